Context: an optimization exercise on an open-source flow, tuned for small area. The choices shown serve that exercise and are no tape-out recipe. RTL that was checked went through simulation tests only; none was proved equivalent to the original. Runs are listed by start time; runs that overlapped did not see each other's results, and the first one shown may already differ from the original design. The series may have gaps, and a smaller design here may also do less where the tests do not look. No functional check of the RTL was part of run 18. The clock cells of runs 6 to 18 come from the design's own scripts or RTL, not from TritonCTS. The clock port is modelled as an ideal driver, which makes a skipped or thinned clock tree look cheaper than it is; a real chip needs a root buffer or a tree. No activity file was given, so power comes from the tool's default toggle rates.

===== flow/design.v =====
module DigitTo7Seg(input unsigned [3:0] digit, output reg [6:0] segment);
	always@(digit)
	begin
		case(digit)
		4'h1: segment = 7'b1111001;
		4'h2: segment = 7'b0100100;
		4'h3: segment = 7'b0110000;
		4'h4: segment = 7'b0011001;
		4'h5: segment = 7'b0010010;
		4'h6: segment = 7'b0000010;
		4'h7: segment = 7'b1111000;
		4'h8: segment = 7'b0000000;
		4'h9: segment = 7'b0011000;
		4'ha: segment = 7'b0001000;
		4'hb: segment = 7'b0000011;
		4'hc: segment = 7'b1000110;
		4'hd: segment = 7'b0100001;
		4'he: segment = 7'b0000110;
		4'hf: segment = 7'b0001110;
		4'h0: segment = 7'b1000000;
		endcase
end
endmodule
module TimeTo7Seg(input unsigned [5:0] minutes, hours, output [6:0] segment0, segment1, segment2, segment3);
	wire [5:0] minutesOne, minutesTen, hoursOne, hoursTen;
	assign minutesOne = minutes % 4'd10;
	DigitTo7Seg digitTo7Seg0(minutesOne[3:0], segment0);
	assign minutesTen = minutes / 4'd10;
	DigitTo7Seg digitTo7Seg1(minutesTen[3:0], segment1);
	assign hoursOne = hours % 4'd10;
	DigitTo7Seg digitTo7Seg2(hoursOne[3:0], segment2);
	assign hoursTen = hours / 4'd10;
	DigitTo7Seg digitTo7Seg3(hoursTen[3:0], segment3);
endmodule
module TimeOfDay
	#(parameter CounterMax = 50,
	  parameter MicroSecondsMax = 1000,
	  parameter MilliSecondsMax = 1000)
	(input reset, clk_50MHz, incrementMinutes, incrementHours, output reg unsigned [5:0] minutes, hours);
	integer counter;
	integer microSeconds;
	integer milliSeconds;
	integer seconds;
	reg incrementMinutesOld;
	reg incrementHoursOld;
	always@(posedge clk_50MHz or posedge reset)
	begin
		if(reset)
		begin
			counter = 0;
			microSeconds = 0;
			milliSeconds = 0;
			seconds = 0;
			minutes = 0;
			hours = 0;
			incrementMinutesOld = 0;
			incrementHoursOld = 0;
		end
		else
		begin
			if(incrementMinutes && !incrementMinutesOld)
			begin
				minutes = minutes + 1'b1;
			end
			incrementMinutesOld = incrementMinutes;
			if(incrementHours && !incrementHoursOld)
			begin
				hours = hours + 1'b1;
			end
			incrementHoursOld = incrementHours;
			counter = counter + 1;
			if(counter >= CounterMax)
			begin
				microSeconds = microSeconds + 1;
				counter = 0;
			end
			if(microSeconds >= MicroSecondsMax)
			begin
				milliSeconds = milliSeconds + 1;
				microSeconds = 0;
			end
			if(milliSeconds >= MilliSecondsMax)
			begin
				seconds = seconds + 1;
				milliSeconds = 0;
			end
			if(seconds >= 60)
			begin
				minutes = minutes + 1'b1;
				seconds = 0;
			end
			if(minutes >= 60)
			begin
				hours = hours + 1'b1;
				minutes = 0;
			end
			if(hours >= 24)
			begin
				hours = 0;
			end
		end
	end
endmodule
module UartTx
	#(parameter ClockFrequency = 1000000,
	  parameter BaudRate = 9600,
	  parameter NrOfDataBits = 8)
	(input reset,
     input clock,
	 input startTransmission,
	 input [NrOfDataBits-1 : 0] dataBits,
	 output reg ready,
     output reg tx);
	localparam TxStartBit=2'b01, TxDataBits=2'b10, TxStopBit=2'b11;
	integer txClockCounter;
	integer bitCounter;
	reg [1:0] state;
	reg startTransmissionSyncronized;
	always@(posedge clock or posedge reset)
	begin
		if(reset)
		begin
			txClockCounter = 0;
			bitCounter = 0;
			state = TxStartBit;
			startTransmissionSyncronized = 0;
			ready = 1;
			tx = 1;
		end
		else
		begin
			if(startTransmission)
			begin
				startTransmissionSyncronized = 1;
			end
			if(txClockCounter < (ClockFrequency/(BaudRate)-1))
			begin
				txClockCounter = txClockCounter + 1;
			end
			else
			begin
				txClockCounter = 0;
				case(state)
				TxStartBit:
				begin
					if(startTransmissionSyncronized)
					begin
						startTransmissionSyncronized = 0;
						ready = 0;
						tx = 0;
						bitCounter = 0;
						state = TxDataBits;
					end
				end	
				TxDataBits:
				begin
					tx = dataBits[bitCounter];
					bitCounter = bitCounter + 1;
					if(bitCounter >= NrOfDataBits)
					begin
						state = TxStopBit;
					end
				end
				TxStopBit:
				begin
					tx = 1;
					ready = 1;
					state = TxStartBit;
				end
			endcase
			end
		end
	end
endmodule
module clock_top(
	input clk,
	input rst_n,
	input [3:1] key_n,
	input [9:0] sw,
	output [6:0] hex0,
	output [6:0] hex1,
	output [6:0] hex2,
	output [6:0] hex3,
	output [7:0] ledg
);
	wire [3:0] KEY = {key_n, rst_n};
	assign ledg[0] = (~KEY[3:0]) || sw[9:8] || 0;
	assign ledg[7:3] = 5'b00000;
	wire [5:0] minutes, hours;
	TimeOfDay#(
	.CounterMax(24),
	.MicroSecondsMax(10),
	.MilliSecondsMax(10))
	timeOfDay(!KEY[0], clk, !KEY[2], !KEY[3], minutes, hours);
	TimeTo7Seg timeTo7Seg(minutes, hours, hex0, hex1, hex2, hex3);
	UartTx#(
	.ClockFrequency(24_000_000),
	.BaudRate(9600),
	.NrOfDataBits(8))
	uartTx(
		.reset(!KEY[0]),
		.clock(clk),
		.startTransmission(!KEY[1]),
		.dataBits(sw[7:0]),
		.ready(ledg[1]),
		.tx(ledg[2])
	);
endmodule

===== flow/run.sh =====
#!/bin/bash
# synth_recipe.tcl (not shown) runs the flow's synth.tcl, then flattens the netlist and writes it again
# the make line also repeats each setting of config.mk as NAME=value (left out here)
make -C /OpenROAD-flow-scripts/flow DESIGN_CONFIG=/design/flow/config.mk WORK_HOME=/design/flow/orfs CLKGATE_MAP_FILE= SYNTH_SCRIPT=/design/flow/synth_recipe.tcl finish

===== flow/config.mk =====
export PLATFORM = sky130hd
export DESIGN_NAME = clock_top
export DESIGN_NICKNAME = clock_top
export VERILOG_FILES = /design/flow/design.v
export SDC_FILE = /design/flow/constraint.sdc
export NUM_CORES = 4
export LEC_CHECK = 0
export CAP_MARGIN = 20
export CORE_MARGIN = 2
export CORE_UTILIZATION = 40
export SLEW_MARGIN = 20

===== flow/constraint.sdc =====
create_clock -name core_clock -period 15.0 [get_ports {clk}]
set_input_delay 3.0000 -clock core_clock [delete_from_list [all_inputs] [get_ports {clk}]]
set_output_delay 3.0000 -clock core_clock [all_outputs]
set_load 0.01 [all_outputs]

==> impl_metrics.env, run 1 <==
export IMPL_status="complete, no violations"
export IMPL_cts_hold_buffers_added=0
export IMPL_max_freq_ghz=0.1135
export IMPL_worstReg2RegEnd="timeOfDay.hours[3]"
export IMPL_fin_util=0.4471
export IMPL_ys_flop_type="dfrtp_1"
export IMPL_finalSetupTns_ns=0
export IMPL_clock_skew_final_ns=0.01033
export IMPL_cp_depth=24
export IMPL_n_antenna_cell=0
export IMPL_cp_slowest_stage_delay_ns=0.70
export IMPL_port_buffers=45
export IMPL_startpoint="timeOfDay.counter[0]"
export IMPL_grt_overflow=0
export IMPL_reg2regPathDepth=24
export IMPL_synth_top_area_cell="dfrtp_1"
export IMPL_cap_violations=0
export IMPL_hpwl_mm=24.69
export IMPL_r2r_start="timeOfDay.counter[0]"
export IMPL_std_cell_rows=71
export IMPL_synthAdderAreaFrac=0.03633
export IMPL_peakVddDrop_mv=0.08933
export IMPL_via_count=12901
export IMPL_grt_setup_unrepaired="no"
export IMPL_die_w_um=198.6
export IMPL_synth_xor_area_share=0.1092
export IMPL_maxSlewHeadroom=0.4003
export IMPL_place_gp_congestion=0.9002
export IMPL_crit_top_cell="or3_1"
export IMPL_syn_inst=1833
export IMPL_grt_max_degree=64
export IMPL_critical_path_arrival_ns=9.24
export IMPL_worstSkewPairLatency_ns=0.54
export IMPL_vias_per_cell=5.520
export IMPL_critPathBufInv=1
export IMPL_synth_distinct_cells=94
export IMPL_drc=0
export IMPL_cp_slowest_cell="or4_1"
export IMPL_h_tree_depth=1
export IMPL_yosysWarnings=3
export IMPL_ys_top_cells_by_area="dfrtp_1, nor2_1, xnor2_1"
export IMPL_hold_slack_ns=0.4849
export IMPL_worst_pin_slew_ns=0.8965
export IMPL_syn_avg_cell_area_um2=8.266
export IMPL_ant_nets=0
export IMPL_drive_gt1_frac=0.06627
export IMPL_cp_cell_sequence="ha_1 > nand4_2 > or4_1 > or3_1 > a211o_1 > nor4b_4 > nand3_2 > nand2_1 > o211ai_1 > or4_1 > o21ai_2 > mux2i_1 > nand4b_1 > or4_4 > o21ai_2 > or3_1 > xor2_1 > inv_1 > a21o_1 > or3_1 > xor2_1 > and2_1 > a211oi_1 > o21a_1"
export IMPL_end_kind="flip-flop"
export IMPL_cts_tree="built"
export IMPL_routedWlPerCell_um=15.06
export IMPL_synth_top_area_frac=0.3435
export IMPL_synth_compound_area_frac=0.1359
export IMPL_grt_pass1_vias=11860
export IMPL_antenna_found_initial=0
export IMPL_drt_initial_drc_count=797
export IMPL_path_max_fanout=16
export IMPL_crit_end="timeOfDay.hours[3]"
export IMPL_setup_viol=0
export IMPL_dieHeight_um=198.6
export IMPL_synthArstFlopShare=1.000
export IMPL_finalHoldViolations=0
export IMPL_synth_edff_count=0
export IMPL_clockBufferDepth=3
export IMPL_io_pins=51
export IMPL_cts_sinks=211
export IMPL_crit_family="simple AND/OR/NAND/NOR gates"
export IMPL_grt_usage=0.1780
export IMPL_synth_area_mux_share=0.02609
export IMPL_cts_resized=0
export IMPL_drt_wl_total_mm=35.21
export IMPL_synth_seq_cells=211
export IMPL_synth_top_family_by_area="simple AND/OR/NAND/NOR gates"
export IMPL_cp_start_kind="flip-flop"
export IMPL_r2r_slack_ns=6.19
export IMPL_dpl_worst_slack_ns=6.300
export IMPL_numCtsBuffers=25
export IMPL_cts_setup_buffers=0
export IMPL_power_density_nw_per_um2=104.0
export IMPL_dr_pass1_iters=5
export IMPL_critPathRequiredTime_ns=15.43
export IMPL_synth_simple_area_share=0.2963
export IMPL_clock_root_buffer="clkbuf_16"
export IMPL_ys_seq_area_frac=0.3487
export IMPL_hold_class="flip-flop to flip-flop"
export IMPL_cts_clk_slew_worst_paths_ns=0.06
export IMPL_worst_slack_ns=6.191
export IMPL_die_area_um2=39450
export IMPL_fin_crit_sh=0.5872
export IMPL_fin_nets=1866
export IMPL_p_leak_nw=7.065
export IMPL_core_area_um2=37490
export IMPL_finalCriticalPeriod_ns=8.809
export IMPL_grt_pass1_wl_mm=59.17
export IMPL_slew_viol_final=0
export IMPL_initial_core_util=0.4042
export IMPL_netlist_area_um2=15150
export IMPL_crit_type="flip-flop to flip-flop"
export IMPL_area_delta_synth_final_pct=10.61
[area by class of cell]
cell class	count	area [µm²]
clock buffers	31	688.2
clock inverters	15	235.2
fillers	3690	20730
inverters	47	176.4
multi-input cells	1465	9194
flip-flops and latches	211	5284
well taps	511	639.4
repair buffers	57	543.0
[metal layers]
| layer | global-route usage | vias up | routed length [µm] |
|---|---|---|---|
| met5 | 0 | - | 0 |
| met4 | 0.04312 | 0 | 725 |
| met3 | 0.02035 | 45 | 1184 |
| met2 | 0.2853 | 233 | 16100 |
| met1 | 0.2563 | 6208 | 17190 |
| li1 | - | 6415 | - |
[worst min-delay path by stage]
stage | start | endpoint | slack [ns] | cells past startpoint
after global placement | uartTx.tx | uartTx.tx | 0.48 | 2
after detailed placement | uartTx.txClockCounter[0] | uartTx.txClockCounter[0] | 0.49 | 1
after floorplan | uartTx.txClockCounter[0] | uartTx.txClockCounter[0] | 0.46 | 1
final | uartTx.tx | uartTx.tx | 0.48 | 2
after global routing | uartTx.txClockCounter[0] | uartTx.txClockCounter[0] | 0.50 | 1
after CTS | uartTx.txClockCounter[0] | uartTx.txClockCounter[0] | 0.49 | 1
[cells by family (layout without fill, tap and decap cells)]
family                     count (synthesis)  after routing
muxes                                     36             36
DFF                                      211            211
other                                      1              6
buffers and inverters                    162            150
adders and majority gates                 44             44
and+or+nand+nor                          892            892
AOI/OAI and AO/OA                        299            299
xor gates and xnor gates                 188            188
[cell usage in the layout, fill, tap and decap left out, types with 10 or more instances in the layout]
cell type          n
a21o_1            12
and2_1            34
xnor2_1          103
nand4_1           46
a31oi_1           14
nand2_1          168
nor4_1            25
xor2_1            84
and3_1            57
or2_2             13
o21ai_0           71
clkdlybuf4s50_1   44
a22o_1            28
a21oi_1           47
mux2i_1           26
o22ai_1           11
nor2b_1           10
clkbuf_16         25
nor2_1           279
nand3_1          112
or4_1             12
nor3_1            55
dfrtp_1          208
buf_4             11
ha_1              44
a211oi_1          16
inv_1             45
and4_1            10
or3_1             17
o31ai_1           16
[synthesized netlist by cell type, drive strengths merged, types with 31 or more instances]
cell type    n
a21oi       51
and2        35
and3        58
buf         39
clkbuf      76
dfrtp      208
ha          44
inv         46
nand2      168
nand3      113
nand4       50
nor2       281
nor3        56
nor4        31
o21ai       76
xnor2      104
xor2        84
[sequential cells by signal, summed over array words and instances, names as in the netlist]
register and count:
timeOfDay.counter 32, timeOfDay.microSeconds 32, timeOfDay.milliSeconds 32, timeOfDay.seconds 32
uartTx.bitCounter 32, uartTx.txClockCounter 32, timeOfDay.hours 6, timeOfDay.minutes 6
uartTx.state 2, timeOfDay.incrementHoursOld 1, timeOfDay.incrementMinutesOld 1, uartTx.ready 1
uartTx.startTransmissionSyncronized 1, uartTx.tx 1
[worst reg2reg max path: stages, from the launching register on]
cell and delay, ns:
dfrtp_1 0.47, ha_1 0.34, nand4_2 0.24, or4_1 0.70, or3_1 0.45, a211o_1 0.34, nor4b_4 0.27, nand3_2 0.26
nand2_1 0.58, o211ai_1 0.27, or4_1 0.62, o21ai_2 0.41, mux2i_1 0.27, nand4b_1 0.11, or4_4 0.50, o21ai_2 0.42
or3_1 0.21, xor2_1 0.37, inv_1 0.16, a21o_1 0.22, or3_1 0.39, xor2_1 0.37, and2_1 0.41, a211oi_1 0.13
o21a_1 0.20
[report_power, final]
part / switching, W / internal, W
sequential: 0.0000166 / 0.000577
combinational: 0.000244 / 0.000228
clock: 0.000248 / 0.000429
total: 0.000508 / 0.00123
[stage by stage]
stage	total power [W]	cell area, µm²	instances
3_5_place_dp	0.001079	15830	2290
2_1_floorplan	0.0008850	15170	1838
3_3_place_gp	0.001071	15830	2290
4_1_cts	0.001771	16750	2336
5_1_grt	0.001852	16760	2337
6_report	0.001742	16760	2337
==> inputs of run 2 (changes only) <==
==> flow/design.v (replaced) <==
module DigitTo7Seg(input [3:0] digit, output reg [6:0] segment);
	always @(*)
		case (digit)
		4'h0: segment = 7'b1000000;
		4'h1: segment = 7'b1111001;
		4'h2: segment = 7'b0100100;
		4'h3: segment = 7'b0110000;
		4'h4: segment = 7'b0011001;
		4'h5: segment = 7'b0010010;
		4'h6: segment = 7'b0000010;
		4'h7: segment = 7'b1111000;
		4'h8: segment = 7'b0000000;
		4'h9: segment = 7'b0011000;
		default: segment = 7'bxxxxxxx;
		endcase
endmodule
module TimeTo7Seg(input [3:0] mu, input [2:0] mt, input [3:0] hu, input [1:0] ht,
	output [6:0] segment0, segment1, segment2, segment3);
	DigitTo7Seg digitTo7Seg0(mu, segment0);
	DigitTo7Seg digitTo7Seg1({1'b0, mt}, segment1);
	DigitTo7Seg digitTo7Seg2(hu, segment2);
	DigitTo7Seg digitTo7Seg3({2'b0, ht}, segment3);
endmodule
module TimeOfDay(input clk, input rst_n, input keyMin_n, input keyHour_n, input mtick,
	output reg [3:0] mu, output reg [2:0] mt, output reg [3:0] hu, output reg [1:0] ht);
	reg minOld, hourOld;
	wire bm = ~keyMin_n & ~minOld;
	wire bh = ~keyHour_n & ~hourOld;
	wire [1:0] im = {1'b0, bm} + {1'b0, mtick};
	wire [3:0] mus = mu + {2'b0, im};
	wire mcar = mus >= 4'd10;
	wire mov = mcar & (mt == 3'd5);
	wire [3:0] mu1 = mcar ? mus - 4'd10 : mus;
	wire [2:0] mt1 = mt + {2'b0, mcar};
	wire [1:0] ih = {1'b0, bh} + {1'b0, mov};
	wire [3:0] hus = hu + {2'b0, ih};
	wire hcar = hus >= 4'd10;
	wire [3:0] hu1 = hcar ? hus - 4'd10 : hus;
	wire [1:0] ht1 = ht + {1'b0, hcar};
	wire hov = (ht1 == 2'd2) & (hu1 >= 4'd4);
	always @(posedge clk or negedge rst_n)
		if (!rst_n) begin
			minOld <= 1'b0;
			hourOld <= 1'b0;
			mu <= 4'd0;
			mt <= 3'd0;
			hu <= 4'd0;
			ht <= 2'd0;
		end else begin
			minOld <= ~keyMin_n;
			hourOld <= ~keyHour_n;
			mu <= mov ? 4'd0 : mu1;
			mt <= mov ? 3'd0 : mt1;
			hu <= hov ? 4'd0 : hu1;
			ht <= hov ? 2'd0 : ht1;
		end
endmodule
module UartTx(input clk, input rst_n, input send_n, input utick, input [7:0] dataBits,
	output ready, output reg tx);
	reg [3:0] st;
	reg req;
	wire idle = ~st[3] & st[0];
	wire rq = req | ~send_n;
	wire start = utick & idle & rq;
	assign ready = idle;
	always @(posedge clk or negedge rst_n)
		if (!rst_n) begin
			st <= 4'b0001;
			req <= 1'b0;
			tx <= 1'b1;
		end else begin
			req <= rq & ~start;
			if (utick) begin
				if (idle) begin
					if (rq) begin
						st <= 4'b1000;
						tx <= 1'b0;
					end
				end else begin
					st <= st + 4'd1;
					tx <= st[3] ? dataBits[st[2:0]] : 1'b1;
				end
			end
		end
endmodule
module clock_top(
	input clk,
	input rst_n,
	input [3:1] key_n,
	input [9:0] sw,
	output [6:0] hex0,
	output [6:0] hex1,
	output [6:0] hex2,
	output [6:0] hex3,
	output [7:0] ledg
);
	assign ledg[0] = ~rst_n | ~key_n[1] | ~key_n[2] | ~key_n[3] | sw[9] | sw[8];
	assign ledg[7:3] = 5'b00000;
	wire pc, mtick, utick;
	TimeBase timeBase(.clk(clk), .rst_n(rst_n), .pc(pc), .mtick(mtick), .utick(utick));
	wire [3:0] mu, hu;
	wire [2:0] mt;
	wire [1:0] ht;
	TimeOfDay timeOfDay(.clk(clk), .rst_n(rst_n), .keyMin_n(key_n[2]), .keyHour_n(key_n[3]),
		.mtick(mtick), .mu(mu), .mt(mt), .hu(hu), .ht(ht));
	TimeTo7Seg timeTo7Seg(.mu(mu), .mt(mt), .hu(hu), .ht(ht),
		.segment0(hex0), .segment1(hex1), .segment2(hex2), .segment3(hex3));
	UartTx uartTx(.clk(clk), .rst_n(rst_n), .send_n(key_n[1]), .utick(utick),
		.dataBits(sw[7:0]), .ready(ledg[1]), .tx(ledg[2]));
endmodule
module TimeBase(input clk, input rst_n, output pc, output mtick, output utick);
	reg [8:0] pre;
	reg [2:0] ub;
	reg [8:0] mb;
	assign pc = &pre;
	assign utick = pc & (&ub);
	assign mtick = pc & (&mb);
	always @(posedge clk or negedge rst_n)
		if (!rst_n) begin
			pre <= 9'd12;
			ub <= 3'd3;
			mb <= 9'd224;
		end else begin
			pre <= (pre + 9'd1) | {5'b0, pc, pc, 2'b0};
			ub <= (ub + {2'b0, pc}) | {1'b0, utick, utick};
			mb <= (mb + {8'b0, pc}) | {1'b0, mtick, mtick, mtick, 5'b0};
		end
endmodule
==> run 2 against run 1 <==
Compared with the run above: clock skew fell by 0.0035 ns; highest routed layer unchanged; critical endpoint is now ledg[0]; synthesized cell count shrank 85%; non-clock buffer count decreased by 12.
==> impl_metrics.env, run 2 <==
export IMPL_status="complete, no violations"
export IMPL_die_area_um2=7430
export IMPL_grt_max_degree=44
export IMPL_p_int_w=0.0003323
export IMPL_finalCriticalPeriod_ns=7.489
export IMPL_core_area_um2=6459
export IMPL_synthArstFlopShare=1.000
export IMPL_cts_tree="built"
export IMPL_critical_path_arrival_ns=4.49
export IMPL_via_count=1960
export IMPL_synth_xor_area_share=0.06528
export IMPL_seqPwrFrac=0.301
export IMPL_synth_area_mux_share=0.03056
export IMPL_drt_initial_drc_count=102
export IMPL_netlist_area_um2=2703
export IMPL_path_max_fanout=43
export IMPL_synth_most_common_cell="dfrtp_1"
export IMPL_numCtsBuffers=5
export IMPL_end_kind="output port"
export IMPL_p_switching_w=0.0001998
export IMPL_synth_compound_area_frac=0.09630
export IMPL_hold_class="flip-flop to flip-flop"
export IMPL_p_total_w=0.0005321
export IMPL_synth_simple_area_share=0.1870
export IMPL_antenna_found_initial=0
export IMPL_maxSlewHeadroom=0.5999
export IMPL_h_tree_depth=2
export IMPL_hold_path_end="timeBase.pre[5]"
export IMPL_drive_gt1_frac=0.07837
export IMPL_routedWlPerCell_um=11.59
export IMPL_synthAdderAreaFrac=0.1537
export IMPL_stdcell_area_um2=3246
export IMPL_syn_avg_cell_area_um2=9.652
export IMPL_ant_nets=0
export IMPL_crit_type="primary input to output port"
export IMPL_synth_top_family_by_area="simple AND/OR/NAND/NOR gates"
export IMPL_dr_pass1_iters=4
export IMPL_drc=0
export IMPL_fin_nets=365
export IMPL_worstSkewPairLatency_ns=0.28
export IMPL_syn_inst=280
export IMPL_mostFrequentLayoutCell="clkdlybuf4s50_1"
export IMPL_cts_setup_buffers=0
export IMPL_cts_sinks=42
export IMPL_io_pins=51
export IMPL_fin_crit_sh=0.4992
export IMPL_mostFrequentLayoutCells="clkdlybuf4s50_1, dfrtp_1, ha_1, nor2_1, a21oi_1"
export IMPL_hold_slack_ns=0.4718
export IMPL_synth_top_area_cell="dfrtp_1"
export IMPL_synth_edff_count=0
export IMPL_finalSetupTns_ns=0
export IMPL_dpl_cell_area_um2=3139
export IMPL_r2r_slack_ns=9.21
export IMPL_dieHeight_um=86.20
export IMPL_slew_viol_final=0
export IMPL_worstReg2RegEnd="timeOfDay.hu[1]"
export IMPL_critPathRequiredTime_ns=12.00
export IMPL_hpwl_mm=3.417
export IMPL_yosysWarnings=4
export IMPL_reg_largest_list="timeBase.mb x9, timeBase.pre x9"
export IMPL_area_delta_synth_final_pct=20.09
export IMPL_p_sw_frac=0.3754
export IMPL_place_gp_congestion=0.7449
export IMPL_min_from="timeBase.pre[5]"
export IMPL_cp_start_kind="primary input"
export IMPL_grt_pass1_vias=1857
export IMPL_grt_overflow=0
export IMPL_ys_top_cells_by_area="dfrtp_1, ha_1, dfstp_2"
export IMPL_max_freq_ghz=0.1335
export IMPL_setup_viol=0
export IMPL_peakVddDrop_mv=0.05752
export IMPL_worst_pin_slew_ns=0.5958
export IMPL_synth_common_cells="dfrtp_1, ha_1, nor2_1"
export IMPL_clock_root_buffer="clkbuf_8"
export IMPL_cap_violations=0
export IMPL_port_buffers=44
export IMPL_ys_seq_area_frac=0.3931
export IMPL_grt_pass1_wl_mm=8.266
export IMPL_reg2regPathDepth=24
export IMPL_p_clk_frac=0.163
export IMPL_clock_skew_final_ns=0.006843
export IMPL_std_cell_rows=29
export IMPL_power_density_nw_per_um2=163.9
export IMPL_ys_flop_type="dfrtp_1"
export IMPL_drt_wl_total_mm=4.589
export IMPL_die_w_um=86.20
export IMPL_r2r_start="timeBase.pre[2]"
export IMPL_grt_usage=0.1356
export IMPL_cts_hold_buffers_added=0
export IMPL_synth_seq_cells=42
export IMPL_n_antenna_cell=0
export IMPL_cts_clk_slew_worst_paths_ns=0.08
export IMPL_finalHoldViolations=0
export IMPL_whs_path_depth=1
export IMPL_power_frac_comb=0.537
export IMPL_clockBufferDepth=2
export IMPL_grt_setup_unrepaired="no"
export IMPL_synth_top_area_frac=0.3056
export IMPL_cts_resized=0
export IMPL_initial_core_util=0.4184
export IMPL_synth_distinct_cells=46
export IMPL_p_leak_nw=1.514
export IMPL_vias_per_cell=4.949
[run 2: changes by cell type after synthesis, sizes merged, moves of 72 or more]
| cell | change |
|---|---|
| xnor2 | -94 |
| nor2 | -253 |
| xor2 | -76 |
| nand3 | -106 |
| nand2 | -149 |
| dfrtp | -175 |
| clkbuf | -72 |
[run 2: per-layer routing]
metal	global-route usage	up-vias	wire (µm)	share of wire
li1	-	997	-	-
met1	0.1916	916	2219	0.48
met2	0.2079	41	2165	0.47
met3	0.03048	6	144	0.031
met4	0.04403	0	59	0.013
met5	0	-	0	0
[run 2: worst max path at each step]
stage	start	end	slack [ns]	cells after the start
after global placement	key_n[2]	timeOfDay.hu[0]	7.48	20
final	rst_n	ledg[0]	7.51	5
after detailed placement	key_n[2]	timeOfDay.hu[1]	7.32	20
after CTS	rst_n	ledg[0]	7.46	5
after global routing	key_n[2]	timeOfDay.ht[1]	7.22	20
after floorplan	key_n[2]	timeOfDay.ht[1]	8.30	19
[run 2: cell type report]
class | count | area, µm²
inverters | 20 | 75.07
well taps | 77 | 96.34
clock inverters | 1 | 30.03
flip-flops and latches | 42 | 1062
multi-input cells | 204 | 1463
repair buffers | 45 | 442.9
fillers | 601 | 3213
clock buffers | 7 | 76.32
[run 2: worst max-delay path, stage by stage]
cell,delay [ns]
buf_2,0.07
buf_4,0.44
nand4_1,0.15
or3_1,0.31
clkdlybuf4s50_1,0.49
[run 2: power groups by stage]
stage,Clock (W),Combinational [W],Sequential (W)
finish,0.0000865,0.000286,0.000160
CTS,0.0000893,0.000288,0.000160
global placement,0,0.000285,0.000163
global route,0.0000945,0.000322,0.000165
floorplan,0,0.000182,0.000146
detailed placement,0,0.000286,0.000162
[run 2: logic make-up (layout without fill, tap and decap cells)]
family,Yosys count,count (layout)
compound gates,44,44
xor+xnor,18,18
fa+ha+maj,32,32
buf+inv,39,73
flops,42,42
mux,7,7
other cells,1,6
simple gates,97,97
[run 2: through the flow]
stage,util,cells,worst slack [ns]
floorplan,-,285,8.299
CTS,0.5025,396,7.464
finish,0.5025,396,7.511
detailed placement,0.4861,388,7.319
global placement,0.4861,388,7.478
global route,0.5025,396,7.224
==> inputs of run 3 (changes only) <==
==> flow/flow/run.sh (new file) <==
#!/bin/bash
set -euo pipefail
export BUFFER_PORTS_ARGS="-buffer_cell sky130_fd_sc_hd__buf_1"
export CTS_ARGS="-sink_clustering_enable -repair_clock_nets -dont_use_dummy_load -buf_list sky130_fd_sc_hd__clkbuf_4 sky130_fd_sc_hd__clkbuf_8"
bash standard.sh > standard.log 2>&1
==> flow/standard.sh (new file) <==
#!/bin/bash
# synth_recipe.tcl (not shown) runs the flow's synth.tcl, then flattens the netlist and writes it again
# the make line also repeats each setting of config.mk as NAME=value (left out here)
make -C /OpenROAD-flow-scripts/flow DESIGN_CONFIG=/design/flow/config.mk WORK_HOME=/design/flow/orfs CLKGATE_MAP_FILE= SYNTH_SCRIPT=/design/flow/synth_recipe.tcl "${@:-finish}"
removed: flow/run.sh
==> run 3 against run 2 <==
Compared with the run above: the run now fails in 4_1_cts; synthesized area did not move; synthesized cell count is the same.
==> impl_metrics.env, run 3 <==
export IMPL_netlist_area_um2=2703
export IMPL_place_gp_congestion=0.7643
export IMPL_synth_seq_cells=42
export IMPL_dpl_worst_slack_ns=7.670
export IMPL_syn_inst=280
export IMPL_dieHeight_um=86.20
export IMPL_synth_top_area_cell="dfrtp_1"
export IMPL_ys_top_cells_by_area="dfrtp_1, ha_1, dfstp_2"
export IMPL_numPlacedInstances=388
export IMPL_port_buffers=44
export IMPL_synth_most_common_cell="dfrtp_1"
export IMPL_yosysWarnings=4
export IMPL_std_cell_rows=29
export IMPL_synthArstFlopShare=1.000
export IMPL_ys_flop_type="dfrtp_1"
export IMPL_initial_core_util=0.4184
export IMPL_synth_edff_count=0
export IMPL_error_message="[ERROR STA-0564] clock_tree_synthesis positional arguments not supported."
export IMPL_hpwl_mm=3.394
export IMPL_die_w_um=86.20
export IMPL_synth_distinct_cells=46
export IMPL_synth_top_area_frac=0.3056
export IMPL_failed_stage="4_1_cts"
export IMPL_syn_avg_cell_area_um2=9.652
export IMPL_io_pins=51
export IMPL_status="aborted with a tool error"
export IMPL_ys_seq_area_frac=0.3931
export IMPL_synth_common_cells="dfrtp_1, ha_1, nor2_1"
[run 3: worst max path at each step]
| stage | startpoint | end | slack (ns) |
|---|---|---|---|
| 3_3_place_gp | key_n[2] | timeOfDay.hu[0] | 7.84 |
| 2_1_floorplan | key_n[2] | timeOfDay.ht[1] | 8.30 |
| 3_5_place_dp | key_n[2] | timeOfDay.hu[1] | 7.67 |
[run 3: logic make-up after synthesis]
group,after synthesis,synth area share
simple gates,97,0.1870
fa+ha+maj,32,0.1537
compound gates,44,0.09630
xor+xnor,18,0.06528
buf+inv,39,0.07268
mux,7,0.03056
other cells,1,0.001388
flops,42,0.3931
[run 3: power groups by stage]
stage          clock network, W  registers [W]  logic [W]
2_1_floorplan                 0       0.000146   0.000182
3_3_place_gp                  0       0.000162   0.000221
3_5_place_dp                  0       0.000162   0.000226
[run 3: stage by stage]
| step | cell area [µm²] | utilization | hold WS [ns] | total power (W) |
|---|---|---|---|---|
| detailed placement | 2870 | 0.4444 | 0.4514 | 0.0003879 |
| global placement | 2870 | 0.4444 | 0.4508 | 0.0003836 |
| floorplan | 2721 | - | 0.4342 | 0.0003279 |
==> inputs of run 4 (changes only) <==
==> flow/flow/run.sh (replaced) <==
#!/bin/bash
set -euo pipefail
export BUFFER_PORTS_ARGS="-buffer_cell sky130_fd_sc_hd__buf_1"
export CTS_ARGS="-sink_clustering_enable -repair_clock_nets -dont_use_dummy_load -buf_list {sky130_fd_sc_hd__clkbuf_4 sky130_fd_sc_hd__clkbuf_8}"
bash standard.sh > standard.log 2>&1
==> run 4 against run 3 <==
Compared with the run above: the run now finishes clean; synthesized area is the same; synthesized cell count stayed put.
==> impl_metrics.env, run 4 <==
export IMPL_end_kind="output port"
export IMPL_p_total_w=0.0004450
export IMPL_die_area_um2=7430
export IMPL_reg2regPathDepth=24
export IMPL_vias_per_cell=4.919
export IMPL_place_gp_congestion=0.7643
export IMPL_cts_clk_slew_worst_paths_ns=0.07
export IMPL_startpoint="rst_n"
export IMPL_drc=0
export IMPL_finalSetupTns_ns=0
export IMPL_cts_resized=0
export IMPL_synthArstFlopShare=1.000
export IMPL_grt_usage=0.1304
export IMPL_drive_gt1_frac=0.07595
export IMPL_crit_type="primary input to output port"
export IMPL_cts_hold_buffers_added=0
export IMPL_slew_viol_final=0
export IMPL_fin_nets=365
export IMPL_r2r_slack_ns=9.25
export IMPL_cp_start_kind="primary input"
export IMPL_critical_path_arrival_ns=4.10
export IMPL_worstReg2RegEnd="timeOfDay.hu[1]"
export IMPL_worst_pin_slew_ns=0.5643
export IMPL_setup_viol=0
export IMPL_clock_skew_final_ns=0.01950
export IMPL_drt_wl_total_mm=4.413
export IMPL_synth_top_family_by_area="simple AND/OR/NAND/NOR gates"
export IMPL_synth_distinct_cells=46
export IMPL_synthAdderAreaFrac=0.1537
export IMPL_dr_pass1_iters=4
export IMPL_mostFrequentLayoutCells="buf_1, dfrtp_1, ha_1, nor2_1, a21oi_1"
export IMPL_clock_root_buffer="clkbuf_8"
export IMPL_max_freq_ghz=0.1408
export IMPL_cap_violations=0
export IMPL_grt_pass1_vias=1824
export IMPL_fin_crit_sh=0.4734
export IMPL_finalHoldViolations=0
export IMPL_r2r_start="timeBase.pre[2]"
export IMPL_drt_initial_drc_count=43
export IMPL_syn_inst=280
export IMPL_grt_pass1_wl_mm=7.900
export IMPL_ys_top_cells_by_area="dfrtp_1, ha_1, dfstp_2"
export IMPL_die_w_um=86.20
export IMPL_synth_common_cells="dfrtp_1, ha_1, nor2_1"
export IMPL_cts_setup_buffers=0
export IMPL_hold_class="flip-flop to flip-flop"
export IMPL_mostFrequentLayoutCell="buf_1"
export IMPL_grt_setup_unrepaired="no"
export IMPL_ys_seq_area_frac=0.3931
export IMPL_n_antenna_cell=0
export IMPL_antenna_found_initial=0
export IMPL_synth_most_common_cell="dfrtp_1"
export IMPL_ys_flop_type="dfrtp_1"
export IMPL_stdcell_area_um2=2939
export IMPL_dpl_cell_area_um2=2870
export IMPL_cts_sinks=42
export IMPL_status="complete, no violations"
export IMPL_min_from="timeBase.pre[5]"
export IMPL_h_tree_depth=2
export IMPL_grt_overflow=0
export IMPL_std_cell_rows=29
export IMPL_core_area_um2=6459
export IMPL_cts_tree="built"
export IMPL_finalCriticalPeriod_ns=7.101
export IMPL_whs_path_depth=1
export IMPL_maxSlewHeadroom=0.6211
export IMPL_numPlacedInstances=388
export IMPL_synth_edff_count=0
export IMPL_synth_xor_area_share=0.06528
export IMPL_synth_compound_area_frac=0.09630
export IMPL_area_delta_synth_final_pct=8.750
export IMPL_synth_area_mux_share=0.03056
export IMPL_io_pins=51
export IMPL_hpwl_mm=3.394
export IMPL_synth_top_area_cell="dfrtp_1"
export IMPL_via_count=1933
export IMPL_clockBufferDepth=2
export IMPL_synth_top_area_frac=0.3056
export IMPL_routedWlPerCell_um=11.23
export IMPL_peakVddDrop_mv=0.06629
export IMPL_numCtsBuffers=5
export IMPL_synth_seq_cells=42
export IMPL_hold_slack_ns=0.4663
export IMPL_dieHeight_um=86.20
export IMPL_netlist_area_um2=2703
export IMPL_syn_avg_cell_area_um2=9.652
export IMPL_path_max_fanout=43
export IMPL_reg_largest_list="timeBase.mb x9, timeBase.pre x9"
export IMPL_initial_core_util=0.4184
export IMPL_grt_max_degree=44
export IMPL_worstSkewPairLatency_ns=0.29
export IMPL_ant_nets=0
export IMPL_stdcell_count=393
export IMPL_critPathRequiredTime_ns=12.00
export IMPL_power_density_nw_per_um2=151.4
export IMPL_hold_path_end="timeBase.pre[5]"
export IMPL_synth_simple_area_share=0.1870
export IMPL_yosysWarnings=4
export IMPL_port_buffers=44
export IMPL_p_leak_nw=1.383
## run 4: cell counts after synthesis
No cell type changed its count.
## run 4: area by class of cell
type / count / area (µm²)
clock buffer: 5 / 68.82
fill: 615 / 3520
inverter: 20 / 75.07
multi-input combinational: 204 / 1463
sequential: 42 / 1062
tap: 77 / 96.34
timing repair buffer: 45 / 173.9
## run 4: critical path, cell delays in order
cell and delay [ns]:
clkbuf_2 0.07, buf_4 0.43, nand4_1 0.14, or3_1 0.31, buf_1 0.13
## run 4: per-stage QoR
stage	utilization	setup WS (ns)
floorplan	-	8.299
global placement	0.4444	7.840
detailed placement	0.4444	7.670
CTS	0.4551	7.850
global route	0.4551	7.658
finish	0.4551	7.899
## run 4: worst max path at each step
stage,endpoint,slack [ns],cells after the start
after floorplan,timeOfDay.ht[1],8.30,19
after global placement,timeOfDay.hu[0],7.84,20
after detailed placement,timeOfDay.hu[1],7.67,20
after CTS,ledg[0],7.85,5
after global routing,timeOfDay.ht[1],7.66,20
final,ledg[0],7.90,5
## run 4: cell families after synthesis
| kind of cell | after synthesis |
|---|---|
| AND/OR/NAND/NOR | 97 |
| AO/OA/AOI/OAI | 44 |
| flip-flops | 42 |
| buffers and inverters | 39 |
| adder cells (fa/ha/maj) | 32 |
| XOR/XNOR | 18 |
| multiplexers | 7 |
| other | 1 |
## run 4: power by group
group          switching (W)   total, W  internal [W]
combinational       0.000133   0.000223     0.0000903
clock              0.0000321  0.0000621     0.0000300
sequential         0.0000304   0.000160      0.000129
total               0.000195   0.000445      0.000250
## run 4: routing by layer
metal  share of wire  vias up  track usage
met5               0        -            0
met2            0.47       29       0.2149
li1                -     1000            -
met4          0.0093        0      0.04119
met3           0.033        5      0.02286
met1            0.49      899       0.1758
==> inputs of run 5 (changes only) <==
==> flow/design.v (replaced) <==
module DigitTo7Seg(input [3:0] digit, output [6:0] segment);
	wire d0 = digit[0];
	wire d1 = digit[1];
	wire d2 = digit[2];
	wire d3 = digit[3];
	assign segment[0] = (d0 & ~d1 & ~d2 & ~d3) | (~d0 & ~d1 & d2);
	assign segment[1] = (d0 & ~d1 & d2) | (~d0 & d1 & d2);
	assign segment[2] = (~d0 & d1 & ~d2);
	assign segment[3] = (d0 & ~d1 & ~d2) | (~d0 & ~d1 & d2) | (d0 & d1 & d2);
	assign segment[4] = (d0) | (~d1 & d2);
	assign segment[5] = (d0 & ~d2 & ~d3) | (d1 & ~d2) | (d0 & d1);
	assign segment[6] = (~d1 & ~d2 & ~d3) | (d0 & d1 & d2);
endmodule
module Digit5To7Seg(input [2:0] digit, output [6:0] segment);
	wire d0 = digit[0];
	wire d1 = digit[1];
	wire d2 = digit[2];
	assign segment[0] = (d0 & ~d1 & ~d2) | (~d0 & d2);
	assign segment[1] = (d0 & d2);
	assign segment[2] = (~d0 & d1);
	assign segment[3] = (d0 & ~d1 & ~d2) | (~d0 & d2);
	assign segment[4] = (d0) | (d2);
	assign segment[5] = (d0 & ~d2) | (d1);
	assign segment[6] = (~d1 & ~d2);
endmodule
module Digit2To7Seg(input [1:0] digit, output [6:0] segment);
	wire d0 = digit[0];
	wire d1 = digit[1];
	assign segment[0] = (d0);
	assign segment[1] = 1'b0;
	assign segment[2] = (d1);
	assign segment[3] = (d0);
	assign segment[4] = (d0);
	assign segment[5] = (d0) | (d1);
	assign segment[6] = (~d1);
endmodule
module TimeTo7Seg(input [3:0] mu, input [2:0] mt, input [3:0] hu, input [1:0] ht,
	output [6:0] segment0, segment1, segment2, segment3);
	DigitTo7Seg digitTo7Seg0(mu, segment0);
	Digit5To7Seg digitTo7Seg1(mt, segment1);
	DigitTo7Seg digitTo7Seg2(hu, segment2);
	Digit2To7Seg digitTo7Seg3(ht, segment3);
endmodule
module TimeOfDay(input clk, input rst_n, input keyMin_n, input keyHour_n, input mtick,
	output reg [3:0] mu, output reg [2:0] mt, output reg [3:0] hu, output reg [1:0] ht);
	reg minOld, hourOld;
	wire bm = ~keyMin_n & ~minOld;
	wire bh = ~keyHour_n & ~hourOld;
	wire tk = mtick;
	wire mu0 = mu[0];
	wire mu1 = mu[1];
	wire mu2 = mu[2];
	wire mu3 = mu[3];
	wire mt0 = mt[0];
	wire mt1 = mt[1];
	wire mt2 = mt[2];
	wire hu0 = hu[0];
	wire hu1 = hu[1];
	wire hu2 = hu[2];
	wire hu3 = hu[3];
	wire ht0 = ht[0];
	wire ht1 = ht[1];
	wire mov = ~((~bm & ~tk) | (~mt2) | (~mu3) | (~mt0) | (~mu0 & ~bm) | (~mu0 & ~tk));
	always @(posedge clk or negedge rst_n)
		if (!rst_n) begin
			minOld <= 1'b0;
			hourOld <= 1'b0;
			mu <= 4'd0;
			mt <= 3'd0;
			hu <= 4'd0;
			ht <= 2'd0;
		end else begin
			minOld <= ~keyMin_n;
			hourOld <= ~keyHour_n;
			mu <= {(mu1 & mu2 & bm & tk) | (mu0 & mu1 & mu2 & tk) | (mu0 & mu1 & mu2 & bm) | (mu3 & ~bm & ~tk) | (~mu0 & mu3 & ~bm) | (~mu0 & mu3 & ~tk), (mu0 & mu1 & ~mu2 & tk) | (mu2 & ~bm & ~tk) | (mu1 & ~mu2 & bm & tk) | (mu0 & mu1 & ~mu2 & bm) | (~mu1 & mu2) | (~mu0 & mu2 & ~tk) | (~mu0 & mu2 & ~bm), ~((~mu1 & ~bm & ~tk) | (~mu0 & ~mu1 & ~tk) | (mu0 & mu1 & bm) | (~mu0 & ~mu1 & ~bm) | (mu1 & bm & tk) | (mu0 & mu1 & tk) | (mu3)), ~((~mu0 & ~bm & ~tk) | (mu0 & bm & ~tk) | (~mu0 & bm & tk) | (mu0 & ~bm & tk) | (mu3 & mt0 & mt2 & bm & tk))};
			mt <= {(mu0 & mu3 & mt0 & mt1 & tk) | (mt2 & ~bm & ~tk) | (~mu3 & mt2) | (~mu0 & mt2 & ~bm) | (~mt0 & mt2) | (mu3 & mt0 & mt1 & bm & tk) | (~mu0 & mt2 & ~tk) | (mu0 & mu3 & mt0 & mt1 & bm), ~((~mt1 & ~bm & ~tk) | (~mt0 & ~mt1) | (~mu3 & ~mt1) | (~mu0 & ~mt1 & ~bm) | (mu0 & mu3 & mt0 & mt1 & bm) | (mt2) | (mu3 & mt0 & mt1 & bm & tk) | (~mu0 & ~mt1 & ~tk) | (mu0 & mu3 & mt0 & mt1 & tk)), (mu0 & mu3 & ~mt0 & tk) | (mt0 & ~bm & ~tk) | (mu0 & mu3 & ~mt0 & bm) | (~mu3 & mt0) | (~mu0 & mt0 & ~bm) | (mu3 & ~mt0 & bm & tk) | (~mu0 & mt0 & ~tk)};
			hu <= {(hu1 & hu2 & bh & mov) | (hu0 & hu1 & hu2 & mov) | (hu0 & hu1 & hu2 & bh) | (hu3 & ~bh & ~mov) | (~hu0 & hu3 & ~mov) | (~hu0 & hu3 & ~bh), ~((~hu2 & ~bh & ~mov) | (~hu1 & ~hu2) | (~hu0 & ~hu2 & ~bh) | (~hu0 & ~hu2 & ~mov) | (ht1) | (hu1 & hu2 & bh & mov) | (hu0 & hu1 & hu2 & mov) | (hu0 & hu1 & hu2 & bh)), ~((~hu1 & ~bh & ~mov) | (~hu0 & ~hu1 & ~bh) | (hu0 & hu1 & mov) | (hu3) | (~hu0 & ~hu1 & ~mov) | (hu1 & bh & mov) | (hu0 & hu1 & bh)), (~hu0 & ~bh & mov) | (hu0 & ~bh & ~mov) | (~hu0 & bh & ~mov) | (hu0 & ~hu1 & bh & mov) | (hu0 & ~ht1 & bh & mov)};
			ht <= {(hu3 & ht0 & bh & mov) | (hu0 & hu3 & ht0 & mov) | (ht1 & ~bh & ~mov) | (~hu1 & ht1) | (~hu0 & ht1 & ~bh) | (hu0 & hu3 & ht0 & bh) | (~hu0 & ht1 & ~mov), (hu0 & hu3 & ~ht0 & mov) | (~hu0 & ht0 & ~bh) | (~hu3 & ht0) | (hu3 & ~ht0 & bh & mov) | (~hu0 & ht0 & ~mov) | (hu0 & hu3 & ~ht0 & bh) | (ht0 & ~bh & ~mov)};
		end
endmodule
module UartTx(input clk, input rst_n, input send_n, input utick, input [7:0] dataBits,
	output ready, output reg tx);
	reg [3:0] st;
	reg req;
	wire idle = ~st[3] & st[0];
	wire rq = req | ~send_n;
	wire tick = utick;
	wire s0 = st[0];
	wire s1 = st[1];
	wire s2 = st[2];
	wire s3 = st[3];
	assign ready = idle;
	always @(posedge clk or negedge rst_n)
		if (!rst_n) begin
			st <= 4'b0001;
			req <= 1'b0;
			tx <= 1'b1;
		end else begin
			req <= rq & ~(utick & idle);
			st <= {~((~s3 & ~rq) | (s0 & s1 & s2 & tick) | (~s3 & ~tick) | (~s0 & ~s3)), (s2 & ~tick) | (s0 & s1 & ~s2 & tick) | (~s1 & s2) | (~s0 & s2), (s1 & ~tick) | (s0 & ~s1 & s3 & tick) | (~s0 & s1), (s0 & ~tick) | (~s0 & tick) | (s0 & ~s3 & ~rq)};
			if (utick & ~(idle & ~rq))
				tx <= st[3] ? dataBits[st[2:0]] : ~idle;
		end
endmodule
module clock_top(
	input clk,
	input rst_n,
	input [3:1] key_n,
	input [9:0] sw,
	output [6:0] hex0,
	output [6:0] hex1,
	output [6:0] hex2,
	output [6:0] hex3,
	output [7:0] ledg
);
	assign ledg[0] = ~rst_n | ~key_n[1] | ~key_n[2] | ~key_n[3] | sw[9] | sw[8];
	assign ledg[7:3] = 5'b00000;
	wire mtick, utick;
	TimeBase timeBase(.clk(clk), .rst_n(rst_n), .utick(utick), .mtick(mtick));
	wire [3:0] mu, hu;
	wire [2:0] mt;
	wire [1:0] ht;
	TimeOfDay timeOfDay(.clk(clk), .rst_n(rst_n), .keyMin_n(key_n[2]), .keyHour_n(key_n[3]),
		.mtick(mtick), .mu(mu), .mt(mt), .hu(hu), .ht(ht));
	TimeTo7Seg timeTo7Seg(.mu(mu), .mt(mt), .hu(hu), .ht(ht),
		.segment0(hex0), .segment1(hex1), .segment2(hex2), .segment3(hex3));
	UartTx uartTx(.clk(clk), .rst_n(rst_n), .send_n(key_n[1]), .utick(utick),
		.dataBits(sw[7:0]), .ready(ledg[1]), .tx(ledg[2]));
endmodule
module TimeBase(input clk, input rst_n, output utick, output mtick);
	reg [1:0] j;
	reg [4:0] c32;
	reg [3:0] c9;
	reg [6:0] c125;
	reg [2:0] c5;
	wire jt = j[1] & ~j[0];
	wire t9 = (c9[2] & c9[3]);
	wire t125 = (~c125[1] & ~c125[2] & c125[3] & ~c125[4] & ~c125[5] & c125[6]);
	wire t5 = (c5[2]);
	assign utick = jt & t125 & t5;
	assign mtick = jt & (&c32) & t9 & t125;
	wire s0 = c5[0];
	wire s1 = c5[1];
	wire s2 = c5[2];
	wire en = t125;
	always @(posedge clk or negedge rst_n)
		if (!rst_n) begin
			j <= 2'd0;
			c32 <= 5'd0;
			c9 <= 4'd8;
			c125 <= 7'd16;
			c5 <= 3'd0;
		end else begin
			j <= {j[0], ~j[1]};
			c32 <= c32 + {4'd0, jt};
			c9 <= {c9[2:0], (~c9[0] & ~c9[1] & ~c9[3]) | (c9[0] & c9[3])};
			c125 <= {c125[5:0], (~c125[4] & ~c125[6]) | (c125[5] & ~c125[6]) | (c125[4] & ~c125[5] & c125[6])};
			c5 <= {(~s0 & s1 & en) | (s2 & ~en), (s0 & en) | (s1 & ~en), (~s1 & ~s2 & en) | (s0 & ~en)};
		end
endmodule
==> run 5 against run 4 <==
Compared with the run above: largest power group is now sequential cells; critical path depth stayed put; global-route usage is 0.82 points lower; count of clock-buffer cells in the layout stayed put; clock power is 4.2% higher; fmax is 0.16% lower; non-clock buffer count stayed put; clock skew is 0.0052 ns lower; wire length is 24% lower.
==> impl_metrics.env, run 5 <==
export IMPL_mostFrequentLayoutCell="buf_1"
export IMPL_grt_setup_unrepaired="no"
export IMPL_grt_pass1_vias=1306
export IMPL_stdcell_count=301
export IMPL_yosysWarnings=3
export IMPL_min_from="timeBase.c125[0]"
export IMPL_ys_seq_area_frac=0.4994
export IMPL_peakVddDrop_mv=0.05496
export IMPL_cts_setup_buffers=0
export IMPL_place_gp_congestion=0.7196
export IMPL_maxSlewHeadroom=0.6524
export IMPL_reg_largest_list="timeBase.c125 x7, timeBase.c32 x5"
export IMPL_cts_clk_slew_worst_paths_ns=0.08
export IMPL_vias_per_cell=4.714
export IMPL_power_density_nw_per_um2=145.4
export IMPL_grt_usage=0.1222
export IMPL_hpwl_mm=2.407
export IMPL_hold_class="flip-flop to flip-flop"
export IMPL_die_w_um=76.71
export IMPL_cts_tree="built"
export IMPL_grt_overflow=0
export IMPL_std_cell_rows=26
export IMPL_cts_hold_buffers_added=0
export IMPL_regMostFlops="timeBase.c125"
export IMPL_seqPwrFrac=0.466
export IMPL_dr_pass1_iters=4
export IMPL_mostFrequentLayoutCells="buf_1, dfrtp_1, nand2_1, o21ai_0, nor2_1"
export IMPL_area_delta_synth_final_pct=9.941
export IMPL_grt_pass1_wl_mm=5.761
export IMPL_worst_pin_slew_ns=0.5214
export IMPL_p_leak_nw=0.9718
export IMPL_clock_skew_final_ns=0.01426
export IMPL_clockBufferDepth=2
export IMPL_io_pins=51
export IMPL_port_buffers=44
export IMPL_critical_path_arrival_ns=4.11
export IMPL_drt_initial_drc_count=30
export IMPL_synth_most_common_cell="dfrtp_1"
export IMPL_clock_root_buffer="clkbuf_8"
export IMPL_crit_type="primary input to output port"
export IMPL_dpl_cell_area_um2=2256
export IMPL_worstSkewPairLatency_ns=0.29
export IMPL_n_antenna_cell=0
export IMPL_cap_violations=0
export IMPL_synth_top_area_frac=0.4497
export IMPL_syn_inst=197
export IMPL_setup_viol=0
export IMPL_end_kind="output port"
export IMPL_fin_util=0.4552
export IMPL_dieHeight_um=76.71
export IMPL_slew_viol_final=0
export IMPL_cp_start_kind="primary input"
export IMPL_syn_avg_cell_area_um2=10.73
export IMPL_via_count=1419
export IMPL_initial_core_util=0.4140
export IMPL_cts_resized=0
export IMPL_finalSetupTns_ns=0
export IMPL_power_frac_comb=0.342
export IMPL_ys_flop_type="dfrtp_1"
export IMPL_core_area_um2=5107
export IMPL_grt_max_degree=44
export IMPL_stdcell_area_um2=2325
export IMPL_r2r_start="timeBase.c125[5]"
export IMPL_numCtsBuffers=5
export IMPL_p_switching_w=0.0001289
export IMPL_synth_seq_cells=42
export IMPL_max_freq_ghz=0.1406
export IMPL_startpoint="rst_n"
export IMPL_path_max_fanout=43
export IMPL_critPathRequiredTime_ns=12.00
export IMPL_fin_nets=250
export IMPL_hold_slack_ns=0.3751
export IMPL_netlist_area_um2=2115
export IMPL_drive_gt1_frac=0.1299
export IMPL_p_int_w=0.0002092
export IMPL_h_tree_depth=2
export IMPL_synth_top_area_cell="dfrtp_1"
export IMPL_synth_distinct_cells=48
export IMPL_synth_edff_count=0
export IMPL_die_area_um2=5884
export IMPL_routedWlPerCell_um=11.14
export IMPL_fin_crit_sh=0.4742
export IMPL_antenna_found_initial=0
export IMPL_largest_reg_flops=7
export IMPL_finalHoldViolations=0
export IMPL_finalCriticalPeriod_ns=7.112
export IMPL_synthArstFlopShare=1.000
export IMPL_p_clk_frac=0.191
export IMPL_synth_common_cells="dfrtp_1, nand2_1, buf_4"
export IMPL_drc=0
export IMPL_numPlacedInstances=296
export IMPL_ys_top_cells_by_area="dfrtp_1, dfstp_2, buf_4"
export IMPL_cts_sinks=42
export IMPL_ant_nets=0
export IMPL_status="complete, no violations"
export IMPL_p_sw_frac=0.3813
export IMPL_drt_wl_total_mm=3.352
[run 5: power by group through the flow]
stage	clock network (W)	logic, W	registers [W]
after floorplan	0	0.000110	0.000141
after global placement	0	0.000115	0.000160
after detailed placement	0	0.000117	0.000161
after CTS	0.0000675	0.000118	0.000158
after global routing	0.0000718	0.000131	0.000163
final	0.0000647	0.000116	0.000158
[run 5: layout make-up]
| cell class | count | area (µm²) |
|---|---|---|
| multi-input combinational | 132 | 912.1 |
| timing repair buffer | 45 | 173.9 |
| sequential | 42 | 1056 |
| tap | 70 | 87.58 |
| fill | 527 | 2783 |
| inverter | 7 | 26.28 |
| clock buffer | 5 | 68.82 |
[run 5: worst paths after layout]
path,endpoint,slack [ns],cells after the start
worst max-delay path,ledg[0],7.89,5
worst min-delay path,timeBase.c125[1],0.38,0
worst max register to register,timeOfDay.hu[3],12.69,5
worst min register to register,timeBase.c125[1],0.38,0
max in group asynchronous,timeBase.c125[4],11.86,2
min in group asynchronous,timeBase.c125[1],2.77,2
[run 5: through the flow]
| step | power (W) | setup slack, ns |
|---|---|---|
| finish | 0.0003381 | 7.888 |
| floorplan | 0.0002506 | 8.581 |
| global placement | 0.0002750 | 7.839 |
| global route | 0.0003652 | 7.730 |
| detailed placement | 0.0002776 | 7.832 |
| CTS | 0.0003432 | 7.831 |
[run 5: worst max-delay path: stages]
cell,delay (ns)
clkbuf_2,0.07
buf_4,0.43
nand4_1,0.15
or3_1,0.32
buf_1,0.13
[run 5: cell families (layout without fill, tap and decap cells)]
kind of cell    after synthesis  count (layout)  share of synthesized area
simple gates                 73              73                     0.2000
other cells                   1               6                   0.001773
mux                           9               9                    0.06094
compound gates               27              27                    0.08343
flops                        42              42                     0.4994
xor+xnor                     14              14                    0.05798
fa+ha+maj                     3               3                    0.01834
buf+inv                      28              57                    0.07810
[run 5: routing by layer]
metal	vias to the layer above	part of all wire	global-route usage	routed length, µm
met5	-	0	0	0
met3	2	0.048	0.04235	160
li1	713	-	-	-
met1	670	0.46	0.1557	1540
met4	0	0.0045	0.04909	15
met2	34	0.49	0.1904	1636
==> inputs of run 6 (changes only) <==
--- a/flow/design.v
+++ b/flow/design.v
@@ -17,8 +17,8 @@
 	wire d2 = digit[2];
-	assign segment[0] = (d0 & ~d1 & ~d2) | (~d0 & d2);
-	assign segment[1] = (d0 & d2);
+	assign segment[0] = (d0 & ~d1 & ~d2) | (d1 & d2);
+	assign segment[1] = (~d1 & d2);
 	assign segment[2] = (~d0 & d1);
-	assign segment[3] = (d0 & ~d1 & ~d2) | (~d0 & d2);
-	assign segment[4] = (d0) | (d2);
-	assign segment[5] = (d0 & ~d2) | (d1);
+	assign segment[3] = (d0 & ~d1 & ~d2) | (d1 & d2);
+	assign segment[4] = (d0);
+	assign segment[5] = (d0 & ~d2) | (~d0 & d1);
 	assign segment[6] = (~d1 & ~d2);
@@ -30,7 +30,7 @@
 	assign segment[1] = 1'b0;
-	assign segment[2] = (d1);
+	assign segment[2] = (~d0 & d1);
 	assign segment[3] = (d0);
 	assign segment[4] = (d0);
-	assign segment[5] = (d0) | (d1);
-	assign segment[6] = (~d1);
+	assign segment[5] = (d1);
+	assign segment[6] = (~d1) | (d0);
 endmodule
@@ -62,3 +62,3 @@
 	wire ht1 = ht[1];
-	wire mov = ~((~bm & ~tk) | (~mt2) | (~mu3) | (~mt0) | (~mu0 & ~bm) | (~mu0 & ~tk));
+	wire mov = ~((~bm & ~tk) | (~mt2) | (~mu3) | (~mu0 & ~bm) | (mt1) | (~mu0 & ~tk));
 	always @(posedge clk or negedge rst_n)
@@ -74,6 +74,6 @@
 			hourOld <= ~keyHour_n;
-			mu <= {(mu1 & mu2 & bm & tk) | (mu0 & mu1 & mu2 & tk) | (mu0 & mu1 & mu2 & bm) | (mu3 & ~bm & ~tk) | (~mu0 & mu3 & ~bm) | (~mu0 & mu3 & ~tk), (mu0 & mu1 & ~mu2 & tk) | (mu2 & ~bm & ~tk) | (mu1 & ~mu2 & bm & tk) | (mu0 & mu1 & ~mu2 & bm) | (~mu1 & mu2) | (~mu0 & mu2 & ~tk) | (~mu0 & mu2 & ~bm), ~((~mu1 & ~bm & ~tk) | (~mu0 & ~mu1 & ~tk) | (mu0 & mu1 & bm) | (~mu0 & ~mu1 & ~bm) | (mu1 & bm & tk) | (mu0 & mu1 & tk) | (mu3)), ~((~mu0 & ~bm & ~tk) | (mu0 & bm & ~tk) | (~mu0 & bm & tk) | (mu0 & ~bm & tk) | (mu3 & mt0 & mt2 & bm & tk))};
-			mt <= {(mu0 & mu3 & mt0 & mt1 & tk) | (mt2 & ~bm & ~tk) | (~mu3 & mt2) | (~mu0 & mt2 & ~bm) | (~mt0 & mt2) | (mu3 & mt0 & mt1 & bm & tk) | (~mu0 & mt2 & ~tk) | (mu0 & mu3 & mt0 & mt1 & bm), ~((~mt1 & ~bm & ~tk) | (~mt0 & ~mt1) | (~mu3 & ~mt1) | (~mu0 & ~mt1 & ~bm) | (mu0 & mu3 & mt0 & mt1 & bm) | (mt2) | (mu3 & mt0 & mt1 & bm & tk) | (~mu0 & ~mt1 & ~tk) | (mu0 & mu3 & mt0 & mt1 & tk)), (mu0 & mu3 & ~mt0 & tk) | (mt0 & ~bm & ~tk) | (mu0 & mu3 & ~mt0 & bm) | (~mu3 & mt0) | (~mu0 & mt0 & ~bm) | (mu3 & ~mt0 & bm & tk) | (~mu0 & mt0 & ~tk)};
-			hu <= {(hu1 & hu2 & bh & mov) | (hu0 & hu1 & hu2 & mov) | (hu0 & hu1 & hu2 & bh) | (hu3 & ~bh & ~mov) | (~hu0 & hu3 & ~mov) | (~hu0 & hu3 & ~bh), ~((~hu2 & ~bh & ~mov) | (~hu1 & ~hu2) | (~hu0 & ~hu2 & ~bh) | (~hu0 & ~hu2 & ~mov) | (ht1) | (hu1 & hu2 & bh & mov) | (hu0 & hu1 & hu2 & mov) | (hu0 & hu1 & hu2 & bh)), ~((~hu1 & ~bh & ~mov) | (~hu0 & ~hu1 & ~bh) | (hu0 & hu1 & mov) | (hu3) | (~hu0 & ~hu1 & ~mov) | (hu1 & bh & mov) | (hu0 & hu1 & bh)), (~hu0 & ~bh & mov) | (hu0 & ~bh & ~mov) | (~hu0 & bh & ~mov) | (hu0 & ~hu1 & bh & mov) | (hu0 & ~ht1 & bh & mov)};
-			ht <= {(hu3 & ht0 & bh & mov) | (hu0 & hu3 & ht0 & mov) | (ht1 & ~bh & ~mov) | (~hu1 & ht1) | (~hu0 & ht1 & ~bh) | (hu0 & hu3 & ht0 & bh) | (~hu0 & ht1 & ~mov), (hu0 & hu3 & ~ht0 & mov) | (~hu0 & ht0 & ~bh) | (~hu3 & ht0) | (hu3 & ~ht0 & bh & mov) | (~hu0 & ht0 & ~mov) | (hu0 & hu3 & ~ht0 & bh) | (ht0 & ~bh & ~mov)};
+			mu <= {(mu1 & mu2 & bm & tk) | (mu0 & mu1 & mu2 & tk) | (mu0 & mu1 & mu2 & bm) | (mu3 & ~bm & ~tk) | (~mu0 & mu3 & ~tk) | (~mu0 & mu3 & ~bm), (mu0 & mu1 & ~mu2 & tk) | (mu2 & ~bm & ~tk) | (mu1 & ~mu2 & bm & tk) | (mu0 & mu1 & ~mu2 & bm) | (~mu1 & mu2) | (~mu0 & mu2 & ~tk) | (~mu0 & mu2 & ~bm), ~((~mu1 & ~bm & ~tk) | (~mu0 & ~mu1 & ~tk) | (mu0 & mu1 & bm) | (~mu0 & ~mu1 & ~bm) | (mu1 & bm & tk) | (mu0 & mu1 & tk) | (mu3)), ~((~mu0 & ~bm & ~tk) | (mu0 & bm & ~tk) | (~mu0 & bm & tk) | (mu0 & ~bm & tk) | (mu0 & mu3 & ~mt1 & mt2 & bm))};
+			mt <= {~((~mt2 & ~bm & ~tk) | (~mt0) | (~mu3 & ~mt2) | (~mu0 & ~mt2 & ~bm) | (mu0 & mu3 & ~mt1 & bm) | (mu3 & ~mt1 & bm & tk) | (mu0 & mu3 & ~mt1 & tk) | (~mu0 & ~mt2 & ~tk)), ~((~mt1 & ~bm & ~tk) | (~mt0 & ~mt1) | (~mu3 & ~mt1) | (~mu0 & ~mt1 & ~bm) | (mu0 & mu3 & mt2 & bm) | (mu0 & mu3 & mt2 & tk) | (mu3 & mt2 & bm & tk) | (~mu0 & ~mt1 & ~tk)), (mt0 & ~bm & ~tk) | (mu0 & mu3 & ~mt0 & bm) | (~mu3 & mt0) | (mu3 & ~mt0 & bm & tk) | (mu0 & mu3 & ~mt0 & tk) | (~mu0 & mt0 & ~bm) | (~mu0 & mt0 & ~tk) | (mt0 & mt1)};
+			hu <= {(hu1 & hu2 & bh & mov) | (hu0 & hu1 & hu2 & mov) | (hu0 & hu1 & hu2 & bh) | (hu3 & ~bh & ~mov) | (~hu0 & hu3 & ~mov) | (~hu0 & hu3 & ~bh), ~((~hu2 & ~bh & ~mov) | (~hu1 & ~hu2) | (~hu0 & ~hu2 & ~bh) | (~hu0 & ~hu2 & ~mov) | (~ht0 & ht1) | (hu1 & hu2 & bh & mov) | (hu0 & hu1 & hu2 & mov) | (hu0 & hu1 & hu2 & bh)), ~((~hu1 & ~bh & ~mov) | (~hu0 & ~hu1 & ~bh) | (hu0 & hu1 & mov) | (hu3) | (~hu0 & ~hu1 & ~mov) | (hu1 & bh & mov) | (hu0 & hu1 & bh)), ~((~hu0 & ~bh & ~mov) | (hu0 & ~bh & mov) | (~hu0 & bh & mov) | (hu0 & bh & ~mov) | (hu1 & ~ht0 & ht1 & bh & mov))};
+			ht <= {(hu0 & hu3 & mov) | (ht1 & ~bh & ~mov) | (~hu1 & ht1) | (~hu0 & ht1 & ~bh) | (~hu0 & ht1 & ~mov) | (hu3 & bh & mov) | (hu0 & hu3 & bh) | (ht0), (~hu3 & ht0) | (~hu0 & ht0 & ~mov) | (hu3 & ~ht0 & bh & mov) | (~hu0 & ht0 & ~bh) | (ht0 & ~bh & ~mov) | (hu0 & hu3 & ~ht0 & mov) | (hu0 & hu3 & ~ht0 & bh)};
 		end
@@ -81,12 +81,12 @@
 module UartTx(input clk, input rst_n, input send_n, input utick, input [7:0] dataBits,
-	output ready, output reg tx);
+	output ready, output tx);
 	reg [3:0] st;
+	reg txn;   
+	assign tx = ~txn;
 	reg req;
-	wire idle = ~st[3] & st[0];
+	wire s0 = st[0], s1 = st[1], s2 = st[2], s3 = st[3];
 	wire rq = req | ~send_n;
-	wire tick = utick;
-	wire s0 = st[0];
-	wire s1 = st[1];
-	wire s2 = st[2];
-	wire s3 = st[3];
+	wire tk = utick;
+	wire idle = (~s2 & ~s3);
+	wire [7:0] g = {dataBits[7], dataBits[6], dataBits[5], dataBits[4], dataBits[3], dataBits[2], dataBits[1], dataBits[0]};
 	assign ready = idle;
@@ -94,10 +94,10 @@
 		if (!rst_n) begin
-			st <= 4'b0001;
+			st <= 4'd0;
 			req <= 1'b0;
-			tx <= 1'b1;
+			txn <= 1'b0;
 		end else begin
 			req <= rq & ~(utick & idle);
-			st <= {~((~s3 & ~rq) | (s0 & s1 & s2 & tick) | (~s3 & ~tick) | (~s0 & ~s3)), (s2 & ~tick) | (s0 & s1 & ~s2 & tick) | (~s1 & s2) | (~s0 & s2), (s1 & ~tick) | (s0 & ~s1 & s3 & tick) | (~s0 & s1), (s0 & ~tick) | (~s0 & tick) | (s0 & ~s3 & ~rq)};
+			st <= {(~s2 & rq & tk) | (s3 & ~tk) | (~s1 & s3) | (~s0 & s3) | (s0 & ~s2), (s2 & ~tk) | (s0 & s1 & tk) | (s2 & s3), (s1 & ~tk) | (s0 & ~s1 & tk) | (~s0 & s1), (s0 & ~tk) | (~s0 & s3 & tk)};
 			if (utick & ~(idle & ~rq))
-				tx <= st[3] ? dataBits[st[2:0]] : ~idle;
+				txn <= st[3] ? ~g[st[2:0]] : idle;
 		end
@@ -136,4 +136,4 @@
 	wire jt = j[1] & ~j[0];
-	wire t9 = (c9[2] & c9[3]);
-	wire t125 = (~c125[1] & ~c125[2] & c125[3] & ~c125[4] & ~c125[5] & c125[6]);
+	wire t9 = (~c9[0] & ~c9[2] & c9[3]);
+	wire t125 = (~c125[0] & ~c125[1] & ~c125[2] & ~c125[3] & ~c125[4] & ~c125[5] & c125[6]);
 	wire t5 = (c5[2]);
@@ -149,4 +149,4 @@
 			c32 <= 5'd0;
-			c9 <= 4'd8;
-			c125 <= 7'd16;
+			c9 <= 4'd0;
+			c125 <= 7'd0;
 			c5 <= 3'd0;
==> flow/flow/run.sh (replaced) <==
#!/bin/bash
# The standard layout with three changes:
#  - the logic is mapped with an area-oriented ABC script (flow/synth.tcl, flow/area.abc).
#    The standard synthesis runs first; the area-mapped netlist, whose registers are the
#    same, then gets the standard synthesis's register names (flow/pair_regs.py) and
#    replaces the standard netlist before floorplanning;
#  - every port gets the smallest buffer (buf_1) instead of the default;
#  - the clock reaches the registers through a few clkbuf cells fed straight from the
#    clock port (flow/post_cts.tcl) instead of the two-level H-tree.
# Each tool's output goes to a log file of its own in this folder.
set -euo pipefail
W=$PWD
R=orfs/results/sky130hd/clock_top/base
export MY_FLOW_DIR=$W/flow
export AREA_ABC_SCRIPT=$W/flow/area.abc
export BUFFER_PORTS_ARGS="-buffer_cell sky130_fd_sc_hd__buf_1"
export CTS_ARGS="-sink_clustering_enable -repair_clock_nets -dont_use_dummy_load"
export POST_CTS_TCL=$W/flow/post_cts.tcl
export MY_CLK_BUFS=${MY_CLK_BUFS:-3}
export MY_CLK_BUF_CELL=${MY_CLK_BUF_CELL:-sky130_fd_sc_hd__clkbuf_8}

# 1. standard synthesis
bash standard.sh synth > std_synth.log 2>&1
cp $R/1_2_yosys.v std_1_2_yosys.v
# 2. area-oriented synthesis in a folder of its own
sed -e "s#SYNTH_SCRIPT=[^ ]*#SYNTH_SCRIPT=$W/flow/synth.tcl#" \
    -e "s#WORK_HOME=[^ ]*#WORK_HOME=$W/orfs_area#" standard.sh > area_synth.sh
bash area_synth.sh synth > area_synth.log 2>&1
# 3. area netlist with the standard register names replaces the standard netlist
if python3 flow/pair_regs.py std_1_2_yosys.v orfs_area/$R/1_2_yosys.v > paired_1_2_yosys.v 2> pair_regs.log; then
  cp paired_1_2_yosys.v $R/1_2_yosys.v
else
  cat pair_regs.log
fi
# 4. the rest of the standard flow
bash standard.sh > flow.log 2>&1
==> flow/flow/area.abc (new file) <==
strash
&get -n
&st
&syn2
&dch
&nf -R 1000 -p
&put
topo
dnsize
==> flow/flow/clkbuf.tcl (new file) <==
# Replace the clock tree by K buffers fed straight from the clock port, each
# driving one cluster of registers (k-means on the register positions).
proc my_clock_buffers {K bufname} {
  set block [ord::get_db_block]
  set db [ord::get_db]
  set clkport [$block findBTerm clk]
  set clknet [$clkport getNet]
  # collect sinks through any existing clock buffers, remove those buffers
  set sinks {}
  set todo [list $clknet]
  set dead {}
  while {[llength $todo]} {
    set net [lindex $todo 0]; set todo [lrange $todo 1 end]
    foreach it [$net getITerms] {
      if {[$it isInputSignal] == 0 && [$it getIoType] != "INPUT"} continue
      set inst [$it getInst]
      set m [[$inst getMaster] getName]
      if {[string match "sky130_fd_sc_hd__clkbuf*" $m] || [string match "sky130_fd_sc_hd__clkinv*" $m]} {
        foreach o [$inst getITerms] { if {[$o getIoType] == "OUTPUT" && [$o getNet] != "NULL"} { lappend todo [$o getNet] } }
        lappend dead $inst
      } else {
        lappend sinks $it
      }
    }
    if {$net != $clknet} { lappend deadnets $net }
  }
  foreach it $sinks { $it disconnect }
  foreach inst $dead { odb::dbInst_destroy $inst }
  if {[info exists deadnets]} { foreach n $deadnets { odb::dbNet_destroy $n } }
  # positions
  set pts {}
  foreach it $sinks { set b [[$it getInst] getBBox]; lappend pts [list [expr {([$b xMin]+[$b xMax])/2}] [expr {([$b yMin]+[$b yMax])/2}]] }
  set n [llength $pts]
  # init centroids spread along x
  set sorted [lsort -integer -index 0 $pts]
  set cs {}
  for {set k 0} {$k < $K} {incr k} { lappend cs [lindex $sorted [expr {int(($k + 0.5) * $n / $K)}]] }
  for {set iter 0} {$iter < 30} {incr iter} {
    set asg {}
    foreach p $pts {
      set best 0; set bd 1e18
      for {set k 0} {$k < $K} {incr k} {
        set c [lindex $cs $k]
        set d [expr {abs([lindex $p 0]-[lindex $c 0]) + abs([lindex $p 1]-[lindex $c 1])}]
        if {$d < $bd} { set bd $d; set best $k }
      }
      lappend asg $best
    }
    set ncs {}
    for {set k 0} {$k < $K} {incr k} {
      set sx 0; set sy 0; set c 0
      foreach p $pts a $asg { if {$a == $k} { set sx [expr {$sx + [lindex $p 0]}]; set sy [expr {$sy + [lindex $p 1]}]; incr c } }
      if {$c} { lappend ncs [list [expr {$sx / $c}] [expr {$sy / $c}]] } else { lappend ncs [lindex $cs $k] }
    }
    set cs $ncs
  }
  set master [$db findMaster $bufname]
  for {set k 0} {$k < $K} {incr k} {
    set inst [odb::dbInst_create $block $master clkbuf_my_$k]
    set net [odb::dbNet_create $block clknet_my_$k]
    $net setSigType CLOCK
    [$inst findITerm A] connect $clknet
    [$inst findITerm X] connect $net
    foreach it $sinks a $asg { if {$a == $k} { $it connect $net } }
    set c [lindex $cs $k]
    $inst setLocation [expr {int([lindex $c 0])}] [expr {int([lindex $c 1])}]
    $inst setPlacementStatus PLACED
  }
  puts "my_clock_buffers: $n sinks, $K x $bufname, removed [llength $dead] buffers"
}
==> flow/flow/pair_regs.py (new file) <==
#!/usr/bin/env python3
"""Give the registers of the area-mapped netlist the instance names the standard synthesis
gave them. Both netlists come from the same design up to ABC, so each register drives the
same named net in both; registers are paired by that net. Other cells with generated names
(_NNN_) get a prefix so they cannot clash.
usage: pair_regs.py STANDARD.v AREA.v > OUT.v   (exit 1 if the registers do not pair)"""
import re, sys

INST = re.compile(r'^  (sky130_fd_sc_hd__\w+) (\\\S+ |\S+) \($')

def blocks(text):
    """yields (start line, end line, cell type, instance name, {pin: net})"""
    lines = text.split('\n')
    i = 0
    while i < len(lines):
        m = INST.match(lines[i])
        if m:
            j = i
            pins = {}
            while not lines[j].rstrip().endswith(');'):
                j += 1
                pm = re.match(r'^\s*\.(\w+)\((.*?)\)\s*,?\s*(\);)?\s*$', lines[j])
                if pm: pins[pm.group(1)] = pm.group(2).strip()
            yield i, j, m.group(1), m.group(2), pins
            i = j + 1
        else:
            i += 1

def is_reg(cell): return re.match(r'sky130_fd_sc_hd__(df|sdf|edf|dl)', cell) is not None
def base(cell): return re.sub(r'_\d+$', '', cell)

std = open(sys.argv[1]).read()
area = open(sys.argv[2]).read()
std_regs = {}
for _, _, cell, name, pins in blocks(std):
    if is_reg(cell): std_regs[pins['Q']] = (name, base(cell))
lines = area.split('\n')
seen = set()
for i, j, cell, name, pins in blocks(area):
    if is_reg(cell):
        q = pins.get('Q')
        if q not in std_regs or std_regs[q][1] != base(cell) or q in seen:
            sys.exit(f"pair_regs: register {name} ({cell}, Q {q}) has no partner")
        seen.add(q)
        new = std_regs[q][0]
    elif re.fullmatch(r'_\d+_', name):
        new = '_a' + name[1:]
    else:
        continue
    lines[i] = f'  {cell} {new} ('
if seen != set(std_regs):
    sys.exit(f"pair_regs: {len(std_regs) - len(seen)} standard registers have no partner")
sys.stdout.write('\n'.join(lines))
==> flow/flow/post_cts.tcl (new file) <==
# After CTS: replace the clock tree by a few buffers fed straight from the
# clock port, then legalise and re-check hold.
source $::env(MY_FLOW_DIR)/clkbuf.tcl
my_clock_buffers $::env(MY_CLK_BUFS) $::env(MY_CLK_BUF_CELL)
detailed_placement
estimate_parasitics -placement
==> flow/flow/synth.tcl (new file) <==
# The standard flow's synthesis script (synth_recipe.tcl), with ABC run on an area-oriented
# script (flow/area.abc) instead of ORFS's speed script. Everything before ABC,
# including the flip-flop mapping, is unchanged, so the registers are the same.
proc synth {args} { yosys synth -nofsm -noshare {*}$args }
proc abc {args} {
  set i [lsearch -exact $args -script]
  if {$i >= 0} { lset args [expr {$i + 1}] $::env(AREA_ABC_SCRIPT) }
  yosys abc {*}$args
}
source $::env(SCRIPTS_DIR)/synth.tcl
# left out here: clear keep_hierarchy, flatten, clean up, hide names made inside functions, write 1_2_yosys.v
==> run 6 against run 5 <==
Compared with the run above: largest power group unchanged; sequential share of layout area about the same; final cell count up 3.7%; still clean on timing, DRC and antenna; first-iteration DRC count rose to 2.7 times the previous value; worst hold slack better by 0.0032 ns.
==> impl_metrics.env, run 6 <==
export IMPL_status="complete, no violations"
export IMPL_p_switching_w=0.0001033
export IMPL_synth_distinct_cells=40
export IMPL_syn_avg_cell_area_um2=10.22
export IMPL_multi_input_area_um2=924.6
export IMPL_grt_pass1_vias=1330
export IMPL_grt_pass1_wl_mm=5.920
export IMPL_drive_gt1_frac=0.07438
export IMPL_ys_top_cells_by_area="dfrtp_1, buf_4, nor2_1"
export IMPL_fin_crit_sh=0.4728
export IMPL_power_frac_comb=0.337
export IMPL_slew_viol_final=0
export IMPL_hpwl_mm=2.582
export IMPL_r2r_slack_ns=12.87
export IMPL_drt_wl_total_mm=3.392
export IMPL_setup_viol=0
export IMPL_min_from="timeBase.j[0]"
export IMPL_routedWlPerCell_um=10.87
export IMPL_critPathRequiredTime_ns=12.00
export IMPL_core_area_um2=5107
export IMPL_yosysWarnings=3
export IMPL_syn_inst=207
export IMPL_mostFrequentLayoutCells="buf_1, dfrtp_1, nor2_1, nand2_1, o21ai_0"
export IMPL_p_sw_frac=0.3611
export IMPL_ys_flop_type="dfrtp_1"
export IMPL_seqCellArea_um2=1051
export IMPL_cp_start_kind="primary input"
export IMPL_max_freq_ghz=0.1410
export IMPL_finalHoldViolations=0
export IMPL_n_antenna_cell=0
export IMPL_initial_core_util=0.4140
export IMPL_drt_initial_drc_count=80
export IMPL_die_w_um=76.71
export IMPL_hold_path_end="timeBase.j[1]"
export IMPL_cts_clk_slew_worst_paths_ns=0.08
export IMPL_r2r_start="timeBase.c125[1]"
export IMPL_antenna_found_initial=0
export IMPL_synth_top_area_cell="dfrtp_1"
export IMPL_stdcell_count=312
export IMPL_grt_usage=0.1227
export IMPL_critical_path_arrival_ns=4.09
export IMPL_cap_violations=0
export IMPL_fin_nets=261
export IMPL_die_area_um2=5884
export IMPL_power_density_nw_per_um2=123.7
export IMPL_fillers=525
export IMPL_p_int_w=0.0001827
export IMPL_grt_setup_unrepaired="no"
export IMPL_numPlacedInstances=309
export IMPL_io_pins=51
export IMPL_synthArstFlopShare=1.000
export IMPL_hold_class="flip-flop to flip-flop"
export IMPL_clock_skew_final_ns=0.02697
export IMPL_reg2regPathDepth=6
export IMPL_maxSlewHeadroom=0.5708
export IMPL_ant_nets=0
export IMPL_p_leak_nw=0.9820
export IMPL_synth_common_cells="dfrtp_1, nor2_1, nand2_1"
export IMPL_place_gp_congestion=0.7386
export IMPL_via_count=1447
export IMPL_worstReg2RegEnd="timeOfDay.ht[1]"
export IMPL_dpl_worst_slack_ns=7.851
export IMPL_port_buffers=44
export IMPL_p_clk_frac=0.156
export IMPL_worst_pin_slew_ns=0.6371
export IMPL_grt_overflow=0
export IMPL_worst_slack_ns=7.908
export IMPL_grt_max_degree=44
export IMPL_synth_top_area_frac=0.4970
export IMPL_crit_type="primary input to output port"
export IMPL_synth_seq_cells=42
export IMPL_path_max_fanout=43
export IMPL_cts_sinks=42
export IMPL_finalCriticalPeriod_ns=7.092
export IMPL_end_kind="output port"
export IMPL_vias_per_cell=4.638
export IMPL_ys_seq_area_frac=0.4970
export IMPL_peakVddDrop_mv=0.05448
export IMPL_dieHeight_um=76.71
export IMPL_std_cell_rows=26
export IMPL_worstSkewPairLatency_ns=0.16
export IMPL_finalSetupTns_ns=0
export IMPL_synth_most_common_cell="dfrtp_1"
export IMPL_whs_path_depth=0
export IMPL_netlist_area_um2=2115
export IMPL_mostFrequentLayoutCell="buf_1"
export IMPL_seqPwrFrac=0.507
export IMPL_dr_pass1_iters=4
export IMPL_drc=0
export IMPL_area_delta_synth_final_pct=9.349
export IMPL_synth_edff_count=0
-- run 6: cell types whose count changed after synthesis, moves of 3 or more --
cell and delta:
nor2_1 +13, nand2_1 +8, a21oi_1 +6, dfrtp_1 +4, dfstp_2 -4, mux2i_1 +4
nand3_1 -4, xnor2_1 -4, clkbuf_1 -3, o21a_1 -3
-- run 6: layout make-up --
class | count | area share
timing repair buffer | 45 | 0.07522
inverter | 9 | 0.01461
buffer | 3 | 0.01786
sequential | 42 | 0.4545
tap | 70 | 0.03788
multi-input combinational | 143 | 0.3999
-- run 6: how the worst max path moves through the flow --
stage / slack, ns / cells after the start / to / from
after floorplan: 8.58 / 2 / ledg[0] / rst_n
final: 7.91 / 5 / ledg[0] / rst_n
after global placement: 7.86 / 5 / ledg[0] / rst_n
after global routing: 7.76 / 5 / ledg[0] / rst_n
after detailed placement: 7.85 / 5 / ledg[0] / rst_n
-- run 6: kinds of logic after synthesis --
logic type | after synthesis | share of synthesized area
compound gates | 29 | 0.09172
xor+xnor | 11 | 0.04556
fa+ha+maj | 2 | 0.01183
buf+inv | 27 | 0.07456
flops | 42 | 0.4970
mux | 10 | 0.06095
other cells | 1 | 0.001773
simple gates | 85 | 0.2166
-- run 6: per-stage QoR --
step	util	hold slack (ns)	area [µm²]	power [W]
after global placement	0.4446	0.3525	2271	0.0002437
after floorplan	-	0.3467	2133	0.0002211
after detailed placement	0.4446	0.3575	2271	0.0002447
after global routing	0.4527	0.3938	2312	0.0003097
final	0.4527	0.3783	2312	0.0002860
-- run 6: power by group through the flow --
stage               logic [W]  registers, W  clock network [W]
floorplan           0.0000817      0.000139                  0
global placement    0.0000963      0.000147                  0
detailed placement  0.0000975      0.000147                  0
global route         0.000110      0.000149          0.0000509
finish              0.0000963      0.000145          0.0000447
-- run 6: critical path, cell delays in order --
cell	delay, ns
clkbuf_2	0.07
buf_4	0.43
nand4_1	0.14
or3_1	0.31
buf_1	0.13
-- run 6: per-layer routing --
| layer | share of wire | GRT usage |
|---|---|---|
| met4 | 0.013 | 0.04182 |
| met5 | 0 | 0 |
| met2 | 0.46 | 0.1956 |
| met1 | 0.48 | 0.1619 |
| met3 | 0.042 | 0.03294 |
==> inputs of run 7 (changes only) <==
--- a/flow/flow/run.sh
+++ b/flow/flow/run.sh
@@ -18,2 +18,3 @@
 export POST_CTS_TCL=$W/flow/post_cts.tcl
+export SKIP_REPAIR_TIE_FANOUT=1
 export MY_CLK_BUFS=${MY_CLK_BUFS:-3}
@@ -29,3 +30,3 @@
 # 3. area netlist with the standard register names replaces the standard netlist
-if python3 flow/pair_regs.py std_1_2_yosys.v orfs_area/$R/1_2_yosys.v > paired_1_2_yosys.v 2> pair_regs.log; then
+if python3 flow/pair_regs.py std_1_2_yosys.v orfs_area/results/sky130hd/clock_top/base/1_2_yosys.v > paired_1_2_yosys.v 2> pair_regs.log; then
   cp paired_1_2_yosys.v $R/1_2_yosys.v
==> run 7 against run 6 <==
Compared with the run above: still clean; clock skew shrank 0.010 ns; largest cell class unchanged; wire length shrank 3.8%; final area shrank 6.6%; final cell count shrank 5.1%; critical endpoint unchanged.
==> impl_metrics.env, run 7 <==
export IMPL_status="complete, no violations"
export IMPL_n_antenna_cell=0
export IMPL_finalHoldViolations=0
export IMPL_grt_usage=0.1224
export IMPL_numPlacedInstances=293
export IMPL_seqPwrFrac=0.518
export IMPL_io_pins=51
export IMPL_syn_inst=195
export IMPL_vias_per_cell=4.824
export IMPL_grt_overflow=0
export IMPL_initial_core_util=0.4162
export IMPL_port_buffers=44
export IMPL_power_density_nw_per_um2=135.9
export IMPL_cp_cell_sequence="clkbuf_2 > buf_4 > nand4_1 > or3_1 > buf_1"
export IMPL_yosysWarnings=3
export IMPL_end_kind="output port"
export IMPL_critPathRequiredTime_ns=12.00
export IMPL_die_w_um=74.10
export IMPL_critical_path_arrival_ns=4.10
export IMPL_critPathBufInv=3
export IMPL_drive_gt1_frac=0.03057
export IMPL_finalCriticalPeriod_ns=7.104
export IMPL_fin_nets=248
export IMPL_drt_wl_total_mm=3.263
export IMPL_slew_viol_final=0
export IMPL_via_count=1428
export IMPL_cts_sinks=42
export IMPL_stdcell_count=296
export IMPL_worstSkewPairLatency_ns=0.15
export IMPL_p_switching_w=0.0001106
export IMPL_syn_avg_cell_area_um2=10.08
export IMPL_area_delta_synth_final_pct=9.866
export IMPL_crit_type="primary input to output port"
export IMPL_p_sw_frac=0.3770
export IMPL_p_int_w=0.0001828
export IMPL_setup_viol=0
export IMPL_peakVddDrop_mv=0.05635
export IMPL_path_max_fanout=43
export IMPL_hpwl_mm=2.380
export IMPL_reg2regPathDepth=9
export IMPL_worst_pin_slew_ns=0.7147
export IMPL_grt_pass1_wl_mm=5.326
export IMPL_grt_setup_unrepaired="no"
export IMPL_core_area_um2=4723
export IMPL_std_cell_rows=25
export IMPL_power_frac_comb=0.330
export IMPL_max_freq_ghz=0.1408
export IMPL_cp_depth=5
export IMPL_grt_max_degree=44
export IMPL_grtUsageMet1=0.1728
export IMPL_met2_usage=0.1954
export IMPL_cap_violations=0
export IMPL_clock_skew_final_ns=0.01671
export IMPL_fin_crit_sh=0.4736
export IMPL_mostFrequentLayoutCells="buf_1, dfrtp_1, nand2_1, nor2_1, a21oi_1"
export IMPL_antenna_found_initial=0
export IMPL_grtUsageMet3=0.02439
export IMPL_whs_path_depth=0
export IMPL_cp_slowest_cell="buf_4"
export IMPL_cp_start_kind="primary input"
export IMPL_dieHeight_um=74.10
export IMPL_place_gp_congestion=0.6879
export IMPL_grt_pass1_vias=1221
export IMPL_dr_pass1_iters=4
export IMPL_maxSlewHeadroom=0.5185
export IMPL_crit_family="buffers and inverters"
export IMPL_top_usage_layer="met2"
export IMPL_stdcell_area_um2=2160
export IMPL_dpl_cell_area_um2=2118
export IMPL_cts_clk_slew_worst_paths_ns=0.08
export IMPL_ant_nets=0
export IMPL_cp_slowest_stage_delay_ns=0.43
export IMPL_fillers=478
export IMPL_drc=0
export IMPL_p_clk_frac=0.152
export IMPL_drt_initial_drc_count=39
export IMPL_p_leak_nw=0.8801
export IMPL_hold_class="flip-flop to flip-flop"
export IMPL_mostFrequentLayoutCell="buf_1"
export IMPL_netlist_area_um2=1966
export IMPL_die_area_um2=5491
export IMPL_finalSetupTns_ns=0
export IMPL_routedWlPerCell_um=11.02
==> run 7: layer usage <==
metal  part of all wire  routed length [µm]  up-vias
li1                   -                   -      716
met1               0.49                1608      676
met2               0.46                1509       36
met3              0.044                 145        0
met4                  0                   0        0
met5                  0                   0        -
==> run 7: final cells by class <==
type / count / area [µm²] / area share
inverter: 7 / 26.28 / 0.01217
timing repair buffer: 45 / 173.9 / 0.08053
tap: 67 / 83.83 / 0.03882
multi-input combinational: 132 / 783.3 / 0.3627
buffer: 3 / 41.29 / 0.01912
sequential: 42 / 1051 / 0.4867
==> run 7: path summary, 6_finish.rpt <==
| path | startpoint | to | slack (ns) |
|---|---|---|---|
| hold reg to reg | timeBase.j[0] | timeBase.j[1] | 0.39 |
| max in group asynchronous | rst_n | timeOfDay.hu[2] | 11.72 |
| setup / recovery | rst_n | ledg[0] | 7.90 |
| hold / removal | timeBase.j[0] | timeBase.j[1] | 0.39 |
| min in group asynchronous | rst_n | timeBase.c125[0] | 2.89 |
| setup reg to reg | timeBase.c125[5] | timeOfDay.ht[1] | 11.59 |
==> run 7: power by group through the flow <==
stage | Combinational [W] | Sequential [W] | Clock [W]
finish | 0.0000967 | 0.000152 | 0.0000447
global route | 0.000110 | 0.000156 | 0.0000507
detailed placement | 0.0000979 | 0.000154 | 0
global placement | 0.0000967 | 0.000154 | 0
floorplan | 0.0000764 | 0.000148 | 0
==> run 7: through the flow <==
stage          utilization  worst slack (ns)  hold slack, ns  total power (W)
2_1_floorplan            -             8.581          0.3454        0.0002248
3_3_place_gp        0.4485             7.860          0.3606        0.0002507
3_5_place_dp        0.4485             7.848          0.3585        0.0002524
5_1_grt             0.4572             7.742          0.4006        0.0003172
6_report            0.4572             7.896          0.3858        0.0002934
==> inputs of run 8 (changes only) <==
--- a/flow/flow/run.sh
+++ b/flow/flow/run.sh
@@ -8,3 +8,5 @@
 #  - the clock reaches the registers through a few clkbuf cells fed straight from the
-#    clock port (flow/post_cts.tcl) instead of the two-level H-tree.
+#    clock port (flow/post_cts.tcl, the smallest set that keeps the estimated clock-pin
+#    slew under 110 ps) instead of the two-level H-tree;
+#  - one tie cell drives all constant outputs (SKIP_REPAIR_TIE_FANOUT).
 # Each tool's output goes to a log file of its own in this folder.
@@ -18,5 +20,4 @@
 export POST_CTS_TCL=$W/flow/post_cts.tcl
+export MY_CLK_SLEW_PS=110
 export SKIP_REPAIR_TIE_FANOUT=1
-export MY_CLK_BUFS=${MY_CLK_BUFS:-3}
-export MY_CLK_BUF_CELL=${MY_CLK_BUF_CELL:-sky130_fd_sc_hd__clkbuf_8}
 
--- a/flow/flow/clkbuf.tcl
+++ b/flow/flow/clkbuf.tcl
@@ -1,9 +1,6 @@
-# Replace the clock tree by K buffers fed straight from the clock port, each
-# driving one cluster of registers (k-means on the register positions).
-proc my_clock_buffers {K bufname} {
+
+proc myclk_sinks {} {
+  # disconnect every register clock pin from the existing clock tree and delete the tree
   set block [ord::get_db_block]
-  set db [ord::get_db]
-  set clkport [$block findBTerm clk]
-  set clknet [$clkport getNet]
-  # collect sinks through any existing clock buffers, remove those buffers
+  set clknet [[$block findBTerm clk] getNet]
   set sinks {}
@@ -11,2 +8,3 @@
   set dead {}
+  set deadnets {}
   while {[llength $todo]} {
@@ -14,6 +12,6 @@
     foreach it [$net getITerms] {
-      if {[$it isInputSignal] == 0 && [$it getIoType] != "INPUT"} continue
+      if {[$it getIoType] != "INPUT"} continue
       set inst [$it getInst]
       set m [[$inst getMaster] getName]
-      if {[string match "sky130_fd_sc_hd__clkbuf*" $m] || [string match "sky130_fd_sc_hd__clkinv*" $m]} {
+      if {[string match "sky130_fd_sc_hd__clkbuf*" $m] || [string match "sky130_fd_sc_hd__buf_*" $m]} {
         foreach o [$inst getITerms] { if {[$o getIoType] == "OUTPUT" && [$o getNet] != "NULL"} { lappend todo [$o getNet] } }
@@ -28,8 +26,8 @@
   foreach inst $dead { odb::dbInst_destroy $inst }
-  if {[info exists deadnets]} { foreach n $deadnets { odb::dbNet_destroy $n } }
-  # positions
-  set pts {}
-  foreach it $sinks { set b [[$it getInst] getBBox]; lappend pts [list [expr {([$b xMin]+[$b xMax])/2}] [expr {([$b yMin]+[$b yMax])/2}]] }
+  foreach n $deadnets { odb::dbNet_destroy $n }
+  return $sinks
+}
+
+proc myclk_kmeans {pts K} {
   set n [llength $pts]
-  # init centroids spread along x
   set sorted [lsort -integer -index 0 $pts]
@@ -37,3 +35,3 @@
   for {set k 0} {$k < $K} {incr k} { lappend cs [lindex $sorted [expr {int(($k + 0.5) * $n / $K)}]] }
-  for {set iter 0} {$iter < 30} {incr iter} {
+  for {set iter 0} {$iter < 50} {incr iter} {
     set asg {}
@@ -56,3 +54,13 @@
   }
-  set master [$db findMaster $bufname]
+  return [list $asg $cs]
+}
+
+proc myclk_build {sinks K cell} {
+  set block [ord::get_db_block]
+  set clknet [[$block findBTerm clk] getNet]
+  set pts {}
+  foreach it $sinks { set b [[$it getInst] getBBox]; lappend pts [list [expr {([$b xMin]+[$b xMax])/2}] [expr {([$b yMin]+[$b yMax])/2}]] }
+  lassign [myclk_kmeans $pts $K] asg cs
+  set master [[ord::get_db] findMaster $cell]
+  set insts {}
   for {set k 0} {$k < $K} {incr k} {
@@ -67,4 +75,45 @@
     $inst setPlacementStatus PLACED
+    lappend insts $inst
   }
-  puts "my_clock_buffers: $n sinks, $K x $bufname, removed [llength $dead] buffers"
+  return $insts
 }
+
+proc myclk_unbuild {sinks insts} {
+  foreach it $sinks { $it disconnect }
+  foreach inst $insts {
+    set net [[$inst findITerm X] getNet]
+    odb::dbInst_destroy $inst
+    odb::dbNet_destroy $net
+  }
+}
+
+proc myclk_max_slew {} {
+  estimate_parasitics -placement
+  set m 0
+  foreach p [get_pins -hierarchical */CLK] { set s [get_property $p slew_max]; if {$s > $m} { set m $s } }
+  return $m
+}
+
+proc my_clock_buffers {limit} {
+  set sinks [myclk_sinks]
+  set lib [[[ord::get_db] findMaster sky130_fd_sc_hd__clkbuf_8] getLib]
+  set options {}
+  foreach cell {sky130_fd_sc_hd__clkbuf_2 sky130_fd_sc_hd__clkbuf_4 sky130_fd_sc_hd__clkbuf_8 sky130_fd_sc_hd__clkbuf_16} {
+    set area [expr {[[[ord::get_db] findMaster $cell] getWidth] * [[[ord::get_db] findMaster $cell] getHeight]}]
+    for {set K 1} {$K <= 4} {incr K} { lappend options [list [expr {$K * $area}] $K $cell] }
+  }
+  set options [lsort -real -index 0 $options]
+  foreach o $options {
+    lassign $o area K cell
+    set insts [myclk_build $sinks $K $cell]
+    set s [myclk_max_slew]
+    puts "my_clock_buffers: $K x $cell, estimated clock-pin slew [format %.1f [expr {$s * 1000}]] ps"
+    if {$s <= $limit} {
+      puts "my_clock_buffers: keeping $K x $cell for [llength $sinks] registers"
+      return
+    }
+    myclk_unbuild $sinks $insts
+  }
+  # fallback: four clkbuf_16
+  myclk_build $sinks 4 sky130_fd_sc_hd__clkbuf_16
+}
==> flow/flow/post_cts.tcl (replaced) <==
# After CTS: replace the clock tree by a few buffers fed straight from the
# clock port, then legalise.
source $::env(MY_FLOW_DIR)/clkbuf.tcl
my_clock_buffers [expr {$::env(MY_CLK_SLEW_PS) / 1000.0}]
detailed_placement
estimate_parasitics -placement
--- a/flow/config.mk
+++ b/flow/config.mk
@@ -9,3 +9,4 @@
 export CORE_MARGIN = 2
-export CORE_UTILIZATION = 40
+export CORE_UTILIZATION = 70
+export PLACE_DENSITY = 0.85
 export SLEW_MARGIN = 20
==> run 8 against run 7 <==
Compared with the run above: still clean on timing, DRC and antenna; combinational power grew 1%; setup slack gained 0.020 ns; worst hold slack lost 0.0098 ns; core utilization grew 32 points; final cell count shrank 12%; sequential power is essentially flat; synthesized area is the same; largest cell class unchanged; highest routed layer is now met4.
==> impl_metrics.env, run 8 <==
export IMPL_status="complete, no violations"
export IMPL_cap_violations=0
export IMPL_maxSlewHeadroom=0.5753
export IMPL_max_freq_ghz=0.1412
export IMPL_n_antenna_cell=0
export IMPL_p_leak_nw=0.8801
export IMPL_reg2regPathDepth=9
export IMPL_syn_inst=195
export IMPL_port_buffers=44
export IMPL_die_area_um2=3248
export IMPL_dieHeight_um=56.99
export IMPL_std_cell_rows=19
export IMPL_fin_crit_sh=0.4723
export IMPL_place_gp_congestion=0.7732
export IMPL_mostFrequentLayoutCell="buf_1"
export IMPL_slew_viol_final=0
export IMPL_grt_pass1_vias=1462
export IMPL_grt_overflow=0
export IMPL_peakVddDrop_mv=0.1546
export IMPL_worstSkewPairLatency_ns=0.14
export IMPL_grt_setup_unrepaired="no"
export IMPL_seqCellArea_um2=1051
export IMPL_dr_pass1_iters=5
export IMPL_grtUsageMet3=0.03175
export IMPL_fillers=171
export IMPL_critPathRequiredTime_ns=12.00
export IMPL_syn_avg_cell_area_um2=10.08
export IMPL_initial_core_util=0.7253
export IMPL_multi_input_area_um2=783.3
export IMPL_end_kind="output port"
export IMPL_drc=0
export IMPL_vias_per_cell=5.727
export IMPL_cts_clk_slew_worst_paths_ns=0.08
export IMPL_clock_skew_final_ns=0.004940
export IMPL_die_w_um=56.99
export IMPL_grt_max_degree=44
export IMPL_core_area_um2=2710
export IMPL_whs_path_depth=0
export IMPL_cp_start_kind="primary input"
export IMPL_p_total_w=0.0002955
export IMPL_critical_path_arrival_ns=4.08
export IMPL_worstReg2RegEnd="timeOfDay.ht[1]"
export IMPL_cts_sinks=42
export IMPL_setup_viol=0
export IMPL_met2_usage=0.4286
export IMPL_finalHoldViolations=0
export IMPL_dpl_worst_slack_ns=7.876
export IMPL_fin_nets=248
export IMPL_drive_gt1_frac=0.03057
export IMPL_io_pins=51
export IMPL_area_delta_synth_final_pct=7.575
export IMPL_r2r_slack_ns=11.67
export IMPL_top_usage_layer="met2"
export IMPL_r2r_start="timeBase.c125[5]"
export IMPL_crit_type="primary input to output port"
export IMPL_hold_class="flip-flop to flip-flop"
export IMPL_grtUsageMet1=0.2839
export IMPL_min_from="timeBase.c9[2]"
export IMPL_netlist_area_um2=1966
export IMPL_grt_usage=0.2316
export IMPL_via_count=1489
export IMPL_drt_initial_drc_count=115
export IMPL_antenna_found_initial=0
export IMPL_grt_pass1_wl_mm=6.030
export IMPL_hpwl_mm=2.528
export IMPL_worst_pin_slew_ns=0.6304
export IMPL_ant_nets=0
export IMPL_hold_path_end="timeBase.c9[3]"
export IMPL_yosysWarnings=3
export IMPL_finalCriticalPeriod_ns=7.084
export IMPL_finalSetupTns_ns=0
export IMPL_worst_slack_ns=7.916
export IMPL_power_density_nw_per_um2=139.8
export IMPL_mostFrequentLayoutCells="buf_1, dfrtp_1, nand2_1, nor2_1, a21oi_1"
export IMPL_drt_wl_total_mm=3.374
export IMPL_routedWlPerCell_um=12.98
export IMPL_path_max_fanout=43
## run 8: critical path, stage by stage
cell and delay (ns):
clkbuf_2 0.07, buf_4 0.42, nand4_1 0.13, or3_1 0.31
buf_1 0.13
## run 8: how the worst max path moves through the flow
stage	start	endpoint	slack (ns)	depth (start not counted)
floorplan	rst_n	ledg[0]	8.58	2
global placement	rst_n	ledg[0]	7.90	5
detailed placement	rst_n	ledg[0]	7.88	5
global route	rst_n	ledg[0]	7.73	5
finish	rst_n	ledg[0]	7.92	5
## run 8: stage by stage
stage | hold WS (ns) | instances | util | area, µm²
after detailed placement | 0.3602 | 257 | 0.7650 | 2073
after global placement | 0.3574 | 257 | 0.7650 | 2073
after floorplan | 0.3454 | 195 | - | 1966
after global routing | 0.3920 | 260 | 0.7802 | 2115
final | 0.3760 | 260 | 0.7802 | 2115
## run 8: where the power goes
part | internal [W] | total (W) | switching (W)
Combinational | 0.0000385 | 0.0000980 | 0.0000595
Clock | 0.0000184 | 0.0000446 | 0.0000262
Sequential | 0.000126 | 0.000153 | 0.0000270
Total | 0.000183 | 0.000296 | 0.000113
## run 8: layout make-up
class                      count  area share
buffer                         3     0.01953
tap                           31     0.01834
timing repair buffer          45     0.08225
sequential                    42      0.4970
inverter                       7     0.01243
multi-input combinational    132      0.3704
## run 8: per-layer routing
| metal | part of all wire | vias to the layer above |
|---|---|---|
| li1 | - | 720 |
| met1 | 0.41 | 729 |
| met2 | 0.54 | 38 |
| met3 | 0.042 | 2 |
| met4 | 0.0036 | 0 |
| met5 | 0 | - |
==> inputs of run 9 (changes only) <==
==> flow/flow/run.sh (replaced) <==
#!/bin/bash
# The standard layout with these changes:
#  - the logic is mapped with area-oriented ABC scripts (flow/synth.tcl, flow/area*.abc).
#    The standard synthesis runs first; the smallest area-mapped netlist, whose registers
#    are the same, then gets the standard synthesis's register names (flow/pair_regs.py)
#    and replaces the standard netlist before floorplanning;
#  - every port gets the smallest buffer (buf_1) instead of the default;
#  - the clock reaches the registers through a few clkbuf cells fed straight from the
#    clock port (flow/post_cts.tcl, the smallest set that keeps the estimated clock-pin
#    slew under 110 ps) instead of the two-level H-tree;
#  - one tie cell drives all constant outputs (SKIP_REPAIR_TIE_FANOUT).
# Each tool's output goes to a log file of its own in this folder.
set -euo pipefail
W=$PWD
R=orfs/results/sky130hd/clock_top/base
export MY_FLOW_DIR=$W/flow
export BUFFER_PORTS_ARGS="-buffer_cell sky130_fd_sc_hd__buf_1"
export CTS_ARGS="-sink_clustering_enable -repair_clock_nets -dont_use_dummy_load"
export POST_CTS_TCL=$W/flow/post_cts.tcl
export MY_CLK_SLEW_PS=110
export SKIP_REPAIR_TIE_FANOUT=1

# 1. standard synthesis
bash standard.sh synth > std_synth.log 2>&1
cp $R/1_2_yosys.v std_1_2_yosys.v
# 2. area-oriented syntheses, one per ABC script (flow/area*.abc), each in a folder of its
#    own and run side by side; the one with the smallest cell area is kept
best=""; best_area=""
pids=()
for abc in flow/area*.abc; do
  k=$(basename $abc .abc)
  sed -e "s#SYNTH_SCRIPT=[^ ]*#SYNTH_SCRIPT=$W/flow/synth.tcl#" \
      -e "s#WORK_HOME=[^ ]*#WORK_HOME=$W/orfs_$k#" standard.sh > synth_$k.sh
  AREA_ABC_SCRIPT=$W/$abc bash synth_$k.sh synth > synth_$k.log 2>&1 &
  pids+=($!)
done
for p in "${pids[@]}"; do wait $p || true; done
for abc in flow/area*.abc; do
  k=$(basename $abc .abc)
  stat=orfs_$k/reports/sky130hd/clock_top/base/synth_stat.txt
  net=orfs_$k/results/sky130hd/clock_top/base/1_2_yosys.v
  [[ -f $stat && -f $net ]] || continue
  a=$(awk '/Chip area for module/ {print $NF}' $stat | tail -1)
  echo "$k $a" >> synth_areas.log
  if [[ -z "$best" ]] || awk -v a=$a -v b=$best_area 'BEGIN {exit !(a < b)}'; then best=$k; best_area=$a; fi
done
echo "kept $best $best_area" >> synth_areas.log
# 3. the kept netlist, with the standard register names, replaces the standard netlist
if [[ -n "$best" ]] && python3 flow/pair_regs.py std_1_2_yosys.v orfs_$best/results/sky130hd/clock_top/base/1_2_yosys.v > paired_1_2_yosys.v 2> pair_regs.log; then
  cp paired_1_2_yosys.v $R/1_2_yosys.v
else
  cat pair_regs.log || true
fi
# 4. the rest of the standard flow
bash standard.sh > flow.log 2>&1
==> flow/flow/area1.abc (new file) <==
strash
&get -n
&st
&syn2
&dch
&nf -R 1000 -p
&put
topo
dnsize
==> flow/flow/area2.abc (new file) <==
strash
&get -n
&st
&syn2
&deepsyn -T 40
&dch
&nf -R 1000 -p
&put
topo
dnsize
==> flow/flow/area3.abc (new file) <==
strash
&get -n
&st
&deepsyn -T 30 -S 11
&syn2
&dch
&nf -R 1000 -p
&put
topo
dnsize
==> flow/flow/area4.abc (new file) <==
strash
&get -n
&st
&syn2
&deepsyn -T 30 -S 3
&dch -f
&nf -R 1000 -p
&put
topo
dnsize
--- a/flow/flow/synth.tcl
+++ b/flow/flow/synth.tcl
@@ -1,3 +1,3 @@
 # The standard flow's synthesis script (synth_recipe.tcl), with ABC run on an area-oriented
-# script (flow/area.abc) instead of ORFS's speed script. Everything before ABC,
+# script (AREA_ABC_SCRIPT, one of flow/area*.abc) instead of ORFS's speed script. Everything before ABC,
 # including the flip-flop mapping, is unchanged, so the registers are the same.
--- a/flow/config.mk
+++ b/flow/config.mk
@@ -9,4 +9,3 @@
 export CORE_MARGIN = 2
-export CORE_UTILIZATION = 70
-export PLACE_DENSITY = 0.85
+export CORE_UTILIZATION = 40
 export SLEW_MARGIN = 20
removed: flow/flow/area.abc
==> run 9 against run 8 <==
Compared with the run above: fmax rose by 1.7%; die area rose by 65%; largest cell class unchanged; still clean; clock skew rose by 0.022 ns; highest routed layer unchanged.
==> impl_metrics.env, run 9 <==
export IMPL_die_area_um2=5371
export IMPL_p_leak_nw=0.8818
export IMPL_routedWlPerCell_um=10.95
export IMPL_peakVddDrop_mv=0.05506
export IMPL_mostFrequentLayoutCell="buf_1"
export IMPL_n_antenna_cell=0
export IMPL_grt_setup_unrepaired="no"
export IMPL_fin_crit_sh=0.4645
export IMPL_critPathRequiredTime_ns=12.00
export IMPL_status="complete, no violations"
export IMPL_drc=0
export IMPL_dpl_cell_area_um2=2057
export IMPL_wl_met2_mm=1.470
export IMPL_drt_initial_drc_count=89
export IMPL_ant_nets=0
export IMPL_syn_avg_cell_area_um2=10.06
export IMPL_die_w_um=73.29
export IMPL_cap_violations=0
export IMPL_hold_slack_ns=0.3510
export IMPL_drt_wl_total_mm=3.054
export IMPL_min_from="timeBase.c125[0]"
export IMPL_whs_path_depth=0
export IMPL_cts_sinks=42
export IMPL_grt_pass1_wl_mm=4.968
export IMPL_path_max_fanout=43
export IMPL_grt_max_degree=44
export IMPL_fin_nets=244
export IMPL_crit_type="primary input to output port"
export IMPL_antenna_found_initial=0
export IMPL_hold_class="flip-flop to flip-flop"
export IMPL_drive_gt1_frac=0.03111
export IMPL_slew_viol_final=0
export IMPL_r2r_start="timeBase.c125[5]"
export IMPL_grt_pass1_vias=1135
export IMPL_finalHoldViolations=0
export IMPL_grt_usage=0.1198
export IMPL_max_freq_ghz=0.1435
export IMPL_via_count=1333
export IMPL_place_gp_congestion=0.7151
export IMPL_io_pins=51
export IMPL_drt_met1_wl_mm=1.419
export IMPL_fillers=474
export IMPL_cp_cell_sequence="clkbuf_2 > buf_4 > nand2_1 > nor3_1 > nand3_1 > buf_1"
export IMPL_yosysWarnings=3
export IMPL_stdcell_area_um2=2098
export IMPL_worstSkewPairLatency_ns=0.16
export IMPL_seqCellArea_um2=1051
export IMPL_cp_start_kind="primary input"
export IMPL_end_kind="output port"
export IMPL_multi_input_area_um2=719.4
export IMPL_hpwl_mm=2.307
export IMPL_grt_overflow=0
export IMPL_met3WireLength_um=124
export IMPL_cp_slowest_cell="buf_4"
export IMPL_critPathBufInv=3
export IMPL_highest_layer="met4"
export IMPL_worstReg2RegEnd="timeOfDay.hu[2]"
export IMPL_setup_viol=0
export IMPL_syn_inst=191
export IMPL_reg2regPathDepth=11
export IMPL_core_area_um2=4661
export IMPL_startpoint="rst_n"
export IMPL_vias_per_cell=4.778
export IMPL_cp_slowest_stage_delay_ns=0.43
export IMPL_port_buffers=44
export IMPL_dr_pass1_iters=4
export IMPL_finalSetupTns_ns=0
export IMPL_dieHeight_um=73.29
export IMPL_numPlacedInstances=276
export IMPL_hold_path_end="timeBase.c125[1]"
export IMPL_finalCriticalPeriod_ns=6.968
export IMPL_maxSlewHeadroom=0.5957
export IMPL_mostFrequentLayoutCells="buf_1, dfrtp_1, nor2_1, nand2_1, a21oi_1"
export IMPL_power_density_nw_per_um2=148.3
export IMPL_std_cell_rows=25
export IMPL_initial_core_util=0.4121
export IMPL_stdcell_count=279
export IMPL_cts_clk_slew_worst_paths_ns=0.10
export IMPL_r2r_slack_ns=11.89
export IMPL_area_delta_synth_final_pct=9.251
export IMPL_worst_pin_slew_ns=0.5981
export IMPL_clock_skew_final_ns=0.02717
export IMPL_netlist_area_um2=1921
export IMPL_crit_family="buffers and inverters"
export IMPL_critical_path_arrival_ns=3.97
run 9: final cells by class:
cell class | count | area share
well taps | 54 | 0.03220
multi-input cells | 123 | 0.3429
plain buffers | 3 | 0.01968
flip-flops and latches | 42 | 0.5009
inverters | 12 | 0.02147
repair buffers | 45 | 0.08289
run 9: worst max-delay path by stage:
stage | end | slack, ns | cells past startpoint
2_1_floorplan | ledg[0] | 8.70 | 2
3_3_place_gp | ledg[0] | 7.99 | 6
3_5_place_dp | ledg[0] | 7.99 | 6
5_1_grt | ledg[0] | 7.87 | 6
6_report | ledg[0] | 8.03 | 6
run 9: worst reg2reg max path, stage by stage, from the launching register on:
cell and delay, ns:
dfrtp_1 0.40, nor3_1 0.19, nand4b_1 0.26, nor3_1 0.26
nor4b_1 0.54, maj3_1 0.41, and3_1 0.25, o21ai_0 0.14
nand2_1 0.19, and2_0 0.20, xnor2_1 0.13, nor2_1 0.05
run 9: per-stage QoR:
step | setup slack [ns] | utilization | total power [W]
floorplan | 8.700 | - | 0.0002393
global placement | 7.989 | 0.4413 | 0.0002687
detailed placement | 7.987 | 0.4413 | 0.0002703
global route | 7.869 | 0.4502 | 0.0003403
finish | 8.032 | 0.4502 | 0.0003112
run 9: layer usage:
| layer | up-vias | track usage |
|---|---|---|
| met5 | - | 0 |
| met4 | 0 | 0.03838 |
| met3 | 4 | 0.02881 |
| met2 | 27 | 0.1972 |
| met1 | 608 | 0.1570 |
| li1 | 694 | - |
run 9: report_power, final:
group / internal [W] / total, W / switching (W)
clock network: 0.0000184 / 0.0000447 / 0.0000263
logic: 0.0000458 / 0.000114 / 0.0000686
registers: 0.000127 / 0.000152 / 0.0000247
==> inputs of run 10 (changes only) <==
--- a/flow/flow/run.sh
+++ b/flow/flow/run.sh
@@ -28,2 +28,3 @@
 best=""; best_area=""
+n=0
 pids=()
@@ -35,2 +36,8 @@
   pids+=($!)
+  n=$((n + 1))
+  # at most NUM_CORES at a time: ABC's deep synthesis runs on a time budget
+  if (( n % ${NUM_CORES:-4} == 0 )); then
+    for p in "${pids[@]}"; do wait $p || true; done
+    pids=()
+  fi
 done
==> flow/flow/area5.abc (new file) <==
strash
&get -n
&st
&syn2
&deepsyn -T 40 -S 21
&dch
&nf -R 1000 -p
&put
topo
dnsize
==> flow/flow/area6.abc (new file) <==
strash
&get -n
&st
&deepsyn -T 40 -S 33
&dch -f
&nf -R 1000 -p
&put
topo
dnsize
==> flow/flow/area7.abc (new file) <==
strash
&get -n
&st
&syn3
&deepsyn -T 40 -S 47
&dch
&nf -R 1000 -p
&put
topo
dnsize
==> flow/flow/area8.abc (new file) <==
strash
&get -n
&st
&syn2
&deepsyn -T 40 -S 59 -o
&dch
&nf -R 1000 -p
&put
topo
dnsize
--- a/flow/config.mk
+++ b/flow/config.mk
@@ -7,5 +7,5 @@
 export LEC_CHECK = 0
-export CAP_MARGIN = 20
+export CAP_MARGIN = 0
 export CORE_MARGIN = 2
 export CORE_UTILIZATION = 40
-export SLEW_MARGIN = 20
+export SLEW_MARGIN = 0
==> run 10 against run 9 <==
Compared with the run above: still clean on timing, DRC and antenna; final cell count increased by 0.72%; setup slack got worse by 0.0095 ns; via count increased by 3.4%; register-to-register slack improved by 0.06 ns; sequential power decreased by 4%; wire length up 0.56%; power is 7.8% lower; core utilization shrank 0.30 points; synthesized area is 0.72% lower; clock skew fell by 0.021 ns; critical path depth stayed put; clock power is 2% higher; critical endpoint unchanged.
==> impl_metrics.env, run 10 <==
export IMPL_numPlacedInstances=278
export IMPL_end_kind="output port"
export IMPL_seqPwrFrac=0.508
export IMPL_max_freq_ghz=0.1433
export IMPL_top_usage_layer="met2"
export IMPL_p_clk_frac=0.159
export IMPL_min_from="timeBase.c125[4]"
export IMPL_routedWlPerCell_um=10.93
export IMPL_met2_usage=0.2012
export IMPL_die_area_um2=5336
export IMPL_power_frac_comb=0.334
export IMPL_power_density_nw_per_um2=137.6
export IMPL_die_w_um=73.05
export IMPL_cts_clk_slew_worst_paths_ns=0.08
export IMPL_cts_sinks=42
export IMPL_antenna_found_initial=0
export IMPL_fin_crit_sh=0.4651
export IMPL_grt_pass1_wl_mm=5.237
export IMPL_worstSkewPairLatency_ns=0.15
export IMPL_cp_slowest_cell="buf_4"
export IMPL_drc=0
export IMPL_maxSlewHeadroom=0.6568
export IMPL_hold_class="flip-flop to flip-flop"
export IMPL_syn_inst=193
export IMPL_worst_slack_ns=8.023
export IMPL_r2r_start="timeBase.c125[5]"
export IMPL_critical_path_arrival_ns=3.98
export IMPL_vias_per_cell=4.904
export IMPL_seqCellArea_um2=1051
export IMPL_critPathBufInv=3
export IMPL_drt_initial_drc_count=59
export IMPL_via_count=1378
export IMPL_finalSetupTns_ns=0
export IMPL_slew_viol_final=0
export IMPL_stdcell_count=281
export IMPL_startpoint="rst_n"
export IMPL_n_antenna_cell=0
export IMPL_yosysWarnings=3
export IMPL_p_int_w=0.0001809
export IMPL_initial_core_util=0.4091
export IMPL_ant_nets=0
export IMPL_dpl_worst_slack_ns=7.954
export IMPL_grt_pass1_vias=1203
export IMPL_drt_wl_total_mm=3.071
export IMPL_grtUsageMet1=0.1662
export IMPL_cp_cell_sequence="clkbuf_2 > buf_4 > nand2_1 > nor3_1 > nand3_1 > buf_1"
export IMPL_grt_max_degree=44
export IMPL_clock_skew_final_ns=0.006135
export IMPL_drive_gt1_frac=0.03084
export IMPL_place_gp_congestion=0.7178
export IMPL_hpwl_mm=2.271
export IMPL_cap_violations=0
export IMPL_cp_slowest_stage_delay_ns=0.42
export IMPL_multi_input_area_um2=709.4
export IMPL_port_buffers=44
export IMPL_path_max_fanout=43
export IMPL_grt_usage=0.1260
export IMPL_dieHeight_um=73.05
export IMPL_core_area_um2=4661
export IMPL_status="complete, no violations"
export IMPL_syn_avg_cell_area_um2=9.880
export IMPL_area_delta_synth_final_pct=9.318
export IMPL_crit_family="buffers and inverters"
export IMPL_grt_setup_unrepaired="no"
export IMPL_p_sw_frac=0.3696
export IMPL_fin_nets=246
export IMPL_mostFrequentLayoutCells="buf_1, dfrtp_1, nor2_1, nand2_1, a21oi_1"
export IMPL_dr_pass1_iters=4
export IMPL_crit_type="primary input to output port"
export IMPL_p_switching_w=0.0001061
export IMPL_p_leak_nw=0.8895
export IMPL_critPathRequiredTime_ns=12.00
export IMPL_io_pins=51
export IMPL_grtUsageMet3=0.03453
export IMPL_finalHoldViolations=0
export IMPL_peakVddDrop_mv=0.06634
export IMPL_fillers=464
export IMPL_worst_pin_slew_ns=0.5148
export IMPL_setup_viol=0
export IMPL_grt_overflow=0
export IMPL_cp_start_kind="primary input"
export IMPL_std_cell_rows=25
export IMPL_netlist_area_um2=1907
export IMPL_finalCriticalPeriod_ns=6.977
export IMPL_mostFrequentLayoutCell="buf_1"
[run 10: worst register-to-register path: stages (launching register included)]
cell and delay [ns]:
dfrtp_1 0.41, nor3_1 0.20, nand4b_1 0.26, nor3_1 0.29, nor4b_1 0.46, maj3_1 0.33
and2_0 0.26, nand3_1 0.15, nand2_1 0.15, and2_0 0.25, o21ai_0 0.11, a21oi_1 0.12
[run 10: area by class of cell]
cell class | instances | share of cell area
Buffer | 3 | 0.01981
Timing Repair Buffer | 45 | 0.08343
Multi-Input combinational cell | 126 | 0.3403
Inverter | 11 | 0.01981
Tap cell | 54 | 0.03241
Sequential cell | 42 | 0.5042
[run 10: per-layer routing]
layer / up-vias / share of wire
li1: 703 / -
met1: 640 / 0.48
met2: 31 / 0.47
met3: 4 / 0.044
met4: 0 / 0.012
met5: - / 0
[run 10: final timing paths]
check,depth (start not counted),slack [ns],end
setup / recovery,6,8.02,ledg[0]
hold / removal,0,0.38,timeBase.c125[5]
setup reg to reg,11,11.95,timeOfDay.hu[2]
hold reg to reg,0,0.38,timeBase.c125[5]
max in group asynchronous,2,11.74,timeBase.c125[4]
min in group asynchronous,2,2.90,uartTx.st[1]
[run 10: metrics by stage]
step | power, W | utilization | area [µm²] | hold slack (ns)
detailed placement | 0.0002454 | 0.4384 | 2043 | 0.3647
global route | 0.0003106 | 0.4472 | 2085 | 0.3991
global placement | 0.0002443 | 0.4384 | 2043 | 0.3565
finish | 0.0002869 | 0.4472 | 2085 | 0.3811
floorplan | 0.0002193 | - | 1907 | 0.3454
[run 10: power by group through the flow]
stage / Combinational, W / Sequential, W / Clock, W
3_3_place_gp: 0.0000968 / 0.000148 / 0
3_5_place_dp: 0.0000974 / 0.000148 / 0
6_report: 0.0000958 / 0.000146 / 0.0000455
2_1_floorplan: 0.0000761 / 0.000143 / 0
5_1_grt: 0.000111 / 0.000149 / 0.0000512
==> inputs of run 11 (changes only) <==
--- a/flow/design.v
+++ b/flow/design.v
@@ -18,3 +18,3 @@
 	assign segment[0] = (d0 & ~d1 & ~d2) | (d1 & d2);
-	assign segment[1] = (~d1 & d2);
+	assign segment[1] = (d0 & ~d1 & d2);
 	assign segment[2] = (~d0 & d1);
@@ -74,5 +74,5 @@
 			hourOld <= ~keyHour_n;
-			mu <= {(mu1 & mu2 & bm & tk) | (mu0 & mu1 & mu2 & tk) | (mu0 & mu1 & mu2 & bm) | (mu3 & ~bm & ~tk) | (~mu0 & mu3 & ~tk) | (~mu0 & mu3 & ~bm), (mu0 & mu1 & ~mu2 & tk) | (mu2 & ~bm & ~tk) | (mu1 & ~mu2 & bm & tk) | (mu0 & mu1 & ~mu2 & bm) | (~mu1 & mu2) | (~mu0 & mu2 & ~tk) | (~mu0 & mu2 & ~bm), ~((~mu1 & ~bm & ~tk) | (~mu0 & ~mu1 & ~tk) | (mu0 & mu1 & bm) | (~mu0 & ~mu1 & ~bm) | (mu1 & bm & tk) | (mu0 & mu1 & tk) | (mu3)), ~((~mu0 & ~bm & ~tk) | (mu0 & bm & ~tk) | (~mu0 & bm & tk) | (mu0 & ~bm & tk) | (mu0 & mu3 & ~mt1 & mt2 & bm))};
+			mu <= {(mu1 & mu2 & bm & tk) | (mu0 & mu1 & mu2 & tk) | (mu0 & mu1 & mu2 & bm) | (mu3 & ~bm & ~tk) | (~mu0 & mu3 & ~tk) | (~mu0 & mu3 & ~bm), (mu0 & mu1 & ~mu2 & tk) | (mu2 & ~bm & ~tk) | (mu1 & ~mu2 & bm & tk) | (mu0 & mu1 & ~mu2 & bm) | (~mu1 & mu2) | (~mu0 & mu2 & ~tk) | (~mu0 & mu2 & ~bm), ~((~mu1 & ~bm & ~tk) | (~mu0 & ~mu1 & ~tk) | (mu0 & mu1 & bm) | (~mu0 & ~mu1 & ~bm) | (mu1 & bm & tk) | (mu0 & mu1 & tk) | (mu3)), (~mu0 & ~bm & tk) | (mu0 & ~bm & ~tk) | (~mu0 & bm & ~tk) | (mu0 & ~mt2 & bm & tk) | (mu0 & ~mu3 & bm & tk) | (mu0 & mt1 & bm & tk)};
 			mt <= {~((~mt2 & ~bm & ~tk) | (~mt0) | (~mu3 & ~mt2) | (~mu0 & ~mt2 & ~bm) | (mu0 & mu3 & ~mt1 & bm) | (mu3 & ~mt1 & bm & tk) | (mu0 & mu3 & ~mt1 & tk) | (~mu0 & ~mt2 & ~tk)), ~((~mt1 & ~bm & ~tk) | (~mt0 & ~mt1) | (~mu3 & ~mt1) | (~mu0 & ~mt1 & ~bm) | (mu0 & mu3 & mt2 & bm) | (mu0 & mu3 & mt2 & tk) | (mu3 & mt2 & bm & tk) | (~mu0 & ~mt1 & ~tk)), (mt0 & ~bm & ~tk) | (mu0 & mu3 & ~mt0 & bm) | (~mu3 & mt0) | (mu3 & ~mt0 & bm & tk) | (mu0 & mu3 & ~mt0 & tk) | (~mu0 & mt0 & ~bm) | (~mu0 & mt0 & ~tk) | (mt0 & mt1)};
-			hu <= {(hu1 & hu2 & bh & mov) | (hu0 & hu1 & hu2 & mov) | (hu0 & hu1 & hu2 & bh) | (hu3 & ~bh & ~mov) | (~hu0 & hu3 & ~mov) | (~hu0 & hu3 & ~bh), ~((~hu2 & ~bh & ~mov) | (~hu1 & ~hu2) | (~hu0 & ~hu2 & ~bh) | (~hu0 & ~hu2 & ~mov) | (~ht0 & ht1) | (hu1 & hu2 & bh & mov) | (hu0 & hu1 & hu2 & mov) | (hu0 & hu1 & hu2 & bh)), ~((~hu1 & ~bh & ~mov) | (~hu0 & ~hu1 & ~bh) | (hu0 & hu1 & mov) | (hu3) | (~hu0 & ~hu1 & ~mov) | (hu1 & bh & mov) | (hu0 & hu1 & bh)), ~((~hu0 & ~bh & ~mov) | (hu0 & ~bh & mov) | (~hu0 & bh & mov) | (hu0 & bh & ~mov) | (hu1 & ~ht0 & ht1 & bh & mov))};
+			hu <= {(hu1 & hu2 & bh & mov) | (hu0 & hu1 & hu2 & mov) | (hu0 & hu1 & hu2 & bh) | (hu3 & ~bh & ~mov) | (~hu0 & hu3 & ~mov) | (~hu0 & hu3 & ~bh), ~((~hu2 & ~bh & ~mov) | (~hu1 & ~hu2) | (~hu0 & ~hu2 & ~bh) | (~hu0 & ~hu2 & ~mov) | (~ht0 & ht1) | (hu1 & hu2 & bh & mov) | (hu0 & hu1 & hu2 & mov) | (hu0 & hu1 & hu2 & bh)), (hu0 & ~hu1 & ~hu3 & mov) | (hu1 & ~bh & ~mov) | (~hu0 & hu1 & ~bh) | (~hu1 & ~hu3 & bh & mov) | (hu0 & ~hu1 & ~hu3 & bh) | (~hu0 & hu1 & ~mov), ~((~hu0 & ~bh & ~mov) | (hu0 & ~bh & mov) | (~hu0 & bh & mov) | (hu0 & bh & ~mov) | (hu1 & ~ht0 & ht1 & bh & mov))};
 			ht <= {(hu0 & hu3 & mov) | (ht1 & ~bh & ~mov) | (~hu1 & ht1) | (~hu0 & ht1 & ~bh) | (~hu0 & ht1 & ~mov) | (hu3 & bh & mov) | (hu0 & hu3 & bh) | (ht0), (~hu3 & ht0) | (~hu0 & ht0 & ~mov) | (hu3 & ~ht0 & bh & mov) | (~hu0 & ht0 & ~bh) | (ht0 & ~bh & ~mov) | (hu0 & hu3 & ~ht0 & mov) | (hu0 & hu3 & ~ht0 & bh)};
==> run 11 against run 10 <==
Compared with the run above: still clean; die area hardly changed; wire length is 3.0% lower; final cell count is 1.4% lower; global-route usage is 0.50 points lower; synthesized area hardly changed; first-iteration DRC count is 29% lower; core utilization hardly changed; register-to-register slack better by 0.26 ns; critical path depth stayed put; setup slack worse by 0.024 ns; combinational power is 24% higher; critical endpoint unchanged.
==> impl_metrics.env, run 11 <==
export IMPL_port_buffers=44
export IMPL_vias_per_cell=4.884
export IMPL_worst_pin_slew_ns=0.5236
export IMPL_via_count=1353
export IMPL_setup_viol=0
export IMPL_cp_start_kind="primary input"
export IMPL_power_density_nw_per_um2=153.0
export IMPL_drive_gt1_frac=0.03139
export IMPL_grt_setup_unrepaired="no"
export IMPL_hold_slack_ns=0.3722
export IMPL_stdcell_count=277
export IMPL_std_cell_rows=25
export IMPL_seqPwrFrac=0.483
export IMPL_p_leak_nw=0.8652
export IMPL_mostFrequentLayoutCells="buf_1, dfrtp_1, nor2_1, nand2_1, nand3_1"
export IMPL_status="complete, no violations"
export IMPL_cp_cell_sequence="clkbuf_2 > buf_4 > nand2_1 > nor3_1 > nand3_1 > buf_1"
export IMPL_peakVddDrop_mv=0.04845
export IMPL_whs_path_depth=0
export IMPL_n_antenna_cell=0
export IMPL_antenna_found_initial=0
export IMPL_dr_pass1_iters=4
export IMPL_p_clk_frac=0.143
export IMPL_cp_slowest_stage_delay_ns=0.43
export IMPL_netlist_area_um2=1906
export IMPL_reg2regPathDepth=11
export IMPL_initial_core_util=0.4089
export IMPL_cp_slowest_cell="buf_4"
export IMPL_cap_violations=0
export IMPL_maxSlewHeadroom=0.6510
export IMPL_path_max_fanout=43
export IMPL_grt_overflow=0
export IMPL_worstReg2RegEnd="timeOfDay.ht[1]"
export IMPL_syn_avg_cell_area_um2=10.08
export IMPL_fin_nets=242
export IMPL_grt_pass1_wl_mm=5.009
export IMPL_grt_pass1_vias=1170
export IMPL_syn_inst=189
export IMPL_drt_wl_total_mm=2.980
export IMPL_die_w_um=73.02
export IMPL_p_switching_w=0.0001249
export IMPL_end_kind="output port"
export IMPL_hold_class="flip-flop to flip-flop"
export IMPL_max_freq_ghz=0.1428
export IMPL_routedWlPerCell_um=10.76
export IMPL_grt_usage=0.1210
export IMPL_min_from="timeBase.c125[4]"
export IMPL_drc=0
export IMPL_worstSkewPairLatency_ns=0.15
export IMPL_drt_initial_drc_count=42
export IMPL_r2r_start="timeBase.c125[5]"
export IMPL_r2r_slack_ns=12.21
export IMPL_slew_viol_final=0
export IMPL_finalCriticalPeriod_ns=7.001
export IMPL_die_area_um2=5332
export IMPL_crit_type="primary input to output port"
export IMPL_numPlacedInstances=274
export IMPL_critPathRequiredTime_ns=12.00
export IMPL_p_sw_frac=0.3919
export IMPL_cts_clk_slew_worst_paths_ns=0.09
export IMPL_yosysWarnings=3
export IMPL_hpwl_mm=2.205
export IMPL_power_frac_comb=0.374
export IMPL_hold_path_end="timeBase.c125[5]"
export IMPL_area_delta_synth_final_pct=9.324
export IMPL_core_area_um2=4661
export IMPL_clock_skew_final_ns=0.01027
export IMPL_grt_max_degree=44
export IMPL_finalHoldViolations=0
export IMPL_p_int_w=0.0001938
export IMPL_cts_sinks=42
export IMPL_dieHeight_um=73.02
export IMPL_fin_crit_sh=0.4667
export IMPL_place_gp_congestion=0.7242
export IMPL_ant_nets=0
export IMPL_mostFrequentLayoutCell="buf_1"
export IMPL_io_pins=51
export IMPL_finalSetupTns_ns=0
export IMPL_critical_path_arrival_ns=4.00
run 11: power groups by stage:
stage	clock, W	sequential, W	combinational, W
3_5_place_dp	0	0.000157	0.000121
6_report	0.0000455	0.000154	0.000119
2_1_floorplan	0	0.000151	0.0000945
3_3_place_gp	0	0.000156	0.000119
5_1_grt	0.0000510	0.000160	0.000135
run 11: worst max path at each step:
stage,from,to,slack (ns),cells after the start
floorplan,sw[9],ledg[0],8.70,2
global placement,rst_n,ledg[0],7.97,6
detailed placement,rst_n,ledg[0],7.93,6
global route,rst_n,ledg[0],7.84,6
finish,rst_n,ledg[0],8.00,6
run 11: layout make-up:
cell class / instances / area, µm²
tap: 54 / 67.56
buffer: 3 / 41.29
inverter: 10 / 37.54
timing repair buffer: 45 / 173.9
fill: 484 / 2577
multi-input combinational: 123 / 711.9
sequential: 42 / 1051
run 11: per-stage QoR:
step / area, µm² / utilization / worst slack [ns] / power (W)
after global routing: 2083 / 0.4470 / 7.836 / 0.0003456
after global placement: 2042 / 0.4381 / 7.965 / 0.0002759
after detailed placement: 2042 / 0.4381 / 7.930 / 0.0002776
final: 2083 / 0.4470 / 7.999 / 0.0003187
after floorplan: 1906 / - / 8.700 / 0.0002452
run 11: metal layers:
layer | GRT usage | vias up | part of all wire
li1 | - | 696 | -
met1 | 0.1508 | 626 | 0.47
met2 | 0.1972 | 28 | 0.47
met3 | 0.04144 | 3 | 0.045
met4 | 0.03909 | 0 | 0.013
met5 | 0 | - | 0
run 11: worst max-delay path, delay by kind of cell:
family / cells / cell delay, ns
simple gates: 3 / 0.34
buf+inv: 3 / 0.63
==> inputs of run 12 (changes only) <==
--- a/flow/design.v
+++ b/flow/design.v
@@ -45,5 +45,5 @@
 	output reg [3:0] mu, output reg [2:0] mt, output reg [3:0] hu, output reg [1:0] ht);
-	reg minOld, hourOld;
-	wire bm = ~keyMin_n & ~minOld;
-	wire bh = ~keyHour_n & ~hourOld;
+	reg minKeyOld, hourKeyOld;
+	wire bm = ~keyMin_n & minKeyOld;
+	wire bh = ~keyHour_n & hourKeyOld;
 	wire tk = mtick;
@@ -65,4 +65,4 @@
 		if (!rst_n) begin
-			minOld <= 1'b0;
-			hourOld <= 1'b0;
+			minKeyOld <= 1'b1;
+			hourKeyOld <= 1'b1;
 			mu <= 4'd0;
@@ -72,4 +72,4 @@
 		end else begin
-			minOld <= ~keyMin_n;
-			hourOld <= ~keyHour_n;
+			minKeyOld <= keyMin_n;
+			hourKeyOld <= keyHour_n;
 			mu <= {(mu1 & mu2 & bm & tk) | (mu0 & mu1 & mu2 & tk) | (mu0 & mu1 & mu2 & bm) | (mu3 & ~bm & ~tk) | (~mu0 & mu3 & ~tk) | (~mu0 & mu3 & ~bm), (mu0 & mu1 & ~mu2 & tk) | (mu2 & ~bm & ~tk) | (mu1 & ~mu2 & bm & tk) | (mu0 & mu1 & ~mu2 & bm) | (~mu1 & mu2) | (~mu0 & mu2 & ~tk) | (~mu0 & mu2 & ~bm), ~((~mu1 & ~bm & ~tk) | (~mu0 & ~mu1 & ~tk) | (mu0 & mu1 & bm) | (~mu0 & ~mu1 & ~bm) | (mu1 & bm & tk) | (mu0 & mu1 & tk) | (mu3)), (~mu0 & ~bm & tk) | (mu0 & ~bm & ~tk) | (~mu0 & bm & ~tk) | (mu0 & ~mt2 & bm & tk) | (mu0 & ~mu3 & bm & tk) | (mu0 & mt1 & bm & tk)};
@@ -81,6 +81,4 @@
 module UartTx(input clk, input rst_n, input send_n, input utick, input [7:0] dataBits,
-	output ready, output tx);
+	output ready, output reg tx);
 	reg [3:0] st;
-	reg txn;   
-	assign tx = ~txn;
 	reg req;
@@ -96,3 +94,3 @@
 			req <= 1'b0;
-			txn <= 1'b0;
+			tx <= 1'b1;
 		end else begin
@@ -101,3 +99,3 @@
 			if (utick & ~(idle & ~rq))
-				txn <= st[3] ? ~g[st[2:0]] : idle;
+				tx <= st[3] ? g[st[2:0]] : ~idle;
 		end
--- a/flow/flow/run.sh
+++ b/flow/flow/run.sh
@@ -7,5 +7,2 @@
 #  - every port gets the smallest buffer (buf_1) instead of the default;
-#  - the clock reaches the registers through a few clkbuf cells fed straight from the
-#    clock port (flow/post_cts.tcl, the smallest set that keeps the estimated clock-pin
-#    slew under 110 ps) instead of the two-level H-tree;
 #  - one tie cell drives all constant outputs (SKIP_REPAIR_TIE_FANOUT).
@@ -19,3 +16,3 @@
 export POST_CTS_TCL=$W/flow/post_cts.tcl
-export MY_CLK_SLEW_PS=110
+export MY_CLK_SLEW_PS=120
 export SKIP_REPAIR_TIE_FANOUT=1
==> flow/flow/area3.abc (replaced) <==
strash
&get -n
&st
&syn2
&deepsyn -T 40 -S 59 -o
&dch -f
&nf -R 1000 -p -F 8 -A 8
&put
topo
dnsize
==> flow/flow/area7.abc (replaced) <==
strash
&get -n
&st
&syn2
&deepsyn -T 40 -S 71
&dch -f
&nf -R 1000 -p -F 8 -A 8
&put
topo
dnsize
--- a/flow/flow/clkbuf.tcl
+++ b/flow/flow/clkbuf.tcl
@@ -96,19 +96,33 @@
 
+proc myclk_area {insts} {
+  set a 0
+  foreach inst $insts { set m [$inst getMaster]; set a [expr {$a + [$m getWidth] * [$m getHeight]}] }
+  return $a
+}
+
 proc my_clock_buffers {limit} {
+  # For K = 1..4 buffers: start from clkbuf_16 everywhere, then shrink each buffer as far as
+  # the slew limit allows. Keep the K with the smallest total buffer area.
   set sinks [myclk_sinks]
-  set lib [[[ord::get_db] findMaster sky130_fd_sc_hd__clkbuf_8] getLib]
-  set options {}
-  foreach cell {sky130_fd_sc_hd__clkbuf_2 sky130_fd_sc_hd__clkbuf_4 sky130_fd_sc_hd__clkbuf_8 sky130_fd_sc_hd__clkbuf_16} {
-    set area [expr {[[[ord::get_db] findMaster $cell] getWidth] * [[[ord::get_db] findMaster $cell] getHeight]}]
-    for {set K 1} {$K <= 4} {incr K} { lappend options [list [expr {$K * $area}] $K $cell] }
-  }
-  set options [lsort -real -index 0 $options]
-  foreach o $options {
-    lassign $o area K cell
-    set insts [myclk_build $sinks $K $cell]
+  set db [ord::get_db]
+  set sizes {sky130_fd_sc_hd__clkbuf_16 sky130_fd_sc_hd__clkbuf_8 sky130_fd_sc_hd__clkbuf_4 sky130_fd_sc_hd__clkbuf_2}
+  set best ""
+  for {set K 1} {$K <= 4} {incr K} {
+    set insts [myclk_build $sinks $K sky130_fd_sc_hd__clkbuf_16]
     set s [myclk_max_slew]
-    puts "my_clock_buffers: $K x $cell, estimated clock-pin slew [format %.1f [expr {$s * 1000}]] ps"
     if {$s <= $limit} {
-      puts "my_clock_buffers: keeping $K x $cell for [llength $sinks] registers"
-      return
+      foreach inst $insts {
+        foreach cell [lrange $sizes 1 end] {
+          set old [[$inst getMaster] getName]
+          $inst swapMaster [$db findMaster $cell]
+          if {[myclk_max_slew] > $limit} { $inst swapMaster [$db findMaster $old]; break }
+        }
+      }
+      set s [myclk_max_slew]
+      set cells [lmap inst $insts { [$inst getMaster] getName }]
+      set area [myclk_area $insts]
+      puts "my_clock_buffers: K=$K [join $cells { }], estimated clock-pin slew [format %.1f [expr {$s * 1000}]] ps"
+      if {$best == "" || $area < [lindex $best 0]} { set best [list $area $K $cells] }
+    } else {
+      puts "my_clock_buffers: K=$K clkbuf_16 only, estimated clock-pin slew [format %.1f [expr {$s * 1000}]] ps"
     }
@@ -116,4 +130,7 @@
   }
-  # fallback: four clkbuf_16
-  myclk_build $sinks 4 sky130_fd_sc_hd__clkbuf_16
+  if {$best == ""} { set best [list 0 4 [lrepeat 4 sky130_fd_sc_hd__clkbuf_16]] }
+  lassign $best area K cells
+  set insts [myclk_build $sinks $K sky130_fd_sc_hd__clkbuf_16]
+  foreach inst $insts cell $cells { $inst swapMaster [$db findMaster $cell] }
+  puts "my_clock_buffers: keeping [join $cells { }] for [llength $sinks] registers, estimated clock-pin slew [format %.1f [expr {[myclk_max_slew] * 1000}]] ps"
 }
==> run 12 against run 11 <==
Compared with the run above: still clean on timing, DRC and antenna; sequential share of layout area rose by 0.58 points; critical path depth did not move; clock skew rose by 0.024 ns; first-iteration DRC count fell by 31%; global-route usage fell by 0.19 points; flip-flop and latch count did not move; via count rose by 1.1%; worst hold slack improved by 0.011 ns; setup slack got worse by 0.17 ns; register-to-register slack got worse by 0.29 ns; synthesized area fell by 0.59%; fmax fell by 2.4%; highest routed layer unchanged.
==> impl_metrics.env, run 12 <==
export IMPL_die_w_um=72.82
export IMPL_place_gp_congestion=0.7076
export IMPL_critPathRequiredTime_ns=12.00
export IMPL_grt_pass1_wl_mm=4.795
export IMPL_drc=0
export IMPL_hold_class="flip-flop to flip-flop"
export IMPL_power_density_nw_per_um2=145.2
export IMPL_fin_nets=239
export IMPL_end_kind="output port"
export IMPL_via_count=1368
export IMPL_area_delta_synth_final_pct=9.115
export IMPL_netlist_area_um2=1894
export IMPL_mostFrequentLayoutCells="buf_1, dfrtp_1, nand2_1, nor2_1"
export IMPL_dpl_cell_area_um2=2031
export IMPL_crit_type="primary input to output port"
export IMPL_max_freq_ghz=0.1394
export IMPL_syn_inst=185
export IMPL_r2r_slack_ns=11.92
export IMPL_numPlacedInstances=270
export IMPL_reg2regPathDepth=10
export IMPL_whs_path_depth=0
export IMPL_hpwl_mm=2.284
export IMPL_mostFrequentLayoutCell="buf_1"
export IMPL_stdcell_area_um2=2067
export IMPL_drt_wl_total_mm=3.029
export IMPL_worstSkewPairLatency_ns=0.17
export IMPL_finalHoldViolations=0
export IMPL_slew_viol_final=0
export IMPL_fin_crit_sh=0.4784
export IMPL_p_total_w=0.0003001
export IMPL_finalSetupTns_ns=0
export IMPL_drive_gt1_frac=0.05000
export IMPL_port_buffers=44
export IMPL_crit_end="ledg[0]"
export IMPL_vias_per_cell=4.993
export IMPL_grt_max_degree=44
export IMPL_std_cell_rows=25
export IMPL_worstReg2RegEnd="timeOfDay.ht[1]"
export IMPL_finalCriticalPeriod_ns=7.176
export IMPL_syn_avg_cell_area_um2=10.24
export IMPL_stdcell_count=274
export IMPL_grt_usage=0.1191
export IMPL_cts_clk_slew_worst_paths_ns=0.08
export IMPL_dieHeight_um=72.82
export IMPL_clock_skew_final_ns=0.03412
export IMPL_path_max_fanout=43
export IMPL_maxSlewHeadroom=0.6319
export IMPL_initial_core_util=0.4092
export IMPL_cap_violations=0
export IMPL_cts_sinks=42
export IMPL_grt_pass1_vias=1121
export IMPL_n_antenna_cell=0
export IMPL_peakVddDrop_mv=0.04860
export IMPL_cp_start_kind="primary input"
export IMPL_drt_initial_drc_count=29
export IMPL_status="complete, no violations"
export IMPL_p_leak_nw=0.8392
export IMPL_antenna_found_initial=0
export IMPL_grt_overflow=0
export IMPL_worst_pin_slew_ns=0.5522
export IMPL_grt_setup_unrepaired="no"
export IMPL_startpoint="rst_n"
export IMPL_critical_path_arrival_ns=4.18
export IMPL_r2r_start="timeBase.c125[4]"
export IMPL_die_area_um2=5302
export IMPL_ant_nets=0
export IMPL_routedWlPerCell_um=11.05
export IMPL_yosysWarnings=3
export IMPL_core_area_um2=4629
export IMPL_dr_pass1_iters=4
export IMPL_setup_viol=0
export IMPL_io_pins=51
[run 12: cell types whose count changed in the layout (fill, tap and decap cells not counted), moves of 3 or more]
| cell | delta |
|---|---|
| nor2_1 | -5 |
| clkbuf_4 | +3 |
| dfrtp_1 | -3 |
| dfstp_2 | +3 |
| nor2b_1 | +3 |
[run 12: how the worst min path moves through the flow]
stage                           startpoint          endpoint  slack, ns
after global routing        timeBase.c9[1]    timeBase.c9[2]       0.39
final                     timeBase.c125[3]  timeBase.c125[4]       0.38
after global placement    timeBase.c125[4]  timeBase.c125[5]       0.36
after floorplan             timeBase.c9[2]    timeBase.c9[3]       0.35
after detailed placement  timeBase.c125[3]  timeBase.c125[4]       0.36
[run 12: cell type report]
| class | count | area [µm²] |
|---|---|---|
| buffer | 4 | 36.28 |
| timing repair buffer | 45 | 173.9 |
| sequential | 42 | 1055 |
| tap | 54 | 67.56 |
| fill | 476 | 2562 |
| multi-input combinational | 120 | 700.7 |
| inverter | 9 | 33.78 |
[run 12: stage by stage]
stage	hold slack [ns]	worst slack, ns	util
floorplan	0.3454	8.700	-
global placement	0.3636	7.756	0.4386
detailed placement	0.3640	7.745	0.4386
global route	0.3904	7.631	0.4465
finish	0.3829	7.824	0.4465
[run 12: worst max-delay path: stages]
cell and delay [ns]:
clkbuf_2 0.08, buf_4 0.42, nand2_1 0.10, nor3_1 0.30, nand3_1 0.12, buf_1 0.14
[run 12: power by group]
group	total, W	leakage, nW	internal [W]	switching [W]
logic	0.000110	0.330	0.0000418	0.0000678
clock network	0.0000409	0.0210	0.0000157	0.0000252
registers	0.000150	0.489	0.000127	0.0000225
total	0.000300	0.839	0.000185	0.000116
[run 12: layer usage]
layer,part of all wire,track usage
met1,0.45,0.1450
met2,0.49,0.1919
met3,0.046,0.03591
met4,0.019,0.05967
met5,0,0
==> inputs of run 13 (changes only) <==
--- a/flow/design.v
+++ b/flow/design.v
@@ -45,5 +45,5 @@
 	output reg [3:0] mu, output reg [2:0] mt, output reg [3:0] hu, output reg [1:0] ht);
-	reg minKeyOld, hourKeyOld;
-	wire bm = ~keyMin_n & minKeyOld;
-	wire bh = ~keyHour_n & hourKeyOld;
+	reg minOld, hourOld;
+	wire bm = ~keyMin_n & ~minOld;
+	wire bh = ~keyHour_n & ~hourOld;
 	wire tk = mtick;
@@ -65,4 +65,4 @@
 		if (!rst_n) begin
-			minKeyOld <= 1'b1;
-			hourKeyOld <= 1'b1;
+			minOld <= 1'b0;
+			hourOld <= 1'b0;
 			mu <= 4'd0;
@@ -72,4 +72,4 @@
 		end else begin
-			minKeyOld <= keyMin_n;
-			hourKeyOld <= keyHour_n;
+			minOld <= ~keyMin_n;
+			hourOld <= ~keyHour_n;
 			mu <= {(mu1 & mu2 & bm & tk) | (mu0 & mu1 & mu2 & tk) | (mu0 & mu1 & mu2 & bm) | (mu3 & ~bm & ~tk) | (~mu0 & mu3 & ~tk) | (~mu0 & mu3 & ~bm), (mu0 & mu1 & ~mu2 & tk) | (mu2 & ~bm & ~tk) | (mu1 & ~mu2 & bm & tk) | (mu0 & mu1 & ~mu2 & bm) | (~mu1 & mu2) | (~mu0 & mu2 & ~tk) | (~mu0 & mu2 & ~bm), ~((~mu1 & ~bm & ~tk) | (~mu0 & ~mu1 & ~tk) | (mu0 & mu1 & bm) | (~mu0 & ~mu1 & ~bm) | (mu1 & bm & tk) | (mu0 & mu1 & tk) | (mu3)), (~mu0 & ~bm & tk) | (mu0 & ~bm & ~tk) | (~mu0 & bm & ~tk) | (mu0 & ~mt2 & bm & tk) | (mu0 & ~mu3 & bm & tk) | (mu0 & mt1 & bm & tk)};
@@ -81,4 +81,6 @@
 module UartTx(input clk, input rst_n, input send_n, input utick, input [7:0] dataBits,
-	output ready, output reg tx);
+	output ready, output tx);
 	reg [3:0] st;
+	reg txn;   
+	assign tx = ~txn;
 	reg req;
@@ -94,3 +96,3 @@
 			req <= 1'b0;
-			tx <= 1'b1;
+			txn <= 1'b0;
 		end else begin
@@ -99,3 +101,3 @@
 			if (utick & ~(idle & ~rq))
-				tx <= st[3] ? g[st[2:0]] : ~idle;
+				txn <= st[3] ? ~g[st[2:0]] : idle;
 		end
==> run 13 against run 12 <==
Compared with the run above: sequential power increased by 3%; wire length down 2.6%; synthesized cell count rose by 2.2%; sequential share of layout area shrank 0.37 points; via count fell by 0.51%; core utilization is 0.14 points lower; setup slack improved by 0.17 ns; largest cell class unchanged; highest routed layer is now met3.
==> impl_metrics.env, run 13 <==
export IMPL_dieHeight_um=73.02
export IMPL_dr_pass1_iters=4
export IMPL_antenna_found_initial=1
export IMPL_std_cell_rows=25
export IMPL_finalCriticalPeriod_ns=7.007
export IMPL_hold_slack_ns=0.3770
export IMPL_status="complete, no violations"
export IMPL_cp_depth=6
export IMPL_ant_nets=0
export IMPL_path_max_fanout=43
export IMPL_finalSetupTns_ns=0
export IMPL_grt_usage=0.1204
export IMPL_grt_pass1_wl_mm=4.995
export IMPL_p_leak_nw=0.8620
export IMPL_peakVddDrop_mv=0.04824
export IMPL_place_gp_congestion=0.7242
export IMPL_end_kind="output port"
export IMPL_die_area_um2=5332
export IMPL_fin_nets=243
export IMPL_grt_overflow=0
export IMPL_area_delta_synth_final_pct=8.864
export IMPL_grt_pass1_vias=1183
export IMPL_syn_avg_cell_area_um2=10.08
export IMPL_whs_path_depth=0
export IMPL_crit_family="buffers and inverters"
export IMPL_drt_wl_total_mm=2.951
export IMPL_crit_type="primary input to output port"
export IMPL_r2r_slack_ns=12.18
export IMPL_syn_inst=189
export IMPL_critical_path_arrival_ns=4.01
export IMPL_critPathBufInv=3
export IMPL_fin_crit_sh=0.4672
export IMPL_drt_initial_drc_count=52
export IMPL_cp_slowest_stage_delay_ns=0.44
export IMPL_mostFrequentLayoutCells="buf_1, dfrtp_1, nor2_1, nand2_1, nand3_1"
export IMPL_grt_max_degree=44
export IMPL_worstReg2RegEnd="timeOfDay.ht[1]"
export IMPL_slew_viol_final=0
export IMPL_die_w_um=73.02
export IMPL_fillers=483
export IMPL_drc=0
export IMPL_clock_skew_final_ns=0.01962
export IMPL_worst_pin_slew_ns=0.5289
export IMPL_critPathRequiredTime_ns=12.00
export IMPL_cap_violations=0
export IMPL_power_density_nw_per_um2=150.5
export IMPL_via_count=1361
export IMPL_startpoint="rst_n"
export IMPL_maxSlewHeadroom=0.6474
export IMPL_hpwl_mm=2.205
export IMPL_cts_clk_slew_worst_paths_ns=0.11
export IMPL_cp_cell_sequence="clkbuf_2 > buf_4 > nand2_1 > nor3_1 > nand3_1 > buf_1"
export IMPL_yosysWarnings=3
export IMPL_crit_end="ledg[0]"
export IMPL_r2r_start="timeBase.c125[5]"
export IMPL_setup_viol=0
export IMPL_reg2regPathDepth=11
export IMPL_initial_core_util=0.4089
export IMPL_io_pins=51
export IMPL_cp_start_kind="primary input"
export IMPL_netlist_area_um2=1906
export IMPL_cp_slowest_cell="buf_4"
export IMPL_max_freq_ghz=0.1427
export IMPL_routedWlPerCell_um=10.58
export IMPL_vias_per_cell=4.878
export IMPL_mostFrequentLayoutCell="buf_1"
export IMPL_cts_sinks=42
export IMPL_core_area_um2=4661
export IMPL_port_buffers=44
export IMPL_worstSkewPairLatency_ns=0.17
export IMPL_hold_class="flip-flop to flip-flop"
export IMPL_drive_gt1_frac=0.03571
export IMPL_finalHoldViolations=0
export IMPL_grt_setup_unrepaired="no"
-- run 13: report_power, final --
part | switching, W | total, W | internal, W
clock | 0.0000262 | 0.0000390 | 0.0000128
sequential | 0.0000254 | 0.000154 | 0.000128
combinational | 0.0000723 | 0.000119 | 0.0000469
-- run 13: area by class of cell --
type	instances	area, µm²	area share
Multi-Input combinational cell	123	711.9	0.3432
Inverter	10	37.54	0.01809
Timing Repair Buffer	45	173.9	0.08384
Sequential cell	42	1051	0.5066
Antenna cell	1	2.502	0.001206
Buffer	4	30.03	0.01448
Tap cell	54	67.56	0.03257
-- run 13: worst min path at each step --
stage / startpoint / endpoint
final: timeBase.c125[4] / timeBase.c125[5]
after global placement: timeBase.c125[4] / timeBase.c125[5]
after global routing: timeBase.c125[4] / timeBase.c125[5]
after detailed placement: timeBase.c125[4] / timeBase.c125[5]
after floorplan: timeBase.c125[4] / timeBase.c125[5]
-- run 13: per-layer routing --
| layer | vias up | GRT usage | routed length [µm] |
|---|---|---|---|
| li1 | 702 | - | - |
| met1 | 626 | 0.1490 | 1369 |
| met2 | 33 | 0.1972 | 1423 |
| met3 | 0 | 0.04144 | 158 |
| met4 | 0 | 0.03909 | 0 |
| met5 | - | 0 | 0 |
-- run 13: stage by stage --
step           setup slack (ns)  cell area (µm²)  total power [W]  std cells  utilization
2_1_floorplan             8.700             1906        0.0002452        189            -
3_3_place_gp              7.965             2042        0.0002759        274       0.4381
3_5_place_dp              7.930             2042        0.0002776        274       0.4381
5_1_grt                   7.836             2074        0.0003396        279       0.4451
6_report                  7.993             2074        0.0003121        279       0.4451
==> inputs of run 14 (changes only) <==
--- a/flow/design.v
+++ b/flow/design.v
@@ -45,5 +45,5 @@
 	output reg [3:0] mu, output reg [2:0] mt, output reg [3:0] hu, output reg [1:0] ht);
-	reg minOld, hourOld;
-	wire bm = ~keyMin_n & ~minOld;
-	wire bh = ~keyHour_n & ~hourOld;
+	reg minKeyOld, hourKeyOld;
+	wire bm = ~keyMin_n & minKeyOld;
+	wire bh = ~keyHour_n & hourKeyOld;
 	wire tk = mtick;
@@ -65,4 +65,4 @@
 		if (!rst_n) begin
-			minOld <= 1'b0;
-			hourOld <= 1'b0;
+			minKeyOld <= 1'b1;
+			hourKeyOld <= 1'b1;
 			mu <= 4'd0;
@@ -72,4 +72,4 @@
 		end else begin
-			minOld <= ~keyMin_n;
-			hourOld <= ~keyHour_n;
+			minKeyOld <= keyMin_n;
+			hourKeyOld <= keyHour_n;
 			mu <= {(mu1 & mu2 & bm & tk) | (mu0 & mu1 & mu2 & tk) | (mu0 & mu1 & mu2 & bm) | (mu3 & ~bm & ~tk) | (~mu0 & mu3 & ~tk) | (~mu0 & mu3 & ~bm), (mu0 & mu1 & ~mu2 & tk) | (mu2 & ~bm & ~tk) | (mu1 & ~mu2 & bm & tk) | (mu0 & mu1 & ~mu2 & bm) | (~mu1 & mu2) | (~mu0 & mu2 & ~tk) | (~mu0 & mu2 & ~bm), ~((~mu1 & ~bm & ~tk) | (~mu0 & ~mu1 & ~tk) | (mu0 & mu1 & bm) | (~mu0 & ~mu1 & ~bm) | (mu1 & bm & tk) | (mu0 & mu1 & tk) | (mu3)), (~mu0 & ~bm & tk) | (mu0 & ~bm & ~tk) | (~mu0 & bm & ~tk) | (mu0 & ~mt2 & bm & tk) | (mu0 & ~mu3 & bm & tk) | (mu0 & mt1 & bm & tk)};
@@ -81,6 +81,4 @@
 module UartTx(input clk, input rst_n, input send_n, input utick, input [7:0] dataBits,
-	output ready, output tx);
+	output ready, output reg tx);
 	reg [3:0] st;
-	reg txn;   
-	assign tx = ~txn;
 	reg req;
@@ -96,3 +94,3 @@
 			req <= 1'b0;
-			txn <= 1'b0;
+			tx <= 1'b1;
 		end else begin
@@ -101,3 +99,3 @@
 			if (utick & ~(idle & ~rq))
-				txn <= st[3] ? ~g[st[2:0]] : idle;
+				tx <= st[3] ? g[st[2:0]] : ~idle;
 		end
--- a/flow/flow/run.sh
+++ b/flow/flow/run.sh
@@ -7,2 +7,4 @@
 #  - every port gets the smallest buffer (buf_1) instead of the default;
+#  - the reset port's buffer (a buf_4) drives the reset pins without a second buffer
+#    (flow/rstbuf.tcl);
 #  - one tie cell drives all constant outputs (SKIP_REPAIR_TIE_FANOUT).
==> flow/flow/post_cts.tcl (replaced) <==
# After CTS: replace the clock tree by a few buffers fed straight from the clock port,
# let the reset port's buffer drive the reset pins itself, then legalise.
source $::env(MY_FLOW_DIR)/clkbuf.tcl
source $::env(MY_FLOW_DIR)/rstbuf.tcl
my_clock_buffers [expr {$::env(MY_CLK_SLEW_PS) / 1000.0}]
my_merge_reset_buffer rst_n 1.0
detailed_placement
estimate_parasitics -placement
==> flow/flow/rstbuf.tcl (new file) <==
# The reset input's port buffer feeds a second buffer that drives the registers' reset pins.
# Drive everything from the port buffer instead (sized up to buf_4) when the reset pins'
# estimated slew stays under a limit; otherwise leave the net as it is.
proc my_merge_reset_buffer {port limit} {
  set block [ord::get_db_block]
  set db [ord::get_db]
  set net [[$block findBTerm $port] getNet]
  set pbuf ""
  foreach it [$net getITerms] { if {[$it getIoType] == "INPUT"} { set pbuf [$it getInst] } }
  if {$pbuf == "" || [llength [$net getITerms]] != 1} { puts "my_merge_reset_buffer: no port buffer"; return }
  set pnet [[$pbuf findITerm X] getNet]
  set bufs {}
  foreach it [$pnet getITerms] {
    if {[$it getIoType] != "INPUT"} continue
    set m [[[$it getInst] getMaster] getName]
    if {[string match "sky130_fd_sc_hd__buf_*" $m] || [string match "sky130_fd_sc_hd__clkbuf_*" $m]} { lappend bufs [$it getInst] }
  }
  if {[llength $bufs] != 1} { puts "my_merge_reset_buffer: [llength $bufs] second buffers, nothing done"; return }
  set b [lindex $bufs 0]
  set bnet [[$b findITerm X] getNet]
  set loads {}
  foreach it [$bnet getITerms] { if {[$it getIoType] == "INPUT"} { lappend loads $it } }
  if {[llength [$bnet getBTerms]] != 0} { puts "my_merge_reset_buffer: second buffer drives a port"; return }
  set oldm [[$pbuf getMaster] getName]
  foreach it $loads { $it disconnect; $it connect $pnet }
  [$b findITerm A] disconnect
  $pbuf swapMaster [$db findMaster sky130_fd_sc_hd__buf_4]
  estimate_parasitics -placement
  set m 0
  foreach it $loads {
    set pin [get_pins -of_objects [get_cells [[$it getInst] getName]] -filter "name == [[$it getMTerm] getName]"]
    set s [get_property $pin slew_max]
    if {$s > $m} { set m $s }
  }
  if {$m <= $limit} {
    odb::dbInst_destroy $b
    odb::dbNet_destroy $bnet
    puts "my_merge_reset_buffer: [llength $loads] loads now on the port buffer (buf_4), estimated slew [format %.0f [expr {$m * 1000}]] ps"
  } else {
    foreach it $loads { $it disconnect; $it connect $bnet }
    [$b findITerm A] connect $pnet
    $pbuf swapMaster [$db findMaster $oldm]
    puts "my_merge_reset_buffer: estimated slew [format %.0f [expr {$m * 1000}]] ps over the limit, nothing done"
  }
}
==> run 14 against run 13 <==
Compared with the run above: die area up 0.25%; critical endpoint unchanged; first-iteration DRC count decreased by 15%; highest routed layer is now met4; register-to-register slack worse by 0.23 ns; largest power group unchanged; wire length up 6.1%; final area increased by 0.18%; still clean.
==> impl_metrics.env, run 14 <==
export IMPL_fin_util=0.4459
export IMPL_critPathBufInv=2
export IMPL_mostFrequentLayoutCells="buf_1, dfrtp_1, nand2_1, nor2_1, nand3_1"
export IMPL_crit_type="primary input to output port"
export IMPL_end_kind="output port"
export IMPL_grt_max_degree=44
export IMPL_hold_slack_ns=0.3826
export IMPL_dr_pass1_iters=4
export IMPL_seqCellArea_um2=1055
export IMPL_cap_violations=0
export IMPL_ant_nets=0
export IMPL_syn_avg_cell_area_um2=10.38
export IMPL_n_antenna_cell=0
export IMPL_cp_slowest_cell="buf_4"
export IMPL_die_w_um=73.11
export IMPL_drt_initial_drc_count=44
export IMPL_mostFrequentLayoutCell="buf_1"
export IMPL_hold_class="flip-flop to flip-flop"
export IMPL_antenna_found_initial=0
export IMPL_cts_sinks=42
export IMPL_p_leak_nw=0.8484
export IMPL_drc=0
export IMPL_power_density_nw_per_um2=145.0
export IMPL_worst_pin_slew_ns=0.5238
export IMPL_drive_gt1_frac=0.04587
export IMPL_cp_cell_sequence="buf_4 > nand2_1 > nor3_1 > nand3_1 > buf_1"
export IMPL_syn_inst=184
export IMPL_setup_viol=0
export IMPL_slew_viol_final=0
export IMPL_drt_wl_total_mm=3.131
export IMPL_grt_pass1_wl_mm=5.326
export IMPL_netlist_area_um2=1911
export IMPL_max_freq_ghz=0.1444
export IMPL_path_max_fanout=43
export IMPL_io_pins=51
export IMPL_routedWlPerCell_um=11.51
export IMPL_hpwl_mm=2.363
export IMPL_cp_start_kind="primary input"
export IMPL_fin_nets=237
export IMPL_critPathRequiredTime_ns=12.00
export IMPL_yosysWarnings=3
export IMPL_finalHoldViolations=0
export IMPL_peakVddDrop_mv=0.05042
export IMPL_port_buffers=44
export IMPL_std_cell_rows=25
export IMPL_stdcell_area_um2=2078
export IMPL_grt_overflow=0
export IMPL_worstSkewPairLatency_ns=0.16
export IMPL_maxSlewHeadroom=0.6459
export IMPL_fin_crit_sh=0.4618
export IMPL_multi_input_area_um2=716.9
export IMPL_initial_core_util=0.4099
export IMPL_grt_setup_unrepaired="no"
export IMPL_via_count=1354
export IMPL_critical_path_arrival_ns=3.93
export IMPL_finalSetupTns_ns=0
export IMPL_grt_usage=0.1298
export IMPL_cp_slowest_stage_delay_ns=0.42
export IMPL_status="complete, no violations"
export IMPL_dpl_cell_area_um2=2047
export IMPL_die_area_um2=5345
export IMPL_vias_per_cell=4.978
export IMPL_core_area_um2=4661
export IMPL_fillers=452
export IMPL_area_delta_synth_final_pct=8.775
export IMPL_numPlacedInstances=269
export IMPL_place_gp_congestion=0.7990
export IMPL_stdcell_count=272
export IMPL_crit_family="buffers and inverters"
export IMPL_finalCriticalPeriod_ns=6.927
export IMPL_cts_clk_slew_worst_paths_ns=0.09
export IMPL_clock_skew_final_ns=0.02403
export IMPL_dieHeight_um=73.11
export IMPL_grt_pass1_vias=1218
-- run 14: layout make-up --
type / instances / share of cell area
Sequential cell: 42 / 0.5075
Multi-Input combinational cell: 119 / 0.3450
Timing Repair Buffer: 44 / 0.08128
Tap cell: 54 / 0.03251
Buffer: 4 / 0.01746
Inverter: 9 / 0.01626
-- run 14: worst reg2reg max path, delay by kind of cell, from the launching register on --
| kind | cells | cell delay (ns) |
|---|---|---|
| flops | 1 | 0.39 |
| fa+ha+maj | 1 | 0.36 |
| simple gates | 7 | 1.63 |
| compound gates | 2 | 0.59 |
-- run 14: metal layers --
metal  routed length, µm  track usage
met4                  60      0.05761
met3                 157      0.02901
met5                   0            0
met2                1483       0.2122
met1                1431       0.1644
-- run 14: through the flow --
step | setup slack (ns) | total power (W)
floorplan | 8.700 | 0.0002338
finish | 8.073 | 0.0003014
detailed placement | 7.936 | 0.0002644
global placement | 7.941 | 0.0002632
global route | 7.879 | 0.0003289
-- run 14: path summary, 6_finish.rpt --
kind,from,endpoint,slack (ns),cells after the start
worst min register to register,timeBase.c125[4],timeBase.c125[5],0.38,0
min in group asynchronous,rst_n,uartTx.st[3],2.80,1
worst max-delay path,rst_n,ledg[0],8.07,5
worst max register to register,timeBase.c125[0],timeOfDay.ht[1],11.95,10
worst min-delay path,timeBase.c125[4],timeBase.c125[5],0.38,0
max in group asynchronous,rst_n,timeOfDay.minKeyOld,11.80,1
-- run 14: power by group --
part	leakage (nW)	internal, W	switching, W
sequential	0.491	0.000127	0.0000226
clock	0.0210	0.0000157	0.0000257
combinational	0.336	0.0000425	0.0000679
total	0.848	0.000185	0.000116
==> inputs of run 15 (changes only) <==
==> flow/flow/area01.abc (new file) <==
strash
&get -n
&st
&syn2
&dch
&nf -R 1000 -p
&put
topo
dnsize
==> flow/flow/area02.abc (new file) <==
strash
&get -n
&st
&syn2
&deepsyn -T 30 -S 3
&dch -f
&nf -R 1000 -p -F 8 -A 8
&put
topo
dnsize
==> flow/flow/area03.abc (new file) <==
strash
&get -n
&st
&syn2
&deepsyn -T 30 -S 11 -o
&dch
&nf -R 1000 -p
&put
topo
dnsize
==> flow/flow/area04.abc (new file) <==
strash
&get -n
&st
&syn2
&deepsyn -T 30 -S 21
&dch
&nf -R 1000 -p
&put
topo
dnsize
==> flow/flow/area05.abc (new file) <==
strash
&get -n
&st
&deepsyn -T 30 -S 33
&syn2
&dch
&nf -R 1000 -p
&put
topo
dnsize
==> flow/flow/area06.abc (new file) <==
strash
&get -n
&st
&syn2
&deepsyn -T 30 -S 47
&dch -f
&nf -R 1000 -p -F 8 -A 8
&put
topo
dnsize
==> flow/flow/area07.abc (new file) <==
strash
&get -n
&st
&syn2
&deepsyn -T 30 -S 59 -o
&dch
&nf -R 1000 -p
&put
topo
dnsize
==> flow/flow/area08.abc (new file) <==
strash
&get -n
&st
&syn2
&deepsyn -T 30 -S 71
&dch
&nf -R 1000 -p
&put
topo
dnsize
==> flow/flow/area09.abc (new file) <==
strash
&get -n
&st
&deepsyn -T 30 -S 83
&syn2
&dch
&nf -R 1000 -p
&put
topo
dnsize
==> flow/flow/area10.abc (new file) <==
strash
&get -n
&st
&syn2
&deepsyn -T 30 -S 89
&dch -f
&nf -R 1000 -p -F 8 -A 8
&put
topo
dnsize
==> flow/flow/area11.abc (new file) <==
strash
&get -n
&st
&syn2
&deepsyn -T 30 -S 97 -o
&dch
&nf -R 1000 -p
&put
topo
dnsize
==> flow/flow/area12.abc (new file) <==
strash
&get -n
&st
&syn2
&deepsyn -T 30 -S 5
&dch
&nf -R 1000 -p
&put
topo
dnsize
removed: flow/flow/area1.abc
removed: flow/flow/area2.abc
removed: flow/flow/area3.abc
removed: flow/flow/area4.abc
removed: flow/flow/area5.abc
removed: flow/flow/area6.abc
removed: flow/flow/area7.abc
removed: flow/flow/area8.abc
==> run 15 against run 14 <==
Compared with the run above: sequential share of layout area up 0.18 points; critical endpoint unchanged; critical path depth unchanged; final area down 0.36%; clock power down 7.2%; register-to-register slack worse by 0.10 ns; combinational power about the same; global-route usage down 0.45 points; critical path type unchanged; via count down 3.4%; die area about the same; final cell count unchanged; power down 0.53%; wire length down 2.4%.
==> impl_metrics.env, run 15 <==
export IMPL_finalCriticalPeriod_ns=6.982
export IMPL_fin_nets=237
export IMPL_routedWlPerCell_um=11.24
export IMPL_setup_viol=0
export IMPL_clock_skew_final_ns=0.02172
export IMPL_worstSkewPairLatency_ns=0.17
export IMPL_grt_pass1_wl_mm=5.285
export IMPL_netlist_area_um2=1909
export IMPL_cp_start_kind="primary input"
export IMPL_cts_clk_slew_worst_paths_ns=0.09
export IMPL_fin_crit_sh=0.4655
export IMPL_die_w_um=73.09
export IMPL_port_buffers=44
export IMPL_cap_violations=0
export IMPL_p_leak_nw=0.8382
export IMPL_via_count=1308
export IMPL_critPathRequiredTime_ns=12.00
export IMPL_io_pins=51
export IMPL_drive_gt1_frac=0.04587
export IMPL_grt_setup_unrepaired="no"
export IMPL_n_antenna_cell=0
export IMPL_finalHoldViolations=0
export IMPL_fin_util=0.4443
export IMPL_area_delta_synth_final_pct=8.454
export IMPL_drt_wl_total_mm=3.056
export IMPL_mostFrequentLayoutCells="buf_1, dfrtp_1, nand2_1, nor2_1, nand3_1"
export IMPL_vias_per_cell=4.809
export IMPL_grt_pass1_vias=1232
export IMPL_grtUsageMet1=0.1677
export IMPL_power_density_nw_per_um2=144.8
export IMPL_dr_pass1_iters=4
export IMPL_end_kind="output port"
export IMPL_hold_class="flip-flop to flip-flop"
export IMPL_grt_max_degree=44
export IMPL_mostFrequentLayoutCell="buf_1"
export IMPL_path_max_fanout=43
export IMPL_r2r_start="timeBase.c125[0]"
export IMPL_dieHeight_um=73.09
export IMPL_maxSlewHeadroom=0.6243
export IMPL_max_freq_ghz=0.1432
export IMPL_drt_initial_drc_count=59
export IMPL_grtUsageMet3=0.03039
export IMPL_finalSetupTns_ns=0
export IMPL_cp_slowest_stage_delay_ns=0.42
export IMPL_drc=0
export IMPL_slew_viol_final=0
export IMPL_grt_overflow=0
export IMPL_die_area_um2=5342
export IMPL_hpwl_mm=2.285
export IMPL_ant_nets=0
export IMPL_startpoint="rst_n"
export IMPL_status="complete, no violations"
export IMPL_cp_slowest_cell="buf_4"
export IMPL_place_gp_congestion=0.7572
export IMPL_grt_usage=0.1253
export IMPL_initial_core_util=0.4097
export IMPL_hold_slack_ns=0.3774
export IMPL_dpl_worst_slack_ns=7.844
export IMPL_min_from="timeBase.c125[4]"
export IMPL_syn_avg_cell_area_um2=10.38
export IMPL_syn_inst=184
export IMPL_met2_usage=0.2042
export IMPL_cts_sinks=42
export IMPL_antenna_found_initial=0
export IMPL_top_usage_layer="met2"
export IMPL_worst_pin_slew_ns=0.5557
export IMPL_yosysWarnings=3
export IMPL_critical_path_arrival_ns=3.98
export IMPL_cp_cell_sequence="buf_4 > nand2_1 > nor3_1 > nand3_1 > buf_1"
export IMPL_crit_type="primary input to output port"
export IMPL_std_cell_rows=25
export IMPL_peakVddDrop_mv=0.04849
export IMPL_core_area_um2=4661
export IMPL_worst_slack_ns=8.018
-- run 15: stage by stage --
step | area (µm²) | cells | power [W]
final | 2071 | 272 | 0.0002998
after global routing | 2071 | 272 | 0.0003293
after floorplan | 1909 | 184 | 0.0002344
after detailed placement | 2046 | 269 | 0.0002650
after global placement | 2046 | 269 | 0.0002646
-- run 15: path summary, 6_finish.rpt --
kind	endpoint	slack, ns	cells past startpoint
worst max-delay path	ledg[0]	8.02	5
worst min-delay path	timeBase.c125[5]	0.38	0
worst max register to register	timeOfDay.ht[1]	11.85	10
worst min register to register	timeBase.c125[5]	0.38	0
max in group asynchronous	timeOfDay.hourKeyOld	11.84	1
min in group asynchronous	timeBase.j[0]	2.80	1
-- run 15: report_power, final --
group          switching [W]  leakage (nW)  internal, W
combinational      0.0000691         0.328    0.0000427
clock              0.0000256        0.0184    0.0000128
sequential         0.0000226         0.491     0.000127
total               0.000117         0.838     0.000182
-- run 15: metal layers --
layer / vias to the layer above / wire length, µm / share of wire
met4: 0 / 31 / 0.010
met3: 3 / 145 / 0.047
met2: 32 / 1295 / 0.42
met1: 586 / 1582 / 0.52
met5: - / 0 / 0
li1: 687 / - / -
-- run 15: area by class of cell --
cell class,count,area [µm²]
fill,448,2590
sequential,42,1055
multi-input combinational,118,711.9
timing repair buffer,44,168.9
tap,54,67.56
inverter,10,37.54
buffer,4,30.03
-- run 15: worst max-delay path: cells and delay by family --
kind	cells	cell delay, ns
simple gates	3	0.41
buf+inv	2	0.56
==> inputs of run 16 (changes only) <==
==> flow/flow/area03.abc (replaced) <==
strash
&get -n
&st
&syn2
&deepsyn -T 30 -S 3
&dch
&put
amap
topo
dnsize
==> flow/flow/area05.abc (replaced) <==
strash
&get -n
&st
&syn2
&dch
&put
amap
topo
dnsize
==> flow/flow/area07.abc (replaced) <==
strash
&get -n
&st
&syn2
&deepsyn -T 40 -S 71
&dch -f
&nf -R 1000 -p -F 8 -A 8
&put
topo
dnsize
==> flow/flow/area09.abc (replaced) <==
strash
&get -n
&st
&syn2
&deepsyn -T 30 -S 71
&dch -f
&put
amap
topo
dnsize
==> run 16 against run 15 <==
Compared with the run above: register-to-register slack hardly changed; worst hold slack did not move; flip-flop and latch count is the same; die area unchanged; sequential share of layout area did not move; power is the same; final cell count is the same; final area is the same; clock skew is the same; synthesized area did not move; first-iteration DRC count stayed put; core utilization unchanged; largest power group unchanged; highest routed layer unchanged.
==> impl_metrics.env, run 16 <==
export IMPL_status="complete, no violations"
export IMPL_drt_initial_drc_count=59
export IMPL_area_delta_synth_final_pct=8.454
export IMPL_netlist_area_um2=1909
export IMPL_hpwl_mm=2.285
export IMPL_grt_max_degree=44
export IMPL_die_w_um=73.09
export IMPL_vias_per_cell=4.809
export IMPL_met3WireLength_um=145
export IMPL_fin_nets=237
export IMPL_crit_type="primary input to output port"
export IMPL_mostFrequentLayoutCells="buf_1, dfrtp_1, nand2_1, nor2_1, nand3_1"
export IMPL_worstSkewPairLatency_ns=0.17
export IMPL_whs_path_depth=0
export IMPL_die_area_um2=5342
export IMPL_setup_viol=0
export IMPL_yosysWarnings=3
export IMPL_stdcell_count=272
export IMPL_r2r_slack_ns=11.85
export IMPL_n_antenna_cell=0
export IMPL_cts_sinks=42
export IMPL_dr_pass1_iters=4
export IMPL_hold_class="flip-flop to flip-flop"
export IMPL_syn_inst=184
export IMPL_routedWlPerCell_um=11.24
export IMPL_wl_met2_mm=1.295
export IMPL_p_total_w=0.0002998
export IMPL_syn_avg_cell_area_um2=10.38
export IMPL_numPlacedInstances=269
export IMPL_stdcell_area_um2=2071
export IMPL_mostFrequentLayoutCell="buf_1"
export IMPL_grt_setup_unrepaired="no"
export IMPL_critical_path_arrival_ns=3.98
export IMPL_peakVddDrop_mv=0.04849
export IMPL_cap_violations=0
export IMPL_hold_slack_ns=0.3774
export IMPL_cp_start_kind="primary input"
export IMPL_finalCriticalPeriod_ns=6.982
export IMPL_ant_nets=0
export IMPL_cts_clk_slew_worst_paths_ns=0.09
export IMPL_p_leak_nw=0.8382
export IMPL_core_area_um2=4661
export IMPL_worst_pin_slew_ns=0.5557
export IMPL_grt_overflow=0
export IMPL_fin_crit_sh=0.4655
export IMPL_maxSlewHeadroom=0.6243
export IMPL_drt_met1_wl_mm=1.582
export IMPL_finalSetupTns_ns=0
export IMPL_place_gp_congestion=0.7572
export IMPL_drt_wl_total_mm=3.056
export IMPL_io_pins=51
export IMPL_highest_layer="met4"
export IMPL_slew_viol_final=0
export IMPL_critPathRequiredTime_ns=12.00
export IMPL_dieHeight_um=73.09
export IMPL_clock_skew_final_ns=0.02172
export IMPL_drive_gt1_frac=0.04587
export IMPL_max_freq_ghz=0.1432
export IMPL_via_count=1308
export IMPL_initial_core_util=0.4097
export IMPL_power_density_nw_per_um2=144.8
export IMPL_dpl_cell_area_um2=2046
export IMPL_drc=0
export IMPL_std_cell_rows=25
export IMPL_grt_pass1_vias=1232
export IMPL_antenna_found_initial=0
export IMPL_grt_pass1_wl_mm=5.285
export IMPL_end_kind="output port"
export IMPL_port_buffers=44
export IMPL_reg2regPathDepth=10
export IMPL_path_max_fanout=43
export IMPL_finalHoldViolations=0
export IMPL_fillers=448
export IMPL_grt_usage=0.1253
==> run 16: final timing paths <==
check / startpoint / endpoint
max reg2reg: timeBase.c125[0] / timeOfDay.ht[1]
min: timeBase.c125[4] / timeBase.c125[5]
min reg2reg: timeBase.c125[4] / timeBase.c125[5]
max: rst_n / ledg[0]
max in group asynchronous: rst_n / timeOfDay.hourKeyOld
min in group asynchronous: rst_n / timeBase.j[0]
==> run 16: layout make-up <==
class	count	area, µm²	area share
plain buffers	4	30.03	0.01450
inverters	10	37.54	0.01813
multi-input cells	118	711.9	0.3438
flip-flops and latches	42	1055	0.5094
well taps	54	67.56	0.03263
repair buffers	44	168.9	0.08157
==> run 16: per-layer routing <==
metal  GRT usage  up-vias
li1            -      687
met1      0.1677      586
met2      0.2042       32
met3     0.03039        3
met4     0.03292        0
met5           0        -
==> run 16: critical path: stages <==
cell and delay, ns:
buf_4 0.42, nand2_1 0.11, nor3_1 0.19, nand3_1 0.11
buf_1 0.14
==> run 16: metrics by stage <==
stage          worst slack [ns]    util
6_report                  8.018  0.4443
3_5_place_dp              7.844  0.4389
5_1_grt                   7.840  0.4443
2_1_floorplan             8.700       -
3_3_place_gp              7.866  0.4389
==> run 16: power by group <==
part / switching (W) / internal [W]
clock network: 0.0000256 / 0.0000128
registers: 0.0000226 / 0.000127
logic: 0.0000691 / 0.0000427
total: 0.000117 / 0.000182
==> inputs of run 17 (changes only) <==
--- a/flow/flow/run.sh
+++ b/flow/flow/run.sh
@@ -5,3 +5,4 @@
 #    are the same, then gets the standard synthesis's register names (flow/pair_regs.py)
-#    and replaces the standard netlist before floorplanning;
+#    and replaces the standard netlist before floorplanning. These syntheses leave the
+#    adders to ABC (ADDER_MAP_FILE empty) instead of mapping them to half/full adder cells;
 #  - every port gets the smallest buffer (buf_1) instead of the default;
@@ -33,3 +34,3 @@
       -e "s#WORK_HOME=[^ ]*#WORK_HOME=$W/orfs_$k#" standard.sh > synth_$k.sh
-  AREA_ABC_SCRIPT=$W/$abc bash synth_$k.sh synth > synth_$k.log 2>&1 &
+  AREA_ABC_SCRIPT=$W/$abc bash synth_$k.sh ADDER_MAP_FILE= synth > synth_$k.log 2>&1 &
   pids+=($!)
==> flow/flow/area03.abc (replaced) <==
strash
&get -n
&st
&syn2
&deepsyn -T 30 -S 13
&dch -f
&nf -R 1000 -p -F 8 -A 8
&put
topo
dnsize
==> flow/flow/area05.abc (replaced) <==
strash
&get -n
&st
&deepsyn -T 30 -S 29
&syn2
&dch
&nf -R 1000 -p
&put
topo
dnsize
==> flow/flow/area09.abc (replaced) <==
strash
&get -n
&st
&syn2
&deepsyn -T 30 -S 41
&dch -f
&nf -R 1000 -p -F 8 -A 8
&put
topo
dnsize
==> run 17 against run 16 <==
Compared with the run above: synthesized cell count increased by 2.7%; sequential power shrank 5%; combinational power decreased by 22%; die area is 0.44% lower; global-route usage up 0.74 points; worst hold slack worse by 0.0072 ns; critical endpoint unchanged; largest cell class unchanged.
==> impl_metrics.env, run 17 <==
export IMPL_status="complete, no violations"
export IMPL_cp_start_kind="primary input"
export IMPL_worstReg2RegEnd="timeOfDay.ht[1]"
export IMPL_area_delta_synth_final_pct=8.493
export IMPL_max_freq_ghz=0.1417
export IMPL_dpl_cell_area_um2=2037
export IMPL_finalCriticalPeriod_ns=7.059
export IMPL_cap_violations=0
export IMPL_drt_wl_total_mm=3.158
export IMPL_crit_type="primary input to output port"
export IMPL_fin_nets=240
export IMPL_core_area_um2=4661
export IMPL_ant_nets=0
export IMPL_p_total_w=0.0002689
export IMPL_worstSkewPairLatency_ns=0.17
export IMPL_die_area_um2=5319
export IMPL_min_from="timeBase.c9[2]"
export IMPL_peakVddDrop_mv=0.05659
export IMPL_routedWlPerCell_um=11.40
export IMPL_grt_pass1_vias=1205
export IMPL_hpwl_mm=2.344
export IMPL_place_gp_congestion=0.7460
export IMPL_grt_usage=0.1326
export IMPL_n_antenna_cell=0
export IMPL_antenna_found_initial=0
export IMPL_end_kind="output port"
export IMPL_r2r_start="timeBase.j[1]"
export IMPL_fillers=466
export IMPL_numPlacedInstances=274
export IMPL_worst_pin_slew_ns=0.5234
export IMPL_maxSlewHeadroom=0.6511
export IMPL_critPathRequiredTime_ns=12.00
export IMPL_syn_inst=189
export IMPL_hold_path_end="timeBase.c9[3]"
export IMPL_via_count=1368
export IMPL_std_cell_rows=25
export IMPL_netlist_area_um2=1901
export IMPL_port_buffers=44
export IMPL_yosysWarnings=3
export IMPL_mostFrequentLayoutCells="buf_1, dfrtp_1, nor2_1, nand2_1"
export IMPL_drc=0
export IMPL_r2r_slack_ns=11.52
export IMPL_grt_pass1_wl_mm=5.395
export IMPL_fin_crit_sh=0.4706
export IMPL_grt_max_degree=44
export IMPL_grt_overflow=0
export IMPL_clock_skew_final_ns=0.01436
export IMPL_cts_sinks=42
export IMPL_dieHeight_um=72.93
export IMPL_dr_pass1_iters=4
export IMPL_slew_viol_final=0
export IMPL_io_pins=51
export IMPL_power_density_nw_per_um2=130.4
export IMPL_worst_slack_ns=7.941
export IMPL_grt_setup_unrepaired="no"
export IMPL_dpl_worst_slack_ns=7.776
export IMPL_hold_class="flip-flop to flip-flop"
export IMPL_stdcell_area_um2=2062
export IMPL_p_leak_nw=0.8335
export IMPL_drive_gt1_frac=0.04484
export IMPL_path_max_fanout=43
export IMPL_setup_viol=0
export IMPL_die_w_um=72.93
export IMPL_whs_path_depth=0
export IMPL_finalHoldViolations=0
export IMPL_finalSetupTns_ns=0
export IMPL_initial_core_util=0.4078
export IMPL_cts_clk_slew_worst_paths_ns=0.11
export IMPL_mostFrequentLayoutCell="buf_1"
export IMPL_stdcell_count=277
export IMPL_vias_per_cell=4.939
export IMPL_critical_path_arrival_ns=4.06
export IMPL_syn_avg_cell_area_um2=10.06
export IMPL_reg2regPathDepth=13
export IMPL_drt_initial_drc_count=55
run 17: metrics by stage:
step | hold WS, ns | utilization
global route | 0.3784 | 0.4424
global placement | 0.3510 | 0.4370
finish | 0.3702 | 0.4424
detailed placement | 0.3601 | 0.4370
floorplan | 0.3465 | -
run 17: critical path, cell delays in order:
cell and delay (ns):
buf_4 0.42, nand2_1 0.10, nor3_1 0.26, nand3_1 0.12, buf_1 0.14
run 17: power breakdown:
group | internal, W | switching [W] | leakage, nW
Clock | 0.0000128 | 0.0000261 | 0.0184
Combinational | 0.0000339 | 0.0000538 | 0.324
Sequential | 0.000125 | 0.0000178 | 0.491
run 17: per-layer routing:
| metal | global-route usage | wire length [µm] | vias to the layer above |
|---|---|---|---|
| li1 | - | - | 700 |
| met1 | 0.1695 | 1478 | 637 |
| met2 | 0.2232 | 1518 | 29 |
| met3 | 0.02901 | 134 | 2 |
| met4 | 0.04527 | 27 | 0 |
| met5 | 0 | 0 | - |
run 17: area by class of cell:
cell class	instances	area [µm²]	share of cell area
Buffer	4	30.03	0.01456
Inverter	9	33.78	0.01638
Multi-Input combinational cell	124	706.9	0.3428
Sequential cell	42	1055	0.5115
Tap cell	54	67.56	0.03277
Timing Repair Buffer	44	168.9	0.08192
run 17: worst max-delay path by stage:
stage | from | endpoint | slack [ns] | depth (start not counted)
2_1_floorplan | sw[9] | ledg[0] | 8.70 | 2
3_3_place_gp | rst_n | ledg[0] | 7.77 | 6
3_5_place_dp | rst_n | ledg[0] | 7.78 | 6
5_1_grt | rst_n | ledg[0] | 7.73 | 5
6_report | rst_n | ledg[0] | 7.94 | 5
==> inputs of run 18 (changes only) <==
--- a/flow/design.v
+++ b/flow/design.v
@@ -74,5 +74,5 @@
 			hourKeyOld <= keyHour_n;
-			mu <= {(mu1 & mu2 & bm & tk) | (mu0 & mu1 & mu2 & tk) | (mu0 & mu1 & mu2 & bm) | (mu3 & ~bm & ~tk) | (~mu0 & mu3 & ~tk) | (~mu0 & mu3 & ~bm), (mu0 & mu1 & ~mu2 & tk) | (mu2 & ~bm & ~tk) | (mu1 & ~mu2 & bm & tk) | (mu0 & mu1 & ~mu2 & bm) | (~mu1 & mu2) | (~mu0 & mu2 & ~tk) | (~mu0 & mu2 & ~bm), ~((~mu1 & ~bm & ~tk) | (~mu0 & ~mu1 & ~tk) | (mu0 & mu1 & bm) | (~mu0 & ~mu1 & ~bm) | (mu1 & bm & tk) | (mu0 & mu1 & tk) | (mu3)), (~mu0 & ~bm & tk) | (mu0 & ~bm & ~tk) | (~mu0 & bm & ~tk) | (mu0 & ~mt2 & bm & tk) | (mu0 & ~mu3 & bm & tk) | (mu0 & mt1 & bm & tk)};
+			mu <= {(mu1 & mu2 & bm & tk) | (mu0 & mu1 & mu2 & tk) | (mu0 & mu1 & mu2 & bm) | (mu3 & ~bm & ~tk) | (~mu0 & mu3 & ~tk) | (~mu0 & mu3 & ~bm), (mu0 & mu1 & ~mu2 & tk) | (mu2 & ~bm & ~tk) | (mu1 & ~mu2 & bm & tk) | (mu0 & mu1 & ~mu2 & bm) | (~mu1 & mu2) | (~mu0 & mu2 & ~tk) | (~mu0 & mu2 & ~bm), (mu0 & ~mu1 & ~mu3 & ~mt2 & tk) | (mu1 & ~mu3 & ~mt2 & ~bm & ~tk) | (~mu1 & ~mu3 & ~mt2 & bm & tk) | (mu0 & ~mu1 & ~mu3 & ~mt2 & bm) | (~mu0 & mu1 & ~mu3 & ~mt2 & ~tk) | (~mu0 & mu1 & ~mu3 & ~mt2 & ~bm) | (mu0 & ~mu1 & ~mu3 & mt0 & tk) | (~mu1 & ~mu3 & mt0 & bm & tk) | (mu0 & ~mu1 & ~mu3 & mt0 & bm) | (~mu0 & mu1 & ~mu3 & mt0 & ~bm) | (~mu0 & mu1 & ~mu3 & mt0 & ~tk) | (mu1 & ~mu3 & mt0 & ~bm & ~tk), (~mu0 & ~bm & tk) | (mu0 & ~bm & ~tk) | (~mu0 & bm & ~tk) | (mu0 & ~mt2 & bm & tk) | (mu0 & ~mu3 & bm & tk) | (mu0 & mt1 & bm & tk)};
 			mt <= {~((~mt2 & ~bm & ~tk) | (~mt0) | (~mu3 & ~mt2) | (~mu0 & ~mt2 & ~bm) | (mu0 & mu3 & ~mt1 & bm) | (mu3 & ~mt1 & bm & tk) | (mu0 & mu3 & ~mt1 & tk) | (~mu0 & ~mt2 & ~tk)), ~((~mt1 & ~bm & ~tk) | (~mt0 & ~mt1) | (~mu3 & ~mt1) | (~mu0 & ~mt1 & ~bm) | (mu0 & mu3 & mt2 & bm) | (mu0 & mu3 & mt2 & tk) | (mu3 & mt2 & bm & tk) | (~mu0 & ~mt1 & ~tk)), (mt0 & ~bm & ~tk) | (mu0 & mu3 & ~mt0 & bm) | (~mu3 & mt0) | (mu3 & ~mt0 & bm & tk) | (mu0 & mu3 & ~mt0 & tk) | (~mu0 & mt0 & ~bm) | (~mu0 & mt0 & ~tk) | (mt0 & mt1)};
-			hu <= {(hu1 & hu2 & bh & mov) | (hu0 & hu1 & hu2 & mov) | (hu0 & hu1 & hu2 & bh) | (hu3 & ~bh & ~mov) | (~hu0 & hu3 & ~mov) | (~hu0 & hu3 & ~bh), ~((~hu2 & ~bh & ~mov) | (~hu1 & ~hu2) | (~hu0 & ~hu2 & ~bh) | (~hu0 & ~hu2 & ~mov) | (~ht0 & ht1) | (hu1 & hu2 & bh & mov) | (hu0 & hu1 & hu2 & mov) | (hu0 & hu1 & hu2 & bh)), (hu0 & ~hu1 & ~hu3 & mov) | (hu1 & ~bh & ~mov) | (~hu0 & hu1 & ~bh) | (~hu1 & ~hu3 & bh & mov) | (hu0 & ~hu1 & ~hu3 & bh) | (~hu0 & hu1 & ~mov), ~((~hu0 & ~bh & ~mov) | (hu0 & ~bh & mov) | (~hu0 & bh & mov) | (hu0 & bh & ~mov) | (hu1 & ~ht0 & ht1 & bh & mov))};
+			hu <= {(hu1 & hu2 & bh & mov) | (hu0 & hu1 & hu2 & mov) | (hu0 & hu1 & hu2 & bh) | (hu3 & ~bh & ~mov) | (~hu0 & hu3 & ~mov) | (~hu0 & hu3 & ~bh), ~((~hu2 & ~bh & ~mov) | (~hu1 & ~hu2) | (~hu0 & ~hu2 & ~bh) | (~hu0 & ~hu2 & ~mov) | (~ht0 & ht1) | (hu1 & hu2 & bh & mov) | (hu0 & hu1 & hu2 & mov) | (hu0 & hu1 & hu2 & bh)), (hu0 & ~hu1 & ~hu3 & mov) | (hu1 & ~bh & ~mov) | (~hu0 & hu1 & ~bh) | (~hu1 & ~hu3 & bh & mov) | (hu0 & ~hu1 & ~hu3 & bh) | (~hu0 & hu1 & ~mov), (~hu0 & ~bh & mov) | (hu0 & ~bh & ~mov) | (~hu0 & bh & ~mov) | (hu0 & ~hu1 & bh & mov) | (hu0 & ~ht1 & bh & mov) | (hu0 & ht0 & bh & mov)};
 			ht <= {(hu0 & hu3 & mov) | (ht1 & ~bh & ~mov) | (~hu1 & ht1) | (~hu0 & ht1 & ~bh) | (~hu0 & ht1 & ~mov) | (hu3 & bh & mov) | (hu0 & hu3 & bh) | (ht0), (~hu3 & ht0) | (~hu0 & ht0 & ~mov) | (hu3 & ~ht0 & bh & mov) | (~hu0 & ht0 & ~bh) | (ht0 & ~bh & ~mov) | (hu0 & hu3 & ~ht0 & mov) | (hu0 & hu3 & ~ht0 & bh)};
@@ -97,3 +97,3 @@
 			req <= rq & ~(utick & idle);
-			st <= {(~s2 & rq & tk) | (s3 & ~tk) | (~s1 & s3) | (~s0 & s3) | (s0 & ~s2), (s2 & ~tk) | (s0 & s1 & tk) | (s2 & s3), (s1 & ~tk) | (s0 & ~s1 & tk) | (~s0 & s1), (s0 & ~tk) | (~s0 & s3 & tk)};
+			st <= {(~s2 & rq & tk) | (s3 & ~tk) | (~s1 & s3) | (~s0 & s3) | (s0 & ~s2), (s2 & ~tk) | (s0 & s1 & tk) | (s2 & s3), (s1 & s3 & ~tk) | (s0 & ~s1 & s3 & tk) | (~s0 & s1 & s3), (s0 & ~tk) | (~s0 & s3 & tk)};
 			if (utick & ~(idle & ~rq))
@@ -155,3 +155,3 @@
 			c125 <= {c125[5:0], (~c125[4] & ~c125[6]) | (c125[5] & ~c125[6]) | (c125[4] & ~c125[5] & c125[6])};
-			c5 <= {(~s0 & s1 & en) | (s2 & ~en), (s0 & en) | (s1 & ~en), (~s1 & ~s2 & en) | (s0 & ~en)};
+			c5 <= {(~s0 & s1 & ~s2 & en) | (~s0 & ~s1 & s2 & ~en), (s0 & en) | (s1 & ~en), ~((~s0 & ~en) | (s1 & en) | (s2))};
 		end
==> run 18 against run 17 <==
Compared with the run above: core utilization grew 0.30 points; fmax up 0.24%; combinational power rose by about 40%; wire length is 5.1% lower; die area hardly changed; final area up 0.67%; sequential power rose by 8%; power increased by 18%; sequential share of layout area fell by 0.34 points; still clean on timing, DRC and antenna; clock skew increased by 0.0092 ns; largest power group unchanged; flip-flop and latch count unchanged; largest cell class unchanged.
==> impl_metrics.env, run 18 <==
export IMPL_status="complete, no violations"
export IMPL_finalHoldViolations=0
export IMPL_antenna_found_initial=0
export IMPL_drt_initial_drc_count=64
export IMPL_hold_class="flip-flop to flip-flop"
export IMPL_path_max_fanout=43
export IMPL_peakVddDrop_mv=0.06418
export IMPL_p_clk_frac=0.132
export IMPL_p_leak_nw=0.8352
export IMPL_grt_pass1_wl_mm=5.444
export IMPL_finalSetupTns_ns=0
export IMPL_cp_start_kind="primary input"
export IMPL_power_frac_comb=0.386
export IMPL_stdcell_count=275
export IMPL_cp_slowest_cell="buf_4"
export IMPL_reg_largest_list="timeBase.c125 x7, timeBase.c32 x5"
export IMPL_worstSkewPairLatency_ns=0.17
export IMPL_p_sw_frac=0.3984
export IMPL_die_area_um2=5322
export IMPL_r2r_slack_ns=11.22
export IMPL_critPathRequiredTime_ns=12.00
export IMPL_std_cell_rows=25
export IMPL_regMostFlops="timeBase.c125"
export IMPL_hold_slack_ns=0.3765
export IMPL_end_kind="output port"
export IMPL_yosysWarnings=3
export IMPL_cp_slowest_stage_delay_ns=0.43
export IMPL_numPlacedInstances=273
export IMPL_port_buffers=44
export IMPL_critical_path_arrival_ns=4.04
export IMPL_cap_violations=0
export IMPL_fin_nets=238
export IMPL_hold_path_end="timeBase.c125[1]"
export IMPL_grt_setup_unrepaired="no"
export IMPL_io_pins=51
export IMPL_worst_pin_slew_ns=0.6106
export IMPL_p_int_w=0.0001912
export IMPL_setup_viol=0
export IMPL_drc=0
export IMPL_finalCriticalPeriod_ns=7.042
export IMPL_vias_per_cell=4.938
export IMPL_drt_wl_total_mm=2.996
export IMPL_cts_clk_slew_worst_paths_ns=0.09
export IMPL_largest_reg_flops=7
export IMPL_netlist_area_um2=1902
export IMPL_ant_nets=0
export IMPL_dieHeight_um=72.96
export IMPL_power_density_nw_per_um2=153.1
export IMPL_min_from="timeBase.c125[0]"
export IMPL_syn_inst=187
export IMPL_core_area_um2=4661
export IMPL_worstReg2RegEnd="timeOfDay.ht[1]"
export IMPL_place_gp_congestion=0.7188
export IMPL_whs_path_depth=0
export IMPL_fillers=443
export IMPL_fin_crit_sh=0.4695
export IMPL_p_total_w=0.0003178
export IMPL_via_count=1358
export IMPL_grt_usage=0.1297
export IMPL_initial_core_util=0.4081
export IMPL_syn_avg_cell_area_um2=10.17
export IMPL_grt_overflow=0
export IMPL_area_delta_synth_final_pct=9.145
export IMPL_seqPwrFrac=0.482
export IMPL_p_switching_w=0.0001266
export IMPL_r2r_start="timeBase.j[1]"
export IMPL_cp_cell_sequence="buf_4 > nand2_1 > nor3_1 > nand3_1 > buf_1"
export IMPL_clock_skew_final_ns=0.02353
export IMPL_drive_gt1_frac=0.04525
export IMPL_crit_type="primary input to output port"
export IMPL_slew_viol_final=0
export IMPL_reg2regPathDepth=13
export IMPL_grt_max_degree=44
export IMPL_max_freq_ghz=0.1420
export IMPL_cts_sinks=42
export IMPL_maxSlewHeadroom=0.5886
export IMPL_dr_pass1_iters=4
export IMPL_mostFrequentLayoutCells="buf_1, dfrtp_1, a21oi_1, nor2_1, nand2_1"
export IMPL_die_w_um=72.96
export IMPL_n_antenna_cell=0
export IMPL_grt_pass1_vias=1261
export IMPL_routedWlPerCell_um=10.89
export IMPL_mostFrequentLayoutCell="buf_1"
export IMPL_hpwl_mm=2.239
-- run 18: worst max-delay path by stage --
stage	startpoint	end	slack, ns	cells after the start
3_3_place_gp	rst_n	ledg[0]	7.78	6
3_5_place_dp	rst_n	ledg[0]	7.78	6
5_1_grt	rst_n	ledg[0]	7.70	5
2_1_floorplan	sw[9]	ledg[0]	8.70	2
6_report	rst_n	ledg[0]	7.96	5
-- run 18: cell type report --
| type | instances | area (µm²) | area share |
|---|---|---|---|
| multi-input cells | 119 | 696.9 | 0.3357 |
| flip-flops and latches | 42 | 1055 | 0.5081 |
| inverters | 12 | 45.04 | 0.02170 |
| well taps | 54 | 67.56 | 0.03255 |
| plain buffers | 3 | 35.03 | 0.01688 |
| repair buffers | 45 | 176.4 | 0.08499 |
-- run 18: worst max-delay path, delay by kind of cell --
kind | cells | cell delay, ns
buffers and inverters | 2 | 0.57
AND/OR/NAND/NOR | 3 | 0.47
-- run 18: stage by stage --
step,setup slack (ns),util,area (µm²)
floorplan,8.700,-,1902
detailed placement,7.775,0.4389,2046
finish,7.958,0.4454,2076
global placement,7.782,0.4389,2046
global route,7.700,0.4454,2076
-- run 18: routing by layer --
layer	vias up	share of wire	GRT usage
li1	694	-	-
met1	629	0.48	0.1785
met2	30	0.47	0.2061
met3	5	0.038	0.02901
met4	0	0.013	0.03909
met5	-	0	0
-- run 18: power by group through the flow --
stage	registers [W]	logic (W)	clock network, W
2_1_floorplan	0.000150	0.0000975	0
3_3_place_gp	0.000155	0.000123	0
3_5_place_dp	0.000156	0.000125	0
5_1_grt	0.000157	0.000141	0.0000490
6_report	0.000153	0.000123	0.0000419

[static timing again, ports no longer ideal]
The flow's constraints put no driver on any port. The routed layouts listed below were extracted and timed again, unchanged, in two steps.
Step 1, drivers: a clkbuf_16 drives clk and a buf_2 each remaining input, both assumed.
Step 2, shift: input delay + t, output delay - t, t = (earliest + latest rising clock arrival at the registers) / 2. This alone moves slack from input paths to output paths.
Slacks: no drivers / after step 1 / after step 2; pairs: no drivers / after step 1.
run | t, ns | setup slack, ns | slew at the worst register clock pin (ns)
run 1 | 0.581 | 6.191 / 6.191 / 6.191 | 0.06 / 0.06
run 2 | 0.307 | 7.511 / 7.491 / 7.274 | 0.08 / 0.08
run 4 | 0.302 | 7.899 / 7.876 / 7.724 | 0.08 / 0.08
run 5 | 0.310 | 7.888 / 7.865 / 7.865 | 0.08 / 0.08
run 6 | 0.188 | 7.908 / 7.886 / 7.886 | 0.10 / 0.10
run 7 | 0.183 | 7.896 / 7.874 / 7.874 | 0.09 / 0.09
run 8 | 0.177 | 7.916 / 7.892 / 7.892 | 0.08 / 0.08
run 9 | 0.189 | 8.032 / 8.011 / 8.011 | 0.10 / 0.10
run 10 | 0.188 | 8.023 / 8.001 / 8.001 | 0.09 / 0.09
run 11 | 0.191 | 7.999 / 7.978 / 7.978 | 0.09 / 0.09
run 12 | 0.198 | 7.824 / 7.801 / 7.801 | 0.11 / 0.11
run 13 | 0.202 | 7.993 / 7.971 / 7.971 | 0.11 / 0.11
run 14 | 0.196 | 8.073 / 8.050 / 8.050 | 0.10 / 0.10
run 15 | 0.197 | 8.018 / 7.995 / 7.995 | 0.11 / 0.11
run 16 | 0.197 | 8.018 / 7.995 / 7.995 | 0.11 / 0.11
run 17 | 0.203 | 7.941 / 7.919 / 7.919 | 0.11 / 0.11
run 18 | 0.197 | 7.958 / 7.936 / 7.936 | 0.11 / 0.11
After both steps setup and hold are still met in every run listed. For run 2, which loses most, drivers alone change the setup slack by -0.020 ns; drivers and shift together by -0.237 ns.
